This is an optimization exercise on Yosys and OpenROAD, whose aim is small area, not a production implementation.
Only simulation tests tie the RTL to the original design; equivalence was not proved.
Order is by start time. A run may have started before the one above it ended, and the first run may already hold edits.
The series may have gaps, and a smaller design here may also do less where the tests do not look.

### config.mk
export PLATFORM = sky130hd
export DESIGN_NAME = I2C_MASTER_SLAVE
export DESIGN_NICKNAME = I2C_MASTER_SLAVE
export VERILOG_FILES = /design/flow/design.v
export SDC_FILE = /design/flow/constraint.sdc
export NUM_CORES = 4
export LEC_CHECK = 0
export CAP_MARGIN = 20
export CORE_MARGIN = 2
export CORE_UTILIZATION = 40
export PLACE_DENSITY = 0.6
export SLEW_MARGIN = 20
### constraint.sdc
create_clock -name core_clock -period 10.0 [get_ports {clk}]
set_input_delay 2.0000 -clock core_clock [delete_from_list [all_inputs] [get_ports {clk}]]
set_output_delay 2.0000 -clock core_clock [all_outputs]
set_load 0.01 [all_outputs]
### design.v
module I2C_MASTER(clk, reset, start, ready, sda_i, scl_i, sda_o, scl_o, send, datasend, sended, receive, datareceive, received);
localparam STATE_IDLE_0							= 6'd0;
localparam STATE_START_11						= 6'd11;
localparam STATE_WAIT_RESTART_12				= 6'd12;
localparam STATE_RESTART_13					= 6'd13;
localparam STATE_PREPARE_SEND_21				= 6'd21;
localparam STATE_SEND_22						= 6'd22;
localparam STATE_WAIT_ACK_31					= 6'd31;
localparam STATE_WAIT_GEN_ACK_32				= 6'd32;
localparam STATE_ACK_33							= 6'd33;
localparam STATE_PREPARE_RECEIVE_41			= 6'd41;
localparam STATE_RECEIVE_42					= 6'd42;
localparam STATE_PREPARE_STRETCH_51			= 6'd51;
localparam STATE_STRETCH_52					= 6'd52;
localparam STATE_PREPARE_STRETCH_53			= 6'd53;
localparam STATE_STRETCH_54					= 6'd54;
localparam STATE_PREPARE_STRETCH_55			= 6'd55;
localparam STATE_STRETCH_56					= 6'd56;
localparam STATE_PREPARE_STRETCH_57			= 6'd57;
localparam STATE_STRETCH_58					= 6'd58;
localparam STATE_STOP_63						= 6'd63;
localparam STATE_WAIT_START_10				= 6'd10;
localparam STATE_WAIT_GEN_ACK_ADR_34		= 6'd34;
localparam STATE_GEN_ACK_35					= 6'd35;
localparam STATE_PREPARE_RECEIVE_ADR_43	= 6'd43;
localparam STATE_RECEIVE_ADR_44				= 6'd44;
localparam STATE_WAIT_STOP_62					= 6'd62;
localparam SIXTEEN8								= 8'd15;
localparam EIGHTH8								= 8'd31;
localparam QUARTER8								= 8'd62;
localparam HALF8									= 8'd124;
localparam STRETCH_2								= 8'd2;
localparam ZERO8									= 8'd0;
localparam ONE8									= 8'd1;
localparam RAND8									= 8'h0F;
localparam COUNT_MAX4							= 4'd7;
localparam ZERO16									= 16'h0000;
input wire clk;					 
input wire reset;					 
input wire start;					 
output wire ready;				 
input wire sda_i;							 
input wire scl_i;							 
output wire sda_o;
output wire scl_o;
wire sda = sda_i;
wire scl = scl_i;
input	wire send;					 
input wire [7:0] datasend;		 
output wire sended;				 
input	wire receive;				 
output reg[7:0] datareceive;	 
output wire received;				 
reg zsda;						 
reg zscl;						 
reg rw;						 
reg ask;						 
reg waitSend;				 
reg waitReceive;			 
reg[3:0]	count;					 
reg[7:0]	delay;					 
reg[5:0] stateSda;				 
reg[5:0] stateScl;				 
reg	   stateStart;				 
reg receivedBit; 
reg lockReceived;
reg lockSended;
localparam START_IDLE_0	= 1'b0;
localparam START_1		= 1'b1;
assign sda_o = zsda;
assign scl_o = zscl;
assign ready = (stateSda == STATE_IDLE_0) ? 1'b1 : 1'b0;
assign sended 		= (lockSended) 	? 1'b1 : 1'b0;
assign received 	= (lockReceived) 	? 1'b1 : 1'b0;
always@(posedge clk)
begin
	if (!reset)
		begin
			stateStart	<= START_IDLE_0;
		end
	else
		begin
			if (start) 
				begin
					stateStart <= START_1;
				end
			else
				begin
					if (stateSda == STATE_START_11 || stateSda == STATE_RESTART_13)
						begin
							stateStart <= START_IDLE_0;
						end
				end
		end
end 
always@(posedge clk)
begin
	if (!reset)
		begin
			stateSda	<= STATE_IDLE_0;
			zsda	<= 1'b1;
			rw		<= 1'b0;
			ask	<= 1'b1;
			lockSended		<= 1'b0;
			lockReceived	<= 1'b0;
			count 			<= COUNT_MAX4;
			datareceive 	<= ZERO8;
			waitSend			<= 1'b0;
			waitReceive		<= 1'b0;
			receivedBit		<= 1'b1;
		end
	else
		begin
			case (stateSda)
			STATE_IDLE_0: begin
				if (stateStart == START_1) 
					begin
						stateSda <= STATE_START_11;
					end
				else
					begin
						stateSda <= STATE_IDLE_0;
					end
				zsda	<= 1'b1;							 
				count <= COUNT_MAX4;							 
				ask	<= 1'b1;							 
				lockSended		<= 1'b0;				 
				lockReceived	<= 1'b0;				 
				waitSend			<= 1'b0;				 
				waitReceive		<= 1'b0;				 
				receivedBit		<= 1'b1;
			end
			STATE_START_11: begin						 
				if (stateScl == STATE_START_11) 
					begin 								 
						stateSda <= STATE_PREPARE_SEND_21;
						rw	<=	datasend[0];				 
					end
				zsda	<= 1'b0;	
				lockSended		<= 1'b0;							 
				lockReceived	<= 1'b0;							 
			end	
			STATE_WAIT_RESTART_12: begin
				 if (stateScl == STATE_WAIT_RESTART_12) 
					begin
						stateSda <= STATE_RESTART_13;
					end
				zsda    <= 1'b1;
			end  
			STATE_RESTART_13: begin
				if (stateScl == STATE_RESTART_13) 
					begin 								 
						stateSda <= STATE_PREPARE_SEND_21;
						rw	<=	datasend[0];			 
					end
				zsda	<= 1'b0;
				lockSended		<= 1'b0;							 
				lockReceived	<= 1'b0;							 
			end    		
			STATE_PREPARE_SEND_21: begin			 
				if (stateScl == STATE_PREPARE_SEND_21) 
					begin 								 
						stateSda <= STATE_PREPARE_STRETCH_51;
						count <= count - 4'd1;		 
					end
				if (datasend[count] == 1)			 
					zsda	<= 1'b1;
				else
					zsda	<= 1'b0;
			end
			STATE_SEND_22: begin
				if (stateScl == STATE_SEND_22) 
					begin 											 
						if (count == 4'hF) 						 
							begin
								stateSda <= STATE_WAIT_ACK_31;	 
								waitSend<= 1'b0;						 
								waitReceive<= 1'b0;					 
								count <= COUNT_MAX4;
							end
						else
							stateSda <= STATE_PREPARE_SEND_21;  
					end
			end
			STATE_WAIT_GEN_ACK_32: begin
				if (waitSend == 1'b1 || waitReceive ==  1'b1)
						zsda	<= 1'b0;
				else
						zsda	<= 1'b1;
				lockReceived	<= 1'b1;								 
				if (send)										 
						waitSend <= 1'b1;
				if (receive)									 
						waitReceive <= 1'b1;
				if (stateScl == STATE_WAIT_GEN_ACK_32) 
					begin 										 
						stateSda <= STATE_PREPARE_STRETCH_55;
						ask	<= 1'b1;
					end
			end	
			STATE_WAIT_ACK_31: begin
				zsda	<= 1'b1;
				lockSended		<= 1'b1;									 
				if (send)										 
						waitSend <= 1'b1;							
				if (receive)									 
						waitReceive <= 1'b1;
				if (stateScl == STATE_WAIT_ACK_31) 
					begin 										 
						stateSda <= STATE_PREPARE_STRETCH_53;
						ask	<= 1'b1;	
					end
			end
			STATE_ACK_33: begin
				if (stateScl == STATE_ACK_33) 
					begin
						if (!ask) 
							begin									 
								if (stateStart == START_1) 
									begin
										stateSda <= STATE_WAIT_RESTART_12;
									end
								else
									begin
										if (rw)							 
											begin
												if (waitReceive)
													begin	
														waitReceive <= 1'b0;						 
														stateSda <= STATE_PREPARE_RECEIVE_41; 
													end
												else
													stateSda <= STATE_STOP_63;					 
											end
										else
											begin							 
												if (waitSend)
													begin	
														waitSend <= 1'b0;							 
														stateSda <= STATE_PREPARE_SEND_21;	 
													end
												else
													stateSda <= STATE_STOP_63;					 
											end
									end
							end
						else																	 
							stateSda <= STATE_STOP_63;
					end
				else
					begin
						if (sda == 0) 			 
							ask <= 1'b0;
					end
				lockSended		<= 1'b0;							 
				lockReceived	<= 1'b0;							 
			end 
			STATE_PREPARE_RECEIVE_41: begin	 
				if (stateScl == STATE_PREPARE_RECEIVE_41) 
					begin 						 
						stateSda <= STATE_PREPARE_STRETCH_57;
						receivedBit<= 1'b1;
					end
				zsda	<= 1'b1;
			end
			STATE_RECEIVE_42: begin
				if (stateScl == STATE_RECEIVE_42) 
					begin 								 
						if (count == 4'h0) 			 
							begin
								stateSda <= STATE_WAIT_GEN_ACK_32;
								waitSend<= 1'b0;						 
								waitReceive<= 1'b0;					 
								count <= COUNT_MAX4;
							end
						else
							begin
								stateSda <= STATE_PREPARE_RECEIVE_41;
								count <= count - 4'd1;
							end
						datareceive[count] <= receivedBit;
					end
				if (sda == 0) 							 
					begin
						receivedBit<= 1'b0;
					end
				zsda	<= 1'b1;
			end
			STATE_PREPARE_STRETCH_51: begin
				if (stateScl == STATE_PREPARE_STRETCH_51) 
				begin
					stateSda <= STATE_STRETCH_52;
				end
			end
			STATE_STRETCH_52: begin
				if (stateScl == STATE_PREPARE_SEND_21) 
				begin
					stateSda <= STATE_SEND_22;
				end
			end
			STATE_PREPARE_STRETCH_53: begin
				if (stateScl == STATE_PREPARE_STRETCH_53) 
				begin
					stateSda <= STATE_STRETCH_54;
				end
			end
			STATE_STRETCH_54: begin
				if (stateScl == STATE_WAIT_ACK_31) 
				begin
					stateSda <= STATE_ACK_33;
				end
			end
			STATE_PREPARE_STRETCH_55: begin
				if (stateScl == STATE_PREPARE_STRETCH_55) 
				begin
					stateSda <= STATE_STRETCH_56;
				end
			end
			STATE_STRETCH_56: begin
				if (stateScl == STATE_WAIT_GEN_ACK_32) 
				begin
					stateSda <= STATE_ACK_33;
				end
			end	
			STATE_PREPARE_STRETCH_57: begin
				if (stateScl == STATE_PREPARE_STRETCH_57) 
				begin
					stateSda <= STATE_STRETCH_58;
				end
			end
			STATE_STRETCH_58: begin
				if (stateScl == STATE_PREPARE_RECEIVE_41) 
				begin
					stateSda <= STATE_RECEIVE_42;
				end
			end
			STATE_STOP_63: begin	
				if (stateScl == STATE_IDLE_0)
					begin
						stateSda <= STATE_IDLE_0;
					end
				zsda	<= 1'b0;
			end
			endcase
		end
end
always@(negedge clk)
begin
	if (!reset)
		begin
			zscl	<= 1'b1;
			stateScl <= STATE_IDLE_0;
			delay <= ZERO8;
		end
	else
		begin
			case (stateSda)
			STATE_IDLE_0: begin
				zscl	<= 1'b1;
				stateScl <= STATE_IDLE_0;
				delay <= ZERO8;
			end
			STATE_START_11: begin
				if (delay == HALF8+QUARTER8) 
					begin  
						stateScl <= STATE_START_11;
						delay <= QUARTER8;
					end
				else 
					delay <= delay + ONE8;
				if (delay < HALF8)
					zscl	<= 1'b1;
				else
					zscl	<= 1'b0;
			end
			STATE_WAIT_RESTART_12: begin
				if (delay == HALF8) 
					begin 
						stateScl <= STATE_WAIT_RESTART_12;
						delay <= ZERO8;
					end
				else
					delay <= delay + ONE8;
				if (delay < QUARTER8)
					zscl	<= 1'b0;
				else
					zscl	<= 1'b1;
			end
			STATE_RESTART_13: begin
				if (delay == HALF8) 
					begin 
						stateScl <= STATE_RESTART_13;
						delay <= QUARTER8;
					end
				else
					delay <= delay + ONE8;
				if (delay < QUARTER8)
					zscl	<= 1'b1;
				else
					zscl	<= 1'b0;
			end
			STATE_STOP_63: begin
				if (delay == HALF8+HALF8) 
					begin 
						stateScl <= STATE_IDLE_0;
						delay <= ZERO8;
					end
				else
					delay <= delay + ONE8;
				if (delay < HALF8)
					zscl	<= 1'b0;
				else
					zscl	<= 1'b1;
			end
			STATE_PREPARE_SEND_21: begin
				if (delay == HALF8-STRETCH_2)
					begin 
						stateScl <= STATE_PREPARE_SEND_21;
						delay <= ZERO8;
					end
				else
					delay <= delay + ONE8;
				zscl	<= 1'b0;
			end
			STATE_WAIT_GEN_ACK_32: begin
				if (delay == HALF8-STRETCH_2) 
					begin 
						stateScl <= STATE_WAIT_GEN_ACK_32;
						delay <= ZERO8;
					end
				else
					delay <= delay + ONE8;
				zscl	<= 1'b0;
			end
			STATE_WAIT_ACK_31: begin
				if (delay == HALF8-STRETCH_2) 
					begin 
						stateScl <= STATE_WAIT_ACK_31;
						delay <= ZERO8;
					end
				else
					delay <= delay + ONE8;
				zscl	<= 1'b0;
			end
			STATE_PREPARE_RECEIVE_41: begin
				if (delay == HALF8-STRETCH_2)
					begin 
						stateScl <= STATE_PREPARE_RECEIVE_41;
						delay <= ZERO8;
					end
				else
					delay <= delay + ONE8;
				zscl	<= 1'b0;
			end
			STATE_SEND_22: begin
				if (delay == HALF8) 
					begin 
						stateScl <= STATE_SEND_22;
						delay <= ZERO8;
					end
				else
					delay <= delay + ONE8;
				zscl	<= 1'b1;
			end
			STATE_ACK_33: begin
				if (delay == HALF8) 
					begin 
						stateScl <= STATE_ACK_33;
						delay <= ZERO8;
					end
				else
					delay <= delay + ONE8;
				zscl	<= 1'b1;
			end
			STATE_RECEIVE_42: begin
				if (delay == HALF8) 
					begin 
						stateScl <= STATE_RECEIVE_42;
						delay <= ZERO8;
					end
				else
					delay <= delay + ONE8;
				zscl	<= 1'b1;
			end
			STATE_PREPARE_STRETCH_51: begin
				stateScl <= STATE_PREPARE_STRETCH_51;
				zscl	<= 1'b1;
			end
			STATE_STRETCH_52: begin
				if (scl == 1'b1) 
					begin
						stateScl <= STATE_PREPARE_SEND_21;
					end
			end
			STATE_PREPARE_STRETCH_53: begin
				stateScl <= STATE_PREPARE_STRETCH_53;
				zscl	<= 1'b1;
			end
			STATE_STRETCH_54: begin
				if (scl == 1'b1) 
					begin
						stateScl <= STATE_WAIT_ACK_31;
					end
			end
			STATE_PREPARE_STRETCH_55: begin
				stateScl <= STATE_PREPARE_STRETCH_55;
				zscl	<= 1'b1;
			end
			STATE_STRETCH_56: begin
				if (scl == 1'b1) 
					begin
						stateScl <= STATE_WAIT_GEN_ACK_32;
					end
			end
			STATE_PREPARE_STRETCH_57: begin
				stateScl <= STATE_PREPARE_STRETCH_57;
				zscl	<= 1'b1;
			end
			STATE_STRETCH_58: begin
				if (scl == 1'b1) 
					begin
						stateScl <= STATE_PREPARE_RECEIVE_41;
					end
			end
			endcase
		end
end
endmodule
module I2C_SLAVE(
clk, reset, sda_i, scl_i, sda_o, scl_o, address, datasend, sended, datareceive, received
);
localparam STATE_IDLE_0							= 6'd0;
localparam STATE_START_11						= 6'd11;
localparam STATE_WAIT_RESTART_12				= 6'd12;
localparam STATE_RESTART_13					= 6'd13;
localparam STATE_PREPARE_SEND_21				= 6'd21;
localparam STATE_SEND_22						= 6'd22;
localparam STATE_WAIT_ACK_31					= 6'd31;
localparam STATE_WAIT_GEN_ACK_32				= 6'd32;
localparam STATE_ACK_33							= 6'd33;
localparam STATE_PREPARE_RECEIVE_41			= 6'd41;
localparam STATE_RECEIVE_42					= 6'd42;
localparam STATE_PREPARE_STRETCH_51			= 6'd51;
localparam STATE_STRETCH_52					= 6'd52;
localparam STATE_PREPARE_STRETCH_53			= 6'd53;
localparam STATE_STRETCH_54					= 6'd54;
localparam STATE_PREPARE_STRETCH_55			= 6'd55;
localparam STATE_STRETCH_56					= 6'd56;
localparam STATE_PREPARE_STRETCH_57			= 6'd57;
localparam STATE_STRETCH_58					= 6'd58;
localparam STATE_STOP_63						= 6'd63;
localparam STATE_WAIT_START_10				= 6'd10;
localparam STATE_WAIT_GEN_ACK_ADR_34		= 6'd34;
localparam STATE_GEN_ACK_35					= 6'd35;
localparam STATE_PREPARE_RECEIVE_ADR_43	= 6'd43;
localparam STATE_RECEIVE_ADR_44				= 6'd44;
localparam STATE_WAIT_STOP_62					= 6'd62;
localparam SIXTEEN8								= 8'd15;
localparam EIGHTH8								= 8'd31;
localparam QUARTER8								= 8'd62;
localparam HALF8									= 8'd124;
localparam STRETCH_2								= 8'd2;
localparam ZERO8									= 8'd0;
localparam ONE8									= 8'd1;
localparam RAND8									= 8'h0F;
localparam COUNT_MAX4							= 4'd7;
localparam ZERO16									= 16'h0000;
input wire clk;					 
input wire reset;					 
input wire sda_i;							 
input wire scl_i;							 
output wire sda_o;
output wire scl_o;
wire sda = sda_i;
wire scl = scl_i;
input	wire[6:0] address;
input  wire[7:0] datasend;		 
output wire sended;				 
output reg[7:0] datareceive;	 
output wire received;			 
reg zsda;					 
reg zscl;					 
reg rw;					 
reg[3:0]	count;					 
reg[5:0] stateSda;				 
reg[5:0] stateScl;				 
reg[7:0] delay; 		
reg[5:0] stateFSM;				 
wire topSda;
wire middleSda;
wire bottomSda;
wire topScl;
wire bottomScl;
reg lastScl;
reg lockReceived;
reg lockSended;
reg ack;
reg [3:0]syncSda;
reg [2:0]syncScl;
assign sda_o = zsda;
assign scl_o = zscl;
assign sended 		= (lockSended) 	? 1'b0 : 1'b1;
assign received 	= (lockReceived) 	? 1'b0 : 1'b1;
always @(posedge clk)
begin
	if (!reset)
		begin
			syncSda <= 4'b1111;
		end
	else
		begin
			syncSda <= { syncSda[2], syncSda[1], syncSda[0],  sda };
		end
end
assign bottomSda = syncSda[1];
assign middleSda = syncSda[2];
assign topSda = syncSda[3];
always @(posedge clk)
begin
	if (!reset)
		begin
			syncScl <= 3'b111;
		end
	else
		begin
			syncScl <= { syncScl[1], syncScl[0],  scl };
		end
end
assign bottomScl = syncScl[1];
assign topScl = syncScl[2];
always@(negedge clk)
begin
	if (!reset)
		begin
			stateFSM <= STATE_IDLE_0;
			delay <= ZERO8;
		end
	else
		begin
			case (stateFSM)
				STATE_IDLE_0:begin		
					if (zsda)		 
						begin
							case ({middleSda,bottomSda,scl})	
							3'b101:begin 
										stateFSM <= STATE_WAIT_START_10;
									 end
							3'b011:begin 
										 if (stateSda!=STATE_PREPARE_SEND_21) 
											begin
												stateFSM <= STATE_STOP_63;		
											end
									 end		 
							endcase
						end
					delay <= ZERO8;
				end
				STATE_WAIT_START_10:begin	
					if ({topSda,middleSda,scl} == 3'b001)
						begin
							stateFSM <= STATE_START_11;								
						end	
					else
						begin
								if(delay == EIGHTH8)
									begin
										stateFSM <= STATE_IDLE_0;
									end
						end
					delay <= delay + ONE8;
				end				
				STATE_START_11,
				STATE_STOP_63:begin
					stateFSM <= STATE_IDLE_0;
				end
			endcase	
		end
end
always@(posedge clk)
begin
if (!reset)
	begin
		stateSda	<= STATE_IDLE_0;
		zsda	<= 1'b1;			
		datareceive <= ZERO8;
		lockReceived	<= 1'b1;	
		lockSended	<= 1'b1;	
		count <= COUNT_MAX4;
		ack	<= 1'b1;
	end
else
	begin
		if (stateFSM == STATE_START_11)
			begin
				stateSda <= STATE_PREPARE_RECEIVE_ADR_43;
				zsda	<= 1'b1;
				count <= COUNT_MAX4;
			end
		else
			begin
				case (stateSda)
					STATE_IDLE_0: begin							 
						zsda	<= 1'b1;		
						datareceive <= ZERO8;				
					end
					STATE_PREPARE_RECEIVE_41: begin
							if (stateScl == STATE_RECEIVE_42) 
								begin
									stateSda <= STATE_RECEIVE_42;	
								end				
							zsda	<= 1'b1;
							lockReceived	<= 1'b1;
							lockSended	<= 1'b1;							
					end
					STATE_PREPARE_RECEIVE_ADR_43: begin
							if (stateScl == STATE_RECEIVE_ADR_44) 
								begin
									stateSda <= STATE_RECEIVE_ADR_44;	
								end					
							zsda	<= 1'b1;
							lockReceived	<= 1'b1;
							lockSended	<= 1'b1;							
					end										
					STATE_RECEIVE_42: begin						 
							datareceive[count] <= (topSda == 0) ? 1'b0: 1'b1;	
							if (stateScl == STATE_PREPARE_RECEIVE_41) 	
								begin
									if (count == 4'h0) 
										begin
											stateSda<= STATE_WAIT_GEN_ACK_32;
											count <= COUNT_MAX4;
										end
									else
										begin
											stateSda<= STATE_PREPARE_RECEIVE_41;
											count <= count - 4'd1;
										end
								end							
					end					
					STATE_RECEIVE_ADR_44: begin						 
							datareceive[count] <= (topSda == 0) ? 1'b0: 1'b1;	
							if (stateScl == STATE_PREPARE_RECEIVE_ADR_43) 	
								begin
									if (count == 4'h0) 
										begin
											stateSda<= STATE_WAIT_GEN_ACK_ADR_34;
											count <= COUNT_MAX4;
										end
									else
										begin
											stateSda<= STATE_PREPARE_RECEIVE_ADR_43;
											count <= count - 4'd1;
										end
								end		
					end
					STATE_PREPARE_SEND_21: begin
						if (stateScl == STATE_SEND_22) 
							begin
								stateSda <= STATE_SEND_22;
							end
						else
							begin
								lockReceived	<= 1'b1;
								lockSended	<= 1'b1;
								zsda <= datasend[count] ? 1'b1: 1'b0;
							end
					end
					STATE_SEND_22: begin
						if (stateScl == STATE_PREPARE_SEND_21) 
							begin
								if (count == 4'h0) 			
									begin
										stateSda<=STATE_WAIT_ACK_31;
										count <= COUNT_MAX4;
									end
								else
									begin
										stateSda<=STATE_PREPARE_SEND_21;
										count <= count - 4'd1;
									end
							end
					end
					STATE_WAIT_GEN_ACK_ADR_34: begin  			 
								if (stateScl == STATE_GEN_ACK_35)
								begin
									stateSda <= (datareceive[7:1] == address) ? STATE_GEN_ACK_35:STATE_IDLE_0;
									rw <= datareceive[0];
								end
								zsda	<= 1'b0;	
								count <= COUNT_MAX4;								
					end
					STATE_WAIT_GEN_ACK_32: begin  			
							if (stateScl == STATE_GEN_ACK_35)
								begin
									stateSda <= STATE_GEN_ACK_35;
									rw <= datareceive[0];
								end
							lockReceived	<= 1'b0;
							zsda	<= 1'b0;
					end
					STATE_GEN_ACK_35: begin	
							if (stateScl == STATE_PREPARE_RECEIVE_41 || stateScl == STATE_PREPARE_SEND_21)
								begin
									stateSda <= (rw) ? STATE_PREPARE_SEND_21:STATE_PREPARE_RECEIVE_41;							
								end
								zsda	<= 1'b0;	
					end	
					STATE_WAIT_ACK_31: begin					 
							if (stateScl == STATE_WAIT_ACK_31) 
								begin
									stateSda <= STATE_ACK_33;
									ack	<= 1'b1;							
								end
							else
								begin
									zsda <= 1'b1;
									lockSended	<= 1'b0;
								end
					end
					STATE_ACK_33: begin	
						if (stateScl == STATE_ACK_33) 	 
							begin							
								stateSda <= (ack == 1'b0) ? STATE_PREPARE_SEND_21: STATE_STOP_63;
							end
						else
							begin
								if (topSda == 0)
								begin
									ack	<= 1'b0;
								end
							end
					end
					STATE_STOP_63: begin	
						if (stateFSM == STATE_STOP_63) 	 
							begin							
								stateSda <= STATE_IDLE_0;
							end
						else
							begin
								lockReceived	<= 1'b1;
								lockSended	<= 1'b1;
							end
					end
				endcase
		end
	end
end
always@(negedge clk)
begin
	if (!reset)
		begin
			stateScl <= STATE_IDLE_0;
			zscl	<= 1'b1;
		end
	else
		begin
			case (stateSda)		
				STATE_IDLE_0: begin
					stateScl <= STATE_IDLE_0;
				end
				STATE_PREPARE_RECEIVE_ADR_43: begin
					if ({topScl,bottomScl} == 2'b01)
						begin
							stateScl <= STATE_RECEIVE_ADR_44;
						end					
				end
				STATE_RECEIVE_ADR_44: begin
					if ({topScl,bottomScl} == 2'b10)
						begin
							stateScl <= STATE_PREPARE_RECEIVE_ADR_43;
						end
				end	
				STATE_PREPARE_RECEIVE_41: begin	
					if ({topScl,bottomScl} == 2'b01)
						begin
							stateScl <= STATE_RECEIVE_42;
						end		
				end	
				STATE_RECEIVE_42: begin	
					if ({topScl,bottomScl} == 2'b10)
						begin
							stateScl <= STATE_PREPARE_RECEIVE_41;
						end			
				end
				STATE_PREPARE_SEND_21: begin	
					if ({topScl,bottomScl} == 2'b01)
						begin
							stateScl <= STATE_SEND_22;
						end					
				end	
				STATE_SEND_22: begin
					if ({topScl,bottomScl} == 2'b10)
						begin
							stateScl <= STATE_PREPARE_SEND_21;
						end
				end
				STATE_WAIT_GEN_ACK_ADR_34,
				STATE_WAIT_GEN_ACK_32: begin
					if ({topScl,bottomScl} == 2'b01)
						begin
							stateScl <= STATE_GEN_ACK_35;
						end
				end
				STATE_GEN_ACK_35: begin	
					if ({topScl,bottomScl} == 2'b10)
						begin
							stateScl <= (rw) ? STATE_PREPARE_SEND_21:STATE_PREPARE_RECEIVE_41;
						end
				end
				STATE_WAIT_ACK_31: begin
					if ({topScl,bottomScl} == 2'b01)
						begin
							stateScl <= STATE_WAIT_ACK_31;
						end
				end
				STATE_ACK_33: begin
					if ({topScl,bottomScl} == 2'b10)
						begin
							stateScl <= STATE_ACK_33;
						end						
				end
			endcase	
		end
end
endmodule
module SLAVE_DRIVER(
clk, reset, address, datasend, sended, datareceive, received
);
localparam STATE_IDLE_0						= 4'd0;
localparam STATE_RECEIVE_2					= 4'd2;
localparam STATE_SEND_4						= 4'd4;
localparam STATE_WAIT_STOP_6				= 4'd6;
localparam STATE_STOP_7 					= 4'd7;
localparam STATE_GET_CHIP_ID_8			= 4'd8;
localparam STATE_GET_INT_16_HIGH_9		= 4'd9;
localparam STATE_GET_INT_16_LOW_10		= 4'd10;
localparam SLAVE_ADDRESS						= 7'h75;
localparam SLAVE_ADDRESS_CHIP_ID				= 8'hD0;
localparam SLAVE_CHIP_ID						= 8'h81;
localparam SLAVE_ADDRESS_GET_INT_16			= 8'h16;
localparam SLAVE_ADDRESS_HIGH_INT_16		= 8'hAF;
localparam SLAVE_ADDRESS_LOW_INT_16			= 8'hA5;
localparam STATE_IDLE_10					= 6'd10;
localparam STATE_GET_ID_11					= 6'd11;
localparam STATE_WAIT_READY_12			= 6'd12;
localparam STATE_START_DATA_SEND_20		= 6'd20;
localparam STATE_START_PREPARE_SEND_21	= 6'd21;
localparam STATE_UNLOCK_DATA_SEND_22	= 6'd22;
localparam STATE_PREPARE_SEND_23			= 6'd23;
localparam STATE_SEND_24					= 6'd24;
localparam STATE_GEN_SEND_25				= 6'd25;
localparam STATE_PREPARE_SEND_TO_GET_30= 6'd30;
localparam STATE_SEND_TO_GET_31			= 6'd31;
localparam STATE_GEN_RECEIVE_32			= 6'd32;
localparam STATE_PREPARE_GET_40			= 6'd40;
localparam STATE_GET_41						= 6'd41;
localparam STATE_GEN_RECEIVE_42			= 6'd42;
localparam STATE_END_43						= 6'd43;
localparam STATE_PREPARE_SHOW_61			= 6'd61;
localparam STATE_SHOW_62					= 6'd62;
localparam STATE_SHOW_END_63				= 6'd63;
localparam ZERO8									= 8'd0;
localparam ONE8									= 8'd1;
localparam RAND8									= 8'h0F;
localparam COUNT_MAX4							= 4'd7;
localparam ZERO16									= 16'h0000;
input wire clk;					 
input wire reset;					 
output reg[7:0] datasend;		
input	wire sended;				
input wire[7:0] datareceive;	
input	wire received;				
output wire[6:0] address;
assign address = SLAVE_ADDRESS; 		 
reg[2:0] stateFSM;				 
reg[3:0] stateDRIVER;	
reg[3:0] lastStateDRIVER;
reg lastReceived;
reg lastSended;
always@(negedge clk)
begin
	if (!reset)
		begin
			lastReceived <= 1'b0;
			lastSended	<= 1'b0;
			stateFSM <= STATE_IDLE_0;
		end
	else
		begin
			case (stateFSM)
				STATE_IDLE_0:begin
					case ({lastReceived,received,lastSended,sended})	
					4'b0100:begin 
								stateFSM <= STATE_RECEIVE_2;
							 end
					4'b0001:begin 
								stateFSM <= STATE_SEND_4;		
							 end	 
					endcase
				end
				STATE_RECEIVE_2,
				STATE_SEND_4:begin
					stateFSM <= STATE_WAIT_STOP_6;
				end
				STATE_WAIT_STOP_6:begin
					if (4'b0000 == {lastReceived,received,lastSended,sended})
						stateFSM <= STATE_IDLE_0;
				end
			endcase	
			lastReceived <= received;				
			lastSended <= sended;	
		end
end
always@(posedge clk)
begin
	if (!reset)
		begin
			datasend<=ZERO8;
			stateDRIVER<=STATE_IDLE_0;
			lastStateDRIVER<=STATE_IDLE_0;
		end
	else
		begin
			case (stateDRIVER)
				STATE_IDLE_0:begin
					stateDRIVER <= (stateFSM == STATE_RECEIVE_2)?STATE_RECEIVE_2:(stateFSM == STATE_SEND_4)?STATE_SEND_4:STATE_IDLE_0;
				end
				STATE_RECEIVE_2:begin
					case (datareceive)
						SLAVE_ADDRESS_CHIP_ID:begin
							stateDRIVER <= STATE_GET_CHIP_ID_8;						
						end
						SLAVE_ADDRESS_GET_INT_16:begin
							stateDRIVER <= STATE_GET_INT_16_LOW_10;						
						end
						default:begin
							stateDRIVER <= STATE_STOP_7;
							lastStateDRIVER<=STATE_IDLE_0;
							datasend<=ZERO8;
						end
					endcase
				end
				STATE_SEND_4:begin
					case (lastStateDRIVER)
						STATE_GET_INT_16_LOW_10:begin
							stateDRIVER <= STATE_GET_INT_16_HIGH_9;						
						end
						default:begin
							stateDRIVER <= STATE_STOP_7;
						end
					endcase
				end
				STATE_STOP_7:begin
					stateDRIVER <= STATE_IDLE_0;
				end
				STATE_GET_CHIP_ID_8:begin				
					datasend<=SLAVE_CHIP_ID;
					stateDRIVER <= STATE_STOP_7;
				end
				STATE_GET_INT_16_LOW_10:begin				
					datasend<=SLAVE_ADDRESS_LOW_INT_16;
					lastStateDRIVER<= STATE_GET_INT_16_LOW_10;
					stateDRIVER <= STATE_STOP_7;
				end
				STATE_GET_INT_16_HIGH_9:begin				
					datasend<=SLAVE_ADDRESS_HIGH_INT_16;
					lastStateDRIVER<= STATE_IDLE_0;
					stateDRIVER <= STATE_STOP_7;
				end
			endcase
		end
end
endmodule
module I2C_MASTER_SLAVE(
	clk,
	reset,
	start,
	ready,
	send,
	datasend,
	sended,
	receive,
	datareceive,
	received,
	sda_i,
	scl_i,
	sda_o,
	scl_o
);
input	wire clk;
input	wire reset;
input	wire start;
output	wire ready;
input	wire send;
input	wire [7:0] datasend;
output	wire sended;
input	wire receive;
output	wire [7:0] datareceive;
output	wire received;
input	wire sda_i;
input	wire scl_i;
output	wire sda_o;
output	wire scl_o;
wire m_sda_o;
wire m_scl_o;
wire s_sda_o;
wire s_scl_o;
assign sda_o = m_sda_o & s_sda_o;
assign scl_o = m_scl_o & s_scl_o;
wire sda = sda_o & sda_i;
wire scl = scl_o & scl_i;
wire [6:0] address;
wire [7:0] slv_datasend;
wire slv_sended;
wire [7:0] slv_datareceive;
wire slv_received;
I2C_MASTER I2C_MASTER(
	.clk(clk),
	.reset(reset),
	.start(start),
	.ready(ready),
	.sda_i(sda),
	.scl_i(scl),
	.sda_o(m_sda_o),
	.scl_o(m_scl_o),
	.send(send),
	.datasend(datasend),
	.sended(sended),
	.receive(receive),
	.datareceive(datareceive),
	.received(received)
);
I2C_SLAVE I2C_SLAVE(
	.clk(clk),
	.reset(reset),
	.sda_i(sda),
	.scl_i(scl),
	.sda_o(s_sda_o),
	.scl_o(s_scl_o),
	.address(address),
	.datasend(slv_datasend),
	.sended(slv_sended),
	.datareceive(slv_datareceive),
	.received(slv_received)
);
SLAVE_DRIVER SLAVE_DRIVER(
	.clk(clk),
	.reset(reset),
	.address(address),
	.datasend(slv_datasend),
	.sended(slv_sended),
	.datareceive(slv_datareceive),
	.received(slv_received)
);
endmodule
### run.sh
#!/bin/bash
# synth_recipe.tcl (not shown) runs the flow's synth.tcl, then flattens the netlist and writes it again
# the make line also repeats each setting of config.mk as NAME=value (left out here)
make -C /OpenROAD-flow-scripts/flow DESIGN_CONFIG=/design/flow/config.mk WORK_HOME=/design/flow/orfs CLKGATE_MAP_FILE= SYNTH_SCRIPT=/design/flow/synth_recipe.tcl finish
==> results of run 1 <==
==> sequential cells by signal, summed over array words and instances (netlist names), 6 cells and up <==
name                    cells
I2C_MASTER.stateSda         6
I2C_SLAVE.delay             8
I2C_MASTER.datareceive      8
I2C_MASTER.delay            8
I2C_SLAVE.stateSda          6
I2C_SLAVE.datareceive       8
I2C_MASTER.stateScl         6
I2C_SLAVE.stateScl          6
==> path summary, 6_finish.rpt <==
| kind | startpoint | to | slack (ns) | cells past startpoint |
|---|---|---|---|---|
| min reg2reg | I2C_SLAVE.syncSda[0]$_SDFF_PN1_ | I2C_SLAVE.syncSda[1]$_SDFF_PN1_ | 0.41 | 1 |
| max reg2reg | I2C_MASTER.stateSda[4]$_SDFFE_PN0P_ | I2C_MASTER.stateScl[3]$_SDFFE_NN0P_ | 1.84 | 8 |
| max | I2C_MASTER.zscl$_SDFFE_NN1P_ | scl_o | 1.57 | 1 |
| min | I2C_SLAVE.syncSda[0]$_SDFF_PN1_ | I2C_SLAVE.syncSda[1]$_SDFF_PN1_ | 0.41 | 1 |
==> synth_stat cells, drive strengths merged (6+ instances only) <==
cell type  number
nor2          118
nand2         108
dfxtp         100
a21oi          81
o21ai          72
clkbuf         45
nand3          43
nor3           41
buf            36
nand2b         29
nor2b          26
inv            24
a211oi         23
nand4          21
o211ai         20
ha             19
and2           12
and3           12
xnor2          12
a22oi          11
mux2i          11
a31oi          10
nor4           10
o21a           10
o22ai          10
or2            10
nand3b          9
o31ai           9
nand4b          7
nor3b           7
o2111ai         7
or4             7
or3             6
==> layout make-up <==
class                           count  area, µm²  share of cell area, %
Multi-Input combinational cell    867       5346                  62.24
Sequential cell                   101       2032                  23.66
Timing Repair Buffer               41      375.4                  4.370
Tap cell                          265      331.6                  3.860
Clock buffer                       10      239.0                  2.782
Clock inverter                     42      175.2                  2.039
Inverter                           24      90.09                  1.049
==> routing by layer <==
layer  vias to the layer above  share of wire [%]
li1                       3980                  -
met1                      3810                 47
met5                         -                  0
met2                       355                 44
met4                         0                2.3
met3                        46                6.4
==> stage by stage <==
stage                     instances  hold WS, ns
final                          1350       0.4145
after global placement         1299       0.3898
after global routing           1350       0.4245
after detailed placement       1299       0.4003
after CTS                      1350       0.4179
after floorplan                1074       0.3863
==> logic make-up (layout without fill, tap and decap cells) <==
kind of cell	Yosys count	after routing	synth area share (%)
mux	16	16	2.400
flops	101	101	25.81
compound gates	321	321	27.31
buf+inv	106	117	6.263
xor+xnor	17	17	1.892
fa+ha+maj	19	19	3.020
simple gates	494	494	33.30
==> results.sh, run 1 <==
export IMPL_status="finished clean"
export IMPL_crit_slowest_cell="clkdlybuf4s50_1"
export IMPL_layout_setup_ws_ns=1.570
export IMPL_antenna_cells=0
export IMPL_root_buffer="clkbuf_16"
export IMPL_cts_resized=0
export IMPL_coreArea_um2=19400
export IMPL_cts_tree="built"
export IMPL_clockBufferDepth=2
export IMPL_gr_total_overflow=0
export IMPL_syn_area_um2=7871
export IMPL_critPathKind="register to primary output"
export IMPL_hp_class="register to register"
export IMPL_cts_sinks=101
export IMPL_final_common_cell="nor2_1"
export IMPL_hpwlAfterDp_mm=16.83
export IMPL_seq_area_frac_synth_pct=25.81
export IMPL_placed_area_um2=8179
export IMPL_cp_data_arrival_time_ns=6.43
export IMPL_n_fill_cell=2036
export IMPL_synthArstFlopShare_pct=0
export IMPL_ys_warn_count=3
export IMPL_yosysTopAreaCellShare_pct=25.43
export IMPL_gr_usage_all_layers_pct=22.60
export IMPL_ant_nets=0
export IMPL_grt_pass1_vias=7378
export IMPL_hold_viol_final=0
export IMPL_final_setup_tns_ns=0
export IMPL_cts_setup_buffers=0
export IMPL_antenna_found_initial=0
export IMPL_fp_dieH_um=144.3
export IMPL_synth_ff_type="dfxtp_1"
export IMPL_numCtsBuffers=9
export IMPL_vias_per_cell=6.067
export IMPL_synth_top_area_cell="dfxtp_1"
export IMPL_insertion_delay_ns=0.42
export IMPL_setup_viol=0
export IMPL_yosys_top_cells_area="dfxtp_1 25%, nor2_1 5.6%, a21oi_1 5.2%"
export IMPL_cap_violations=0
export IMPL_grt_pass1_wl_mm=37.87
export IMPL_drive_gt1_share_pct=7.281
export IMPL_start_util_pct=40.58
export IMPL_slew_viol_final=0
export IMPL_grt_max_degree=45
export IMPL_slew_headroom_pct=35.64
export IMPL_top_usage_layer="met2"
export IMPL_path_cells="clkdlybuf4s50_1"
export IMPL_syn2layout_area_growth_pct=9.124
export IMPL_drtPass1Iterations=6
export IMPL_post_route_util_pct=44.28
export IMPL_grt_util_met3_pct=4.007
export IMPL_clock_skew_ns=0.06720
export IMPL_vias=8191
export IMPL_worstSetupStartpointType="register"
export IMPL_wl_mm=23.30
export IMPL_worstPathRequired_ns=8.00
export IMPL_numPortBuffers=27
export IMPL_syn_num_nets=1108
export IMPL_die_x_um=144.3
export IMPL_cp_end_kind="primary output"
export IMPL_synth_edf_count=1
export IMPL_io_pins=28
export IMPL_ys_ff_latch=101
export IMPL_grtUsageMet1_pct=31.61
export IMPL_cts_hold_buf=0
export IMPL_ctsHtreeMaxLevel=3
export IMPL_cp_slowest_stage_delay_ns=0.58
export IMPL_path_clk_slew_ns=0.08
export IMPL_critical_path_buf_inv_count=1
export IMPL_final_nets=1114
export IMPL_dieArea_um2=20820
export IMPL_drt_iter0_drc=948
export IMPL_wire_per_inst_um=17.26
export IMPL_rows=51
export IMPL_stdcell_area_um2=8589
export IMPL_gp_congestion=0.9720
export IMPL_grt_util_met2_pct=35.12
export IMPL_worst_pin_slew_ns=0.9640
export IMPL_drc=0
export IMPL_synthDistinctLibCells=101
export IMPL_crit_fanout=5
export IMPL_synth_cells=1074
export IMPL_rsz0062_at_grt="no"
export IMPL_pre_cts_slack_ns=1.218
export IMPL_syn_avg_cell_area_um2=7.329
export IMPL_cp_top_family="buffers and inverters"
export IMPL_layout_common_cells="117 x nor2_1, 106 x nand2_1, 100 x dfxtp_1"
Power of run 1 is not shown: the default activity estimate is doubtful for this run.
==> run 2: changes to the inputs <==
==> design.v (replaced) <==
module I2C_MASTER(clk, reset, start, ready, sda_i, scl_i, sda_o, scl_o, send, datasend, sended, receive, datareceive, received);
input  wire clk;
input  wire reset;
input  wire start;
output wire ready;
input  wire sda_i;
input  wire scl_i;
output wire sda_o;
output wire scl_o;
input  wire send;
input  wire [7:0] datasend;
output wire sended;
input  wire receive;
output reg  [7:0] datareceive;
output wire received;
localparam S_PS   = 5'b00000;	 
localparam S_PST1 = 5'b00001;
localparam S_ST1  = 5'b00010;
localparam S_SEND = 5'b00011;
localparam S_WA   = 5'b00100;	 
localparam S_PST2 = 5'b00101;
localparam S_ST2  = 5'b00110;
localparam S_ACKA = 5'b00111;	 
localparam S_WGA  = 5'b01000;	 
localparam S_PST3 = 5'b01001;
localparam S_ST3  = 5'b01010;
localparam S_ACKB = 5'b01011;	 
localparam S_PR   = 5'b01100;	 
localparam S_PST4 = 5'b01101;
localparam S_ST4  = 5'b01110;
localparam S_RECV = 5'b01111;
localparam S_IDLE = 5'b10000;
localparam S_STRT = 5'b10001;
localparam S_WRST = 5'b10010;
localparam S_RST  = 5'b10011;
localparam S_STOP = 5'b10100;
reg [4:0] st;
reg       done;		 
reg       zsda;
reg       zscl;
reg       rw;
reg       ask;
reg       waitSend;
reg       waitReceive;
reg [2:0] count;
reg [7:0] delay;
reg       stateStart;
reg       receivedBit;
reg       lockReceived;
reg       lockSended;
assign sda_o    = zsda;
assign scl_o    = zscl;
assign ready    = (st == S_IDLE);
assign sended   = lockSended;
assign received = lockReceived;
wire [2:0] countDec = count - 3'd1;
wire [7:0] delayInc = delay + 8'd1;
wire e122 = (delay == 8'd122);
wire e124 = (delay == 8'd124);
wire e186 = (delay == 8'd186);
wire e248 = (delay == 8'd248);
wire lt62 = (delay < 8'd62);
wire lt124 = (delay < 8'd124);
wire special = st[4];
wire [1:0] kind = st[3:2];
wire [1:0] phase = st[1:0];
always @(posedge clk)
begin
	if (!reset)
		stateStart <= 1'b0;
	else if (start)
		stateStart <= 1'b1;
	else if (st == S_STRT || st == S_RST)
		stateStart <= 1'b0;
end
always @(posedge clk)
begin
	if (!reset)
		begin
			st <= S_IDLE;
			zsda <= 1'b1;
			rw <= 1'b0;
			ask <= 1'b1;
			lockSended <= 1'b0;
			lockReceived <= 1'b0;
			count <= 3'd7;
			datareceive <= 8'd0;
			waitSend <= 1'b0;
			waitReceive <= 1'b0;
			receivedBit <= 1'b1;
		end
	else
		begin
			case (st)
			S_IDLE: begin
				if (stateStart)
					st <= S_STRT;
				zsda <= 1'b1;
				count <= 3'd7;
				ask <= 1'b1;
				lockSended <= 1'b0;
				lockReceived <= 1'b0;
				waitSend <= 1'b0;
				waitReceive <= 1'b0;
				receivedBit <= 1'b1;
			end
			S_STRT, S_RST: begin
				if (done)
					begin
						st <= S_PS;
						rw <= datasend[0];
					end
				zsda <= 1'b0;
				lockSended <= 1'b0;
				lockReceived <= 1'b0;
			end
			S_WRST: begin
				if (done)
					st <= S_RST;
				zsda <= 1'b1;
			end
			S_PS: begin
				if (done)
					begin
						st <= S_PST1;
						count <= countDec;
					end
				zsda <= datasend[count];
			end
			S_SEND: begin
				if (done)
					begin
						if (count == 3'd7)
							begin
								st <= S_WA;
								waitSend <= 1'b0;
								waitReceive <= 1'b0;
							end
						else
							st <= S_PS;
					end
			end
			S_WGA: begin
				zsda <= ~(waitSend | waitReceive);
				lockReceived <= 1'b1;
				if (send)
					waitSend <= 1'b1;
				if (receive)
					waitReceive <= 1'b1;
				if (done)
					begin
						st <= S_PST3;
						ask <= 1'b1;
					end
			end
			S_WA: begin
				zsda <= 1'b1;
				lockSended <= 1'b1;
				if (send)
					waitSend <= 1'b1;
				if (receive)
					waitReceive <= 1'b1;
				if (done)
					begin
						st <= S_PST2;
						ask <= 1'b1;
					end
			end
			S_ACKA, S_ACKB: begin
				if (done)
					begin
						if (ask)
							st <= S_STOP;
						else if (stateStart)
							st <= S_WRST;
						else if (rw)
							begin
								if (waitReceive)
									begin
										waitReceive <= 1'b0;
										st <= S_PR;
									end
								else
									st <= S_STOP;
							end
						else
							begin
								if (waitSend)
									begin
										waitSend <= 1'b0;
										st <= S_PS;
									end
								else
									st <= S_STOP;
							end
					end
				else if (!sda_i)
					ask <= 1'b0;
				lockSended <= 1'b0;
				lockReceived <= 1'b0;
			end
			S_PR: begin
				if (done)
					begin
						st <= S_PST4;
						receivedBit <= 1'b1;
					end
				zsda <= 1'b1;
			end
			S_RECV: begin
				if (done)
					begin
						if (count == 3'd0)
							begin
								st <= S_WGA;
								waitSend <= 1'b0;
								waitReceive <= 1'b0;
								count <= 3'd7;
							end
						else
							begin
								st <= S_PR;
								count <= countDec;
							end
						datareceive[count] <= receivedBit;
					end
				if (!sda_i)
					receivedBit <= 1'b0;
				zsda <= 1'b1;
			end
			S_PST1, S_ST1, S_PST2, S_ST2, S_PST3, S_ST3, S_PST4, S_ST4: begin
				if (done)
					st <= st + 5'd1;
			end
			S_STOP: begin
				if (done)
					st <= S_IDLE;
				zsda <= 1'b0;
			end
			default: ;
			endcase
		end
end
wire isIdle  = special & (st[2:0] == 3'b000);
wire isStart = special & (st[2:0] == 3'b001);
wire isWrst  = special & (st[2:0] == 3'b010);
wire isRst   = special & (st[2:0] == 3'b011);
wire isStop  = special & st[2];
wire isLow   = ~special & (phase == 2'd0);
wire isRel   = ~special & (phase == 2'd1);
wire isWait  = ~special & (phase == 2'd2);
wire isHigh  = ~special & (phase == 2'd3);
wire hit = (isStart & e186) | ((isWrst | isRst | isHigh) & e124) | (isStop & e248) | (isLow & e122);
wire counting = ~(isIdle | isRel | isWait);
always @(negedge clk)
begin
	if (!reset)
		begin
			zscl <= 1'b1;
			done <= 1'b1;
			delay <= 8'd0;
		end
	else
		begin
			done <= isIdle | isRel | (isWait & scl_i) | hit;
			if (isIdle)
				delay <= 8'd0;
			else if (counting)
				delay <= hit ? ((isStart | isRst) ? 8'd62 : 8'd0) : delayInc;
			if (isIdle | isRel | isHigh)
				zscl <= 1'b1;
			else if (isLow)
				zscl <= 1'b0;
			else if (isStart)
				zscl <= lt124;
			else if (isWrst)
				zscl <= ~lt62;
			else if (isRst)
				zscl <= lt62;
			else if (isStop)
				zscl <= ~lt124;
		end
end
endmodule
module I2C_SLAVE(clk, reset, sda_i, scl_i, sda_o, datasend, sended, isD0, is16, received);
input  wire clk;
input  wire reset;
input  wire sda_i;		 
input  wire scl_i;		 
output wire sda_o;
input  wire [1:0] datasend;	 
output wire sended;
output wire isD0;		 
output wire is16;		 
output wire received;
localparam S_IDLE = 4'd0;
localparam S_PR   = 4'd1;	 
localparam S_R    = 4'd2;	 
localparam S_WGA  = 4'd3;	 
localparam S_PRA  = 4'd5;	 
localparam S_RA   = 4'd6;	 
localparam S_WGAA = 4'd7;	 
localparam S_GA   = 4'd4;	 
localparam S_PS   = 4'd8;	 
localparam S_S    = 4'd9;	 
localparam S_WA   = 4'd10;	 
localparam S_A    = 4'd11;	 
localparam S_STOP = 4'd12;
localparam F_IDLE = 2'd0;
localparam F_WAIT = 2'd1;
localparam F_STRT = 2'd2;
localparam F_STOP = 2'd3;
reg [3:0] st;
reg       done;		 
reg       restartHigh;	 
reg       zsda;
reg [2:0] count;
reg       lockReceived;
reg       lockSended;
reg       ack;
reg       b0;		 
reg       mAdr;		 
reg       mD0;		 
reg       m16;		 
reg [3:0] syncSda;
reg [2:0] syncScl;
reg [1:0] fsm;
reg [4:0] delay;
assign sda_o    = zsda;
assign sended   = ~lockSended;
assign received = ~lockReceived;
assign isD0     = mD0 & ~b0;
assign is16     = m16 & ~b0;
wire bottomSda = syncSda[1];
wire middleSda = syncSda[2];
wire topSda    = syncSda[3];
wire bottomScl = syncScl[1];
wire topScl    = syncScl[2];
wire sclRise   = ~topScl & bottomScl;
wire sclFall   = topScl & ~bottomScl;
always @(posedge clk)
begin
	if (!reset)
		begin
			syncSda <= 4'b1111;
			syncScl <= 3'b111;
		end
	else
		begin
			syncSda <= {syncSda[2:0], sda_i};
			syncScl <= {syncScl[1:0], scl_i};
		end
end
always @(negedge clk)
begin
	if (!reset)
		begin
			fsm <= F_IDLE;
			delay <= 5'd0;
		end
	else
		case (fsm)
		F_IDLE: begin
			if (zsda)
				begin
					if ({middleSda, bottomSda, scl_i} == 3'b101)
						fsm <= F_WAIT;
					else if ({middleSda, bottomSda, scl_i} == 3'b011 && st != S_PS)
						fsm <= F_STOP;
				end
			delay <= 5'd0;
		end
		F_WAIT: begin
			if ({topSda, middleSda, scl_i} == 3'b001)
				fsm <= F_STRT;
			else if (delay == 5'd31)
				fsm <= F_IDLE;
			delay <= delay + 5'd1;
		end
		default:
			fsm <= F_IDLE;
		endcase
end
reg txBit;
always @(*)
begin
	case (count)
	3'd7, 3'd0: txBit = (datasend != 2'd0);
	3'd5, 3'd2: txBit = datasend[1];
	3'd3, 3'd1: txBit = (datasend == 2'd3);
	default:    txBit = 1'b0;
	endcase
end
wire [7:0] kAdr = 8'hEA;	 
wire [7:0] kD0  = 8'hD0;
wire [7:0] k16  = 8'h16;
wire first = (count == 3'd7);
wire [2:0] countDec = count - 3'd1;
always @(posedge clk)
begin
	if (!reset)
		begin
			st <= S_IDLE;
			zsda <= 1'b1;
			lockReceived <= 1'b1;
			lockSended <= 1'b1;
			count <= 3'd7;
			ack <= 1'b1;
		end
	else if (fsm == F_STRT)
		begin
			st <= S_PRA;
			zsda <= 1'b1;
			count <= 3'd7;
		end
	else
		begin
			case (st)
			S_IDLE: begin
				zsda <= 1'b1;
			end
			S_PR, S_PRA: begin
				if (done)
					st <= st + 4'd1;
				zsda <= 1'b1;
				lockReceived <= 1'b1;
				lockSended <= 1'b1;
			end
			S_R, S_RA: begin
				if (done)
					begin
						if (count == 3'd0)
							begin
								st <= st + 4'd1;
								b0 <= topSda;
							end
						else
							begin
								st <= st - 4'd1;
								mAdr <= (first | mAdr) & (topSda == kAdr[count]);
								mD0 <= (first | mD0) & (topSda == kD0[count]);
								m16 <= (first | m16) & (topSda == k16[count]);
							end
						count <= countDec;
					end
			end
			S_PS: begin
				if (done)
					st <= S_S;
				else
					begin
						lockReceived <= 1'b1;
						lockSended <= 1'b1;
						zsda <= txBit;
					end
			end
			S_S: begin
				if (done)
					begin
						st <= (count == 3'd0) ? S_WA : S_PS;
						count <= countDec;
					end
			end
			S_WGAA: begin
				if (done)
					st <= mAdr ? S_GA : S_IDLE;
				zsda <= 1'b0;
			end
			S_WGA: begin
				if (done)
					st <= S_GA;
				lockReceived <= 1'b0;
				zsda <= 1'b0;
			end
			S_GA: begin
				if (done)
					st <= b0 ? S_PS : S_PR;
				zsda <= 1'b0;
			end
			S_WA: begin
				if (done)
					begin
						st <= S_A;
						ack <= 1'b1;
					end
				else
					begin
						zsda <= 1'b1;
						lockSended <= 1'b0;
					end
			end
			S_A: begin
				if (done)
					st <= ack ? S_STOP : S_PS;
				else if (!topSda)
					ack <= 1'b0;
			end
			S_STOP: begin
				if (fsm == F_STOP)
					st <= S_IDLE;
				else
					begin
						lockReceived <= 1'b1;
						lockSended <= 1'b1;
					end
			end
			default: ;
			endcase
		end
end
always @(posedge clk)
begin
	if (!reset)
		restartHigh <= 1'b0;
	else
		restartHigh <= (fsm == F_STRT) & (((st == S_PRA) & done) | ((st == S_RA) & ~done));
end
always @(negedge clk)
begin
	if (!reset)
		done <= 1'b0;
	else
		case (st)
		S_PR, S_PS, S_WGA, S_WGAA, S_WA:
			done <= sclRise;
		S_PRA:
			done <= sclRise | restartHigh;
		S_R, S_RA, S_S, S_GA, S_A:
			done <= sclFall;
		default:
			done <= 1'b0;
		endcase
end
endmodule
module SLAVE_DRIVER(clk, reset, datasend, sended, isD0, is16, received);
input  wire clk;
input  wire reset;
output reg  [1:0] datasend;	 
input  wire sended;
input  wire isD0;
input  wire is16;
input  wire received;
localparam F_IDLE = 2'd0;
localparam F_RECV = 2'd1;
localparam F_SEND = 2'd2;
localparam F_WAIT = 2'd3;
localparam D_IDLE = 3'd0;
localparam D_RECV = 3'd1;
localparam D_SEND = 3'd2;
localparam D_STOP = 3'd3;
localparam D_CHIP = 3'd4;
localparam D_HIGH = 3'd5;
localparam D_LOW  = 3'd6;
reg [1:0] fsm;
reg       lastReceived;
reg       lastSended;
reg [2:0] st;
reg       lastLow;
always @(negedge clk)
begin
	if (!reset)
		begin
			lastReceived <= 1'b0;
			lastSended <= 1'b0;
			fsm <= F_IDLE;
		end
	else
		begin
			case (fsm)
			F_IDLE: begin
				case ({lastReceived, received, lastSended, sended})
				4'b0100: fsm <= F_RECV;
				4'b0001: fsm <= F_SEND;
				default: ;
				endcase
			end
			F_RECV, F_SEND:
				fsm <= F_WAIT;
			F_WAIT: begin
				if ({lastReceived, received, lastSended, sended} == 4'b0000)
					fsm <= F_IDLE;
			end
			endcase
			lastReceived <= received;
			lastSended <= sended;
		end
end
always @(posedge clk)
begin
	if (!reset)
		begin
			datasend <= 2'd0;
			st <= D_IDLE;
			lastLow <= 1'b0;
		end
	else
		begin
			case (st)
			D_IDLE:
				st <= (fsm == F_RECV) ? D_RECV : (fsm == F_SEND) ? D_SEND : D_IDLE;
			D_RECV: begin
				if (isD0)
					st <= D_CHIP;
				else if (is16)
					st <= D_LOW;
				else
					begin
						st <= D_STOP;
						lastLow <= 1'b0;
						datasend <= 2'd0;
					end
			end
			D_SEND:
				st <= lastLow ? D_HIGH : D_STOP;
			D_STOP:
				st <= D_IDLE;
			D_CHIP: begin
				datasend <= 2'd1;
				st <= D_STOP;
			end
			D_LOW: begin
				datasend <= 2'd2;
				lastLow <= 1'b1;
				st <= D_STOP;
			end
			D_HIGH: begin
				datasend <= 2'd3;
				lastLow <= 1'b0;
				st <= D_STOP;
			end
			default: ;
			endcase
		end
end
endmodule
module I2C_MASTER_SLAVE(
	clk,
	reset,
	start,
	ready,
	send,
	datasend,
	sended,
	receive,
	datareceive,
	received,
	sda_i,
	scl_i,
	sda_o,
	scl_o
);
input	wire clk;
input	wire reset;
input	wire start;
output	wire ready;
input	wire send;
input	wire [7:0] datasend;
output	wire sended;
input	wire receive;
output	wire [7:0] datareceive;
output	wire received;
input	wire sda_i;
input	wire scl_i;
output	wire sda_o;
output	wire scl_o;
wire m_sda_o;
wire s_sda_o;
assign sda_o = m_sda_o & s_sda_o;
wire sda = sda_o & sda_i;
wire scl = scl_o & scl_i;
wire [1:0] slv_datasend;
wire slv_sended;
wire slv_isD0;
wire slv_is16;
wire slv_received;
I2C_MASTER I2C_MASTER(
	.clk(clk),
	.reset(reset),
	.start(start),
	.ready(ready),
	.sda_i(sda),
	.scl_i(scl),
	.sda_o(m_sda_o),
	.scl_o(scl_o),
	.send(send),
	.datasend(datasend),
	.sended(sended),
	.receive(receive),
	.datareceive(datareceive),
	.received(received)
);
I2C_SLAVE I2C_SLAVE(
	.clk(clk),
	.reset(reset),
	.sda_i(sda),
	.scl_i(scl),
	.sda_o(s_sda_o),
	.datasend(slv_datasend),
	.sended(slv_sended),
	.isD0(slv_isD0),
	.is16(slv_is16),
	.received(slv_received)
);
SLAVE_DRIVER SLAVE_DRIVER(
	.clk(clk),
	.reset(reset),
	.datasend(slv_datasend),
	.sended(slv_sended),
	.isD0(slv_isD0),
	.is16(slv_is16),
	.received(slv_received)
);
endmodule
==> results.sh, run 2 <==
export IMPL_grt_pass1_wl_mm=21.17
export IMPL_gr_total_overflow=0
export IMPL_ys_ff_latch=76
export IMPL_status="finished clean"
export IMPL_antenna_found_initial=0
export IMPL_antenna_cells=0
export IMPL_gr_usage_all_layers_pct=19.47
export IMPL_synthArstFlopShare_pct=0
export IMPL_cts_resized=0
export IMPL_n_fill_cell=1240
export IMPL_path_cells="clkdlybuf4s50_1"
export IMPL_worstPathRequired_ns=8.00
export IMPL_reg_top3="I2C_MASTER.datareceive: 8 flops, I2C_MASTER.delay: 8 flops"
export IMPL_insertion_delay_ns=0.40
export IMPL_path_clk_slew_ns=0.06
export IMPL_synth_cells=619
export IMPL_drtPass1Iterations=4
export IMPL_clockBufferDepth=2
export IMPL_gp_congestion=0.8634
export IMPL_hp_class="register to register"
export IMPL_dieArea_um2=13450
export IMPL_yosys_top_cells_area="dfxtp_1 29%, ha_1 7.7%, nor2_1 4.8%"
export IMPL_cts_setup_buffers=0
export IMPL_synth_top_cells_by_count="72 x dfxtp_1, 64 x nor2_1, 59 x nand2_1"
export IMPL_syn_num_nets=665
export IMPL_wire_per_inst_um=15.27
export IMPL_grt_max_degree=37
export IMPL_grt_pass1_vias=4393
export IMPL_io_pins=28
export IMPL_slew_headroom_pct=41.95
export IMPL_cts_sinks=76
export IMPL_synth_top_area_cell="dfxtp_1"
export IMPL_cp_top_family="buffers and inverters"
export IMPL_crit_fanout=5
export IMPL_rsz0062_at_grt="no"
export IMPL_setup_viol=0
export IMPL_drt_iter0_drc=249
export IMPL_start_util_pct=41.39
export IMPL_ant_nets=0
export IMPL_cap_violations=0
export IMPL_final_setup_tns_ns=0
export IMPL_hpwlAfterDp_mm=8.764
export IMPL_syn_area_um2=5014
export IMPL_synth_edf_count=4
export IMPL_final_nets=685
export IMPL_slew_viol_final=0
export IMPL_ys_warn_count=3
export IMPL_worst_pin_slew_ns=0.8689
export IMPL_vias_per_cell=5.681
export IMPL_numPortBuffers=27
export IMPL_layout_common_cells="72 x dfxtp_1, 64 x nor2_1, 59 x nand2_1"
export IMPL_rows=40
export IMPL_synth_ff_type="dfxtp_1"
export IMPL_drc=0
export IMPL_clock_skew_ns=0.06872
export IMPL_coreArea_um2=12110
export IMPL_syn_avg_cell_area_um2=8.099
export IMPL_critPathKind="register to primary output"
export IMPL_cp_end_kind="primary output"
export IMPL_yosysTopAreaCellShare_pct=28.75
export IMPL_cp_slowest_stage_delay_ns=0.57
export IMPL_critical_path_buf_inv_count=1
export IMPL_seq_area_frac_synth_pct=31.15
export IMPL_final_common_cell="dfxtp_1"
export IMPL_hold_viol_final=0
export IMPL_drive_gt1_share_pct=6.522
export IMPL_crit_slowest_cell="clkdlybuf4s50_1"
export IMPL_vias=4613
export IMPL_fp_dieH_um=116.0
export IMPL_die_x_um=116.0
export IMPL_cp_data_arrival_time_ns=6.34
export IMPL_cts_tree="built"
export IMPL_ctsHtreeMaxLevel=3
export IMPL_numCtsBuffers=9
export IMPL_cts_hold_buf=0
export IMPL_worstSetupStartpointType="register"
export IMPL_wl_mm=12.40
export IMPL_synth_most_common_cell="dfxtp_1"
export IMPL_root_buffer="clkbuf_16"
export IMPL_syn2layout_area_growth_pct=12.03
export IMPL_synthDistinctLibCells=79
-- run 2: kinds of logic after synthesis --
logic type                 count (synthesis)  share of synthesized area (%)
muxes                                     16                          3.743
DFF                                       76                          31.15
AOI/OAI and AO/OA                        172                          23.61
and+or+nand+nor                          239                          24.18
buffers and inverters                     76                          8.011
adders and majority gates                 31                          7.736
xor gates and xnor gates                   9                          1.572
-- run 2: final timing paths --
check,start,end,slack [ns],depth (start not counted)
setup / recovery,I2C_MASTER.zscl$_SDFFE_NP1P_,scl_o,1.66,1
hold / removal,I2C_SLAVE.syncScl[0]$_SDFF_PN1_,I2C_SLAVE.syncScl[1]$_SDFF_PN1_,0.41,1
setup reg to reg,I2C_MASTER.st[0]$_SDFFE_PN0P_,I2C_MASTER.delay[2]$_SDFFE_NP0N_,1.96,8
hold reg to reg,I2C_SLAVE.syncScl[0]$_SDFF_PN1_,I2C_SLAVE.syncScl[1]$_SDFF_PN1_,0.41,1
-- run 2: metrics by stage --
stage               std cells  area, µm²  utilization, %  setup slack [ns]  hold slack (ns)
finish                    812       5617           46.37             1.657           0.4059
global route              812       5617           46.37             1.606           0.4295
CTS                       812       5617           46.37             1.659           0.4055
detailed placement        775       5246           43.32             1.468           0.3917
global placement          775       5246           43.32             1.521           0.4000
floorplan                 619       5014               -             2.069           0.3863
-- run 2: area by class of cell --
type | count | area [µm²] | area share (%)
inverter | 32 | 120.1 | 2.139
timing repair buffer | 31 | 300.3 | 5.346
clock inverter | 27 | 110.1 | 1.960
multi-input combinational | 467 | 3050 | 54.31
sequential | 76 | 1562 | 27.80
tap | 168 | 210.2 | 3.742
clock buffer | 11 | 264.0 | 4.700
-- run 2: metal layers --
| metal | share of wire [%] | vias to the layer above | wire length (µm) | track usage (%) |
|---|---|---|---|---|
| met4 | 2.1 | 0 | 260 | 7.857 |
| li1 | - | 2287 | - | - |
| met1 | 47 | 2168 | 5798 | 26.73 |
| met3 | 5.1 | 19 | 634 | 2.406 |
| met5 | 0 | - | 0 | 0 |
| met2 | 46 | 139 | 5702 | 31.15 |
Power of run 2 is not shown: the default activity estimate is doubtful for this run.
==> run 3: changes to the inputs <==
--- a/config.mk
+++ b/config.mk
@@ -8,5 +8,7 @@
 export CAP_MARGIN = 20
 export CORE_MARGIN = 2
 export CORE_UTILIZATION = 40
+export CTS_BUF_LIST = sky130_fd_sc_hd__clkbuf_8
+export CTS_CLUSTER_SIZE = 40
 export PLACE_DENSITY = 0.6
 export SLEW_MARGIN = 20
==> results.sh, run 3 <==
export IMPL_status="finished clean"
export IMPL_layout_setup_ws_ns=1.655
export IMPL_grt_pass1_vias=4360
export IMPL_start_util_pct=41.39
export IMPL_synthDistinctLibCells=79
export IMPL_drt_iter0_drc=272
export IMPL_final_nets=685
export IMPL_cts_hold_buf=0
export IMPL_post_route_util_pct=45.39
export IMPL_crit_slowest_cell="clkdlybuf4s50_1"
export IMPL_cp_data_arrival_time_ns=6.34
export IMPL_gr_total_overflow=0
export IMPL_whs_ns=0.4095
export IMPL_gr_usage_all_layers_pct=19.27
export IMPL_crit_fanout=5
export IMPL_synth_ff_type="dfxtp_1"
export IMPL_syn2layout_area_growth_pct=9.658
export IMPL_reg_top3="I2C_MASTER.datareceive: 8 flops, I2C_MASTER.delay: 8 flops"
export IMPL_dieArea_um2=13450
export IMPL_root_buffer="clkbuf_8"
export IMPL_numPortBuffers=27
export IMPL_wire_per_inst_um=15.26
export IMPL_slew_viol_final=0
export IMPL_multi_input_area_um2=3050
export IMPL_ctsHtreeMaxLevel=3
export IMPL_holdPathEnd="I2C_SLAVE.syncScl[1]$_SDFF_PN1_"
export IMPL_final_common_cell="dfxtp_1"
export IMPL_pre_cts_slack_ns=1.468
export IMPL_regArea_um2=1562
export IMPL_path_clk_slew_ns=0.07
export IMPL_cts_sinks=76
export IMPL_worst_r2r_setup_slack_ns=1.97
export IMPL_grt_max_degree=37
export IMPL_numCtsBuffers=9
export IMPL_cp_slowest_stage_delay_ns=0.57
export IMPL_drive_gt1_share_pct=6.522
export IMPL_layout_common_cells="72 x dfxtp_1, 64 x nor2_1, 59 x nand2_1"
export IMPL_reg2regPathDepth=8
export IMPL_syn_num_nets=665
export IMPL_wl_mm=12.39
export IMPL_grt_pass1_wl_mm=20.98
export IMPL_die_x_um=116.0
export IMPL_n_fill_cell=1260
export IMPL_synth_cells=619
export IMPL_gp_congestion=0.8634
export IMPL_clockBufferDepth=2
export IMPL_hpwlAfterDp_mm=8.764
export IMPL_synth_top_area_cell="dfxtp_1"
export IMPL_drtPass1Iterations=5
export IMPL_critical_path_buf_inv_count=1
export IMPL_vias=4663
export IMPL_worstPathRequired_ns=8.00
export IMPL_antenna_found_initial=0
export IMPL_syn_area_um2=5014
export IMPL_synth_edf_count=4
export IMPL_synth_most_common_cell="dfxtp_1"
export IMPL_clock_skew_ns=0.05544
export IMPL_vias_per_cell=5.743
export IMPL_syn_avg_cell_area_um2=8.099
export IMPL_r2r_end="I2C_MASTER.delay[2]$_SDFFE_NP0N_"
export IMPL_worstHoldPathCells=1
export IMPL_drc=0
export IMPL_ys_warn_count=3
export IMPL_final_setup_tns_ns=0
export IMPL_fp_dieH_um=116.0
export IMPL_yosysTopAreaCellShare_pct=28.75
export IMPL_hp_class="register to register"
export IMPL_coreArea_um2=12110
export IMPL_ys_ff_latch=76
export IMPL_seq_area_frac_synth_pct=31.15
export IMPL_hold_viol_final=0
export IMPL_cts_tree="built"
export IMPL_cp_top_family="buffers and inverters"
export IMPL_worst_pin_slew_ns=0.9391
export IMPL_insertion_delay_ns=0.40
export IMPL_cp_end_kind="primary output"
export IMPL_rows=40
export IMPL_worstSetupStartpointType="register"
export IMPL_hold_start="I2C_SLAVE.syncScl[0]$_SDFF_PN1_"
export IMPL_setup_viol=0
export IMPL_yosys_top_cells_area="dfxtp_1 29%, ha_1 7.7%, nor2_1 4.8%"
export IMPL_slew_headroom_pct=37.26
export IMPL_cts_resized=0
export IMPL_path_cells="clkdlybuf4s50_1"
export IMPL_cap_violations=0
export IMPL_io_pins=28
export IMPL_rsz0062_at_grt="no"
export IMPL_ant_nets=0
export IMPL_critPathKind="register to primary output"
export IMPL_crit_reg2reg_launch="I2C_MASTER.st[0]$_SDFFE_PN0P_"
export IMPL_synth_top_cells_by_count="72 x dfxtp_1, 64 x nor2_1, 59 x nand2_1"
export IMPL_cts_setup_buffers=0
export IMPL_antenna_cells=0
export IMPL_synthArstFlopShare_pct=0
[run 3: cell type report]
class / count / share of cell area (%)
timing repair buffer: 31 / 5.462
clock buffer: 10 / 2.503
tap: 168 / 3.823
sequential: 76 / 28.40
multi-input combinational: 467 / 55.48
inverter: 32 / 2.185
clock inverter: 28 / 2.139
[run 3: kinds of logic (layout without fill, tap and decap cells)]
kind of cell / Yosys count / after routing / share of synthesized area (%)
AOI/OAI and AO/OA: 172 / 172 / 23.61
DFF: 76 / 76 / 31.15
and+or+nand+nor: 239 / 239 / 24.18
buffers and inverters: 76 / 101 / 8.011
adders and majority gates: 31 / 31 / 7.736
muxes: 16 / 16 / 3.743
xor gates and xnor gates: 9 / 9 / 1.572
[run 3: worst max path at each step]
stage	start	endpoint	cells past startpoint
after global placement	reset	I2C_MASTER.delay[2]$_SDFFE_NP0N_	5
after detailed placement	reset	I2C_MASTER.delay[2]$_SDFFE_NP0N_	5
after global routing	I2C_MASTER.zscl$_SDFFE_NP1P_	scl_o	1
after floorplan	reset	I2C_MASTER.delay[2]$_SDFFE_NP0N_	5
after CTS	I2C_MASTER.zscl$_SDFFE_NP1P_	scl_o	1
final	I2C_MASTER.zscl$_SDFFE_NP1P_	scl_o	1
[run 3: layer usage]
metal,wire (µm),track usage [%]
met1,5794,26.57
met4,222,7.063
met3,625,2.354
met2,5746,31.07
met5,0,0
[run 3: per-stage QoR]
step           instances  cell area [µm²]
5_1_grt              812             5498
2_1_floorplan        619             5014
6_report             812             5498
4_1_cts              812             5498
3_3_place_gp         775             5246
3_5_place_dp         775             5246
[run 3: worst register-to-register path, stage by stage, from the launching register on]
cell	delay, ns
dfxtp_1	0.35
inv_1	0.13
ha_1	0.52
nor2b_2	0.63
nand4b_1	0.19
a211oi_2	0.43
nor2_1	0.19
o21ai_1	0.36
a2111oi_0	0.13
Power of run 3 is not shown: the default activity estimate is doubtful for this run.
==> run 4: changes to the inputs <==
--- a/config.mk
+++ b/config.mk
@@ -7,8 +7,7 @@
 export LEC_CHECK = 0
 export CAP_MARGIN = 20
 export CORE_MARGIN = 2
-export CORE_UTILIZATION = 40
+export CORE_UTILIZATION = 65
 export CTS_BUF_LIST = sky130_fd_sc_hd__clkbuf_8
-export CTS_CLUSTER_SIZE = 40
-export PLACE_DENSITY = 0.6
+export PLACE_DENSITY = 0.85
 export SLEW_MARGIN = 20
==> results.sh, run 4 <==
export IMPL_synth_top_cells_by_count="72 x dfxtp_1, 64 x nor2_1, 59 x nand2_1"
export IMPL_syn2layout_area_growth_pct=7.811
export IMPL_hold_start="I2C_SLAVE.syncSda[0]$_SDFF_PN1_"
export IMPL_synthArstFlopShare_pct=0
export IMPL_synth_adder_area_share_pct=7.736
export IMPL_placedCellCount=708
export IMPL_hp_class="register to register"
export IMPL_insertion_delay_ns=0.39
export IMPL_stdcell_count=745
export IMPL_clock_skew_ns=0.05021
export IMPL_cp_data_arrival_time_ns=3.79
export IMPL_hold_viol_final=0
export IMPL_gr_usage_all_layers_pct=28.29
export IMPL_fp_dieH_um=91.83
export IMPL_drt_iter0_drc=422
export IMPL_vias_per_cell=6.311
export IMPL_worst_r2r_setup_slack_ns=1.93
export IMPL_muxShareOfSynthArea_pct=3.743
export IMPL_status="finished clean"
export IMPL_cp_slowest_stage_delay_ns=0.47
export IMPL_drive_gt1_share_pct=6.221
export IMPL_clockBufferDepth=2
export IMPL_final_common_cell="dfxtp_1"
export IMPL_synth_top_area_cell="dfxtp_1"
export IMPL_synthXorXnorAreaFrac_pct=1.572
export IMPL_gr_total_overflow=0
export IMPL_setup_viol=0
export IMPL_hpwlAfterDp_mm=8.304
export IMPL_seq_area_frac_synth_pct=31.15
export IMPL_reg_top3="I2C_MASTER.datareceive: 8 flops, I2C_MASTER.delay: 8 flops"
export IMPL_layout_common_cells="72 x dfxtp_1, 64 x nor2_1, 59 x nand2_1"
export IMPL_numCtsBuffers=9
export IMPL_wl_mm=11.85
export IMPL_crit_slowest_cell="a2111oi_0"
export IMPL_rows=32
export IMPL_worstHoldPathCells=1
export IMPL_grt_max_degree=37
export IMPL_ant_nets=0
export IMPL_cts_resized=0
export IMPL_yosys_top_cells_area="dfxtp_1 29%, ha_1 7.7%, nor2_1 4.8%"
export IMPL_crit_fanout=25
export IMPL_cp_top_family="compound AO/OA/AOI/OAI gates"
export IMPL_path_clk_slew_ns=0.08
export IMPL_cts_setup_buffers=0
export IMPL_grt_pass1_vias=4319
export IMPL_ys_ff_latch=76
export IMPL_drc=0
export IMPL_antenna_found_initial=0
export IMPL_synth_cells=619
export IMPL_slew_headroom_pct=35.22
export IMPL_grt_pass1_wl_mm=19.71
export IMPL_final_setup_tns_ns=0
export IMPL_antenna_cells=0
export IMPL_synth_compound_area_share_pct=23.61
export IMPL_slew_viol_final=0
export IMPL_worstSetupStartpointType="primary input"
export IMPL_coreArea_um2=7607
export IMPL_syn_num_nets=665
export IMPL_gp_congestion=0.9198
export IMPL_crit_start="reset"
export IMPL_path_cells="clkdlybuf4s50_1, buf_4, inv_2, a31oi_1, o21ai_1, a2111oi_0"
export IMPL_synthDistinctLibCells=79
export IMPL_wire_per_inst_um=15.90
export IMPL_critical_path_buf_inv_count=3
export IMPL_r2r_end="I2C_MASTER.delay[2]$_SDFFE_NP0N_"
export IMPL_numPortBuffers=27
export IMPL_worstPathRequired_ns=5.23
export IMPL_io_pins=28
export IMPL_cts_sinks=76
export IMPL_root_buffer="clkbuf_8"
export IMPL_crit_reg2reg_launch="I2C_MASTER.st[0]$_SDFFE_PN0P_"
export IMPL_synth_ff_type="dfxtp_1"
export IMPL_start_util_pct=65.90
export IMPL_holdPathEnd="I2C_SLAVE.syncSda[1]$_SDFF_PN1_"
export IMPL_synth_edf_count=4
export IMPL_dieArea_um2=8432
export IMPL_die_x_um=91.83
export IMPL_final_nets=684
export IMPL_rsz0062_at_grt="no"
export IMPL_vias=4702
export IMPL_cts_hold_buf=0
export IMPL_synth_most_common_cell="dfxtp_1"
export IMPL_syn_area_um2=5014
export IMPL_ctsHtreeMaxLevel=3
export IMPL_cts_tree="built"
export IMPL_yosysTopAreaCellShare_pct=28.75
export IMPL_critPathKind="primary input to register"
export IMPL_cp_end_kind="register"
export IMPL_ys_warn_count=3
export IMPL_reg2regPathDepth=8
export IMPL_synth_top_family_by_area="simple AND/OR/NAND/NOR gates"
export IMPL_syn_avg_cell_area_um2=8.099
export IMPL_synthSimpleGateAreaFrac_pct=24.18
export IMPL_drtPass1Iterations=5
export IMPL_worst_pin_slew_ns=0.9704
export IMPL_cap_violations=0
==> run 4: how the worst max path moves through the flow <==
stage | endpoint | depth (start not counted)
finish | I2C_MASTER.delay[2]$_SDFFE_NP0N_ | 6
global route | I2C_MASTER.delay[2]$_SDFFE_NP0N_ | 6
CTS | I2C_MASTER.delay[2]$_SDFFE_NP0N_ | 6
detailed placement | I2C_MASTER.delay[2]$_SDFFE_NP0N_ | 6
global placement | I2C_MASTER.delay[2]$_SDFFE_NP0N_ | 6
floorplan | I2C_MASTER.delay[2]$_SDFFE_NP0N_ | 5
==> run 4: final cells by class <==
class	count	area, µm²
fill	580	2202
multi-input combinational	467	3050
inverter	32	120.1
timing repair buffer	30	292.8
clock buffer	9	123.9
sequential	76	1562
clock inverter	29	128.9
tap	102	127.6
==> run 4: cell families (layout without fill, tap and decap cells) <==
logic type | after synthesis | after routing
buf+inv | 76 | 100
xor+xnor | 9 | 9
mux | 16 | 16
compound gates | 172 | 172
fa+ha+maj | 31 | 31
simple gates | 239 | 239
flops | 76 | 76
==> run 4: metal layers <==
metal	GRT usage, %	share of wire, %	routed length (µm)
met2	46.45	48	5652
met5	0	0	0
met1	37.68	43	5136
met4	9.950	1.7	198
met3	4.848	7.2	858
==> run 4: stage by stage <==
stage | setup WS [ns] | instance area [µm²] | util, % | hold WS [ns]
6_report | 1.441 | 5405 | 71.05 | 0.4200
5_1_grt | 1.361 | 5405 | 71.05 | 0.4357
4_1_cts | 1.468 | 5405 | 71.05 | 0.4222
3_5_place_dp | 1.212 | 5156 | 67.78 | 0.4002
3_3_place_gp | 1.323 | 5156 | 67.78 | 0.3919
2_1_floorplan | 2.069 | 5014 | - | 0.3863
Power of run 4 is not shown: the default activity estimate is doubtful for this run.
==> run 5: changes to the inputs <==
==> flow/run.sh (new file) <==
#!/bin/bash
# Own layout flow: the standard ORFS flow, with
#  - synthesis: the standard script, but the combinational logic mapped by an
#    area-oriented ABC script (flow/area.abc) and no half/full adder extraction,
#  - port buffers: the smallest buffer (sky130_fd_sc_hd__buf_1),
# everything else as standard.sh does it. Each tool's output goes to the ORFS
# logs (orfs/logs/...); make's own output goes to flow.log here.
set -euo pipefail
W=$(pwd)
sed 's|log_cmd abc {\*}\$abc_args|set i [lsearch $abc_args -script]; lset abc_args [expr {$i+1}] '"$W"'/flow/area.abc\n  log_cmd abc {*}$abc_args|' \
  "$FLOW_HOME/scripts/synth.tcl" > "$W/own_synth_body.tcl"
grep -q "flow/area.abc" "$W/own_synth_body.tcl"
sed 's|source \$::env(SCRIPTS_DIR)/synth.tcl|source '"$W"'/own_synth_body.tcl|' synth_recipe.tcl > "$W/own_synth.tcl"
grep -q "own_synth_body.tcl" "$W/own_synth.tcl"
sed -E 's|SYNTH_SCRIPT=[^ ]+|SYNTH_SCRIPT='"$W"'/own_synth.tcl ADDER_MAP_FILE= '"'"'BUFFER_PORTS_ARGS=-buffer_cell sky130_fd_sc_hd__buf_1'"'"'|' standard.sh > "$W/own_standard.sh"
grep -q "own_synth.tcl" "$W/own_standard.sh"
cat "$W/own_standard.sh" > "$W/own_standard.log"
bash "$W/own_standard.sh" > "$W/flow.log" 2>&1
==> flow/area.abc (new file) <==
strash
dc2
dch -f
map -a
topo
==> standard.sh (new file) <==
#!/bin/bash
# synth_recipe.tcl (not shown) runs the flow's synth.tcl, then flattens the netlist and writes it again
# the make line also repeats each setting of config.mk as NAME=value (left out here)
make -C /OpenROAD-flow-scripts/flow DESIGN_CONFIG=/design/flow/config.mk WORK_HOME=/design/flow/orfs CLKGATE_MAP_FILE= SYNTH_SCRIPT=/design/flow/synth_recipe.tcl "${@:-finish}"
--- a/config.mk
+++ b/config.mk
@@ -7,7 +7,7 @@
 export LEC_CHECK = 0
 export CAP_MARGIN = 20
 export CORE_MARGIN = 2
-export CORE_UTILIZATION = 65
+export CORE_UTILIZATION = 40
 export CTS_BUF_LIST = sky130_fd_sc_hd__clkbuf_8
-export PLACE_DENSITY = 0.85
+export PLACE_DENSITY = 0.6
 export SLEW_MARGIN = 20
removed: run.sh
==> results.sh, run 5 <==
export IMPL_status="finished clean"
export IMPL_root_buffer="clkbuf_8"
export IMPL_cp_end_kind="primary output"
export IMPL_drive_gt1_share_pct=3.698
export IMPL_slew_viol_final=0
export IMPL_syn_avg_cell_area_um2=6.760
export IMPL_io_pins=28
export IMPL_gr_usage_all_layers_pct=19.86
export IMPL_ctsHtreeMaxLevel=3
export IMPL_start_util_pct=40.70
export IMPL_synth_cells=583
export IMPL_clock_skew_ns=0.03915
export IMPL_cts_sinks=76
export IMPL_critPathKind="register to primary output"
export IMPL_dieArea_um2=10660
export IMPL_wl_mm=9.986
export IMPL_drtPass1Iterations=4
export IMPL_final_common_cell="clkinv_1"
export IMPL_antenna_found_initial=0
export IMPL_syn2layout_area_growth_pct=13.90
export IMPL_cp_top_family="flip-flops"
export IMPL_critical_path_buf_inv_count=1
export IMPL_crit_slowest_cell="dfxtp_1"
export IMPL_yosysTopAreaCellShare_pct=36.57
export IMPL_worstSetupStartpointType="register"
export IMPL_path_cells="buf_1"
export IMPL_grt_pass1_vias=3785
export IMPL_insertion_delay_ns=0.39
export IMPL_post_route_util_pct=46.36
export IMPL_numPortBuffers=27
export IMPL_die_x_um=103.3
export IMPL_worstPathRequired_ns=8.00
export IMPL_drt_iter0_drc=180
export IMPL_stdcell_count=782
export IMPL_final_setup_tns_ns=0
export IMPL_synthDistinctLibCells=34
export IMPL_ys_warn_count=3
export IMPL_cts_tree="built"
export IMPL_synth_top_cells_by_count="116 x nor2_1, 99 x clkinv_1, 72 x dfxtp_1, 72 x nand2_1, 41 x a21oi_1"
export IMPL_cts_hold_buf=0
export IMPL_gp_congestion=0.8910
export IMPL_antenna_cells=0
export IMPL_crit_fanout=3
export IMPL_grt_pass1_wl_mm=16.86
export IMPL_yosys_top_cells_area="dfxtp_1 37%, nor2_1 11%, clkinv_1 9.4%"
export IMPL_gr_total_overflow=0
export IMPL_grt_max_degree=25
export IMPL_hp_class="register to register"
export IMPL_cts_resized=0
export IMPL_cp_slowest_stage_delay_ns=0.38
export IMPL_synth_edf_count=4
export IMPL_fp_dieH_um=103.3
export IMPL_cap_violations=0
export IMPL_synth_ff_type="dfxtp_1"
export IMPL_numCtsBuffers=9
export IMPL_rsz0062_at_grt="no"
export IMPL_slew_headroom_pct=54.84
export IMPL_reg_top3="I2C_MASTER.datareceive: 8 flops, I2C_MASTER.delay: 8 flops"
export IMPL_rows=36
export IMPL_ant_nets=0
export IMPL_syn_num_nets=598
export IMPL_setup_viol=0
export IMPL_ys_ff_latch=76
export IMPL_clockBufferDepth=2
export IMPL_placedCellCount=745
export IMPL_cts_setup_buffers=0
export IMPL_whs_ns=0.4198
export IMPL_final_nets=659
export IMPL_seq_area_frac_synth_pct=39.62
export IMPL_synth_top_area_cell="dfxtp_1"
export IMPL_path_clk_slew_ns=0.09
export IMPL_hpwlAfterDp_mm=7.680
export IMPL_drc=0
export IMPL_vias_per_cell=5.285
export IMPL_vias=4133
export IMPL_syn_area_um2=3941
export IMPL_wire_per_inst_um=12.77
export IMPL_synthArstFlopShare_pct=0
export IMPL_worst_pin_slew_ns=0.6722
export IMPL_cp_data_arrival_time_ns=5.94
export IMPL_layout_common_cells="120 x clkinv_1, 116 x nor2_1, 72 x dfxtp_1, 72 x nand2_1, 41 x a21oi_1"
export IMPL_coreArea_um2=9684
export IMPL_synth_most_common_cell="nor2_1"
export IMPL_hold_viol_final=0
==> run 5: path summary, 6_finish.rpt <==
| kind | startpoint | cells past startpoint | slack, ns | end |
|---|---|---|---|---|
| setup / recovery | I2C_MASTER.zscl$_SDFFE_NP1P_ | 1 | 2.06 | scl_o |
| hold / removal | I2C_SLAVE.syncScl[0]$_SDFF_PN1_ | 1 | 0.42 | I2C_SLAVE.syncScl[1]$_SDFF_PN1_ |
| setup reg to reg | I2C_MASTER.st[4]$_SDFFE_PN1P_ | 14 | 2.27 | I2C_MASTER.delay[3]$_SDFFE_NP0N_ |
| hold reg to reg | I2C_SLAVE.syncScl[0]$_SDFF_PN1_ | 1 | 0.42 | I2C_SLAVE.syncScl[1]$_SDFF_PN1_ |
==> run 5: per-layer routing <==
| metal | vias to the layer above | GRT usage, % | wire length (µm) |
|---|---|---|---|
| met5 | - | 0 | 0 |
| li1 | 2135 | - | - |
| met1 | 1885 | 25.27 | 4647 |
| met2 | 86 | 32.57 | 4680 |
| met3 | 27 | 3.024 | 335 |
| met4 | 0 | 10.43 | 322 |
==> run 5: layout make-up <==
| type | instances | area [µm²] |
|---|---|---|
| clock buffer | 9 | 123.9 |
| clock inverter | 29 | 145.1 |
| fill | 1017 | 5195 |
| inverter | 98 | 367.9 |
| multi-input combinational | 408 | 2008 |
| sequential | 76 | 1562 |
| tap | 133 | 166.4 |
| timing repair buffer | 29 | 116.4 |
==> run 5: kinds of logic (layout without fill, tap and decap cells) <==
group           after synthesis  after routing  share of synthesized area [%]
flops                        76             76                          39.62
compound gates              139            139                          21.81
simple gates                265            265                          28.25
buf+inv                      99            165                          9.429
xor+xnor                      4              4                         0.8891
==> run 5: through the flow <==
stage | area, µm² | setup WS, ns
3_3_place_gp | 4224 | 1.700
6_report | 4489 | 2.059
2_1_floorplan | 3941 | 2.035
3_5_place_dp | 4224 | 1.668
4_1_cts | 4489 | 2.047
5_1_grt | 4489 | 1.938
Power of run 5 is not shown: the default activity estimate is doubtful for this run.
==> run 6: changes to the inputs <==
--- a/design.v
+++ b/design.v
@@ -54,13 +54,19 @@
 assign sended   = lockSended;
 assign received = lockReceived;
 wire [2:0] countDec = count - 3'd1;
-wire [7:0] delayInc = delay + 8'd1;
-wire e122 = (delay == 8'd122);
-wire e124 = (delay == 8'd124);
-wire e186 = (delay == 8'd186);
-wire e248 = (delay == 8'd248);
-wire lt62 = (delay < 8'd62);
-wire lt124 = (delay < 8'd124);
+localparam [7:0] D_0   = 8'h00;
+localparam [7:0] D_62  = 8'hB2;
+localparam [7:0] D_122 = 8'h5D;
+localparam [7:0] D_124 = 8'h77;
+localparam [7:0] D_186 = 8'h26;
+localparam [7:0] D_248 = 8'hF6;
+wire [7:0] delayInc = {delay[6:0], ~(delay[7] ^ delay[5] ^ delay[4] ^ delay[3])};
+wire e0   = (delay == D_0);
+wire e62  = (delay == D_62);
+wire e122 = (delay == D_122);
+wire e124 = (delay == D_124);
+wire e186 = (delay == D_186);
+wire e248 = (delay == D_248);
 wire special = st[4];
 wire [1:0] kind = st[3:2];
 wire [1:0] phase = st[1:0];
@@ -258,27 +264,27 @@
 		begin
 			zscl <= 1'b1;
 			done <= 1'b1;
-			delay <= 8'd0;
+			delay <= D_0;
 		end
 	else
 		begin
 			done <= isIdle | isRel | (isWait & scl_i) | hit;
 			if (isIdle)
-				delay <= 8'd0;
+				delay <= D_0;
 			else if (counting)
-				delay <= hit ? ((isStart | isRst) ? 8'd62 : 8'd0) : delayInc;
+				delay <= hit ? ((isStart | isRst) ? D_62 : D_0) : delayInc;
 			if (isIdle | isRel | isHigh)
 				zscl <= 1'b1;
 			else if (isLow)
 				zscl <= 1'b0;
 			else if (isStart)
-				zscl <= lt124;
+				zscl <= zscl & ~e124;
 			else if (isWrst)
-				zscl <= ~lt62;
+				zscl <= ~e0 & (zscl | e62);
 			else if (isRst)
-				zscl <= lt62;
+				zscl <= zscl & ~e62;
 			else if (isStop)
-				zscl <= ~lt124;
+				zscl <= ~e0 & (zscl | e124);
 		end
 end
 endmodule
@@ -306,13 +312,13 @@
 localparam S_WA   = 4'd10;	 
 localparam S_A    = 4'd11;	 
 localparam S_STOP = 4'd12;
+localparam S_PRAH = 4'd13;	 
 localparam F_IDLE = 2'd0;
 localparam F_WAIT = 2'd1;
 localparam F_STRT = 2'd2;
 localparam F_STOP = 2'd3;
 reg [3:0] st;
 reg       done;		 
-reg       restartHigh;	 
 reg       zsda;
 reg [2:0] count;
 reg       lockReceived;
@@ -409,7 +415,7 @@
 		end
 	else if (fsm == F_STRT)
 		begin
-			st <= S_PRA;
+			st <= (((st == S_PRA) & done) | ((st == S_RA) & ~done)) ? S_PRAH : S_PRA;
 			zsda <= 1'b1;
 			count <= 3'd7;
 		end
@@ -419,6 +425,12 @@
 			S_IDLE: begin
 				zsda <= 1'b1;
 			end
+			S_PRAH: begin
+				st <= S_RA;
+				zsda <= 1'b1;
+				lockReceived <= 1'b1;
+				lockSended <= 1'b1;
+			end
 			S_PR, S_PRA: begin
 				if (done)
 					st <= st + 4'd1;
@@ -508,23 +520,14 @@
 			endcase
 		end
 end
-always @(posedge clk)
-begin
-	if (!reset)
-		restartHigh <= 1'b0;
-	else
-		restartHigh <= (fsm == F_STRT) & (((st == S_PRA) & done) | ((st == S_RA) & ~done));
-end
 always @(negedge clk)
 begin
 	if (!reset)
 		done <= 1'b0;
 	else
 		case (st)
-		S_PR, S_PS, S_WGA, S_WGAA, S_WA:
+		S_PR, S_PRA, S_PS, S_WGA, S_WGAA, S_WA:
 			done <= sclRise;
-		S_PRA:
-			done <= sclRise | restartHigh;
 		S_R, S_RA, S_S, S_GA, S_A:
 			done <= sclFall;
 		default:
@@ -544,13 +547,13 @@
 localparam F_RECV = 2'd1;
 localparam F_SEND = 2'd2;
 localparam F_WAIT = 2'd3;
-localparam D_IDLE = 3'd0;
-localparam D_RECV = 3'd1;
-localparam D_SEND = 3'd2;
-localparam D_STOP = 3'd3;
-localparam D_CHIP = 3'd4;
-localparam D_HIGH = 3'd5;
-localparam D_LOW  = 3'd6;
+localparam D_IDLE = 3'b000;
+localparam D_RECV = 3'b001;
+localparam D_SEND = 3'b010;
+localparam D_STOP = 3'b011;
+localparam D_CHIP = 3'b101;
+localparam D_LOW  = 3'b110;
+localparam D_HIGH = 3'b111;
 reg [1:0] fsm;
 reg       lastReceived;
 reg       lastSended;
@@ -585,6 +588,7 @@
 			lastSended <= sended;
 		end
 end
+wire other = (st == D_RECV) & ~isD0 & ~is16;
 always @(posedge clk)
 begin
 	if (!reset)
@@ -595,40 +599,25 @@
 		end
 	else
 		begin
+			if (st[2])
+				datasend <= st[1:0];
+			else if (other)
+				datasend <= 2'd0;
+			if (st == D_LOW)
+				lastLow <= 1'b1;
+			else if ((st == D_HIGH) | other)
+				lastLow <= 1'b0;
 			case (st)
 			D_IDLE:
 				st <= (fsm == F_RECV) ? D_RECV : (fsm == F_SEND) ? D_SEND : D_IDLE;
-			D_RECV: begin
-				if (isD0)
-					st <= D_CHIP;
-				else if (is16)
-					st <= D_LOW;
-				else
-					begin
-						st <= D_STOP;
-						lastLow <= 1'b0;
-						datasend <= 2'd0;
-					end
-			end
+			D_RECV:
+				st <= isD0 ? D_CHIP : is16 ? D_LOW : D_STOP;
 			D_SEND:
 				st <= lastLow ? D_HIGH : D_STOP;
 			D_STOP:
 				st <= D_IDLE;
-			D_CHIP: begin
-				datasend <= 2'd1;
-				st <= D_STOP;
-			end
-			D_LOW: begin
-				datasend <= 2'd2;
-				lastLow <= 1'b1;
+			default:
 				st <= D_STOP;
-			end
-			D_HIGH: begin
-				datasend <= 2'd3;
-				lastLow <= 1'b0;
-				st <= D_STOP;
-			end
-			default: ;
 			endcase
 		end
 end
==> results.sh, run 6 <==
export IMPL_clockBufferDepth=2
export IMPL_synth_ff_type="dfxtp_1"
export IMPL_syn_num_nets=562
export IMPL_syn2layout_area_growth_pct=14.60
export IMPL_stdcell_area_um2=4389
export IMPL_n_fill_cell=987
export IMPL_post_route_util_pct=47.28
export IMPL_slew_viol_final=0
export IMPL_placed_area_um2=4108
export IMPL_final_common_cell="clkinv_1"
export IMPL_final_setup_tns_ns=0
export IMPL_stdcell_count=742
export IMPL_synthArstFlopShare_pct=0
export IMPL_fp_dieH_um=101.9
export IMPL_clock_skew_ns=0.04142
export IMPL_ys_warn_count=3
export IMPL_wire_per_inst_um=13.64
export IMPL_cts_hold_buf=0
export IMPL_slew_headroom_pct=34.53
export IMPL_cts_resized=0
export IMPL_r2r_end="I2C_MASTER.delay[5]$_SDFFE_NP0N_"
export IMPL_root_buffer="clkbuf_8"
export IMPL_cp_data_arrival_time_ns=3.45
export IMPL_rows=35
export IMPL_coreArea_um2=9284
export IMPL_grt_max_degree=21
export IMPL_drtPass1Iterations=4
export IMPL_path_clk_slew_ns=0.10
export IMPL_placedCellCount=705
export IMPL_ys_ff_latch=75
export IMPL_cts_sinks=75
export IMPL_seq_area_frac_synth_pct=40.25
export IMPL_cap_violations=0
export IMPL_cts_setup_buffers=0
export IMPL_numPortBuffers=27
export IMPL_synth_top_cells_by_count="103 x nor2_1, 91 x clkinv_1, 71 x dfxtp_1"
export IMPL_critPathKind="primary input to register"
export IMPL_setup_viol=0
export IMPL_reg2regPathDepth=12
export IMPL_wl_mm=10.12
export IMPL_synth_top_area_cell="dfxtp_1"
export IMPL_vias=4020
export IMPL_die_x_um=101.9
export IMPL_hp_class="register to register"
export IMPL_hold_viol_final=0
export IMPL_gp_congestion=0.9022
export IMPL_synth_edf_count=4
export IMPL_cp_end_kind="register"
export IMPL_rsz0062_at_grt="no"
export IMPL_gr_total_overflow=0
export IMPL_hpwlAfterDp_mm=7.683
export IMPL_final_nets=623
export IMPL_crit_fanout=20
export IMPL_synth_most_common_cell="nor2_1"
export IMPL_worst_r2r_setup_slack_ns=2.01
export IMPL_layout_common_cells="112 x clkinv_1, 103 x nor2_1, 71 x dfxtp_1"
export IMPL_ctsHtreeMaxLevel=3
export IMPL_crit_reg2reg_launch="I2C_MASTER.st[4]$_SDFFE_PN1P_"
export IMPL_syn_area_um2=3830
export IMPL_worstSetupStartpointType="primary input"
export IMPL_antenna_cells=0
export IMPL_drc=0
export IMPL_synth_cells=547
export IMPL_ant_nets=0
export IMPL_drive_gt1_share_pct=4.078
export IMPL_syn_avg_cell_area_um2=7.002
export IMPL_grt_pass1_vias=3707
export IMPL_start_util_pct=41.25
export IMPL_vias_per_cell=5.418
export IMPL_status="finished clean"
export IMPL_io_pins=28
export IMPL_cts_tree="built"
export IMPL_drt_iter0_drc=177
export IMPL_holdPathEnd="I2C_SLAVE.syncScl[1]$_SDFF_PN1_"
export IMPL_dieArea_um2=10370
export IMPL_insertion_delay_ns=0.40
export IMPL_numCtsBuffers=9
export IMPL_hold_start="I2C_SLAVE.syncScl[0]$_SDFF_PN1_"
export IMPL_yosys_top_cells_area="dfxtp_1 37%, nor2_1 10%, clkinv_1 8.9%"
export IMPL_worstHoldPathCells=1
export IMPL_synthDistinctLibCells=32
export IMPL_yosysTopAreaCellShare_pct=37.11
export IMPL_reg_top3="I2C_MASTER.datareceive: 8 flops, I2C_MASTER.delay: 8 flops"
export IMPL_antenna_found_initial=0
export IMPL_grt_pass1_wl_mm=17.01
export IMPL_gr_usage_all_layers_pct=20.33
export IMPL_worstPathRequired_ns=5.32
export IMPL_worst_pin_slew_ns=0.9718
run 6: cell types whose count changed after synthesis, sizes merged, moves of 4 or more:
cell / change
a21oi: +9
nand2: -23
a311oi: +5
nand3: -7
nor4: +6
nor2: -13
clkinv: -8
nor3: -14
a22oi: -4
o21ai: +5
nand4: +5
run 6: kinds of logic after synthesis:
kind of cell    share of synthesized area (%)
buf+inv                                 8.919
compound gates                          25.12
xor+xnor                                1.144
simple gates                            24.57
flops                                   40.25
run 6: worst max-delay path, cell delays in order:
cell	delay (ns)
buf_1	0.35
clkinv_1	0.61
buf_4	0.40
nor2_1	0.09
run 6: through the flow:
stage	setup slack, ns	hold slack [ns]
floorplan	2.036	0.3925
global placement	1.477	0.3983
detailed placement	1.425	0.3997
CTS	1.833	0.4236
global route	1.641	0.4376
finish	1.869	0.4210
run 6: layer usage:
metal	wire [µm]	global-route usage, %	share of wire (%)	vias to the layer above
met2	4728	34.26	47	137
met1	4604	26.30	45	1813
met5	0	0	0	-
li1	-	-	-	2047
met3	571	3.352	5.6	23
met4	218	7.487	2.2	0
run 6: worst max-delay path by stage:
| stage | slack, ns | start | depth (start not counted) | end |
|---|---|---|---|---|
| global route | 1.64 | I2C_MASTER.st[4]$_SDFFE_PN1P_ | 12 | I2C_MASTER.delay[4]$_SDFFE_NP0N_ |
| CTS | 1.83 | reset | 4 | SLAVE_DRIVER.lastReceived$_SDFF_NN0_ |
| finish | 1.87 | reset | 4 | SLAVE_DRIVER.lastReceived$_SDFF_NN0_ |
| floorplan | 2.04 | scl_i | 7 | I2C_SLAVE.fsm[0]$_SDFFE_NN0P_ |
| global placement | 1.48 | reset | 4 | SLAVE_DRIVER.lastReceived$_SDFF_NN0_ |
| detailed placement | 1.42 | reset | 4 | SLAVE_DRIVER.lastReceived$_SDFF_NN0_ |
run 6: cell type report:
type	count	area (µm²)	share of cell area (%)
Multi-Input combinational cell	381	1947	44.36
Clock buffer	9	123.9	2.822
Clock inverter	29	161.4	3.677
Inverter	90	337.8	7.697
Timing Repair Buffer	29	116.4	2.651
Tap cell	129	161.4	3.677
Sequential cell	75	1541	35.12
Power of run 6 is not shown: the default activity estimate is doubtful for this run.
==> run 7: changes to the inputs <==
--- a/design.v
+++ b/design.v
@@ -55,13 +55,12 @@
 assign received = lockReceived;
 wire [2:0] countDec = count - 3'd1;
 localparam [7:0] D_0   = 8'h00;
-localparam [7:0] D_62  = 8'hB2;
-localparam [7:0] D_122 = 8'h5D;
-localparam [7:0] D_124 = 8'h77;
-localparam [7:0] D_186 = 8'h26;
-localparam [7:0] D_248 = 8'hF6;
-wire [7:0] delayInc = {delay[6:0], ~(delay[7] ^ delay[5] ^ delay[4] ^ delay[3])};
-wire e0   = (delay == D_0);
+localparam [7:0] D_62 = 8'h10;
+localparam [7:0] D_122 = 8'hE4;
+localparam [7:0] D_124 = 8'h93;
+localparam [7:0] D_186 = 8'hD8;
+localparam [7:0] D_248 = 8'h5E;
+wire [7:0] delayInc = {delay[6:0], ~(delay[7] ^ delay[3] ^ delay[2] ^ delay[1])};
 wire e62  = (delay == D_62);
 wire e122 = (delay == D_122);
 wire e124 = (delay == D_124);
@@ -269,22 +268,19 @@
 	else
 		begin
 			done <= isIdle | isRel | (isWait & scl_i) | hit;
-			if (isIdle)
-				delay <= D_0;
-			else if (counting)
-				delay <= hit ? ((isStart | isRst) ? D_62 : D_0) : delayInc;
-			if (isIdle | isRel | isHigh)
-				zscl <= 1'b1;
-			else if (isLow)
+			delay <= (counting & ~hit) ? delayInc : (hit & (isStart | isRst)) ? D_62 : D_0;
+			if (isLow)
 				zscl <= 1'b0;
 			else if (isStart)
 				zscl <= zscl & ~e124;
 			else if (isWrst)
-				zscl <= ~e0 & (zscl | e62);
+				zscl <= ~done & (zscl | e62);
 			else if (isRst)
 				zscl <= zscl & ~e62;
 			else if (isStop)
-				zscl <= ~e0 & (zscl | e124);
+				zscl <= ~done & (zscl | e124);
+			else
+				zscl <= 1'b1;
 		end
 end
 endmodule
==> results.sh, run 7 <==
export IMPL_multi_input_area_um2=1863
export IMPL_yosys_top_cells_area="dfxtp_1 38%, nor2_1 11%, clkinv_1 9.7%"
export IMPL_coreArea_um2=9196
export IMPL_numCtsBuffers=9
export IMPL_rows=35
export IMPL_synth_ff_type="dfxtp_1"
export IMPL_crit_slowest_cell="dfxtp_1"
export IMPL_vias=3906
export IMPL_cts_tree="built"
export IMPL_numPortBuffers=27
export IMPL_final_common_cell="clkinv_1"
export IMPL_grt_pass1_wl_mm=16.35
export IMPL_syn2layout_area_growth_pct=14.28
export IMPL_syn_area_um2=3769
export IMPL_drt_iter0_drc=224
export IMPL_yosysTopAreaCellShare_pct=37.72
export IMPL_cts_hold_buf=0
export IMPL_syn_avg_cell_area_um2=6.840
export IMPL_drtPass1Iterations=4
export IMPL_hpwlAfterDp_mm=7.200
export IMPL_antenna_found_initial=0
export IMPL_drive_gt1_share_pct=4.052
export IMPL_slew_headroom_pct=55.95
export IMPL_synth_top_area_cell="dfxtp_1"
export IMPL_cp_slowest_stage_delay_ns=0.39
export IMPL_slew_viol_final=0
export IMPL_ys_warn_count=3
export IMPL_die_x_um=101.1
export IMPL_critical_path_buf_inv_count=1
export IMPL_hold_viol_final=0
export IMPL_cp_top_family="flip-flops"
export IMPL_rsz0062_at_grt="no"
export IMPL_worstSetupStartpointType="register"
export IMPL_status="finished clean"
export IMPL_wl_mm=9.622
export IMPL_gr_usage_all_layers_pct=20.01
export IMPL_seq_area_frac_synth_pct=40.90
export IMPL_critPathKind="register to primary output"
export IMPL_ctsHtreeMaxLevel=3
export IMPL_n_fill_cell=953
export IMPL_worstPathRequired_ns=8.00
export IMPL_ant_nets=0
export IMPL_cts_sinks=75
export IMPL_grt_max_degree=39
export IMPL_hp_class="register to register"
export IMPL_insertion_delay_ns=0.40
export IMPL_reg_top3="I2C_MASTER.datareceive: 8 flops, I2C_MASTER.delay: 8 flops"
export IMPL_synth_cells=551
export IMPL_synthArstFlopShare_pct=0
export IMPL_drc=0
export IMPL_clockBufferDepth=2
export IMPL_synth_most_common_cell="nor2_1"
export IMPL_io_pins=28
export IMPL_synth_top_cells_by_count="108 x nor2_1, 97 x clkinv_1, 71 x dfxtp_1"
export IMPL_gr_total_overflow=0
export IMPL_wire_per_inst_um=13.22
export IMPL_worst_pin_slew_ns=0.6547
export IMPL_ys_ff_latch=75
export IMPL_path_clk_slew_ns=0.10
export IMPL_antenna_cells=0
export IMPL_cp_data_arrival_time_ns=5.96
export IMPL_cts_resized=0
export IMPL_setup_viol=0
export IMPL_layout_common_cells="118 x clkinv_1, 108 x nor2_1, 71 x dfxtp_1"
export IMPL_dieArea_um2=10210
export IMPL_cp_end_kind="primary output"
export IMPL_start_util_pct=40.98
export IMPL_final_nets=627
export IMPL_gp_congestion=0.9098
export IMPL_worst_r2r_setup_slack_ns=2.64
export IMPL_root_buffer="clkbuf_8"
export IMPL_final_setup_tns_ns=0
export IMPL_fp_dieH_um=101.1
export IMPL_cts_setup_buffers=0
export IMPL_vias_per_cell=5.365
export IMPL_synthDistinctLibCells=32
export IMPL_cap_violations=0
export IMPL_syn_num_nets=566
export IMPL_regArea_um2=1541
export IMPL_clock_skew_ns=0.04492
export IMPL_crit_fanout=6
export IMPL_path_cells="buf_1"
export IMPL_grt_pass1_vias=3617
export IMPL_synth_edf_count=4
## run 7: cell types whose count changed in the layout (fill, tap and decap cells not counted), sizes merged, moves of 5 or more
cell | previous run | this run
nor2 | 103 | 108
nand3 | 19 | 33
a211oi | 12 | 7
a311oi | 6 | 1
a21oi | 50 | 39
nor4 | 14 | 5
clkinv | 113 | 120
nor3 | 21 | 27
nand2 | 49 | 61
## run 7: logic make-up after synthesis
family                 Yosys count  synth area share, %
AND/OR/NAND/NOR                246                27.72
AO/OA/AOI/OAI                  130                21.02
buffers and inverters           97                9.661
flip-flops                      75                40.90
XOR/XNOR                         3               0.6973
## run 7: worst register-to-register path: cells and delay by family (launching register included)
kind | cells | cell delay (ns)
AOI/OAI and AO/OA | 3 | 0.85
DFF | 1 | 0.55
and+or+nand+nor | 1 | 0.22
buffers and inverters | 2 | 0.60
## run 7: final timing paths
check | from | to | depth (start not counted)
min reg2reg | I2C_SLAVE.syncScl[0]$_SDFF_PN1_ | I2C_SLAVE.syncScl[1]$_SDFF_PN1_ | 1
min | I2C_SLAVE.syncScl[0]$_SDFF_PN1_ | I2C_SLAVE.syncScl[1]$_SDFF_PN1_ | 1
max reg2reg | I2C_MASTER.done$_SDFF_NN1_ | I2C_MASTER.st[0]$_SDFFE_PN0P_ | 6
max | I2C_MASTER.zscl$_SDFF_NN1_ | scl_o | 1
## run 7: layer usage
layer | wire (µm) | GRT usage [%] | share of wire (%) | vias up
met2 | 4404 | 32.71 | 46 | 113
met3 | 446 | 5.201 | 4.6 | 23
met1 | 4529 | 25.36 | 47 | 1761
met4 | 240 | 7.380 | 2.5 | 0
li1 | - | - | - | 2009
met5 | 0 | 0 | 0 | -
## run 7: metrics by stage
stage / setup slack, ns / std cells / cell area [µm²] / hold WS, ns / utilization [%]
after floorplan: 1.598 / 551 / 3769 / 0.3925 / -
after global placement: 1.777 / 691 / 4024 / 0.3964 / 43.76
after detailed placement: 1.750 / 691 / 4024 / 0.3980 / 43.76
after CTS: 2.021 / 728 / 4307 / 0.4221 / 46.83
after global routing: 1.995 / 728 / 4307 / 0.4460 / 46.83
final: 2.042 / 728 / 4307 / 0.4208 / 46.83
## run 7: layout make-up
cell class | count | area share [%]
flip-flops and latches | 75 | 35.79
clock buffers | 9 | 2.876
clock inverters | 29 | 3.777
multi-input cells | 379 | 43.26
well taps | 111 | 3.225
repair buffers | 29 | 2.702
inverters | 96 | 8.367
Power of run 7 is not shown: the default activity estimate is doubtful for this run.
==> run 8: changes to the inputs <==
--- a/design.v
+++ b/design.v
@@ -35,7 +35,6 @@
 localparam S_RST  = 5'b10011;
 localparam S_STOP = 5'b10100;
 reg [4:0] st;
-reg       done;		 
 reg       zsda;
 reg       zscl;
 reg       rw;
@@ -61,6 +60,7 @@
 localparam [7:0] D_186 = 8'hD8;
 localparam [7:0] D_248 = 8'h5E;
 wire [7:0] delayInc = {delay[6:0], ~(delay[7] ^ delay[3] ^ delay[2] ^ delay[1])};
+wire e0   = (delay == D_0);
 wire e62  = (delay == D_62);
 wire e122 = (delay == D_122);
 wire e124 = (delay == D_124);
@@ -257,38 +257,39 @@
 wire isHigh  = ~special & (phase == 2'd3);
 wire hit = (isStart & e186) | ((isWrst | isRst | isHigh) & e124) | (isStop & e248) | (isLow & e122);
 wire counting = ~(isIdle | isRel | isWait);
+wire done = isIdle | isRel | (isWait & scl_i) | hit;
+always @(posedge clk)
+begin
+	if (!reset)
+		delay <= D_0;
+	else
+		delay <= (counting & ~hit) ? delayInc : (hit & (isStart | isRst)) ? D_62 : D_0;
+end
 always @(negedge clk)
 begin
 	if (!reset)
-		begin
-			zscl <= 1'b1;
-			done <= 1'b1;
-			delay <= D_0;
-		end
+		zscl <= 1'b1;
+	else if (isLow)
+		zscl <= 1'b0;
+	else if (isStart)
+		zscl <= zscl & ~e124;
+	else if (isWrst)
+		zscl <= ~e0 & (zscl | e62);
+	else if (isRst)
+		zscl <= zscl & ~e62;
+	else if (isStop)
+		zscl <= ~e0 & (zscl | e124);
 	else
-		begin
-			done <= isIdle | isRel | (isWait & scl_i) | hit;
-			delay <= (counting & ~hit) ? delayInc : (hit & (isStart | isRst)) ? D_62 : D_0;
-			if (isLow)
-				zscl <= 1'b0;
-			else if (isStart)
-				zscl <= zscl & ~e124;
-			else if (isWrst)
-				zscl <= ~done & (zscl | e62);
-			else if (isRst)
-				zscl <= zscl & ~e62;
-			else if (isStop)
-				zscl <= ~done & (zscl | e124);
-			else
-				zscl <= 1'b1;
-		end
+		zscl <= 1'b1;
 end
 endmodule
-module I2C_SLAVE(clk, reset, sda_i, scl_i, sda_o, datasend, sended, isD0, is16, received);
+module I2C_SLAVE(clk, reset, sda_i, scl_i, scl_pin, m_scl_o, sda_o, datasend, sended, isD0, is16, received);
 input  wire clk;
 input  wire reset;
 input  wire sda_i;		 
 input  wire scl_i;		 
+input  wire scl_pin;		 
+input  wire m_scl_o;		 
 output wire sda_o;
 input  wire [1:0] datasend;	 
 output wire sended;
@@ -314,7 +315,6 @@
 localparam F_STRT = 2'd2;
 localparam F_STOP = 2'd3;
 reg [3:0] st;
-reg       done;		 
 reg       zsda;
 reg [2:0] count;
 reg       lockReceived;
@@ -328,6 +328,7 @@
 reg [2:0] syncScl;
 reg [1:0] fsm;
 reg [4:0] delay;
+reg       mSclOld;	 
 assign sda_o    = zsda;
 assign sended   = ~lockSended;
 assign received = ~lockReceived;
@@ -353,35 +354,44 @@
 			syncScl <= {syncScl[1:0], scl_i};
 		end
 end
-always @(negedge clk)
+wire sclN = mSclOld & scl_pin;
+reg [1:0] fsmN;
+always @(*)
 begin
+	fsmN = fsm;
+	case (fsm)
+	F_IDLE: begin
+		if (zsda)
+			begin
+				if ({middleSda, bottomSda, sclN} == 3'b101)
+					fsmN = F_WAIT;
+				else if ({middleSda, bottomSda, sclN} == 3'b011 && st != S_PS)
+					fsmN = F_STOP;
+			end
+	end
+	F_WAIT: begin
+		if ({topSda, middleSda, sclN} == 3'b001)
+			fsmN = F_STRT;
+		else if (delay == 5'd31)
+			fsmN = F_IDLE;
+	end
+	default:
+		fsmN = F_IDLE;
+	endcase
+end
+always @(posedge clk)
+begin
+	mSclOld <= m_scl_o;
 	if (!reset)
 		begin
 			fsm <= F_IDLE;
 			delay <= 5'd0;
 		end
 	else
-		case (fsm)
-		F_IDLE: begin
-			if (zsda)
-				begin
-					if ({middleSda, bottomSda, scl_i} == 3'b101)
-						fsm <= F_WAIT;
-					else if ({middleSda, bottomSda, scl_i} == 3'b011 && st != S_PS)
-						fsm <= F_STOP;
-				end
-			delay <= 5'd0;
-		end
-		F_WAIT: begin
-			if ({topSda, middleSda, scl_i} == 3'b001)
-				fsm <= F_STRT;
-			else if (delay == 5'd31)
-				fsm <= F_IDLE;
-			delay <= delay + 5'd1;
+		begin
+			fsm <= fsmN;
+			delay <= (fsm == F_WAIT) ? delay + 5'd1 : (fsm == F_IDLE) ? 5'd0 : delay;
 		end
-		default:
-			fsm <= F_IDLE;
-		endcase
 end
 reg txBit;
 always @(*)
@@ -409,7 +419,7 @@
 			count <= 3'd7;
 			ack <= 1'b1;
 		end
-	else if (fsm == F_STRT)
+	else if (fsmN == F_STRT)
 		begin
 			st <= (((st == S_PRA) & done) | ((st == S_RA) & ~done)) ? S_PRAH : S_PRA;
 			zsda <= 1'b1;
@@ -504,7 +514,7 @@
 					ack <= 1'b0;
 			end
 			S_STOP: begin
-				if (fsm == F_STOP)
+				if (fsmN == F_STOP)
 					st <= S_IDLE;
 				else
 					begin
@@ -516,19 +526,17 @@
 			endcase
 		end
 end
-always @(negedge clk)
+reg done;
+always @(*)
 begin
-	if (!reset)
-		done <= 1'b0;
-	else
-		case (st)
-		S_PR, S_PRA, S_PS, S_WGA, S_WGAA, S_WA:
-			done <= sclRise;
-		S_R, S_RA, S_S, S_GA, S_A:
-			done <= sclFall;
-		default:
-			done <= 1'b0;
-		endcase
+	case (st)
+	S_PR, S_PRA, S_PS, S_WGA, S_WGAA, S_WA:
+		done = sclRise;
+	S_R, S_RA, S_S, S_GA, S_A:
+		done = sclFall;
+	default:
+		done = 1'b0;
+	endcase
 end
 endmodule
 module SLAVE_DRIVER(clk, reset, datasend, sended, isD0, is16, received);
@@ -555,7 +563,27 @@
 reg       lastSended;
 reg [2:0] st;
 reg       lastLow;
-always @(negedge clk)
+reg [1:0] fsmN;
+always @(*)
+begin
+	fsmN = fsm;
+	case (fsm)
+	F_IDLE: begin
+		case ({lastReceived, received, lastSended, sended})
+		4'b0100: fsmN = F_RECV;
+		4'b0001: fsmN = F_SEND;
+		default: ;
+		endcase
+	end
+	F_RECV, F_SEND:
+		fsmN = F_WAIT;
+	F_WAIT: begin
+		if ({lastReceived, received, lastSended, sended} == 4'b0000)
+			fsmN = F_IDLE;
+	end
+	endcase
+end
+always @(posedge clk)
 begin
 	if (!reset)
 		begin
@@ -565,21 +593,7 @@
 		end
 	else
 		begin
-			case (fsm)
-			F_IDLE: begin
-				case ({lastReceived, received, lastSended, sended})
-				4'b0100: fsm <= F_RECV;
-				4'b0001: fsm <= F_SEND;
-				default: ;
-				endcase
-			end
-			F_RECV, F_SEND:
-				fsm <= F_WAIT;
-			F_WAIT: begin
-				if ({lastReceived, received, lastSended, sended} == 4'b0000)
-					fsm <= F_IDLE;
-			end
-			endcase
+			fsm <= fsmN;
 			lastReceived <= received;
 			lastSended <= sended;
 		end
@@ -605,7 +619,7 @@
 				lastLow <= 1'b0;
 			case (st)
 			D_IDLE:
-				st <= (fsm == F_RECV) ? D_RECV : (fsm == F_SEND) ? D_SEND : D_IDLE;
+				st <= (fsmN == F_RECV) ? D_RECV : (fsmN == F_SEND) ? D_SEND : D_IDLE;
 			D_RECV:
 				st <= isD0 ? D_CHIP : is16 ? D_LOW : D_STOP;
 			D_SEND:
@@ -679,6 +693,8 @@
 	.reset(reset),
 	.sda_i(sda),
 	.scl_i(scl),
+	.scl_pin(scl_i),
+	.m_scl_o(scl_o),
 	.sda_o(s_sda_o),
 	.datasend(slv_datasend),
 	.sended(slv_sended),
==> results.sh, run 8 <==
export IMPL_status="finished clean"
export IMPL_multi_input_area_um2=1832
export IMPL_synthDistinctLibCells=33
export IMPL_wl_mm=9.064
export IMPL_syn_area_um2=3680
export IMPL_drc=0
export IMPL_die_x_um=99.92
export IMPL_yosys_top_cells_area="dfxtp_1 38%, nor2_1 11%, clkinv_1 8.9%"
export IMPL_worst_pin_slew_ns=0.6940
export IMPL_synth_most_common_cell="nor2_1"
export IMPL_cts_setup_buffers=0
export IMPL_holdPathEnd="I2C_SLAVE.syncScl[1]$_SDFF_PN1_"
export IMPL_hp_class="register to register"
export IMPL_rsz0062_at_grt="no"
export IMPL_grtUsageMet1_pct=24.41
export IMPL_stdcell_area_um2=4124
export IMPL_drt_iter0_drc=185
export IMPL_n_fill_cell=916
export IMPL_ys_ff_latch=74
export IMPL_clockBufferDepth=2
export IMPL_layout_common_cells="111 x nor2_1, 87 x clkinv_1, 70 x dfxtp_1"
export IMPL_slew_viol_final=0
export IMPL_critPathKind="register to primary output"
export IMPL_numCtsBuffers=9
export IMPL_worst_r2r_setup_slack_ns=2.60
export IMPL_hpwlAfterDp_mm=6.753
export IMPL_gr_total_overflow=0
export IMPL_yosysTopAreaCellShare_pct=38.08
export IMPL_syn_avg_cell_area_um2=6.983
export IMPL_grt_pass1_vias=3465
export IMPL_grt_util_met3_pct=3.273
export IMPL_crit_fanout=7
export IMPL_reg_top3="I2C_MASTER.datareceive: 8 flops, I2C_MASTER.delay: 8 flops"
export IMPL_worstPathRequired_ns=8.00
export IMPL_seq_area_frac_synth_pct=41.35
export IMPL_numPortBuffers=27
export IMPL_synth_ff_type="dfxtp_1"
export IMPL_crit_slowest_cell="dfxtp_1"
export IMPL_worstSetupStartpointType="register"
export IMPL_cp_top_family="flip-flops"
export IMPL_cts_resized=0
export IMPL_syn_num_nets=542
export IMPL_rows=34
export IMPL_path_clk_slew_ns=0.07
export IMPL_gp_congestion=0.8948
export IMPL_critical_path_buf_inv_count=1
export IMPL_cp_data_arrival_time_ns=5.98
export IMPL_cap_violations=0
export IMPL_grt_max_degree=36
export IMPL_antenna_cells=0
export IMPL_crit_reg2reg_launch="I2C_MASTER.zscl$_SDFF_NN1_"
export IMPL_root_buffer="clkbuf_8"
export IMPL_hold_start="I2C_SLAVE.syncScl[0]$_SDFF_PN1_"
export IMPL_synthArstFlopShare_pct=0
export IMPL_ctsHtreeMaxLevel=3
export IMPL_dieArea_um2=9983
export IMPL_grt_pass1_wl_mm=15.59
export IMPL_r2r_end="I2C_MASTER.datareceive[5]$_SDFFE_PN0P_"
export IMPL_antenna_found_initial=0
export IMPL_vias_per_cell=5.494
export IMPL_path_depth=1
export IMPL_hold_viol_final=0
export IMPL_final_common_cell="nor2_1"
export IMPL_slew_headroom_pct=53.52
export IMPL_drtPass1Iterations=5
export IMPL_clock_skew_ns=0.03108
export IMPL_worstHoldPathCells=1
export IMPL_cts_hold_buf=0
export IMPL_crit_start="I2C_MASTER.zscl$_SDFF_NN1_"
export IMPL_drive_gt1_share_pct=4.196
export IMPL_syn2layout_area_growth_pct=12.07
export IMPL_ant_nets=0
export IMPL_placed_area_um2=3931
export IMPL_synth_top_area_cell="dfxtp_1"
export IMPL_io_pins=28
export IMPL_regArea_um2=1521
export IMPL_coreArea_um2=8806
export IMPL_setup_viol=0
export IMPL_synth_top_cells_by_count="111 x nor2_1, 87 x clkinv_1, 70 x dfxtp_1"
export IMPL_cts_sinks=74
export IMPL_final_nets=582
export IMPL_insertion_delay_ns=0.37
export IMPL_gr_usage_all_layers_pct=19.01
export IMPL_top_usage_layer="met2"
export IMPL_reg2regPathDepth=11
export IMPL_synth_cells=527
export IMPL_grt_util_met2_pct=31.65
export IMPL_wire_per_inst_um=13.33
export IMPL_cts_tree="built"
export IMPL_ys_warn_count=3
export IMPL_synth_edf_count=4
export IMPL_cp_slowest_stage_delay_ns=0.41
export IMPL_start_util_pct=41.79
export IMPL_final_setup_tns_ns=0
export IMPL_fp_dieH_um=99.92
export IMPL_vias=3736
export IMPL_path_cells="buf_1"
export IMPL_cp_end_kind="primary output"
-- run 8: changes by cell type after synthesis, sizes merged, moves of 5 or more --
| cell | before | now |
|---|---|---|
| nor4 | 5 | 10 |
| nand3 | 33 | 22 |
| a21oi | 39 | 48 |
| nand2 | 61 | 45 |
| clkinv | 97 | 87 |
-- run 8: how the worst max path moves through the flow --
stage | end | slack (ns)
after floorplan | scl_o | 2.58
after global placement | scl_o | 2.41
after detailed placement | scl_o | 2.40
after CTS | scl_o | 2.01
after global routing | scl_o | 1.97
final | scl_o | 2.02
-- run 8: kinds of logic after synthesis --
| logic type | Yosys count | share of synthesized area (%) |
|---|---|---|
| buffers and inverters | 87 | 8.874 |
| xor gates and xnor gates | 3 | 0.7142 |
| and+or+nand+nor | 223 | 25.81 |
| DFF | 74 | 41.35 |
| AOI/OAI and AO/OA | 140 | 23.26 |
-- run 8: worst register-to-register path: stages, from the launching register on --
cell	delay [ns]
dfxtp_1	0.41
nand2_1	0.10
nor4_1	0.23
a31oi_1	0.07
nand2_1	0.26
clkinv_1	0.16
nor2_1	0.15
clkinv_1	0.12
nor2_1	0.28
clkinv_1	0.19
nor4_1	0.22
nor3_1	0.07
-- run 8: metrics by stage --
stage	instances	hold WS [ns]	setup WS (ns)	utilization [%]
2_1_floorplan	527	0.3925	2.580	-
3_3_place_gp	664	0.3971	2.408	44.64
3_5_place_dp	664	0.3995	2.401	44.64
4_1_cts	680	0.4181	2.008	46.83
5_1_grt	680	0.4232	1.967	46.83
6_report	680	0.4135	2.023	46.83
-- run 8: cell type report --
| class | count | area share, % |
|---|---|---|
| clock buffer | 9 | 3.004 |
| clock inverter | 8 | 1.760 |
| timing repair buffer | 29 | 2.822 |
| multi-input combinational | 366 | 44.42 |
| tap | 108 | 3.277 |
| inverter | 86 | 7.828 |
| sequential | 74 | 36.89 |
-- run 8: metal layers --
layer  wire [µm]  vias to the layer above  share of wire [%]
met2        4304                      120                 47
met1        4126                     1670                 46
met5           0                        -                  0
met3         463                       20                5.1
li1            -                     1926                  -
met4         170                        0                1.9
Power of run 8 is not shown: the default activity estimate is doubtful for this run.
==> run 9: changes to the inputs <==
==> flow/run.sh (replaced) <==
#!/bin/bash
# Own layout flow: the standard ORFS flow (standard.sh's make command), with
#  - synthesis: the standard script, but the combinational logic mapped by an
#    area-oriented ABC script (flow/area.abc) and no half/full adder extraction,
#  - port buffers: the smallest buffer (sky130_fd_sc_hd__buf_1),
#  - the extra make variables in flow/extra.mk (one VAR=value per line).
# Each tool's output goes to the ORFS logs (orfs/logs/...); make's own output
# goes to flow.log here.
set -euo pipefail
W=$(pwd)
sed 's|log_cmd abc {\*}\$abc_args|set i [lsearch $abc_args -script]; lset abc_args [expr {$i+1}] '"$W"'/flow/area.abc\n  log_cmd abc {*}$abc_args|' \
  "$FLOW_HOME/scripts/synth.tcl" > "$W/own_synth_body.tcl"
grep -q "flow/area.abc" "$W/own_synth_body.tcl"
sed 's|source \$::env(SCRIPTS_DIR)/synth.tcl|source '"$W"'/own_synth_body.tcl|' synth_recipe.tcl > "$W/own_synth.tcl"
grep -q "own_synth_body.tcl" "$W/own_synth.tcl"
# standard.sh with our synthesis script and extra variables
python3 - "$W" <<'PY'
import shlex, sys, re
w = sys.argv[1]
s = open(f"{w}/standard.sh").read()
extra = ["ADDER_MAP_FILE=", "BUFFER_PORTS_ARGS=-buffer_cell sky130_fd_sc_hd__buf_1"]
try:
    extra += [l.strip() for l in open(f"{w}/flow/extra.mk") if l.strip() and not l.startswith("#")]
except FileNotFoundError:
    pass
add = " ".join(shlex.quote(x) for x in extra)
s2 = re.sub(r"SYNTH_SCRIPT=\S+", lambda m: f"SYNTH_SCRIPT={w}/own_synth.tcl {add}", s, count=1)
assert s2 != s
open(f"{w}/own_standard.sh", "w").write(s2)
PY
cp "$W/own_standard.sh" "$W/own_standard.log"
bash "$W/own_standard.sh" > "$W/flow.log" 2>&1
==> flow/extra.mk (new file) <==
CTS_ARGS=-sink_clustering_enable -repair_clock_nets -dont_use_dummy_load -buf_list sky130_fd_sc_hd__clkbuf_8
==> results.sh, run 9 <==
export IMPL_status="finished clean"
export IMPL_placedCellCount=664
export IMPL_synth_top_area_cell="dfxtp_1"
export IMPL_clock_skew_ns=0.03510
export IMPL_synthArstFlopShare_pct=0
export IMPL_critical_path_buf_inv_count=1
export IMPL_drtPass1Iterations=5
export IMPL_numPortBuffers=27
export IMPL_synth_top_cells_by_count="111 x nor2_1, 87 x clkinv_1, 70 x dfxtp_1"
export IMPL_grt_max_degree=36
export IMPL_cts_resized=0
export IMPL_cp_slowest_stage_delay_ns=0.41
export IMPL_crit_fanout=7
export IMPL_synth_adder_area_share_pct=0
export IMPL_gp_congestion=0.8948
export IMPL_cp_top_family="flip-flops"
export IMPL_hp_class="register to register"
export IMPL_hpwlAfterDp_mm=6.753
export IMPL_coreArea_um2=8806
export IMPL_dieArea_um2=9983
export IMPL_ys_ff_latch=74
export IMPL_hold_viol_final=0
export IMPL_rows=34
export IMPL_final_common_cell="nor2_1"
export IMPL_final_setup_tns_ns=0
export IMPL_cap_violations=0
export IMPL_fp_dieH_um=99.92
export IMPL_gr_usage_all_layers_pct=19.07
export IMPL_vias_per_cell=5.510
export IMPL_synthXorXnorAreaFrac_pct=0.7140
export IMPL_muxShareOfSynthArea_pct=0
export IMPL_antenna_found_initial=0
export IMPL_numCtsBuffers=9
export IMPL_vias=3708
export IMPL_synth_cells=527
export IMPL_drt_iter0_drc=186
export IMPL_grt_pass1_wl_mm=15.57
export IMPL_cts_hold_buf=0
export IMPL_syn_area_um2=3680
export IMPL_cp_data_arrival_time_ns=5.97
export IMPL_root_buffer="clkbuf_8"
export IMPL_clockBufferDepth=2
export IMPL_setup_viol=0
export IMPL_wire_per_inst_um=13.50
export IMPL_synth_edf_count=4
export IMPL_antenna_cells=0
export IMPL_synthSimpleGateAreaFrac_pct=25.81
export IMPL_crit_slowest_cell="dfxtp_1"
export IMPL_grt_pass1_vias=3502
export IMPL_syn_num_nets=542
export IMPL_cts_tree="built"
export IMPL_post_route_util_pct=46.05
export IMPL_ctsHtreeMaxLevel=3
export IMPL_wl_mm=9.087
export IMPL_syn2layout_area_growth_pct=10.20
export IMPL_synthDistinctLibCells=33
export IMPL_syn_avg_cell_area_um2=6.983
export IMPL_rsz0062_at_grt="no"
export IMPL_cts_sinks=74
export IMPL_synth_compound_area_share_pct=23.26
export IMPL_drive_gt1_share_pct=3.186
export IMPL_drc=0
export IMPL_final_nets=582
export IMPL_cp_end_kind="primary output"
export IMPL_slew_headroom_pct=53.04
export IMPL_worst_pin_slew_ns=0.7011
export IMPL_seq_area_frac_synth_pct=41.35
export IMPL_worstSetupStartpointType="register"
export IMPL_stdcell_count=673
export IMPL_synth_top_family_by_area="simple AND/OR/NAND/NOR gates"
export IMPL_cts_setup_buffers=0
export IMPL_ant_nets=0
export IMPL_synth_most_common_cell="nor2_1"
export IMPL_start_util_pct=41.79
export IMPL_yosys_top_cells_area="dfxtp_1 38%, nor2_1 11%, clkinv_1 8.9%"
export IMPL_insertion_delay_ns=0.37
export IMPL_reg_top3="I2C_MASTER.datareceive: 8 flops, I2C_MASTER.delay: 8 flops"
export IMPL_whs_ns=0.4105
export IMPL_worstPathRequired_ns=8.00
export IMPL_n_fill_cell=913
export IMPL_die_x_um=99.92
export IMPL_gr_total_overflow=0
export IMPL_ys_warn_count=3
export IMPL_critPathKind="register to primary output"
export IMPL_path_cells="buf_1"
export IMPL_synth_ff_type="dfxtp_1"
export IMPL_yosysTopAreaCellShare_pct=38.08
export IMPL_layout_common_cells="111 x nor2_1, 87 x clkinv_1, 70 x dfxtp_1"
export IMPL_slew_viol_final=0
export IMPL_path_clk_slew_ns=0.06
export IMPL_io_pins=28
-- run 9: worst paths after layout --
kind | to | slack, ns | start | depth (start not counted)
worst max-delay path | scl_o | 2.03 | I2C_MASTER.zscl$_SDFF_NN1_ | 1
worst min-delay path | I2C_SLAVE.syncScl[1]$_SDFF_PN1_ | 0.41 | I2C_SLAVE.syncScl[0]$_SDFF_PN1_ | 1
worst max register to register | I2C_MASTER.datareceive[5]$_SDFFE_PN0P_ | 2.60 | I2C_MASTER.zscl$_SDFF_NN1_ | 11
worst min register to register | I2C_SLAVE.syncScl[1]$_SDFF_PN1_ | 0.41 | I2C_SLAVE.syncScl[0]$_SDFF_PN1_ | 1
-- run 9: logic make-up (layout without fill, tap and decap cells) --
group / Yosys count / after routing
AO/OA/AOI/OAI: 140 / 140
XOR/XNOR: 3 / 3
buffers and inverters: 87 / 125
flip-flops: 74 / 74
AND/OR/NAND/NOR: 223 / 223
-- run 9: worst reg2reg max path, delay by kind of cell, from the launching register on --
family | cells | cell delay, ns
AOI/OAI and AO/OA | 1 | 0.07
buffers and inverters | 3 | 0.47
DFF | 1 | 0.41
and+or+nand+nor | 7 | 1.31
-- run 9: final cells by class --
cell class,instances,area (µm²),share of cell area [%]
Clock inverter,1,3.754,0.09256
Sequential cell,74,1521,37.52
Inverter,86,322.8,7.961
Multi-Input combinational cell,366,1832,45.17
Tap cell,108,135.1,3.332
Timing Repair Buffer,29,116.4,2.869
Clock buffer,9,123.9,3.055
-- run 9: layer usage --
metal | vias up | GRT usage, % | share of wire, %
met5 | - | 0 | 0
met4 | 0 | 8.114 | 1.7
met3 | 15 | 3.343 | 5.6
met2 | 113 | 31.91 | 47
met1 | 1664 | 24.29 | 45
li1 | 1916 | - | -
-- run 9: through the flow --
| stage | setup slack [ns] | instance area [µm²] |
|---|---|---|
| 6_report | 2.031 | 4055 |
| 5_1_grt | 1.975 | 4055 |
| 4_1_cts | 2.016 | 4055 |
| 3_5_place_dp | 2.401 | 3931 |
| 3_3_place_gp | 2.408 | 3931 |
| 2_1_floorplan | 2.580 | 3680 |
Power of run 9 is not shown: the default activity estimate is doubtful for this run.
==> run 10: changes to the inputs <==
==> flow/extra.mk (replaced) <==
CTS_ARGS=-sink_clustering_enable -repair_clock_nets -dont_use_dummy_load -buf_list sky130_fd_sc_hd__clkbuf_16 -sink_clustering_size 40 -sink_clustering_max_diameter 400
==> results.sh, run 10 <==
export IMPL_syn2layout_area_growth_pct=12.95
export IMPL_final_common_cell="nor2_1"
export IMPL_coreArea_um2=8806
export IMPL_path_clk_slew_ns=0.05
export IMPL_drive_gt1_share_pct=3.186
export IMPL_worst_pin_slew_ns=0.6973
export IMPL_crit_slowest_cell="dfxtp_1"
export IMPL_yosysTopAreaCellShare_pct=38.08
export IMPL_final_nets=582
export IMPL_insertion_delay_ns=0.36
export IMPL_setup_viol=0
export IMPL_wire_per_inst_um=13.53
export IMPL_synthArstFlopShare_pct=0
export IMPL_synth_most_common_cell="nor2_1"
export IMPL_synth_top_area_cell="dfxtp_1"
export IMPL_crit_reg2reg_launch="I2C_MASTER.zscl$_SDFF_NN1_"
export IMPL_hold_viol_final=0
export IMPL_path_cells="buf_1"
export IMPL_syn_num_nets=542
export IMPL_ys_warn_count=3
export IMPL_ys_ff_latch=74
export IMPL_die_x_um=99.92
export IMPL_ctsHtreeMaxLevel=3
export IMPL_vias=3725
export IMPL_rsz0062_at_grt="no"
export IMPL_gr_total_overflow=0
export IMPL_layout_common_cells="111 x nor2_1, 87 x clkinv_1, 70 x dfxtp_1"
export IMPL_syn_avg_cell_area_um2=6.983
export IMPL_ant_nets=0
export IMPL_dieArea_um2=9983
export IMPL_reg_top3="I2C_MASTER.datareceive: 8 flops, I2C_MASTER.delay: 8 flops"
export IMPL_io_pins=28
export IMPL_grt_pass1_wl_mm=15.57
export IMPL_seq_area_frac_synth_pct=41.35
export IMPL_gp_congestion=0.8948
export IMPL_wl_mm=9.107
export IMPL_final_setup_tns_ns=0
export IMPL_yosys_top_cells_area="dfxtp_1 38%, nor2_1 11%, clkinv_1 8.9%"
export IMPL_drt_iter0_drc=188
export IMPL_cp_top_family="flip-flops"
export IMPL_n_fill_cell=900
export IMPL_numPortBuffers=27
export IMPL_clock_skew_ns=0.05256
export IMPL_gr_usage_all_layers_pct=19.22
export IMPL_critPathKind="register to primary output"
export IMPL_root_buffer="clkbuf_16"
export IMPL_synth_edf_count=4
export IMPL_status="finished clean"
export IMPL_vias_per_cell=5.535
export IMPL_worstSetupStartpointType="register"
export IMPL_antenna_cells=0
export IMPL_crit_start="I2C_MASTER.zscl$_SDFF_NN1_"
export IMPL_clockBufferDepth=2
export IMPL_synth_top_cells_by_count="111 x nor2_1, 87 x clkinv_1, 70 x dfxtp_1"
export IMPL_slew_headroom_pct=53.30
export IMPL_drtPass1Iterations=5
export IMPL_cp_end_kind="primary output"
export IMPL_synthDistinctLibCells=33
export IMPL_grt_pass1_vias=3487
export IMPL_cp_slowest_stage_delay_ns=0.41
export IMPL_numCtsBuffers=9
export IMPL_cts_resized=0
export IMPL_cap_violations=0
export IMPL_critical_path_buf_inv_count=1
export IMPL_antenna_found_initial=0
export IMPL_cts_tree="built"
export IMPL_start_util_pct=41.79
export IMPL_cts_hold_buf=0
export IMPL_synth_cells=527
export IMPL_worstPathRequired_ns=8.00
export IMPL_crit_fanout=7
export IMPL_drc=0
export IMPL_rows=34
export IMPL_slew_viol_final=0
export IMPL_cp_data_arrival_time_ns=5.97
export IMPL_grt_max_degree=36
export IMPL_syn_area_um2=3680
export IMPL_synth_ff_type="dfxtp_1"
export IMPL_hp_class="register to register"
export IMPL_cts_sinks=74
export IMPL_fp_dieH_um=99.92
export IMPL_cts_setup_buffers=0
export IMPL_hold_start="I2C_SLAVE.syncScl[0]$_SDFF_PN1_"
export IMPL_hpwlAfterDp_mm=6.753
[run 10: path summary, 6_finish.rpt]
check	depth (start not counted)	slack, ns	to
max	1	2.03	scl_o
min	1	0.41	I2C_SLAVE.syncScl[1]$_SDFF_PN1_
max reg2reg	11	2.59	I2C_MASTER.datareceive[5]$_SDFFE_PN0P_
min reg2reg	1	0.41	I2C_SLAVE.syncScl[1]$_SDFF_PN1_
[run 10: stage by stage]
stage | utilization, % | hold slack [ns] | instances | worst slack (ns) | instance area (µm²)
global route | 47.20 | 0.4159 | 673 | 1.976 | 4156
global placement | 44.64 | 0.3971 | 664 | 2.408 | 3931
floorplan | - | 0.3925 | 527 | 2.580 | 3680
finish | 47.20 | 0.4067 | 673 | 2.031 | 4156
detailed placement | 44.64 | 0.3995 | 664 | 2.401 | 3931
CTS | 47.20 | 0.4110 | 673 | 2.019 | 4156
[run 10: metal layers]
| metal | part of all wire, % | GRT usage [%] | wire, µm |
|---|---|---|---|
| met5 | 0 | 0 | 0 |
| met4 | 1.6 | 6.955 | 148 |
| met3 | 5.0 | 4.457 | 456 |
| met2 | 48 | 32.12 | 4345 |
| met1 | 46 | 24.34 | 4156 |
[run 10: layout make-up]
class | count | area, µm² | share of cell area [%]
clock buffers | 9 | 225.2 | 5.418
clock inverters | 1 | 3.754 | 0.09031
inverters | 86 | 322.8 | 7.766
multi-input cells | 366 | 1832 | 44.07
flip-flops and latches | 74 | 1521 | 36.60
well taps | 108 | 135.1 | 3.251
repair buffers | 29 | 116.4 | 2.800
[run 10: cell families (layout without fill, tap and decap cells)]
group	after synthesis	in the layout	share of synthesized area (%)
compound gates	140	140	23.26
buf+inv	87	125	8.874
flops	74	74	41.35
xor+xnor	3	3	0.7142
simple gates	223	223	25.81
Power of run 10 is not shown: the default activity estimate is doubtful for this run.
==> run 11: changes to the inputs <==
==> flow/run.sh (replaced) <==
#!/bin/bash
# Own layout flow: the standard ORFS flow (the make command of standard.sh),
# changed in these ways only:
#  - synthesis: the standard synthesis script, except that the
#    combinational logic is mapped by area-oriented ABC scripts (flow/abc/*.abc)
#    and half/full adders are not extracted. Every script is tried (synthesis
#    only, in try_<name>/) and the one giving the smallest cell area is used.
#    Registers are the same whichever script is used (ABC maps only logic).
#  - port buffers: the smallest buffer (sky130_fd_sc_hd__buf_1),
#  - extra make variables from flow/extra.mk (one VAR=value per line).
# Tool output: ORFS logs under orfs/logs/ (and try_*/logs/); make's own output
# in flow.log and try_<name>.log here.
set -euo pipefail
W=$(pwd)

make_script() {  # $1 = ABC script name: writes synth_$1.tcl
  sed 's|log_cmd abc {\*}\$abc_args|set i [lsearch $abc_args -script]; lset abc_args [expr {$i+1}] '"$W"'/flow/abc/'"$1"'.abc\n  log_cmd abc {*}$abc_args|' \
    "$FLOW_HOME/scripts/synth.tcl" > "$W/synth_body_$1.tcl"
  grep -q "flow/abc/$1.abc" "$W/synth_body_$1.tcl"
  sed 's|source \$::env(SCRIPTS_DIR)/synth.tcl|source '"$W"'/synth_body_'"$1"'.tcl|' synth_recipe.tcl > "$W/synth_$1.tcl"
  grep -q "synth_body_$1.tcl" "$W/synth_$1.tcl"
}

make_cmd() {  # $1 = ABC script name, $2 = WORK_HOME, $3 = output file
  python3 - "$W" "$1" "$2" "$3" <<'PY'
import shlex, sys, re
w, name, home, out = sys.argv[1:]
s = open(f"{w}/standard.sh").read()
extra = ["ADDER_MAP_FILE=", "BUFFER_PORTS_ARGS=-buffer_cell sky130_fd_sc_hd__buf_1"]
try:
    extra += [l.strip() for l in open(f"{w}/flow/extra.mk") if l.strip() and not l.startswith("#")]
except FileNotFoundError:
    pass
add = " ".join(shlex.quote(x) for x in extra)
s2 = re.sub(r"SYNTH_SCRIPT=\S+", lambda m: f"SYNTH_SCRIPT={w}/synth_{name}.tcl {add}", s, count=1)
assert s2 != s
if home:
    s3 = re.sub(r"WORK_HOME=\S+", lambda m: f"WORK_HOME={home}", s2, count=1)
    assert s3 != s2
    s2 = s3
open(out, "w").write(s2)
PY
}

names=()
for f in "$W"/flow/abc/*.abc; do
  n=$(basename "$f" .abc)
  names+=("$n")
  make_script "$n"
  make_cmd "$n" "$W/try_$n" "$W/try_$n.sh"
done

# try every script (synthesis only), four at a time
pids=()
for n in "${names[@]}"; do
  bash "$W/try_$n.sh" synth > "$W/try_$n.log" 2>&1 &
  pids+=($!)
  if (( ${#pids[@]} >= ${NUM_CORES:-4} )); then wait "${pids[0]}" || true; pids=("${pids[@]:1}"); fi
done
for p in "${pids[@]}"; do wait "$p" || true; done

best=""
bestarea=""
for n in "${names[@]}"; do
  r="$W/try_$n/reports/$FLOW_PLATFORM/I2C_MASTER_SLAVE/base/synth_stat.txt"
  [[ -f "$r" ]] || continue
  a=$(grep -E "Chip area for module" "$r" | tail -1 | awk '{print $NF}')
  echo "$n $a" >> "$W/try_areas.txt"
  if [[ -z "$best" ]] || python3 -c "import sys; sys.exit(0 if float('$a') < float('$bestarea') else 1)"; then
    best=$n; bestarea=$a
  fi
done
[[ -n "$best" ]]
echo "chosen $best $bestarea" >> "$W/try_areas.txt"

make_cmd "$best" "" "$W/own_standard.sh"
bash "$W/own_standard.sh" > "$W/flow.log" 2>&1
==> flow/abc/b1.abc (new file) <==
strash
dc2
dch -f
map -a
topo
==> flow/abc/c10.abc (new file) <==
strash
dc2
dch -f
map -a
strash
dc2
dch -f
map -a
strash
dc2
dch -f
map -a
strash
dc2
dch -f
map -a
strash
dc2
dch -f
map -a
topo
==> flow/abc/c11.abc (new file) <==
strash
dc2
dch -f
map -a
mfs -a
strash
dc2
dch -f
map -a
topo
==> flow/abc/c12.abc (new file) <==
strash
ifraig
dc2
dch -f
map -a
strash
dc2
dch -f
map -a
strash
dc2
dch -f
map -a
topo
==> flow/abc/c13.abc (new file) <==
strash
dc2
dch -f
map -a
mfs -a
strash
dc2
dch -f
map -a
mfs -a
strash
dc2
dch -f
map -a
topo
==> flow/abc/c8.abc (new file) <==
strash
dc2
dch -f
map -a
strash
dc2
dch -f
map -a
strash
dc2
dch -f
map -a
topo
==> flow/extra.mk (replaced) <==
CTS_ARGS=-sink_clustering_enable -repair_clock_nets -dont_use_dummy_load -buf_list sky130_fd_sc_hd__clkbuf_8
removed: flow/area.abc
==> results.sh, run 11 <==
export IMPL_status="finished clean"
export IMPL_antenna_found_initial=0
export IMPL_drc=0
export IMPL_synthXorXnorAreaFrac_pct=0.7394
export IMPL_synth_most_common_cell="nor2_1"
export IMPL_cap_violations=0
export IMPL_hp_class="register to register"
export IMPL_worst_r2r_setup_slack_ns=2.77
export IMPL_cp_top_family="flip-flops"
export IMPL_hold_viol_final=0
export IMPL_synth_top_area_cell="dfxtp_1"
export IMPL_cp_data_arrival_time_ns=5.94
export IMPL_rows=34
export IMPL_insertion_delay_ns=0.37
export IMPL_wire_per_inst_um=13.75
export IMPL_crit_slowest_cell="dfxtp_1"
export IMPL_setup_viol=0
export IMPL_path_clk_slew_ns=0.07
export IMPL_cts_sinks=74
export IMPL_slew_headroom_pct=52.24
export IMPL_cts_setup_buffers=0
export IMPL_synth_top_family_by_area="compound AO/OA/AOI/OAI gates"
export IMPL_synth_edf_count=4
export IMPL_gr_usage_all_layers_pct=19.43
export IMPL_drt_iter0_drc=173
export IMPL_rsz0062_at_grt="no"
export IMPL_wl_mm=8.771
export IMPL_die_x_um=98.25
export IMPL_numCtsBuffers=9
export IMPL_cts_hold_buf=0
export IMPL_drtPass1Iterations=5
export IMPL_path_cells="buf_1"
export IMPL_grt_pass1_wl_mm=15.31
export IMPL_ant_nets=0
export IMPL_synthSimpleGateAreaFrac_pct=23.73
export IMPL_reg_top3="I2C_MASTER.datareceive: 8 flops, I2C_MASTER.delay: 8 flops"
export IMPL_syn_area_um2=3553
export IMPL_grt_max_degree=33
export IMPL_final_nets=547
export IMPL_cp_end_kind="primary output"
export IMPL_final_common_cell="nor2_1"
export IMPL_n_fill_cell=909
export IMPL_cts_tree="built"
export IMPL_worstPathRequired_ns=8.00
export IMPL_dieArea_um2=9653
export IMPL_vias=3512
export IMPL_fp_dieH_um=98.25
export IMPL_synth_cells=492
export IMPL_worst_pin_slew_ns=0.6983
export IMPL_ys_warn_count=3
export IMPL_start_util_pct=40.95
export IMPL_io_pins=28
export IMPL_seq_area_frac_synth_pct=42.82
export IMPL_crit_fanout=6
export IMPL_final_setup_tns_ns=0
export IMPL_synth_compound_area_share_pct=24.68
export IMPL_synthDistinctLibCells=31
export IMPL_vias_per_cell=5.505
export IMPL_yosys_top_cells_area="dfxtp_1 39%, nor2_1 9.6%, clkinv_1 8.0%"
export IMPL_critPathKind="register to primary output"
export IMPL_syn_avg_cell_area_um2=7.222
export IMPL_muxShareOfSynthArea_pct=0
export IMPL_gr_total_overflow=0
export IMPL_root_buffer="clkbuf_8"
export IMPL_ctsHtreeMaxLevel=3
export IMPL_numPortBuffers=27
export IMPL_cts_resized=0
export IMPL_hpwlAfterDp_mm=6.531
export IMPL_synth_adder_area_share_pct=0
export IMPL_syn_num_nets=507
export IMPL_syn2layout_area_growth_pct=10.56
export IMPL_synth_ff_type="dfxtp_1"
export IMPL_synth_top_cells_by_count="91 x nor2_1, 76 x clkinv_1, 70 x dfxtp_1"
export IMPL_clockBufferDepth=2
export IMPL_grt_pass1_vias=3295
export IMPL_worstSetupStartpointType="register"
export IMPL_gp_congestion=0.9125
export IMPL_slew_viol_final=0
export IMPL_antenna_cells=0
export IMPL_cp_slowest_stage_delay_ns=0.40
export IMPL_coreArea_um2=8678
export IMPL_yosysTopAreaCellShare_pct=39.44
export IMPL_layout_common_cells="91 x nor2_1, 76 x clkinv_1, 70 x dfxtp_1"
export IMPL_critical_path_buf_inv_count=1
export IMPL_ys_ff_latch=74
export IMPL_clock_skew_ns=0.03572
export IMPL_synthArstFlopShare_pct=0
export IMPL_drive_gt1_share_pct=3.208
[run 11: cell count changes after synthesis, sizes merged, moves of 4 or more]
cell	delta
a31oi	+5
nand3	-4
clkinv	-11
a41oi	+4
nor2	-20
[run 11: metal layers]
layer | up-vias | GRT usage [%] | part of all wire [%]
li1 | 1830 | - | -
met1 | 1545 | 26.55 | 49
met2 | 124 | 30.14 | 45
met3 | 13 | 4.295 | 5.4
met4 | 0 | 7.482 | 1.4
met5 | - | 0 | 0
[run 11: final timing paths]
kind	from	end	cells past startpoint
min reg2reg	I2C_SLAVE.syncScl[0]$_SDFF_PN1_	I2C_SLAVE.syncScl[1]$_SDFF_PN1_	1
min	I2C_SLAVE.syncScl[0]$_SDFF_PN1_	I2C_SLAVE.syncScl[1]$_SDFF_PN1_	1
max	I2C_MASTER.zscl$_SDFF_NN1_	scl_o	1
max reg2reg	I2C_MASTER.zscl$_SDFF_NN1_	I2C_MASTER.datareceive[6]$_SDFFE_PN0P_	8
[run 11: logic make-up (layout without fill, tap and decap cells)]
family | Yosys count | after routing
simple gates | 196 | 196
compound gates | 143 | 143
buf+inv | 76 | 114
flops | 74 | 74
xor+xnor | 3 | 3
[run 11: cell type report]
| class | count | area [µm²] | share of cell area [%] |
|---|---|---|---|
| well taps | 108 | 135.1 | 3.439 |
| clock buffers | 9 | 123.9 | 3.153 |
| clock inverters | 1 | 3.754 | 0.09554 |
| multi-input cells | 342 | 1747 | 44.46 |
| repair buffers | 29 | 116.4 | 2.962 |
| inverters | 75 | 281.5 | 7.166 |
| flip-flops and latches | 74 | 1521 | 38.73 |
[run 11: stage by stage]
step / setup slack (ns) / hold WS, ns / instances / util, % / instance area, µm²
2_1_floorplan: 2.590 / 0.3925 / 492 / - / 3553
3_3_place_gp: 2.384 / 0.4081 / 629 / 43.84 / 3805
3_5_place_dp: 2.384 / 0.4088 / 629 / 43.84 / 3805
4_1_cts: 2.036 / 0.4207 / 638 / 45.27 / 3929
5_1_grt: 1.992 / 0.4360 / 638 / 45.27 / 3929
6_report: 2.057 / 0.4133 / 638 / 45.27 / 3929
Power of run 11 is not shown: the default activity estimate is doubtful for this run.
==> run 12: changes to the inputs <==
--- a/design.v
+++ b/design.v
@@ -321,9 +321,8 @@
 reg       lockSended;
 reg       ack;
 reg       b0;		 
-reg       mAdr;		 
-reg       mD0;		 
-reg       m16;		 
+reg       match;	 
+reg       cand;		 
 reg [3:0] syncSda;
 reg [2:0] syncScl;
 reg [1:0] fsm;
@@ -332,8 +331,8 @@
 assign sda_o    = zsda;
 assign sended   = ~lockSended;
 assign received = ~lockReceived;
-assign isD0     = mD0 & ~b0;
-assign is16     = m16 & ~b0;
+assign isD0     = match & cand & ~b0;
+assign is16     = match & ~cand & ~b0;
 wire bottomSda = syncSda[1];
 wire middleSda = syncSda[2];
 wire topSda    = syncSda[3];
@@ -407,6 +406,7 @@
 wire [7:0] kD0  = 8'hD0;
 wire [7:0] k16  = 8'h16;
 wire first = (count == 3'd7);
+wire kBit = st[2] ? kAdr[count] : cand ? kD0[count] : k16[count];
 wire [2:0] countDec = count - 3'd1;
 always @(posedge clk)
 begin
@@ -455,9 +455,13 @@
 						else
 							begin
 								st <= st - 4'd1;
-								mAdr <= (first | mAdr) & (topSda == kAdr[count]);
-								mD0 <= (first | mD0) & (topSda == kD0[count]);
-								m16 <= (first | m16) & (topSda == k16[count]);
+								if (first)
+									begin
+										match <= ~st[2] | topSda;
+										cand <= topSda;
+									end
+								else
+									match <= match & (topSda == kBit);
 							end
 						count <= countDec;
 					end
@@ -481,7 +485,7 @@
 			end
 			S_WGAA: begin
 				if (done)
-					st <= mAdr ? S_GA : S_IDLE;
+					st <= match ? S_GA : S_IDLE;
 				zsda <= 1'b0;
 			end
 			S_WGA: begin
==> results.sh, run 12 <==
export IMPL_io_pins=28
export IMPL_root_buffer="clkbuf_8"
export IMPL_dieArea_um2=9657
export IMPL_yosysTopAreaCellShare_pct=39.42
export IMPL_syn2layout_area_growth_pct=10.35
export IMPL_n_fill_cell=937
export IMPL_cts_resized=0
export IMPL_ant_nets=0
export IMPL_synth_top_area_cell="dfxtp_1"
export IMPL_wl_mm=9.246
export IMPL_cp_slowest_stage_delay_ns=0.42
export IMPL_critical_path_buf_inv_count=1
export IMPL_path_cells="buf_1"
export IMPL_hp_class="register to register"
export IMPL_antenna_cells=0
export IMPL_syn_area_um2=3555
export IMPL_gp_congestion=0.9462
export IMPL_yosys_top_cells_area="dfxtp_1 39%, nor2_1 10%, clkinv_1 8.9%"
export IMPL_path_clk_slew_ns=0.08
export IMPL_hold_viol_final=0
export IMPL_grt_max_degree=31
export IMPL_slew_headroom_pct=35.73
export IMPL_numPortBuffers=27
export IMPL_cp_top_family="flip-flops"
export IMPL_cts_hold_buf=0
export IMPL_worstPathRequired_ns=8.00
export IMPL_numCtsBuffers=9
export IMPL_grt_pass1_wl_mm=15.63
export IMPL_final_setup_tns_ns=0
export IMPL_cts_sinks=73
export IMPL_cts_setup_buffers=0
export IMPL_gr_usage_all_layers_pct=19.55
export IMPL_drive_gt1_share_pct=2.909
export IMPL_die_x_um=98.27
export IMPL_seq_area_frac_synth_pct=41.96
export IMPL_rsz0062_at_grt="no"
export IMPL_fp_dieH_um=98.27
export IMPL_worst_pin_slew_ns=0.9581
export IMPL_synthDistinctLibCells=28
export IMPL_clockBufferDepth=2
export IMPL_insertion_delay_ns=0.38
export IMPL_rows=34
export IMPL_layout_common_cells="98 x nor2_1, 84 x clkinv_1, 70 x dfxtp_1"
export IMPL_synth_cells=513
export IMPL_synth_edf_count=3
export IMPL_final_common_cell="nor2_1"
export IMPL_drc=0
export IMPL_cts_tree="built"
export IMPL_antenna_found_initial=0
export IMPL_status="finished clean"
export IMPL_cp_data_arrival_time_ns=5.98
export IMPL_setup_viol=0
export IMPL_ys_ff_latch=73
export IMPL_clock_skew_ns=0.04726
export IMPL_cp_end_kind="primary output"
export IMPL_wire_per_inst_um=14.05
export IMPL_gr_total_overflow=0
export IMPL_drtPass1Iterations=5
export IMPL_coreArea_um2=8678
export IMPL_slew_viol_final=0
export IMPL_final_nets=567
export IMPL_hpwlAfterDp_mm=6.781
export IMPL_synth_ff_type="dfxtp_1"
export IMPL_synth_top_cells_by_count="98 x nor2_1, 84 x clkinv_1, 70 x dfxtp_1"
export IMPL_start_util_pct=40.96
export IMPL_vias=3643
export IMPL_synthArstFlopShare_pct=0
export IMPL_syn_num_nets=528
export IMPL_reg_top3="I2C_MASTER.datareceive: 8 flops, I2C_MASTER.delay: 8 flops"
export IMPL_worstSetupStartpointType="register"
export IMPL_synth_most_common_cell="nor2_1"
export IMPL_critPathKind="register to primary output"
export IMPL_drt_iter0_drc=246
export IMPL_vias_per_cell=5.536
export IMPL_syn_avg_cell_area_um2=6.929
export IMPL_ctsHtreeMaxLevel=3
export IMPL_crit_fanout=7
export IMPL_grt_pass1_vias=3494
export IMPL_crit_slowest_cell="dfxtp_1"
export IMPL_ys_warn_count=3
export IMPL_cap_violations=0
[run 12: cell types whose count changed after synthesis, moves of 2 or more]
cell      previous run  this run
o211ai_1             8         6
a21oi_1             45        49
a22oi_1              6         4
a41oi_1              4         1
nand2_1             42        50
clkinv_1            76        84
o21ai_0             33        42
nand3_1             18        26
xor2_1               3         0
nor2_1              91        98
o31ai_1              7         2
a31oi_1             15         9
a311oi_1             5         7
[run 12: path summary, 6_finish.rpt]
path	start	to	slack, ns	cells after the start
max	I2C_MASTER.zscl$_SDFF_NN1_	scl_o	2.02	1
min	I2C_SLAVE.syncScl[0]$_SDFF_PN1_	I2C_SLAVE.syncScl[1]$_SDFF_PN1_	0.43	1
max reg2reg	I2C_MASTER.zscl$_SDFF_NN1_	I2C_MASTER.st[0]$_SDFFE_PN0P_	2.91	6
min reg2reg	I2C_SLAVE.syncScl[0]$_SDFF_PN1_	I2C_SLAVE.syncScl[1]$_SDFF_PN1_	0.43	1
[run 12: layer usage]
layer | vias to the layer above | wire length [µm] | track usage, %
met5 | - | 0 | 0
met4 | 0 | 155 | 8.114
met3 | 19 | 490 | 3.579
met2 | 115 | 4382 | 33.14
met1 | 1653 | 4217 | 24.51
li1 | 1856 | - | -
[run 12: layout make-up]
cell class	instances	area (µm²)	share of cell area, %
inverters	83	311.5	7.943
clock inverters	1	3.754	0.09569
flip-flops and latches	73	1491	38.02
repair buffers	28	108.9	2.775
well taps	108	135.1	3.445
multi-input cells	356	1748	44.56
clock buffers	9	123.9	3.158
[run 12: kinds of logic after synthesis]
logic type	after synthesis	share of synthesized area [%]
xor gates and xnor gates	1	0.2464
DFF	73	41.96
and+or+nand+nor	217	26.05
AOI/OAI and AO/OA	138	22.88
buffers and inverters	84	8.870
[run 12: per-stage QoR]
step	worst slack, ns	util, %	std cells	hold WS [ns]	area (µm²)
final	2.016	45.20	658	0.4257	3923
after global routing	1.954	45.20	658	0.4576	3923
after CTS	1.990	45.20	658	0.4381	3923
after detailed placement	2.364	43.77	649	0.3985	3799
after global placement	2.395	43.77	649	0.3942	3799
after floorplan	2.575	-	513	0.3925	3555
Power of run 12 is not shown: the default activity estimate is doubtful for this run.
